Source: an optimization exercise on an open RTL-to-GDS flow (aim: a short achievable clock period and few clock cycles). Production flows keep margins and buffers that such runs may drop. At most, simulation tests tie the RTL to the original design; equivalence was not proved. Runs are listed by start time; runs that overlapped did not see each other's results, and the first one shown may already differ from the original design. Some runs may be left out. An edit can pass the tests and still lose a function that they never use. Only the layout flow was run in runs 3, 7, 9, 10, 12 and 13; the RTL was not checked for function there. Power and IR drop assume default switching activity.

==> design/flow/run.sh <==
#!/bin/bash
# synth_recipe.tcl (not shown) runs the flow's synth.tcl, then flattens the netlist and writes it again
# the make line also repeats each setting of config.mk as NAME=value (left out here)
make -C /OpenROAD-flow-scripts/flow DESIGN_CONFIG=/design/flow/config.mk WORK_HOME=/design/flow/orfs CLKGATE_MAP_FILE= SYNTH_SCRIPT=/design/flow/synth_recipe.tcl finish
==> design/flow/config.mk <==
export PLATFORM = sky130hd
export DESIGN_NAME = cpu
export DESIGN_NICKNAME = cpu
export VERILOG_FILES = /design/flow/design.v
export SDC_FILE = /design/flow/constraint.sdc
export NUM_CORES = 4
export LEC_CHECK = 0
export CAP_MARGIN = 20
export CORE_MARGIN = 2
export CORE_UTILIZATION = 40
export PLACE_DENSITY = 0.6
export SLEW_MARGIN = 20
==> design/flow/constraint.sdc <==
create_clock -name core_clock -period 8.0 [get_ports {clk}]
set_input_delay 1.6000 -clock core_clock [delete_from_list [all_inputs] [get_ports {clk}]]
set_output_delay 1.6000 -clock core_clock [all_outputs]
set_load 0.01 [all_outputs]
==> design/flow/design.v <==
`timescale 1ns / 1ps
module alu_arith (
    input  wire [7:0] operand_a,     
    input  wire [7:0] operand_b,     
    input  wire [3:0] alu_op,        
    input  wire       carry_in,      
    output reg  [7:0] result,        
    output wire       flag_z,        
    output wire       flag_n,        
    output wire       flag_c,        
    output wire       flag_v         
);
    reg [8:0] extended;
    always @(*) begin
        case (alu_op)
            4'h0: extended = {1'b0, operand_a} + {1'b0, operand_b};
            4'h1: extended = {1'b0, operand_a} + {1'b0, operand_b} + {8'b0, carry_in};
            4'h2: extended = {1'b0, operand_a} - {1'b0, operand_b};
            4'h3: extended = {1'b0, operand_a} - {1'b0, operand_b} - {8'b0, carry_in};
            4'h4: extended = {1'b0, operand_a  & operand_b};
            4'h5: extended = {1'b0, operand_a  | operand_b};
            4'h6: extended = {1'b0, ~(operand_a | operand_b)};
            4'h7: extended = {1'b0, ~(operand_a & operand_b)};
            4'h8: extended = {1'b0, operand_a  ^ operand_b};
            4'h9: extended = {1'b0, operand_a} - {1'b0, operand_b};  
            default: extended = {9{1'b0}};
        endcase
        result = extended[7:0];
    end
    assign flag_z = (result == 8'b0);
    assign flag_n = result[7];
    assign flag_c = extended[8];
    reg flag_v_r;
    always @(*) begin
        case (alu_op)
            4'h0, 4'h1:  
                flag_v_r = (~operand_a[7] & ~operand_b[7] &  result[7])
                         | ( operand_a[7] &  operand_b[7] & ~result[7]);
            4'h2, 4'h3, 4'h9:  
                flag_v_r = (~operand_a[7] &  operand_b[7] &  result[7])
                         | ( operand_a[7] & ~operand_b[7] & ~result[7]);
            default:
                flag_v_r = 1'b0;
        endcase
    end
    assign flag_v = flag_v_r;
endmodule
`timescale 1ns / 1ps
module alu_shift (
    input  wire [7:0] operand_a,     
    input  wire [2:0] alu_op,        
    output reg  [7:0] result,        
    output wire       flag_z,        
    output wire       flag_n,        
    output wire       flag_c         
);
    wire carry_out_left  = operand_a[7];
    wire carry_out_right = operand_a[0];
    reg cin;
    always @(*) begin
        case (alu_op)
            3'h0: cin = carry_out_left;    
            3'h1: cin = 1'b1;              
            3'h2: cin = 1'b0;              
            3'h3: cin = ~carry_out_left;   
            3'h4: cin = carry_out_right;   
            3'h5: cin = 1'b1;              
            3'h6: cin = 1'b0;              
            3'h7: cin = ~carry_out_right;  
            default: cin = 1'b0;
        endcase
    end
    always @(*) begin
        case (alu_op)
            3'h0, 3'h1, 3'h2, 3'h3:  
                result = {operand_a[6:0], cin};
            3'h4, 3'h5, 3'h6, 3'h7:  
                result = {cin, operand_a[7:1]};
            default:
                result = operand_a;
        endcase
    end
    assign flag_z = (result == 8'b0);
    assign flag_n =  result[7];
    assign flag_c = (alu_op[2] == 1'b0) ? carry_out_left    
                                         : carry_out_right;  
endmodule
`timescale 1ns / 1ps
module alu_bitmanip (
    input  wire [7:0] operand_a,     
    input  wire [4:0] alu_op,        
    output reg  [7:0] result,        
    output wire       flag_z,        
    output wire       flag_n         
);
    wire b0 = operand_a[0];
    wire b1 = operand_a[1];
    wire b2 = operand_a[2];
    wire b3 = operand_a[3];
    wire b4 = operand_a[4];
    wire b5 = operand_a[5];
    wire b6 = operand_a[6];
    wire b7 = operand_a[7];
    wire [7:0] inv_INV = {~b7, ~b6, ~b5, ~b4, ~b3, ~b2, ~b1, ~b0};
    wire [7:0] inv_INH = {~b7, ~b6, ~b5, ~b4, b3,   b2,   b1,   b0  };
    wire [7:0] inv_INL = {b7,   b6,   b5,   b4,   ~b3, ~b2, ~b1, ~b0};
    wire [7:0] inv_INE = {~b7, b6,   ~b5, b4,   ~b3, b2,   ~b1, b0  };
    wire [7:0] inv_INO = {b7,   ~b6, b5,   ~b4, b3,   ~b2, b1,   ~b0};
    wire [7:0] inv_IEH = {~b7, b6,   ~b5, b4,   b3,   b2,   b1,   b0  };
    wire [7:0] inv_IOH = {b7,   ~b6, b5,   ~b4, b3,   b2,   b1,   b0  };
    wire [7:0] inv_IEL = {b7,   b6,   b5,   b4,   ~b3, b2,   ~b1, b0  };
    wire [7:0] inv_IOL = {b7,   b6,   b5,   b4,   b3,   ~b2, b1,   ~b0};
    wire [7:0] inv_IFB = {b7,   b6,   b5,   b4,   b3,   b2,   b1,   ~b0};
    wire [7:0] inv_ILB = {~b7, b6,   b5,   b4,   b3,   b2,   b1,   b0  };
    wire [7:0] perm_REV = {b0, b1, b2, b3, b4, b5, b6, b7};
    wire [7:0] perm_RVL = {b7, b6, b5, b4, b0, b1, b2, b3};
    wire [7:0] perm_RVH = {b4, b5, b6, b7, b3, b2, b1, b0};
    wire [7:0] perm_RVE = {b1, b6, b3, b4, b5, b2, b7, b0};
    wire [7:0] perm_RVO = {b7, b0, b5, b2, b3, b4, b1, b6};
    wire [7:0] perm_RLE = {b7, b6, b5, b4, b1, b2, b3, b0};
    wire [7:0] perm_RHE = {b5, b6, b7, b4, b3, b2, b1, b0};
    wire [7:0] perm_RLO = {b7, b6, b5, b4, b3, b0, b1, b2};
    wire [7:0] perm_RHO = {b7, b4, b5, b6, b3, b2, b1, b0};
    always @(*) begin
        case (alu_op)
            5'h00: result = inv_INV;
            5'h01: result = inv_INH;
            5'h02: result = inv_INL;
            5'h03: result = inv_INE;
            5'h04: result = inv_INO;
            5'h05: result = inv_IEH;
            5'h06: result = inv_IOH;
            5'h07: result = inv_IEL;
            5'h08: result = inv_IOL;
            5'h09: result = inv_IFB;
            5'h0A: result = inv_ILB;
            5'h0B: result = perm_REV;
            5'h0C: result = perm_RVL;
            5'h0D: result = perm_RVH;
            5'h0E: result = perm_RVE;
            5'h0F: result = perm_RVO;
            5'h10: result = perm_RLE;
            5'h11: result = perm_RHE;
            5'h12: result = perm_RLO;
            5'h13: result = perm_RHO;
            default: result = operand_a;  
        endcase
    end
    assign flag_z = (result == 8'b0);
    assign flag_n =  result[7];
endmodule
`timescale 1ns / 1ps
module alu (
    input  wire [7:0] operand_a,
    input  wire [7:0] operand_b,
    input  wire [1:0] alu_group,
    input  wire [5:0] alu_op,
    input  wire       carry_in,
    output reg  [7:0] result,
    output reg        flag_z,
    output reg        flag_n,
    output reg        flag_c,
    output reg        flag_v
);
    wire [7:0] arith_result;
    wire       arith_z, arith_n, arith_c, arith_v;
    alu_arith u_arith (
        .operand_a  (operand_a),
        .operand_b  (operand_b),
        .alu_op     (alu_op[3:0]),
        .carry_in   (carry_in),
        .result     (arith_result),
        .flag_z     (arith_z),
        .flag_n     (arith_n),
        .flag_c     (arith_c),
        .flag_v     (arith_v)
    );
    wire [7:0] shift_result;
    wire       shift_z, shift_n, shift_c;
    alu_shift u_shift (
        .operand_a  (operand_a),
        .alu_op     (alu_op[2:0]),
        .result     (shift_result),
        .flag_z     (shift_z),
        .flag_n     (shift_n),
        .flag_c     (shift_c)
    );
    wire [7:0] bitmanip_result;
    wire       bitmanip_z, bitmanip_n;
    alu_bitmanip u_bitmanip (
        .operand_a  (operand_a),
        .alu_op     (alu_op[4:0]),
        .result     (bitmanip_result),
        .flag_z     (bitmanip_z),
        .flag_n     (bitmanip_n)
    );
    always @(*) begin
        case (alu_group)
            2'b00: begin     
                result = arith_result;
                flag_z = arith_z;
                flag_n = arith_n;
                flag_c = arith_c;
                flag_v = arith_v;
            end
            2'b01: begin     
                result = shift_result;
                flag_z = shift_z;
                flag_n = shift_n;
                flag_c = shift_c;
                flag_v = 1'b0;
            end
            2'b10: begin     
                result = bitmanip_result;
                flag_z = bitmanip_z;
                flag_n = bitmanip_n;
                flag_c = 1'b0;
                flag_v = 1'b0;
            end
            default: begin   
                result = operand_a;
                flag_z = 1'b0;
                flag_n = 1'b0;
                flag_c = 1'b0;
                flag_v = 1'b0;
            end
        endcase
    end
endmodule
`timescale 1ns / 1ps
module reg_file (
    input  wire        clk,
    input  wire        rst_n,
    input  wire [3:0]  rd_addr0,
    output wire [15:0] rd_data0,
    input  wire [3:0]  rd_addr1,
    output wire [15:0] rd_data1,
    input  wire [3:0]  rd_addr2,
    output wire [15:0] rd_data2,
    input  wire [3:0]  rd_addr3,
    output wire [15:0] rd_data3,
    input  wire        wr_a_en,
    input  wire [3:0]  wr_a_addr,
    input  wire [7:0]  wr_a_data,
    input  wire        wr_a_wide,
    input  wire [15:0] wr_a_data_wide,
    input  wire        wr_b_en,
    input  wire [3:0]  wr_b_addr,
    input  wire [7:0]  wr_b_data,
    input  wire        wr_b_wide,
    input  wire [15:0] wr_b_data_wide
);
    reg [15:0] regs [1:15];  
    assign rd_data0 = (rd_addr0 == 4'h0) ? 16'h0000 : regs[rd_addr0];
    assign rd_data1 = (rd_addr1 == 4'h0) ? 16'h0000 : regs[rd_addr1];
    assign rd_data2 = (rd_addr2 == 4'h0) ? 16'h0000 : regs[rd_addr2];
    assign rd_data3 = (rd_addr3 == 4'h0) ? 16'h0000 : regs[rd_addr3];
    always @(posedge clk or negedge rst_n) begin
        if (!rst_n) begin
            regs[1]  <= 16'h0000; regs[2]  <= 16'h0000;
            regs[3]  <= 16'h0000; regs[4]  <= 16'h0000;
            regs[5]  <= 16'h0000; regs[6]  <= 16'h0000;
            regs[7]  <= 16'h0000; regs[8]  <= 16'h0000;
            regs[9]  <= 16'h0000; regs[10] <= 16'h0000;
            regs[11] <= 16'h0000; regs[12] <= 16'h0000;
            regs[13] <= 16'h0000; regs[14] <= 16'h0000;
            regs[15] <= 16'h0000;
        end else begin
            if (wr_b_en && wr_b_addr != 4'h0) begin
                if (wr_b_wide)
                    regs[wr_b_addr] <= wr_b_data_wide;
                else
                    regs[wr_b_addr] <= {regs[wr_b_addr][15:8], wr_b_data};
            end
            if (wr_a_en && wr_a_addr != 4'h0) begin
                if (wr_a_wide)
                    regs[wr_a_addr] <= wr_a_data_wide;
                else
                    regs[wr_a_addr] <= {regs[wr_a_addr][15:8], wr_a_data};
            end
        end
    end
endmodule
`timescale 1ns / 1ps
module decode (
    input  wire [31:0] instr,         
    input  wire        instr_valid,   
    output reg  [1:0]  alu_group,     
    output reg  [5:0]  alu_op,        
    output reg  [3:0]  dst_addr,      
    output reg  [3:0]  src1_addr,     
    output reg  [3:0]  src2_addr,     
    output reg  [3:0]  jmp_addr,      
    output reg  [1:0]  mode,          
    output reg  [7:0]  imm,           
    output reg  [15:0] imm_wide,      
    output reg         reg_wr_en,     
    output reg         reg_wr_wide,   
    output reg         mem_rd_en,     
    output reg         mem_wr_en,     
    output reg         mar_wr_en,     
    output reg         mar_inc,       
    output reg         mar_dec,       
    output reg         is_branch,     
    output reg         is_compound,   
    output reg         uses_carry,    
    output reg         valid          
);
    wire [7:0] opcode   = instr[31:24];
    wire [1:0] w1_mode  = instr[23:22];
    wire [3:0] w1_dst   = instr[21:18];
    wire [3:0] w2_src1  = instr[15:12];
    wire [3:0] w2_src2  = instr[11:8];
    wire [7:0] w2_imm   = instr[15:8];
    wire [15:0] w12_addr = instr[23:8];
    wire [3:0] cp_src1  = instr[23:20];
    wire [3:0] cp_src2  = instr[19:16];
    wire [3:0] cp_dst   = instr[15:12];
    wire [3:0] cp_jmp   = instr[7:4];
    always @(*) begin
        alu_group    = 2'b00;
        alu_op       = {2'b0, 4'h0};
        dst_addr     = w1_dst;
        src1_addr    = w2_src1;
        src2_addr    = w2_src2;
        jmp_addr     = 4'h0;
        mode         = w1_mode;
        imm          = w2_imm;
        imm_wide     = w12_addr;
        reg_wr_en    = 1'b0;
        reg_wr_wide  = 1'b0;
        mem_rd_en    = 1'b0;
        mem_wr_en    = 1'b0;
        mar_wr_en    = 1'b0;
        mar_inc      = 1'b0;
        mar_dec      = 1'b0;
        is_branch    = 1'b0;
        is_compound  = 1'b0;
        uses_carry   = 1'b0;
        valid        = instr_valid;
        if (instr_valid) begin
            case (opcode)
                8'h00: begin alu_group = 2'b00; alu_op = {2'b0, 4'h0}; reg_wr_en = 1; end
                8'h01: begin alu_group = 2'b00; alu_op = {2'b0, 4'h1}; reg_wr_en = 1; uses_carry = 1; end
                8'h02: begin alu_group = 2'b00; alu_op = {2'b0, 4'h2}; reg_wr_en = 1; end
                8'h03: begin alu_group = 2'b00; alu_op = {2'b0, 4'h3}; reg_wr_en = 1; uses_carry = 1; end
                8'h04: begin alu_group = 2'b00; alu_op = {2'b0, 4'h4}; reg_wr_en = 1; end
                8'h05:  begin alu_group = 2'b00; alu_op = {2'b0, 4'h5};  reg_wr_en = 1; end
                8'h06: begin alu_group = 2'b00; alu_op = {2'b0, 4'h6}; reg_wr_en = 1; end
                8'h07: begin alu_group = 2'b00; alu_op = {2'b0, 4'h7}; reg_wr_en = 1; end
                8'h08: begin alu_group = 2'b00; alu_op = {2'b0, 4'h8}; reg_wr_en = 1; end
                8'h09: begin alu_group = 2'b00; alu_op = {2'b0, 4'h9}; reg_wr_en = 0; end  
                8'h0A: begin alu_group = 2'b01; alu_op = {3'b0, 3'h0}; reg_wr_en = 1; end
                8'h0B: begin alu_group = 2'b01; alu_op = {3'b0, 3'h1}; reg_wr_en = 1; end
                8'h0C: begin alu_group = 2'b01; alu_op = {3'b0, 3'h2}; reg_wr_en = 1; end
                8'h0D: begin alu_group = 2'b01; alu_op = {3'b0, 3'h3}; reg_wr_en = 1; end
                8'h0E: begin alu_group = 2'b01; alu_op = {3'b0, 3'h4}; reg_wr_en = 1; end
                8'h0F: begin alu_group = 2'b01; alu_op = {3'b0, 3'h5}; reg_wr_en = 1; end
                8'h10: begin alu_group = 2'b01; alu_op = {3'b0, 3'h6}; reg_wr_en = 1; end
                8'h11: begin alu_group = 2'b01; alu_op = {3'b0, 3'h7}; reg_wr_en = 1; end
                8'h12: begin alu_group = 2'b10; alu_op = {1'b0, 5'h00}; reg_wr_en = 1; end
                8'h13: begin alu_group = 2'b10; alu_op = {1'b0, 5'h01}; reg_wr_en = 1; end
                8'h14: begin alu_group = 2'b10; alu_op = {1'b0, 5'h02}; reg_wr_en = 1; end
                8'h15: begin alu_group = 2'b10; alu_op = {1'b0, 5'h03}; reg_wr_en = 1; end
                8'h16: begin alu_group = 2'b10; alu_op = {1'b0, 5'h04}; reg_wr_en = 1; end
                8'h17: begin alu_group = 2'b10; alu_op = {1'b0, 5'h05}; reg_wr_en = 1; end
                8'h18: begin alu_group = 2'b10; alu_op = {1'b0, 5'h06}; reg_wr_en = 1; end
                8'h19: begin alu_group = 2'b10; alu_op = {1'b0, 5'h07}; reg_wr_en = 1; end
                8'h1A: begin alu_group = 2'b10; alu_op = {1'b0, 5'h08}; reg_wr_en = 1; end
                8'h1B: begin alu_group = 2'b10; alu_op = {1'b0, 5'h09}; reg_wr_en = 1; end
                8'h1C: begin alu_group = 2'b10; alu_op = {1'b0, 5'h0A}; reg_wr_en = 1; end
                8'h1D: begin alu_group = 2'b10; alu_op = {1'b0, 5'h0B}; reg_wr_en = 1; end
                8'h1E: begin alu_group = 2'b10; alu_op = {1'b0, 5'h0C}; reg_wr_en = 1; end
                8'h1F: begin alu_group = 2'b10; alu_op = {1'b0, 5'h0D}; reg_wr_en = 1; end
                8'h20: begin alu_group = 2'b10; alu_op = {1'b0, 5'h0E}; reg_wr_en = 1; end
                8'h21: begin alu_group = 2'b10; alu_op = {1'b0, 5'h0F}; reg_wr_en = 1; end
                8'h22: begin alu_group = 2'b10; alu_op = {1'b0, 5'h10}; reg_wr_en = 1; end
                8'h23: begin alu_group = 2'b10; alu_op = {1'b0, 5'h11}; reg_wr_en = 1; end
                8'h24: begin alu_group = 2'b10; alu_op = {1'b0, 5'h12}; reg_wr_en = 1; end
                8'h25: begin alu_group = 2'b10; alu_op = {1'b0, 5'h13}; reg_wr_en = 1; end
                8'h26: begin is_branch = 1; src1_addr = w1_dst; alu_group = 2'b11; end
                8'h27: begin is_branch = 1; src1_addr = w1_dst; alu_group = 2'b11; end
                8'h28: begin is_branch = 1; src1_addr = w1_dst; alu_group = 2'b11; end
                8'h29: begin is_branch = 1; src1_addr = w1_dst; alu_group = 2'b11; end
                8'h2A: begin is_branch = 1; src1_addr = w1_dst; alu_group = 2'b11; end
                8'h2B: begin is_branch = 1; src1_addr = w1_dst; alu_group = 2'b11; end
                8'h2C: begin is_branch = 1; src1_addr = w1_dst; alu_group = 2'b11; end
                8'h38: begin is_branch = 1; src1_addr = w1_dst; alu_group = 2'b11; end
                8'h39: begin is_branch = 1; src1_addr = w1_dst; alu_group = 2'b11; end
                8'h3A: begin is_branch = 1; src1_addr = w1_dst; alu_group = 2'b11; end
                8'h2D: begin
                    alu_group = 2'b11;
                    reg_wr_en = 1;
                    mem_rd_en = (w1_mode == 2'b11);
                end
                8'h2E: begin
                    alu_group = 2'b11;
                    mar_wr_en = 1;
                    imm_wide  = w12_addr;
                end
                8'h2F: begin
                    alu_group = 2'b11;
                    mar_wr_en = 1;
                    src1_addr = w1_dst;  
                end
                8'h30: begin
                    alu_group = 2'b11;
                    mem_rd_en = 1;
                    reg_wr_en = 1;
                end
                8'h31: begin
                    alu_group = 2'b11;
                    mem_wr_en = 1;
                    src1_addr = w1_dst;  
                end
                8'h32: begin alu_group = 2'b11; mar_inc = 1; end
                8'h33: begin alu_group = 2'b11; mar_dec = 1; end
                8'h34: begin
                    alu_group   = 2'b00;
                    alu_op      = {2'b0, 4'h0};
                    src1_addr   = cp_src1;
                    src2_addr   = cp_src2;
                    dst_addr    = cp_dst;
                    jmp_addr    = cp_jmp;
                    reg_wr_en   = 1;
                    is_branch   = 1;
                    is_compound = 1;
                end
                8'h35: begin
                    alu_group   = 2'b00;
                    alu_op      = {2'b0, 4'h2};
                    src1_addr   = cp_src1;  
                    dst_addr    = cp_src1;  
                    jmp_addr    = cp_jmp;
                    reg_wr_en   = 1;
                    is_branch   = 1;
                    is_compound = 1;
                end
                8'h36: begin
                    alu_group   = 2'b00;
                    alu_op      = {2'b0, 4'h2};
                    src1_addr   = cp_src1;
                    src2_addr   = cp_src2;
                    dst_addr    = cp_dst;
                    jmp_addr    = cp_jmp;
                    reg_wr_en   = 1;
                    is_branch   = 1;
                    is_compound = 1;
                end
                8'h37: begin
                    alu_group   = 2'b00;
                    alu_op      = {2'b0, 4'h2};
                    src1_addr   = cp_src1;
                    src2_addr   = cp_src2;
                    dst_addr    = cp_dst;
                    jmp_addr    = cp_jmp;
                    reg_wr_en   = 1;
                    is_branch   = 1;
                    is_compound = 1;
                end
                8'h3B: begin
                    alu_group = 2'b11;
                    src1_addr = w1_dst;  
                end
                8'h3C: begin
                    alu_group  = 2'b11;
                    dst_addr   = w1_dst;  
                    reg_wr_en  = 1;
                    reg_wr_wide = 1;     
                end
                8'h3D: begin
                    alu_group = 2'b11;
                    src1_addr = w1_dst;  
                    is_branch = 1;
                end
                8'h3E: begin
                    alu_group = 2'b11;
                    is_branch = 1;
                end
                default: begin
                    valid = 1'b0;  
                end
            endcase
        end
    end
endmodule
`timescale 1ns / 1ps
`default_nettype none
module fetch (
    input  wire        clk,
    input  wire        rst_n,
    output wire [15:0] mem_addr,      
    input  wire [7:0]  mem_data,      
    input  wire        pc_load_en,    
    input  wire [15:0] pc_load_val,   
    output reg  [31:0] instr,         
    output wire        instr_valid,   
    output wire [15:0] pc,            
    output wire        stall          
);
    localparam S_RST0 = 3'd7;    
    localparam S_RST1 = 3'd6;    
    localparam S_W0   = 3'd0;
    localparam S_W1   = 3'd1;
    localparam S_W2   = 3'd2;
    localparam S_W3   = 3'd3;
    localparam S_DONE = 3'd4;
    localparam RESET_VEC_LO = 16'hFFFC;
    localparam RESET_VEC_HI = 16'hFFFD;
    reg [2:0]  state;
    reg [15:0] pc_r;
    reg [2:0]  instr_len;
    reg [7:0]  vec_lo;       
    wire in_rst = (state == S_RST0) || (state == S_RST1);
    assign mem_addr = (state == S_RST0) ? RESET_VEC_LO :
                      (state == S_RST1) ? RESET_VEC_HI :
                                          pc_r;
    assign pc         = pc_r;
    assign stall      = (state != S_DONE);
    assign instr_valid = (state == S_DONE);
    function [2:0] opcode_len;
        input [7:0] opc;
        begin
            case (opc)
                8'h2F,
                8'h30, 8'h31,
                8'h32, 8'h33,
                8'h26,  8'h27, 8'h28,
                8'h29,  8'h2A, 8'h2B, 8'h2C,
                8'h38,  8'h39, 8'h3A,
                8'h3B, 8'h3C, 8'h3D, 8'h3E:
                    opcode_len = 3'd2;
                8'h34, 8'h35, 8'h36, 8'h37:
                    opcode_len = 3'd4;
                default:
                    opcode_len = 3'd3;
            endcase
        end
    endfunction
    always @(posedge clk or negedge rst_n) begin
        if (!rst_n) begin
            pc_r        <= 16'h0000;
            state       <= S_RST0;       
            instr_len   <= 3'd3;
            instr       <= 32'h0000_0000;
            vec_lo      <= 8'h00;
        end else begin
            if (pc_load_en && !in_rst) begin
                pc_r        <= pc_load_val;
                state       <= S_W0;
                instr       <= 32'h0000_0000;
            end else begin
                case (state)
                    S_RST0: begin
                        vec_lo <= mem_data;
                        state  <= S_RST1;
                    end
                    S_RST1: begin
                        pc_r  <= {mem_data, vec_lo};
                        state <= S_W0;
                    end
                    S_W0: begin
                        instr[31:24] <= mem_data;
                        instr[23:0]  <= 24'h000000;
                        instr_len    <= opcode_len(mem_data);
                        pc_r         <= pc_r + 1;
                        state        <= S_W1;
                    end
                    S_W1: begin
                        instr[23:16] <= mem_data;
                        pc_r         <= pc_r + 1;
                        if (instr_len == 3'd2) begin
                            instr[15:0] <= 16'h0000;
                            state       <= S_DONE;
                        end else begin
                            state       <= S_W2;
                        end
                    end
                    S_W2: begin
                        instr[15:8]  <= mem_data;
                        pc_r         <= pc_r + 1;
                        if (instr_len == 3'd3) begin
                            instr[7:0]  <= 8'h00;
                            state       <= S_DONE;
                        end else begin
                            state       <= S_W3;
                        end
                    end
                    S_W3: begin
                        instr[7:0]   <= mem_data;
                        pc_r         <= pc_r + 1;
                        state        <= S_DONE;
                    end
                    S_DONE: begin
                        state        <= S_W0;
                    end
                    default: begin
                        state       <= S_W0;
                    end
                endcase
            end
        end
    end
endmodule
`timescale 1ns / 1ps
module execute (
    input  wire        clk,
    input  wire        rst_n,
    input  wire [31:0] instr,
    input  wire        instr_valid,
    input  wire [7:0]  mem_rd_data,
    output reg  [15:0] mar,           
    output wire [7:0]  mem_wr_data,   
    output wire        mem_wr_en,     
    output reg         pc_load_en,
    output reg  [15:0] pc_load_val,
    output wire [4:0]  flags,         
    input  wire [15:0] pc_in,         
    output wire [3:0]  sp,            
    output wire        stall          
);
    assign stall = 1'b0;
    wire [1:0]  alu_group;
    wire [5:0]  alu_op;
    wire [3:0]  dst_addr, src1_addr, src2_addr, jmp_addr;
    wire [1:0]  mode;
    wire [7:0]  imm;
    wire [15:0] imm_wide;
    wire        reg_wr_en, reg_wr_wide;
    wire        mem_rd_en, dec_mem_wr_en;
    wire        mar_wr_en, mar_inc, mar_dec;
    wire        is_branch, is_compound, uses_carry;
    wire        dec_valid;
    reg  [31:0] instr_r;
    reg         valid_r;
    reg [15:0] pc_in_r;    
    always @(posedge clk or negedge rst_n) begin
        if (!rst_n) begin
            instr_r  <= 32'h0;
            valid_r  <= 1'b0;
            pc_in_r  <= 16'h0000;
        end else begin
            instr_r  <= instr;
            valid_r  <= instr_valid;
            pc_in_r  <= pc_in;    
        end
    end
    decode dec_inst (
        .instr        (instr_r),
        .instr_valid  (valid_r),
        .alu_group    (alu_group),
        .alu_op       (alu_op),
        .dst_addr     (dst_addr),
        .src1_addr    (src1_addr),
        .src2_addr    (src2_addr),
        .jmp_addr     (jmp_addr),
        .mode         (mode),
        .imm          (imm),
        .imm_wide     (imm_wide),
        .reg_wr_en    (reg_wr_en),
        .reg_wr_wide  (reg_wr_wide),
        .mem_rd_en    (mem_rd_en),
        .mem_wr_en    (dec_mem_wr_en),
        .mar_wr_en    (mar_wr_en),
        .mar_inc      (mar_inc),
        .mar_dec      (mar_dec),
        .is_branch    (is_branch),
        .is_compound  (is_compound),
        .uses_carry   (uses_carry),
        .valid        (dec_valid)
    );
    wire [15:0] rd_data0, rd_data1, rd_data2, rd_data3;
    reg        wr_a_en;
    reg [3:0]  wr_a_addr;
    reg [7:0]  wr_a_data;
    reg        wr_a_wide;
    reg [15:0] wr_a_data_wide;
    reg        wr_b_en;           
    reg [3:0]  wr_b_addr;
    reg [15:0] wr_b_data_wide;
    reg_file rf (
        .clk            (clk),
        .rst_n          (rst_n),
        .rd_addr0       (src1_addr),    
        .rd_data0       (rd_data0),
        .rd_addr1       (src2_addr),    
        .rd_data1       (rd_data1),
        .rd_addr2       (dst_addr),     
        .rd_data2       (rd_data2),
        .rd_addr3       (jmp_addr),     
        .rd_data3       (rd_data3),
        .wr_a_en        (wr_a_en),
        .wr_a_addr      (wr_a_addr),
        .wr_a_data      (wr_a_data),
        .wr_a_wide      (wr_a_wide),
        .wr_a_data_wide (wr_a_data_wide),
        .wr_b_en        (wr_b_en),
        .wr_b_addr      (wr_b_addr),
        .wr_b_data      (8'h00),        
        .wr_b_wide      (wr_b_en),      
        .wr_b_data_wide (wr_b_data_wide)
    );
    wire [7:0] opcode = instr_r[31:24];
    reg [15:0] stk_mem [0:15];
    reg [3:0]  stk_sp;            
    reg [15:0] stk_pop_data;      
    wire dec_push_en = dec_valid && valid_r &&
                       ((opcode == 8'h3B) || (opcode == 8'h3D));
    wire dec_pop_en  = dec_valid && valid_r &&
                       ((opcode == 8'h3C)  || (opcode == 8'h3E));
    wire [15:0] stack_push_data = (opcode == 8'h3D) ? pc_in_r : rd_data0;
    assign sp = stk_sp;
    wire [7:0] operand_a = (mode == 2'b00) ? rd_data0[7:0]   
                                           : rd_data2[7:0];  
    wire [7:0] operand_b = (mode == 2'b10)              ? imm             
                         : (mode == 2'b11)              ? mem_rd_data      
                         : (opcode == 8'h35)         ? 8'h01            
                         :                               rd_data1[7:0];   
    reg [4:0] flags_r;    
    reg        pop_wb_en;      
    reg [3:0]  pop_wb_addr;    
    reg        ret_pending;    
    assign flags = flags_r;
    wire flag_O = flags_r[4];
    wire flag_V = flags_r[3];
    wire flag_C = flags_r[2];
    wire flag_N = flags_r[1];
    wire flag_Z = flags_r[0];
    wire [7:0] alu_result;
    wire       alu_zero, alu_neg, alu_carry, alu_ovf;
    alu alu_inst (
        .operand_a  (operand_a),
        .operand_b  (operand_b),
        .alu_group  (alu_group),
        .alu_op     (alu_op),
        .carry_in   (uses_carry ? flag_C : 1'b0),
        .result     (alu_result),
        .flag_z     (alu_zero),
        .flag_n     (alu_neg),
        .flag_c     (alu_carry),
        .flag_v     (alu_ovf)
    );
    wire alu_odd = ^alu_result;
    wire branch_taken;
    assign branch_taken =
        (opcode == 8'h26)                                  ? 1'b1          :
        (opcode == 8'h27)                                  ? flag_Z        :
        (opcode == 8'h28)                                  ? flag_N        :
        (opcode == 8'h29)                                  ? (~flag_Z & ~flag_N) :
        (opcode == 8'h2A)                                  ? flag_V        :
        (opcode == 8'h2B)                                  ? flag_C        :
        (opcode == 8'h2C)                                  ? flag_O        :
        (opcode == 8'h38)                                  ? ~flag_Z       :
        (opcode == 8'h39)                                  ? (flag_N == flag_V) :
        (opcode == 8'h3A)                                  ? (flag_N != flag_V || flag_Z) :
        (opcode == 8'h34)                                  ? ~alu_zero     :
        (opcode == 8'h35)                                  ? ~alu_zero     :
        (opcode == 8'h36)                                  ? (alu_neg | alu_zero) :
        (opcode == 8'h37)                                  ? ~alu_zero     :
        1'b0;
    assign mem_wr_en   = dec_mem_wr_en & valid_r;
    assign mem_wr_data = rd_data0[7:0];   
    always @(posedge clk or negedge rst_n) begin
        if (!rst_n) begin
            flags_r        <= 5'b00000;
            mar            <= 16'h0000;
            wr_a_en        <= 1'b0;
            wr_a_addr      <= 4'h0;
            wr_a_data      <= 8'h00;
            wr_a_wide      <= 1'b0;
            wr_a_data_wide <= 16'h0000;
            pc_load_en     <= 1'b0;
            pc_load_val    <= 16'h0000;
            pop_wb_en      <= 1'b0;
            pop_wb_addr    <= 4'h0;
            ret_pending    <= 1'b0;
            wr_b_en        <= 1'b0;
            wr_b_addr      <= 4'h0;
            wr_b_data_wide <= 16'h0000;
            stk_sp         <= 4'h0;
            stk_pop_data   <= 16'h0000;
        end else begin
            wr_a_en     <= 1'b0;
            wr_b_en     <= 1'b0;
            pc_load_en  <= 1'b0;
            pop_wb_en   <= 1'b0;
            ret_pending <= 1'b0;
            if (pop_wb_en) begin
                wr_b_en        <= 1'b1;
                wr_b_addr      <= pop_wb_addr;
                wr_b_data_wide <= stk_pop_data;
            end
            if (dec_push_en && !dec_pop_en) begin
                stk_mem[stk_sp] <= stack_push_data;
                stk_sp          <= stk_sp - 1;
            end else if (dec_pop_en && !dec_push_en) begin
                stk_pop_data    <= stk_mem[stk_sp + 4'h1];
                stk_sp          <= stk_sp + 1;
            end
            if (valid_r) begin
                if (alu_group != 2'b11) begin
                    flags_r[0] <= alu_zero;            
                    flags_r[1] <= alu_neg;             
                    flags_r[2] <= alu_carry;           
                    flags_r[3] <= alu_ovf;             
                    flags_r[4] <= alu_odd;             
                end
                if (mar_wr_en) begin
                    if (opcode == 8'h2E)
                        mar <= imm_wide;               
                    else
                        mar <= rd_data0;               
                end else if (mar_inc) begin
                    mar <= mar + 1;
                end else if (mar_dec) begin
                    mar <= mar - 1;
                end
                if (reg_wr_en) begin
                    wr_a_en   <= 1'b1;
                    wr_a_wide <= reg_wr_wide;
                    wr_a_addr <= is_compound ? dst_addr : dst_addr;
                    if (mem_rd_en) begin
                        wr_a_data <= mem_rd_data;
                    end else if (opcode == 8'h2D) begin
                        wr_a_data <= rd_data0[7:0];
                    end else begin
                        wr_a_data <= alu_result;
                    end
                    if (reg_wr_wide)
                        wr_a_data_wide <= rd_data0;  
                end
                if (is_branch && branch_taken &&
                    opcode != 8'h3D && opcode != 8'h3E) begin
                    pc_load_en  <= 1'b1;
                    pc_load_val <= is_compound ? rd_data3 : rd_data0;
                end
                if (opcode == 8'h3D) begin
                    pc_load_en  <= 1'b1;
                    pc_load_val <= rd_data0;
                end
                if (opcode == 8'h3C) begin
                    pop_wb_en   <= 1'b1;
                    pop_wb_addr <= dst_addr;
                end
                if (opcode == 8'h3E) begin
                    pc_load_en  <= 1'b1;
                    pc_load_val <= stk_mem[stk_sp + 4'h1];
                end
            end
        end
    end
endmodule
`timescale 1ns/1ps
module cpu (
    input  wire        clk,
    input  wire        rst_n,
    output wire [15:0] imem_addr,
    input  wire [7:0]  imem_data,
    output wire [15:0] dmem_addr,       
    input  wire [7:0]  dmem_rd_data,
    output wire [7:0]  dmem_wr_data,
    output wire        dmem_wr_en
);
    wire [31:0] instr;
    wire        instr_valid;
    wire        pc_load_en;
    wire [15:0] pc_load_val;
    wire        fetch_stall;
    wire        exec_stall;
    wire [15:0] mar;
    wire [15:0] pc_wire;
    wire [3:0]  sp_wire;
    wire [4:0]  flags_wire;
    fetch u_fetch (
        .clk         (clk),
        .rst_n       (rst_n),
        .mem_addr    (imem_addr),
        .mem_data    (imem_data),
        .pc_load_en  (pc_load_en),
        .pc_load_val (pc_load_val),
        .instr       (instr),
        .instr_valid (instr_valid),
        .pc          (pc_wire),
        .stall       (fetch_stall)
    );
    execute u_execute (
        .clk         (clk),
        .rst_n       (rst_n),
        .instr       (instr),
        .instr_valid (instr_valid),
        .mem_rd_data (dmem_rd_data),
        .mar         (mar),
        .mem_wr_data (dmem_wr_data),
        .mem_wr_en   (dmem_wr_en),
        .pc_load_en  (pc_load_en),
        .pc_load_val (pc_load_val),
        .pc_in       (pc_wire),
        .sp          (sp_wire),
        .flags       (flags_wire),
        .stall       (exec_stall)
    );
    assign dmem_addr = mar;
endmodule
==> results of run 1 <==
## cell type report
class	instances	area (sq um)	area share
timing repair buffer	310	2510	0.0515
multi-input combinational	3281	22000	0.451
inverter	95	357	0.00732
antenna	2	5.00	0.000103
tap	1403	1760	0.0360
clock buffer	112	2260	0.0465
clock inverter	32	483	0.00992
sequential	721	19400	0.398
## cell families (layout without fill, tap and decap cells)
logic type | after synthesis | in the layout | synth area share
compound gates | 1453 | 1453 | 0.234
simple gates | 1333 | 1333 | 0.147
flops | 721 | 721 | 0.451
buf+inv | 461 | 549 | 0.0451
mux | 370 | 370 | 0.0910
xor+xnor | 66 | 66 | 0.0138
fa+ha+maj | 59 | 59 | 0.0176
other cells | 0 | 2 | 0
## cell usage after synthesis, drive strengths merged (45+ instances only)
| cell type | number |
|---|---|
| nand2 | 461 |
| dfrtp | 452 |
| nor2 | 343 |
| o21ai | 331 |
| a21oi | 281 |
| clkbuf | 278 |
| edfxtp | 264 |
| mux2i | 234 |
| a22oi | 221 |
| mux2 | 135 |
| nand3 | 124 |
| inv | 93 |
| buf | 88 |
| a22o | 84 |
| a211oi | 81 |
| nor2b | 78 |
| a221oi | 64 |
| nor3 | 63 |
| a222oi | 58 |
| nand4 | 57 |
| ha | 54 |
| and3 | 47 |
| xnor2 | 46 |
| a31oi | 45 |
## power by group through the flow
stage          logic [W]  clock network, W  registers [W]
5_1_grt           0.0107           0.00407        0.00520
2_1_floorplan    0.00622                 0        0.00482
4_1_cts          0.00983           0.00392        0.00514
3_5_place_dp     0.00978                 0        0.00521
3_3_place_gp     0.00982                 0        0.00520
6_report          0.0102           0.00388        0.00518
## layer usage
metal / track usage / up-vias
met5: 0 / -
met4: 0.186 / 12
met3: 0.0939 / 741
met2: 0.533 / 2659
met1: 0.449 / 19900
li1: - / 16900
## sequential cells by signal (all words and copies together) (netlist names), 3 cells and up
signal,flops
u_execute.stk_mem,256
u_execute.rf.regs,248
u_execute.instr_r,28
u_fetch.instr,28
u_execute.mar,16
u_execute.pc_in_r,16
u_execute.pc_load_val,16
u_execute.stk_pop_data,16
u_execute.wr_a_data_wide,16
u_execute.wr_b_data_wide,16
u_fetch.pc_r,16
u_execute.wr_a_data,8
u_fetch.vec_lo,8
u_execute.flags_r,5
u_execute.pop_wb_addr,4
u_execute.stk_sp,4
u_execute.wr_a_addr,4
u_execute.wr_b_addr,4
u_fetch.instr_len,3
u_fetch.state,3
## final timing paths
path                                  startpoint                   endpoint  slack, ns  cells past startpoint
setup reg to reg           u_execute.instr_r[31]  u_execute.pc_load_val[10]       0.43                     31
hold reg to reg                u_fetch.instr[14]      u_execute.instr_r[14]       0.38                      0
setup / recovery           u_execute.instr_r[31]  u_execute.pc_load_val[10]       0.43                     31
min in group asynchronous                  rst_n   u_execute.rf.regs[4][12]       0.84                      1
max in group asynchronous                  rst_n      u_execute.instr_r[29]       4.92                      3
hold / removal                 u_fetch.instr[14]      u_execute.instr_r[14]       0.38                      0
## repair_timing
action                                  CTS  global route
endpoints found under the setup margin   15            21
pin swaps                                 0             2
resized for setup                         1            21
setup buffers                             0             2
## cell usage in the layout (no fill, tap or decap), types with 58 or more instances in the layout
cell type	n
nand2_1	459
dfrtp_1	448
o21ai_0	312
nor2_1	304
a21oi_1	273
edfxtp_1	264
buf_4	249
mux2i_1	232
a22oi_1	221
mux2_2	131
nand3_1	124
inv_1	92
a22o_1	84
clkbuf_16	82
nor2b_1	77
a211oi_1	76
a221oi_1	63
a222oi_1	58
## through the flow
| stage | cells | worst slack (ns) | utilization | power, W |
|---|---|---|---|---|
| floorplan | 4463 | 0.979 | - | 0.0110 |
| global placement | 5807 | 0.125 | 0.429 | 0.0150 |
| detailed placement | 5807 | -0.0130 | 0.429 | 0.0150 |
| CTS | 5951 | 0.0777 | 0.455 | 0.0189 |
| global route | 5955 | 0.00249 | 0.456 | 0.0200 |
| finish | 5956 | 0.427 | 0.456 | 0.0192 |
## worst reg2reg max path, delay by kind of cell, from the launching register on
family,cells,cell delay [ns]
compound gates,14,3.22
fa+ha+maj,2,0.81
simple gates,9,1.67
flops,1,0.48
buf+inv,3,0.67
xor+xnor,2,0.31
mux,1,0.32
==> impl_metrics.ini, run 1 <==
[placement]
dpl.hpwl_microns = 136000
gp_congestion = 1.03
portBuffers = 58
postPlaceCellArea_sq_um = 45800

[floorplan]
rows = 120
ios = 59
fp.coreArea_sq_um = 107000
fp.dieH_microns = 332
die_area_sq_um = 110000
initial_core_util = 0.402
dieWidth_microns = 332

[final_layout]
drive_gt1_frac = 0.146
synthToLayoutAreaGrowth_pct = 13.5
design_area_sq_um = 48700
nNetsFinal = 4564
final.fill_count = 10100

[pwr]
p_switching_w = 0.00900
p_seq_frac = 0.269
clkPwrFrac = 0.202
pwr-share-comb = 0.529
power.density_nw_per_um2 = 395
swShare = 0.468
peakVddDrop_v = 0.000225
internal_power_w = 0.0102
power.leakage_nw = 18.9

[grt]
grt_overflow = 0
grt_usage = 0.348
antenna_found_initial = 9
grt_pass1_vias = 38200
grt_pass1_wl_microns = 281000
grt_start_max_net_pins = 161

[yosys]
syn_avg_cell_area_sq_um = 9.62
postSynth.asyncResetShare = 0.634
syn_area_sq_um = 42900
synth_cell_types = 124
yosys_warnings = 10
synth_top_area_cell = dfrtp_1
synth_seq_area_share = 0.451
syn_inst = 4463
synth_edf_count = 264
synth-seq-cells = 721
syn_nets = 4538
synth_top_cells_by_area = dfrtp_1, edfxtp_1, mux2i_1
synth_ff_type = dfrtp_1
netlist.area_leader.share = 0.263

[timing]
tightest_slew_ns = 1.19
period_share = 0.947
setup_tns_ns = 0
fmax_mhz = 132
min_period_ns = 7.57
fin_skew_ns = 0.0377
slew_violations = 0
rsz0062_at_grt = false
holdWs_ns = 0.377
slew_headroom = 0.206
hold_viol_final = 0
finalSetupViolCount = 0

[setup_path]
cpPeakStageDelay_ns = 0.51
critPathMaxFanout = 14
critPathKind = reg -> reg
critPathLaunchType = register
cp_top_family = compound AO/OA/AOI/OAI gates
required_ns = 8.56
cp_slowest_cell = fa_1
arrival_ns = 8.13
critPathCaptureType = register
crit_buf_inv = 3

[detailed_routing]
final_antenna_net_count = 0
wl_met1_microns = 77200
dr.pass1.iters = 10
finalWirelength_microns = 197000
routed-wl-met2_microns = 86000
drcViolationCount = 0
post_drt_wl_per_cell_microns = 33.1
via_per_inst = 6.74
drt_iter0_drc = 6083
vias = 40200
wl_met3_microns = 21000
routed.top_layer = met5

[cts]
cts_inserted_buffers = 80
htreeDepth = 3
cts_tree = done
path_clk_slew_ns = 0.06
clock_path_buffers = 3
clock_sinks = 721
cts_root_buf = clkbuf_16
hold_buffers = 0
clk_latency_ns = 0.70

[hold_path]
hp-class = reg -> reg

[run]
maxCapViolations = 0

[status]
outcome = timing/DRC/antenna clean
Testbench counts, summed over its fixed seeds: cycles 192,956.
==> inputs of run 2 (changes only) <==
==> design/flow/design.v (replaced) <==
`timescale 1ns / 1ps
`timescale 1ns / 1ps
`timescale 1ns / 1ps
`timescale 1ns / 1ps
`timescale 1ns / 1ps
`timescale 1ns / 1ps
`timescale 1ns / 1ps
`timescale 1ns / 1ps
`timescale 1ns / 1ps
`default_nettype none
module cpu (
    input  wire        clk,
    input  wire        rst_n,
    output wire [15:0] imem_addr,
    input  wire [7:0]  imem_data,
    output wire [15:0] dmem_addr,
    input  wire [7:0]  dmem_rd_data,
    output wire [7:0]  dmem_wr_data,
    output wire        dmem_wr_en
);
    reg  [15:0] rf [1:15];
    wire [15:0] rv [0:15];
    assign rv[0] = 16'h0000;
    genvar gi;
    generate
        for (gi = 1; gi < 16; gi = gi + 1) begin : g_rv
            assign rv[gi] = rf[gi];
        end
    endgenerate
    reg         fO, fV, fC, fN, fZ;
    reg  [15:0] mar;
    reg  [15:0] stk [0:15];
    reg  [3:0]  sp;
    reg  [15:0] tos;             
    reg         s_rv0, s_rv1, s_op, s_b1, s_b2, s_b3;
    reg  [15:0] fa;              
    reg  [15:0] jt;              
    reg         sel_j;           
    reg         sel_t;           
    reg  [7:0]  op;              
    reg  [7:0]  w1;              
    reg  [7:0]  vlo;             
    wire [15:0] cur = sel_j ? jt : (sel_t ? tos : fa);
    assign imem_addr = cur;
    wire [7:0]  b    = imem_data;
    wire [15:0] cur1 = cur + 16'd1;
    wire [15:0] cur2 = cur + 16'd2;
    wire [15:0] r_52 = rv[b[5:2]];
    wire [15:0] r_74 = rv[b[7:4]];
    wire [15:0] r_30 = rv[b[3:0]];
    wire o_arith = (op <= 8'h09) || (op >= 8'h3F);    
    wire o_unary = (op >= 8'h0A) && (op <= 8'h25);    
    wire o_jump  = ((op >= 8'h26) && (op <= 8'h2C)) ||
                   ((op >= 8'h38) && (op <= 8'h3A));
    wire o_mov   = (op == 8'h2D);
    wire o_lmar  = (op == 8'h2E);
    wire o_smar  = (op == 8'h2F);
    wire o_load  = (op == 8'h30);
    wire o_stor  = (op == 8'h31);
    wire o_push  = (op == 8'h3B);
    wire o_pop   = (op == 8'h3C);
    wire o_call  = (op == 8'h3D);
    wire o_comp  = (op >= 8'h34) && (op <= 8'h37);
    wire o_djn   = (op == 8'h35);
    wire o_std3  = o_arith | o_unary | o_mov | o_lmar;
    wire b_imar  = (b == 8'h32);
    wire b_dmar  = (b == 8'h33);
    wire b_ret   = (b == 8'h3E);
    wire [1:0] bmode = b[7:6];
    wire [1:0] mode  = w1[7:6];
    wire need_w2 = o_lmar |
                   (o_mov   & (bmode != 2'b11)) |
                   (o_arith & (bmode != 2'b11)) |
                   (o_unary & (bmode == 2'b00));
    wire djn_skip = o_djn & (bmode != 2'b10);
    reg jcond;
    always @(*) begin
        case (op)
            8'h26: jcond = 1'b1;
            8'h27: jcond = fZ;
            8'h28: jcond = fN;
            8'h29: jcond = ~fZ & ~fN;
            8'h2A: jcond = fV;
            8'h2B: jcond = fC;
            8'h2C: jcond = fO;
            8'h38: jcond = ~fZ;
            8'h39: jcond = (fN == fV);
            8'h3A: jcond = (fN != fV) | fZ;
            default:  jcond = 1'b0;
        endcase
    end
    reg  [7:0]  A, B;
    reg  [3:0]  xrd;
    reg  [15:0] d16;             
    reg  [7:0]  wd;              
    reg         x_alu;           
    reg         x_we;            
    reg         x_pass;          
    reg         x_sub;
    reg  [1:0]  x_cm;            
    reg  [2:0]  x_sel;           
    reg  [2:0]  x_sh;
    reg  [4:0]  x_bm;
    reg  [1:0]  x_cj;            
    reg         x_mar_ld, x_imar, x_dmar;
    reg         x_push, x_pop, x_popw;
    reg         x_stor;
    reg         c_alu, c_we, c_sub;
    reg  [1:0]  c_cm;
    reg  [2:0]  c_sel;
    reg  [2:0]  c_sh;
    reg  [4:0]  c_bm;
    reg  [1:0]  c_cj;
    always @(*) begin
        c_alu = 1'b1; c_we = 1'b0; c_sub = 1'b0; c_cm = 2'd0; c_sel = 3'd0;
        c_sh  = op[2:0] - 3'd2;      
        c_bm  = op[4:0] - 5'h12;     
        c_cj  = 2'd0;
        case (op)
            8'h00: begin c_we = 1'b1; end
            8'h01: begin c_we = 1'b1; c_cm = 2'd2; end
            8'h02: begin c_we = 1'b1; c_sub = 1'b1; c_cm = 2'd1; end
            8'h03: begin c_we = 1'b1; c_sub = 1'b1; c_cm = 2'd3; end
            8'h04: begin c_we = 1'b1; c_sel = 3'd1; end
            8'h05:  begin c_we = 1'b1; c_sel = 3'd2; end
            8'h06: begin c_we = 1'b1; c_sel = 3'd3; end
            8'h07: begin c_we = 1'b1; c_sel = 3'd4; end
            8'h08: begin c_we = 1'b1; c_sel = 3'd5; end
            8'h09: begin c_sub = 1'b1; c_cm = 2'd1; end
            8'h34: begin c_we = 1'b1; c_cj = 2'd1; end
            8'h35: begin c_we = 1'b1; c_sub = 1'b1; c_cm = 2'd1; c_cj = 2'd1; end
            8'h36: begin c_we = 1'b1; c_sub = 1'b1; c_cm = 2'd1; c_cj = 2'd2; end
            8'h37: begin c_we = 1'b1; c_sub = 1'b1; c_cm = 2'd1; c_cj = 2'd1; end
            default: begin
                if (o_unary) begin
                    c_we  = 1'b1;
                    c_sel = (op <= 8'h11) ? 3'd6 : 3'd7;
                end
            end
        endcase
    end
    wire [7:0] bx  = B ^ {8{x_sub}};
    wire       ci  = (x_cm == 2'd0) ? 1'b0 :
                     (x_cm == 2'd1) ? 1'b1 :
                     (x_cm == 2'd2) ? fC : ~fC;
    wire [8:0] s9  = {1'b0, A} + {1'b0, bx} + {8'd0, ci};
    wire       add_c = s9[8] ^ x_sub;
    wire       add_v = (A[7] == bx[7]) & (s9[7] != A[7]);
    wire       sh_right = x_sh[2];
    wire       sh_out   = sh_right ? A[0] : A[7];
    reg        sh_in;
    always @(*) begin
        case (x_sh[1:0])
            2'd0: sh_in = sh_out;
            2'd1: sh_in = 1'b1;
            2'd2: sh_in = 1'b0;
            default: sh_in = ~sh_out;
        endcase
    end
    wire [7:0] sh_r = sh_right ? {sh_in, A[7:1]} : {A[6:0], sh_in};
    reg [7:0] bm_r;
    always @(*) begin
        case (x_bm)
            5'h00: bm_r = A ^ 8'hFF;
            5'h01: bm_r = A ^ 8'hF0;
            5'h02: bm_r = A ^ 8'h0F;
            5'h03: bm_r = A ^ 8'hAA;
            5'h04: bm_r = A ^ 8'h55;
            5'h05: bm_r = A ^ 8'hA0;
            5'h06: bm_r = A ^ 8'h50;
            5'h07: bm_r = A ^ 8'h0A;
            5'h08: bm_r = A ^ 8'h05;
            5'h09: bm_r = A ^ 8'h01;
            5'h0A: bm_r = A ^ 8'h80;
            5'h0B: bm_r = {A[0], A[1], A[2], A[3], A[4], A[5], A[6], A[7]};
            5'h0C: bm_r = {A[7], A[6], A[5], A[4], A[0], A[1], A[2], A[3]};
            5'h0D: bm_r = {A[4], A[5], A[6], A[7], A[3], A[2], A[1], A[0]};
            5'h0E: bm_r = {A[1], A[6], A[3], A[4], A[5], A[2], A[7], A[0]};
            5'h0F: bm_r = {A[7], A[0], A[5], A[2], A[3], A[4], A[1], A[6]};
            5'h10: bm_r = {A[7], A[6], A[5], A[4], A[1], A[2], A[3], A[0]};
            5'h11: bm_r = {A[5], A[6], A[7], A[4], A[3], A[2], A[1], A[0]};
            5'h12: bm_r = {A[7], A[6], A[5], A[4], A[3], A[0], A[1], A[2]};
            5'h13: bm_r = {A[7], A[4], A[5], A[6], A[3], A[2], A[1], A[0]};
            default: bm_r = A;
        endcase
    end
    reg [7:0] res;
    reg       res_c, res_v;
    always @(*) begin
        res_c = 1'b0; res_v = 1'b0;
        case (x_sel)
            3'd0: begin res = s9[7:0]; res_c = add_c; res_v = add_v; end
            3'd1: res = A & B;
            3'd2: res = A | B;
            3'd3: res = ~(A | B);
            3'd4: res = ~(A & B);
            3'd5: res = A ^ B;
            3'd6: begin res = sh_r; res_c = sh_out; end
            default: res = bm_r;
        endcase
        if (x_pass) res = A;
    end
    wire res_z = (res == 8'h00);
    wire res_n = res[7];
    wire res_o = ^res;
    wire ccond = (x_cj == 2'd2) ? (res_n | res_z) : ~res_z;
    assign dmem_addr    = mar;
    assign dmem_wr_en   = x_stor;
    assign dmem_wr_data = wd;
    always @(posedge clk or negedge rst_n) begin
        if (!rst_n) begin
            s_rv0 <= 1'b1; s_rv1 <= 1'b0; s_op <= 1'b0;
            s_b1  <= 1'b0; s_b2  <= 1'b0; s_b3 <= 1'b0;
            fa    <= 16'hFFFC;
            jt    <= 16'h0000;
            sel_j <= 1'b0;
            sel_t <= 1'b0;
            op    <= 8'h00;
            w1    <= 8'h00;
            vlo   <= 8'h00;
            A     <= 8'h00;
            B     <= 8'h00;
            xrd   <= 4'h0;
            d16   <= 16'h0000;
            wd    <= 8'h00;
            x_alu <= 1'b0; x_we <= 1'b0; x_pass <= 1'b0; x_sub <= 1'b0;
            x_cm  <= 2'd0; x_sel <= 3'd0; x_sh <= 3'd0; x_bm <= 5'd0; x_cj <= 2'd0;
            x_mar_ld <= 1'b0; x_imar <= 1'b0; x_dmar <= 1'b0;
            x_push <= 1'b0; x_pop <= 1'b0; x_popw <= 1'b0; x_stor <= 1'b0;
        end else begin
            sel_j <= 1'b0;
            sel_t <= 1'b0;
            x_alu <= 1'b0; x_we <= 1'b0; x_pass <= 1'b0; x_cj <= 2'd0;
            x_mar_ld <= 1'b0; x_imar <= 1'b0; x_dmar <= 1'b0;
            x_push <= 1'b0; x_pop <= 1'b0; x_popw <= 1'b0; x_stor <= 1'b0;
            fa <= cur1;
            x_sub <= c_sub; x_cm <= c_cm; x_sel <= c_sel; x_sh <= c_sh; x_bm <= c_bm;
            if (s_rv0) begin
                vlo   <= b;
                s_rv0 <= 1'b0;
                s_rv1 <= 1'b1;
            end
            if (s_rv1) begin
                jt    <= {b, vlo};
                sel_j <= 1'b1;
                s_rv1 <= 1'b0;
                s_op  <= 1'b1;
            end
            if (s_op) begin
                op <= b;
                if (b_imar | b_dmar) begin
                    x_imar <= b_imar;
                    x_dmar <= b_dmar;
                    fa     <= cur2;
                end else if (b_ret) begin
                    x_pop  <= 1'b1;
                    sel_t  <= 1'b1;
                end else begin
                    s_op <= 1'b0;
                    s_b1 <= 1'b1;
                end
            end
            if (s_b1) begin
                w1  <= b;
                s_b1 <= 1'b0;
                if (o_std3) begin
                    xrd <= b[5:2];
                    A   <= (o_mov & (bmode == 2'b11)) ? dmem_rd_data : r_52[7:0];
                    B   <= dmem_rd_data;
                    if (need_w2) begin
                        s_b2 <= 1'b1;
                    end else begin
                        s_op   <= 1'b1;
                        fa     <= cur2;
                        x_alu  <= ~o_mov;
                        x_we   <= o_mov | c_we;
                        x_pass <= o_mov;
                    end
                end else if (o_comp) begin
                    xrd <= b[7:4];
                    A   <= r_74[7:0];
                    B   <= (bmode == 2'b11) ? dmem_rd_data :
                           o_djn            ? 8'h01 : r_30[7:0];
                    if (djn_skip) begin
                        s_b3   <= 1'b1;
                        fa     <= cur2;
                        x_alu  <= 1'b1;
                        x_we   <= 1'b1;
                        x_cj   <= c_cj;
                    end else begin
                        s_b2 <= 1'b1;
                    end
                end else begin
                    s_op <= 1'b1;
                    xrd  <= b[5:2];
                    A    <= dmem_rd_data;           
                    wd   <= r_52[7:0];              
                    d16  <= o_call ? cur1 : r_52;   
                    jt   <= r_52;                   
                    sel_j    <= (o_jump & jcond) | o_call;
                    x_mar_ld <= o_smar;
                    x_stor   <= o_stor;
                    x_push   <= o_push | o_call;
                    x_pop    <= o_pop;
                    x_popw   <= o_pop;
                    x_we     <= o_load;
                    x_pass   <= o_load;
                end
            end
            if (s_b2) begin
                s_b2 <= 1'b0;
                if (o_comp) begin
                    s_b3 <= 1'b1;
                    if (!o_djn) begin
                        xrd <= b[7:4];
                        if (mode != 2'b00) A <= r_74[7:0];
                    end
                    if (mode == 2'b10) B <= b;
                    x_alu <= 1'b1;
                    x_we  <= 1'b1;
                    x_cj  <= c_cj;
                end else begin
                    s_op <= 1'b1;
                    d16  <= {w1, b};                
                    if (o_mov | (mode == 2'b00)) A <= r_74[7:0];
                    B    <= (mode == 2'b10) ? b : r_30[7:0];
                    x_mar_ld <= o_lmar;
                    x_alu    <= ~o_mov & ~o_lmar;
                    x_we     <= o_mov | c_we;
                    x_pass   <= o_mov;
                end
            end
            if (s_b3) begin
                s_b3  <= 1'b0;
                s_op  <= 1'b1;
                jt    <= r_74;
                sel_j <= ccond;
            end
        end
    end
    always @(posedge clk or negedge rst_n) begin
        if (!rst_n) begin
            fO <= 1'b0; fV <= 1'b0; fC <= 1'b0; fN <= 1'b0; fZ <= 1'b0;
            mar <= 16'h0000;
            sp  <= 4'h0;
        end else begin
            if (x_alu) begin
                fZ <= res_z;
                fN <= res_n;
                fC <= res_c;
                fV <= res_v;
                fO <= res_o;
            end
            if (x_mar_ld)
                mar <= d16;
            else if (x_imar)
                mar <= mar + 16'd1;
            else if (x_dmar)
                mar <= mar - 16'd1;
            if (x_push)
                sp <= sp - 4'd1;
            else if (x_pop)
                sp <= sp + 4'd1;
        end
    end
    integer i;
    always @(posedge clk or negedge rst_n) begin
        if (!rst_n) begin
            for (i = 1; i < 16; i = i + 1)
                rf[i] <= 16'h0000;
        end else begin
            for (i = 1; i < 16; i = i + 1) begin
                if (x_popw && xrd == i[3:0])
                    rf[i] <= tos;
                else if (x_we && xrd == i[3:0])
                    rf[i][7:0] <= res;
            end
        end
    end
    always @(posedge clk) begin
        if (x_push)
            stk[sp] <= d16;
    end
    always @(posedge clk) begin
        if (s_rv0 | s_rv1)
            tos <= stk[4'd1];
        else if (x_push)
            tos <= d16;
        else if (x_pop)
            tos <= stk[sp + 4'd2];
    end
endmodule
`default_nettype wire
==> run 2 against run 1 <==
Die area down 16%. Maximum frequency up 61%. Utilization about the same. Sequential cell count fell by 53. Routed wire length is 28% lower. Sequential share of layout area up 5.0 points. Power fell by 24%. Setup slack improved by 2.9 ns. Largest cell class is now registers. Synthesized area is 16% lower. Worst hold slack gained 0.13 ns.
==> impl_metrics.ini, run 2 <==
[yosys]
synth_cell_types = 107
syn_inst = 3368
yosysMostFrequentCell = nand2_1
yosys.area_share.simple = 0.139
synthTopCellsByCount = nand2_1, dfrtp_1, edfxtp_1
netlist.area_leader.share = 0.266
muxShareOfSynthArea = 0.108
synth_edf_count = 272
synth-seq-cells = 668
synth_top_family_by_area = compound AO/OA/AOI/OAI gates
syn_area_sq_um = 35900
synth-compound-area-share = 0.176
syn_avg_cell_area_sq_um = 10.7
postSynth.asyncResetShare = 0.593
synth_ff_type = dfrtp_1
synth_top_area_cell = dfrtp_1
yosys.area_share.adder = 0.0197
syn_nets = 3440
synth-xor-area-share = 0.0161
yosys_warnings = 2
synth_top_cells_by_area = dfrtp_1, edfxtp_1, mux4_2
synth_seq_area_share = 0.504

[floorplan]
fp.dieH_microns = 303
dieWidth_microns = 303
initial_core_util = 0.405
fp.coreArea_sq_um = 88600
die_area_sq_um = 92100
ios = 59
rows = 109

[final_layout]
drive_gt1_frac = 0.149
synthToLayoutAreaGrowth_pct = 12.8
largest_reg_flops = 256
most-common-layout-cells = nand2_1, dfrtp_1, edfxtp_1
top_register = stk
mostFrequentLayoutCell = nand2_1
nNetsFinal = 3422
finalNonFillerCells = 4577
reg_top3 = stk: 256 flops, rf: 240 flops

[cts]
cts_tree = done
cts_inserted_buffers = 78
cts_root_buf = clkbuf_16
htreeDepth = 3
clock_sinks = 668
cts_setup_buffers = 0
hold_buffers = 0
clock_path_buffers = 3
post_cts_resized = 0
clk_latency_ns = 0.67
path_clk_slew_ns = 0.06

[placement]
dpl.cell_count = 4434
gp_congestion = 1.03
portBuffers = 58
dpl.hpwl_microns = 97900

[timing]
hold_viol_final = 0
fin_skew_ns = 0.0409
slew_violations = 0
fmax_mhz = 212
tightest_slew_ns = 1.25
slew_headroom = 0.161
setup_tns_ns = 0
min_period_ns = 4.71
rsz0062_at_grt = false
finalSetupViolCount = 0
period_share = 0.588

[grt]
grt_pass1_vias = 27800
grt_overflow = 0
antenna_found_initial = 4
grt_usage = 0.303
grt_start_max_net_pins = 155
grt_pass1_wl_microns = 203000

[setup_path]
r2r_setup_slack_ns = 3.59
required_ns = 6.40
critPathKind = reg -> out
arrival_ns = 3.11
critPathMaxFanout = 16
critPathCaptureType = output pin
critPathLaunchType = register

[pwr]
p_switching_w = 0.00601
power.leakage_nw = 15.9
power.density_nw_per_um2 = 362
clkPwrFrac = 0.255
pwr-share-comb = 0.351
peakVddDrop_v = 0.000284
p_seq_frac = 0.394
swShare = 0.411
internal_power_w = 0.00862

[detailed_routing]
drcViolationCount = 0
final_antenna_net_count = 0
finalWirelength_microns = 141000
post_drt_wl_per_cell_microns = 30.8
dr.pass1.iters = 8
via_per_inst = 6.55
drt_iter0_drc = 4352
vias = 30000

[status]
outcome = timing/DRC/antenna clean

[hold_path]
hp-class = reg -> reg

[run]
maxCapViolations = 0
[run 2: changes by cell type after synthesis, moves of 41 or more]
cell / before / now
mux4_2: 1 / 86
nand3_1: 124 / 83
a21oi_1: 277 / 118
o21ai_0: 313 / 166
nand2_1: 460 / 501
a22oi_1: 221 / 128
clkbuf_1: 278 / 160
a22o_1: 84 / 21
dfrtp_1: 452 / 381
nor2b_1: 78 / 34
mux2i_1: 232 / 73
nand4_1: 57 / 13
nor2_1: 339 / 268
[run 2: path summary, 6_finish.rpt]
check | end | startpoint | cells after the start
min in group asynchronous | rf[9][1] | rst_n | 1
setup reg to reg | sel_j | x_sub | 16
max in group asynchronous | rf[14][8] | rst_n | 2
hold / removal | d16[13] | w1[5] | 2
hold reg to reg | d16[13] | w1[5] | 2
setup / recovery | imem_addr[10] | tos[10] | 5
[run 2: cell families after synthesis]
family	after synthesis
flip-flops	668
XOR/XNOR	66
buffers and inverters	315
multiplexers	266
adder cells (fa/ha/maj)	54
other	1
AND/OR/NAND/NOR	1107
AO/OA/AOI/OAI	891
[run 2: power groups by stage]
stage	Clock, W	Combinational, W	Sequential, W
floorplan	0	0.00371	0.00489
global placement	0	0.00500	0.00577
detailed placement	0	0.00505	0.00574
CTS	0.00378	0.00507	0.00569
global route	0.00391	0.00555	0.00579
finish	0.00373	0.00514	0.00577
[run 2: routing by layer]
layer	GRT usage	wire length (microns)	vias up
met5	0	0	-
met1	0.444	59900	15100
met2	0.436	59700	1863
met4	0.121	6290	0
met3	0.0675	15300	346
li1	-	-	12600
[run 2: final cells by class]
type	instances	area [sq um]
well taps	1165	1460
fillers	8200	48200
inverters	69	259
clock buffers	101	2130
flip-flops and latches	668	18100
clock inverters	39	574
diodes	2	5.00
multi-input cells	2385	16700
repair buffers	148	1250
[run 2: worst max-delay path: stages (launching register included)]
cell	delay, ns
edfxtp_1	0.77
mux2i_1	0.29
nor2_1	0.06
a21oi_1	0.54
inv_1	0.19
clkdlybuf4s50_1	0.57
[run 2: per-stage QoR]
step | area [sq um] | power, W | hold slack, ns | worst slack [ns] | util
2_1_floorplan | 35900 | 0.00861 | 0.369 | 4.33 | -
3_3_place_gp | 37700 | 0.0108 | 0.479 | 2.97 | 0.426
3_5_place_dp | 37700 | 0.0108 | 0.493 | 2.87 | 0.426
4_1_cts | 40400 | 0.0145 | 0.477 | 3.27 | 0.456
5_1_grt | 40500 | 0.0153 | 0.529 | 3.21 | 0.456
6_report | 40500 | 0.0146 | 0.503 | 3.29 | 0.456
Testbench counts for the RTL of run 2, summed over its fixed seeds: cycles 116,082.
==> inputs of run 3 (changes only) <==
--- a/design/flow/design.v
+++ b/design/flow/design.v
@@ -34,14 +34,11 @@
     reg  [15:0] tos;             
     reg         s_rv0, s_rv1, s_op, s_b1, s_b2, s_b3;
     reg  [15:0] fa;              
-    reg  [15:0] jt;              
-    reg         sel_j;           
-    reg         sel_t;           
     reg  [7:0]  op;              
     reg  [7:0]  w1;              
     reg  [7:0]  vlo;             
-    wire [15:0] cur = sel_j ? jt : (sel_t ? tos : fa);
-    assign imem_addr = cur;
+    wire [15:0] cur = fa;
+    assign imem_addr = fa;
     wire [7:0]  b    = imem_data;
     wire [15:0] cur1 = cur + 16'd1;
     wire [15:0] cur2 = cur + 16'd2;
@@ -204,6 +201,9 @@
     wire res_n = res[7];
     wire res_o = ^res;
     wire ccond = (x_cj == 2'd2) ? (res_n | res_z) : ~res_z;
+    wire [15:0] tos_d = (s_rv0 | s_rv1) ? stk[4'd1] :
+                        x_push          ? d16 :
+                        x_pop           ? stk[sp + 4'd2] : tos;
     assign dmem_addr    = mar;
     assign dmem_wr_en   = x_stor;
     assign dmem_wr_data = wd;
@@ -212,9 +212,6 @@
             s_rv0 <= 1'b1; s_rv1 <= 1'b0; s_op <= 1'b0;
             s_b1  <= 1'b0; s_b2  <= 1'b0; s_b3 <= 1'b0;
             fa    <= 16'hFFFC;
-            jt    <= 16'h0000;
-            sel_j <= 1'b0;
-            sel_t <= 1'b0;
             op    <= 8'h00;
             w1    <= 8'h00;
             vlo   <= 8'h00;
@@ -228,8 +225,6 @@
             x_mar_ld <= 1'b0; x_imar <= 1'b0; x_dmar <= 1'b0;
             x_push <= 1'b0; x_pop <= 1'b0; x_popw <= 1'b0; x_stor <= 1'b0;
         end else begin
-            sel_j <= 1'b0;
-            sel_t <= 1'b0;
             x_alu <= 1'b0; x_we <= 1'b0; x_pass <= 1'b0; x_cj <= 2'd0;
             x_mar_ld <= 1'b0; x_imar <= 1'b0; x_dmar <= 1'b0;
             x_push <= 1'b0; x_pop <= 1'b0; x_popw <= 1'b0; x_stor <= 1'b0;
@@ -241,8 +236,7 @@
                 s_rv1 <= 1'b1;
             end
             if (s_rv1) begin
-                jt    <= {b, vlo};
-                sel_j <= 1'b1;
+                fa    <= {b, vlo};
                 s_rv1 <= 1'b0;
                 s_op  <= 1'b1;
             end
@@ -254,7 +248,7 @@
                     fa     <= cur2;
                 end else if (b_ret) begin
                     x_pop  <= 1'b1;
-                    sel_t  <= 1'b1;
+                    fa     <= tos_d;
                 end else begin
                     s_op <= 1'b0;
                     s_b1 <= 1'b1;
@@ -296,8 +290,8 @@
                     A    <= dmem_rd_data;           
                     wd   <= r_52[7:0];              
                     d16  <= o_call ? cur1 : r_52;   
-                    jt   <= r_52;                   
-                    sel_j    <= (o_jump & jcond) | o_call;
+                    if ((o_jump & jcond) | o_call)
+                        fa <= r_52;                 
                     x_mar_ld <= o_smar;
                     x_stor   <= o_stor;
                     x_push   <= o_push | o_call;
@@ -333,8 +327,8 @@
             if (s_b3) begin
                 s_b3  <= 1'b0;
                 s_op  <= 1'b1;
-                jt    <= r_74;
-                sel_j <= ccond;
+                if (ccond)
+                    fa <= r_74;
             end
         end
     end
@@ -382,12 +376,7 @@
             stk[sp] <= d16;
     end
     always @(posedge clk) begin
-        if (s_rv0 | s_rv1)
-            tos <= stk[4'd1];
-        else if (x_push)
-            tos <= d16;
-        else if (x_pop)
-            tos <= stk[sp + 4'd2];
+        tos <= tos_d;
     end
 endmodule
 `default_nettype wire
--- a/design/flow/config.mk
+++ b/design/flow/config.mk
@@ -9,4 +9,5 @@
 export CORE_MARGIN = 2
 export CORE_UTILIZATION = 40
 export PLACE_DENSITY = 0.6
+export SETUP_SLACK_MARGIN = 5
 export SLEW_MARGIN = 20
==> run 3 against run 2 <==
Synthesized area is 1.3% higher. Utilization increased by 3.8 points. Sequential share of layout area shrank 5.3 points. Largest cell class is now multi-input combinational cells.
==> impl_metrics.ini, run 3 <==
[timing]
fmax_mhz = 245
finalSetupViolCount = 0
slew_violations = 0
tightest_slew_ns = 1.24
hold_viol_final = 0
min_period_ns = 4.09
fin_skew_ns = 0.0445
period_share = 0.511
slew_headroom = 0.170
setup_tns_ns = 0
rsz0062_at_grt = true

[cts]
path_clk_slew_ns = 0.06
clk_latency_ns = 0.67
cts_root_buf = clkbuf_16
clock_sinks = 650
htreeDepth = 3
cts_tree = done
clock_path_buffers = 3
hold_buffers = 0
cts_inserted_buffers = 73

[placement]
postPlaceCellArea_sq_um = 38200
dpl.hpwl_microns = 97000
gp_congestion = 1.04
portBuffers = 58

[setup_path]
cpPeakStageDelay_ns = 0.39
reg2reg_depth = 19
cp_num_cells = 19
endpoint = fa[10]
rr_endpoint = fa[10]
cp_cell_sequence = nand2_2, xnor2_4, fa_2, inv_2, fa_2, nor2b_2, o21ai_2, nor3b_2, o31ai_2, a221oi_2, a311oi_2, buf_6, inv_4, ha_4, and4_4, or3_4, o211a_4, nand4_1, o221a_1
crit_buf_inv = 3
r2r-start = fC
critPathCaptureType = register
critPathLaunchType = register
cpMostUsedCell = fa_2
required_ns = 8.60
cp_slowest_cell = fa_2
critPathMaxFanout = 11
critPathKind = reg -> reg
cp_top_family = compound AO/OA/AOI/OAI gates
arrival_ns = 4.69
r2r_setup_slack_ns = 3.91
critPathLaunch = fC

[yosys]
syn_area_sq_um = 36300
postSynth.asyncResetShare = 0.582
syn_inst = 3531
syn_avg_cell_area_sq_um = 10.3
synth-seq-cells = 650
synth_top_family_by_area = compound AO/OA/AOI/OAI gates
synth-compound-area-share = 0.197
synth_ff_type = dfrtp_1
synth_top_area_cell = dfrtp_1
synthTopCellsByCount = nand2_1, dfrtp_1, nor2_1
synth_edf_count = 256
yosys_warnings = 2
yosysMostFrequentCell = nand2_1
muxShareOfSynthArea = 0.102
yosys.area_share.adder = 0.0197
synth_cell_types = 108
synth-xor-area-share = 0.0168
yosys.area_share.simple = 0.143
synth_seq_area_share = 0.481
synth_top_cells_by_area = dfrtp_1, edfxtp_1, nand2_1
syn_nets = 3603
netlist.area_leader.share = 0.250

[detailed_routing]
post_drt_wl_per_cell_microns = 31.1
via_per_inst = 6.75
drt_iter0_drc = 5555
vias = 33100
dr.pass1.iters = 13
final_antenna_net_count = 0
drcViolationCount = 0
finalWirelength_microns = 152000

[pwr]
power.density_nw_per_um2 = 363
peakVddDrop_v = 0.000409
power.leakage_nw = 17.6

[floorplan]
fp.coreArea_sq_um = 90000
die_area_sq_um = 93200
initial_core_util = 0.404
rows = 110
fp.dieH_microns = 305
ios = 59
dieWidth_microns = 305

[final_layout]
multi_input_area_sq_um = 19000
mostFrequentLayoutCell = nand2_1
largest_reg_flops = 256
reg_top3 = stk: 256 flops, rf: 240 flops
top_register = stk
final.fill_count = 8157
drive_gt1_frac = 0.253
most-common-layout-cells = nand2_1, dfrtp_1, edfxtp_1
synthToLayoutAreaGrowth_pct = 22.4
nNetsFinal = 3728
design_area_sq_um = 44500
regArea_sq_um = 17500

[grt]
grt_pass1_vias = 31100
grt_pass1_wl_microns = 218000
grt_start_max_net_pins = 119
grt_usage = 0.317
grt_overflow = 0
antenna_found_initial = 6

[hold_path]
min_from = wd[2]
min_path_cells = 2
hp-class = reg -> reg

[status]
outcome = timing/DRC/antenna clean

[run]
maxCapViolations = 0
==> run 3: stage by stage <==
step	total power, W	cells	setup WS [ns]	hold slack (ns)	util
6_report	0.0161	4895	3.91	0.482	0.494
5_1_grt	0.0168	4893	3.79	0.490	0.494
4_1_cts	0.0154	4818	3.99	0.484	0.478
3_5_place_dp	0.0111	4553	2.60	0.475	0.425
3_3_place_gp	0.0111	4553	2.62	0.464	0.424
2_1_floorplan	0.00904	3531	3.93	0.352	-
==> run 3: cell type report <==
cell class,count,share of cell area
clock inverters,40,0.0103
clock buffers,94,0.0454
diodes,4,0.000225
well taps,1176,0.0331
multi-input cells,2538,0.428
flip-flops and latches,650,0.394
inverters,60,0.00560
repair buffers,333,0.0832
==> run 3: worst min path at each step <==
stage / to / slack (ns)
2_1_floorplan: x_bm[0] / 0.35
3_3_place_gp: wd[6] / 0.46
3_5_place_dp: wd[2] / 0.48
4_1_cts: wd[2] / 0.48
5_1_grt: wd[2] / 0.49
6_report: wd[2] / 0.48
==> run 3: worst min-delay path, delay by kind of cell (launching register included) <==
kind	cells	cell delay, ns
and+or+nand+nor	1	0.04
DFF	1	0.34
AOI/OAI and AO/OA	1	0.06
==> run 3: cells by family (layout without fill, tap and decap cells) <==
group	Yosys count	after routing
AO/OA/AOI/OAI	1022	1024
XOR/XNOR	68	68
adder cells (fa/ha/maj)	55	55
buffers and inverters	348	527
flip-flops	650	650
multiplexers	279	279
other	1	5
AND/OR/NAND/NOR	1108	1111
==> run 3: timing repair <==
item | in CTS | in global routing
buffers inserted | 113 | 68
endpoints found under the setup margin | 334 | 212
gates cloned | 18 | 3
pin swaps | 67 | 83
gates resized for setup | 344 | 179
==> run 3: where the power goes <==
group	internal [W]	leakage [nW]	switching (W)	total [W]
Sequential	0.00426	7.32	0.00140	0.00566
Combinational	0.00304	9.07	0.00394	0.00699
Clock	0.00200	1.21	0.00148	0.00349
==> run 3: routing by layer <==
metal,up-vias,global-route usage,share of wire
li1,13600,-,-
met1,16300,0.427,0.39
met2,2518,0.448,0.41
met3,668,0.113,0.13
met4,6,0.160,0.065
met5,-,0.00207,0.00086
==> inputs of run 4 (changes only) <==
--- a/design/flow/design.v
+++ b/design/flow/design.v
@@ -19,14 +19,6 @@
     output wire        dmem_wr_en
 );
     reg  [15:0] rf [1:15];
-    wire [15:0] rv [0:15];
-    assign rv[0] = 16'h0000;
-    genvar gi;
-    generate
-        for (gi = 1; gi < 16; gi = gi + 1) begin : g_rv
-            assign rv[gi] = rf[gi];
-        end
-    endgenerate
     reg         fO, fV, fC, fN, fZ;
     reg  [15:0] mar;
     reg  [15:0] stk [0:15];
@@ -34,17 +26,35 @@
     reg  [15:0] tos;             
     reg         s_rv0, s_rv1, s_op, s_b1, s_b2, s_b3;
     reg  [15:0] fa;              
+    reg  [15:0] ia_n;            
     reg  [7:0]  op;              
     reg  [7:0]  w1;              
     reg  [7:0]  vlo;             
-    wire [15:0] cur = fa;
-    assign imem_addr = fa;
-    wire [7:0]  b    = imem_data;
-    wire [15:0] cur1 = cur + 16'd1;
-    wire [15:0] cur2 = cur + 16'd2;
-    wire [15:0] r_52 = rv[b[5:2]];
-    wire [15:0] r_74 = rv[b[7:4]];
-    wire [15:0] r_30 = rv[b[3:0]];
+    assign imem_addr = ~ia_n;
+    wire [7:0]  b  = imem_data;
+    wire [7:0]  md = dmem_rd_data;
+    wire [15:0] p1 = fa + 16'd1;
+    wire [15:0] p2 = {fa[15:1] + 15'd1, fa[0]};
+    function [15:0] rsel;
+        input [3:0] idx;
+        input [239:0] regs;      
+        integer k;
+        begin
+            rsel = 16'h0000;
+            for (k = 1; k < 16; k = k + 1)
+                rsel = rsel | (regs[(k-1)*16 +: 16] & {16{idx == k}});
+        end
+    endfunction
+    wire [239:0] rflat;
+    genvar gi;
+    generate
+        for (gi = 1; gi < 16; gi = gi + 1) begin : g_rf
+            assign rflat[(gi-1)*16 +: 16] = rf[gi];
+        end
+    endgenerate
+    wire [15:0] r_52 = rsel(b[5:2], rflat);
+    wire [15:0] r_74 = rsel(b[7:4], rflat);
+    wire [7:0]  r_30 = rsel(b[3:0], rflat);
     wire o_arith = (op <= 8'h09) || (op >= 8'h3F);    
     wire o_unary = (op >= 8'h0A) && (op <= 8'h25);    
     wire o_jump  = ((op >= 8'h26) && (op <= 8'h2C)) ||
@@ -60,11 +70,12 @@
     wire o_comp  = (op >= 8'h34) && (op <= 8'h37);
     wire o_djn   = (op == 8'h35);
     wire o_std3  = o_arith | o_unary | o_mov | o_lmar;
+    wire o_two   = ~o_std3 & ~o_comp;
     wire b_imar  = (b == 8'h32);
     wire b_dmar  = (b == 8'h33);
     wire b_ret   = (b == 8'h3E);
-    wire [1:0] bmode = b[7:6];
-    wire [1:0] mode  = w1[7:6];
+    wire [1:0] bmode = b[7:6];       
+    wire [1:0] mode  = w1[7:6];      
     wire need_w2 = o_lmar |
                    (o_mov   & (bmode != 2'b11)) |
                    (o_arith & (bmode != 2'b11)) |
@@ -83,6 +94,7 @@
             8'h38: jcond = ~fZ;
             8'h39: jcond = (fN == fV);
             8'h3A: jcond = (fN != fV) | fZ;
+            8'h3D: jcond = 1'b1;
             default:  jcond = 1'b0;
         endcase
     end
@@ -92,27 +104,22 @@
     reg  [7:0]  wd;              
     reg         x_alu;           
     reg         x_we;            
-    reg         x_pass;          
+    reg         x_passa;         
+    reg         x_passb;         
     reg         x_sub;
-    reg  [1:0]  x_cm;            
+    reg         x_ci;            
     reg  [2:0]  x_sel;           
     reg  [2:0]  x_sh;
     reg  [4:0]  x_bm;
-    reg  [1:0]  x_cj;            
+    reg         x_sle;           
     reg         x_mar_ld, x_imar, x_dmar;
     reg         x_push, x_pop, x_popw;
     reg         x_stor;
-    reg         c_alu, c_we, c_sub;
+    reg         c_we, c_sub;
     reg  [1:0]  c_cm;
     reg  [2:0]  c_sel;
-    reg  [2:0]  c_sh;
-    reg  [4:0]  c_bm;
-    reg  [1:0]  c_cj;
     always @(*) begin
-        c_alu = 1'b1; c_we = 1'b0; c_sub = 1'b0; c_cm = 2'd0; c_sel = 3'd0;
-        c_sh  = op[2:0] - 3'd2;      
-        c_bm  = op[4:0] - 5'h12;     
-        c_cj  = 2'd0;
+        c_we = 1'b0; c_sub = 1'b0; c_cm = 2'd0; c_sel = 3'd0;
         case (op)
             8'h00: begin c_we = 1'b1; end
             8'h01: begin c_we = 1'b1; c_cm = 2'd2; end
@@ -124,10 +131,10 @@
             8'h07: begin c_we = 1'b1; c_sel = 3'd4; end
             8'h08: begin c_we = 1'b1; c_sel = 3'd5; end
             8'h09: begin c_sub = 1'b1; c_cm = 2'd1; end
-            8'h34: begin c_we = 1'b1; c_cj = 2'd1; end
-            8'h35: begin c_we = 1'b1; c_sub = 1'b1; c_cm = 2'd1; c_cj = 2'd1; end
-            8'h36: begin c_we = 1'b1; c_sub = 1'b1; c_cm = 2'd1; c_cj = 2'd2; end
-            8'h37: begin c_we = 1'b1; c_sub = 1'b1; c_cm = 2'd1; c_cj = 2'd1; end
+            8'h34: begin c_we = 1'b1; end
+            8'h35: begin c_we = 1'b1; c_sub = 1'b1; c_cm = 2'd1; end
+            8'h36: begin c_we = 1'b1; c_sub = 1'b1; c_cm = 2'd1; end
+            8'h37: begin c_we = 1'b1; c_sub = 1'b1; c_cm = 2'd1; end
             default: begin
                 if (o_unary) begin
                     c_we  = 1'b1;
@@ -136,13 +143,43 @@
             end
         endcase
     end
-    wire [7:0] bx  = B ^ {8{x_sub}};
-    wire       ci  = (x_cm == 2'd0) ? 1'b0 :
-                     (x_cm == 2'd1) ? 1'b1 :
-                     (x_cm == 2'd2) ? fC : ~fC;
-    wire [8:0] s9  = {1'b0, A} + {1'b0, bx} + {8'd0, ci};
-    wire       add_c = s9[8] ^ x_sub;
-    wire       add_v = (A[7] == bx[7]) & (s9[7] != A[7]);
+    wire c_ci = (c_cm == 2'd0) ? 1'b0 :
+                (c_cm == 2'd1) ? 1'b1 :
+                (c_cm == 2'd2) ? fC : ~fC;
+    wire [7:0] bx = B ^ {8{x_sub}};
+    wire [7:0] g  = A & bx;
+    wire [7:0] pp = A ^ bx;
+    reg [7:0] G0, P0, G1, P1, G2, P2, G3;
+    integer q;
+    always @(*) begin
+        G0 = g; P0 = pp;
+        G0[0] = g[0] | (pp[0] & x_ci);
+        for (q = 0; q < 8; q = q + 1) begin
+            G1[q] = G0[q]; P1[q] = P0[q];
+            if (q >= 1) begin
+                G1[q] = G0[q] | (P0[q] & G0[q-1]);
+                P1[q] = P0[q] & P0[q-1];
+            end
+        end
+        for (q = 0; q < 8; q = q + 1) begin
+            G2[q] = G1[q]; P2[q] = P1[q];
+            if (q >= 2) begin
+                G2[q] = G1[q] | (P1[q] & G1[q-2]);
+                P2[q] = P1[q] & P1[q-2];
+            end
+        end
+        for (q = 0; q < 8; q = q + 1) begin
+            G3[q] = G2[q];
+            if (q >= 4)
+                G3[q] = G2[q] | (P2[q] & G2[q-4]);
+        end
+    end
+    wire [8:0] cy = {G3, x_ci};
+    wire [7:0] sum   = pp ^ cy[7:0];
+    wire       add_c = cy[8] ^ x_sub;
+    wire       add_v = (A[7] == bx[7]) & (sum[7] != A[7]);
+    wire [7:0] zt    = {A[6:0] | bx[6:0], x_ci};
+    wire       add_z = ~|(pp ^ zt);
     wire       sh_right = x_sh[2];
     wire       sh_out   = sh_right ? A[0] : A[7];
     reg        sh_in;
@@ -186,7 +223,7 @@
     always @(*) begin
         res_c = 1'b0; res_v = 1'b0;
         case (x_sel)
-            3'd0: begin res = s9[7:0]; res_c = add_c; res_v = add_v; end
+            3'd0: begin res = sum; res_c = add_c; res_v = add_v; end
             3'd1: res = A & B;
             3'd2: res = A | B;
             3'd3: res = ~(A | B);
@@ -195,23 +232,46 @@
             3'd6: begin res = sh_r; res_c = sh_out; end
             default: res = bm_r;
         endcase
-        if (x_pass) res = A;
+        if (x_passa) res = A;
+        if (x_passb) res = B;
     end
-    wire res_z = (res == 8'h00);
+    wire res_z = (x_sel == 3'd0) ? add_z : (res == 8'h00);
     wire res_n = res[7];
     wire res_o = ^res;
-    wire ccond = (x_cj == 2'd2) ? (res_n | res_z) : ~res_z;
+    wire ccond = x_sle ? (sum[7] | add_z) : ~add_z;
     wire [15:0] tos_d = (s_rv0 | s_rv1) ? stk[4'd1] :
                         x_push          ? d16 :
                         x_pop           ? stk[sp + 4'd2] : tos;
     assign dmem_addr    = mar;
     assign dmem_wr_en   = x_stor;
     assign dmem_wr_data = wd;
+    wire sel_vec = s_rv1;
+    wire sel_r52 = s_b1 & ((o_jump | o_call) & jcond);
+    wire sel_r74 = s_b3 & ccond;
+    wire sel_tos = s_op & b_ret;
+    wire sel_p2  = (s_op & (b_imar | b_dmar)) |
+                   (s_b1 & o_std3 & ~need_w2) |
+                   (s_b1 & o_comp & djn_skip);
+    wire sel_p1  = ~(sel_vec | sel_r52 | sel_r74 | sel_tos | sel_p2);
+    wire [15:0] fa_d = ({16{sel_vec}} & {b, vlo}) |
+                       ({16{sel_r52}} & r_52) |
+                       ({16{sel_r74}} & r_74) |
+                       ({16{sel_tos}} & tos_d) |
+                       ({16{sel_p2}}  & p2) |
+                       ({16{sel_p1}}  & p1);
+    always @(posedge clk or negedge rst_n) begin
+        if (!rst_n) begin
+            fa   <= 16'hFFFC;
+            ia_n <= ~16'hFFFC;
+        end else begin
+            fa   <= fa_d;
+            ia_n <= ~fa_d;
+        end
+    end
     always @(posedge clk or negedge rst_n) begin
         if (!rst_n) begin
             s_rv0 <= 1'b1; s_rv1 <= 1'b0; s_op <= 1'b0;
             s_b1  <= 1'b0; s_b2  <= 1'b0; s_b3 <= 1'b0;
-            fa    <= 16'hFFFC;
             op    <= 8'h00;
             w1    <= 8'h00;
             vlo   <= 8'h00;
@@ -220,23 +280,27 @@
             xrd   <= 4'h0;
             d16   <= 16'h0000;
             wd    <= 8'h00;
-            x_alu <= 1'b0; x_we <= 1'b0; x_pass <= 1'b0; x_sub <= 1'b0;
-            x_cm  <= 2'd0; x_sel <= 3'd0; x_sh <= 3'd0; x_bm <= 5'd0; x_cj <= 2'd0;
+            x_alu <= 1'b0; x_we <= 1'b0; x_passa <= 1'b0; x_passb <= 1'b0;
+            x_sub <= 1'b0; x_ci <= 1'b0; x_sel <= 3'd0; x_sh <= 3'd0; x_bm <= 5'd0;
+            x_sle <= 1'b0;
             x_mar_ld <= 1'b0; x_imar <= 1'b0; x_dmar <= 1'b0;
             x_push <= 1'b0; x_pop <= 1'b0; x_popw <= 1'b0; x_stor <= 1'b0;
         end else begin
-            x_alu <= 1'b0; x_we <= 1'b0; x_pass <= 1'b0; x_cj <= 2'd0;
+            x_alu <= 1'b0; x_we <= 1'b0; x_passa <= 1'b0; x_passb <= 1'b0;
             x_mar_ld <= 1'b0; x_imar <= 1'b0; x_dmar <= 1'b0;
             x_push <= 1'b0; x_pop <= 1'b0; x_popw <= 1'b0; x_stor <= 1'b0;
-            fa <= cur1;
-            x_sub <= c_sub; x_cm <= c_cm; x_sel <= c_sel; x_sh <= c_sh; x_bm <= c_bm;
+            x_sub <= c_sub;
+            x_ci  <= c_ci;
+            x_sel <= c_sel;
+            x_sh  <= op[2:0] - 3'd2;      
+            x_bm  <= op[4:0] - 5'h12;     
+            x_sle <= (op == 8'h36);
             if (s_rv0) begin
                 vlo   <= b;
                 s_rv0 <= 1'b0;
                 s_rv1 <= 1'b1;
             end
             if (s_rv1) begin
-                fa    <= {b, vlo};
                 s_rv1 <= 1'b0;
                 s_op  <= 1'b1;
             end
@@ -245,90 +309,76 @@
                 if (b_imar | b_dmar) begin
                     x_imar <= b_imar;
                     x_dmar <= b_dmar;
-                    fa     <= cur2;
                 end else if (b_ret) begin
                     x_pop  <= 1'b1;
-                    fa     <= tos_d;
                 end else begin
                     s_op <= 1'b0;
                     s_b1 <= 1'b1;
                 end
             end
             if (s_b1) begin
-                w1  <= b;
+                w1   <= b;
                 s_b1 <= 1'b0;
+                A    <= o_comp ? r_74[7:0] : r_52[7:0];
+                B    <= (o_comp & (bmode != 2'b11)) ? (o_djn ? 8'h01 : r_30) : md;
+                xrd  <= o_comp ? b[7:4] : b[5:2];
+                wd   <= r_52[7:0];                  
+                d16  <= o_call ? p1 : r_52;         
                 if (o_std3) begin
-                    xrd <= b[5:2];
-                    A   <= (o_mov & (bmode == 2'b11)) ? dmem_rd_data : r_52[7:0];
-                    B   <= dmem_rd_data;
                     if (need_w2) begin
                         s_b2 <= 1'b1;
                     end else begin
-                        s_op   <= 1'b1;
-                        fa     <= cur2;
-                        x_alu  <= ~o_mov;
-                        x_we   <= o_mov | c_we;
-                        x_pass <= o_mov;
+                        s_op    <= 1'b1;
+                        x_alu   <= ~o_mov;
+                        x_we    <= o_mov | c_we;
+                        x_passb <= o_mov;
                     end
                 end else if (o_comp) begin
-                    xrd <= b[7:4];
-                    A   <= r_74[7:0];
-                    B   <= (bmode == 2'b11) ? dmem_rd_data :
-                           o_djn            ? 8'h01 : r_30[7:0];
                     if (djn_skip) begin
                         s_b3   <= 1'b1;
-                        fa     <= cur2;
                         x_alu  <= 1'b1;
                         x_we   <= 1'b1;
-                        x_cj   <= c_cj;
                     end else begin
                         s_b2 <= 1'b1;
                     end
                 end else begin
-                    s_op <= 1'b1;
-                    xrd  <= b[5:2];
-                    A    <= dmem_rd_data;           
-                    wd   <= r_52[7:0];              
-                    d16  <= o_call ? cur1 : r_52;   
-                    if ((o_jump & jcond) | o_call)
-                        fa <= r_52;                 
+                    s_op     <= 1'b1;
                     x_mar_ld <= o_smar;
                     x_stor   <= o_stor;
                     x_push   <= o_push | o_call;
                     x_pop    <= o_pop;
                     x_popw   <= o_pop;
                     x_we     <= o_load;
-                    x_pass   <= o_load;
+                    x_passb  <= o_load;
                 end
             end
             if (s_b2) begin
                 s_b2 <= 1'b0;
+                d16  <= {w1, b};                    
+                if (mode == 2'b10)
+                    B <= b;
+                else if (o_std3)
+                    B <= r_30;
                 if (o_comp) begin
                     s_b3 <= 1'b1;
                     if (!o_djn) begin
                         xrd <= b[7:4];
                         if (mode != 2'b00) A <= r_74[7:0];
                     end
-                    if (mode == 2'b10) B <= b;
-                    x_alu <= 1'b1;
-                    x_we  <= 1'b1;
-                    x_cj  <= c_cj;
+                    x_alu  <= 1'b1;
+                    x_we   <= 1'b1;
                 end else begin
                     s_op <= 1'b1;
-                    d16  <= {w1, b};                
                     if (o_mov | (mode == 2'b00)) A <= r_74[7:0];
-                    B    <= (mode == 2'b10) ? b : r_30[7:0];
                     x_mar_ld <= o_lmar;
                     x_alu    <= ~o_mov & ~o_lmar;
                     x_we     <= o_mov | c_we;
-                    x_pass   <= o_mov;
+                    x_passa  <= o_mov;
                 end
             end
             if (s_b3) begin
-                s_b3  <= 1'b0;
-                s_op  <= 1'b1;
-                if (ccond)
-                    fa <= r_74;
+                s_b3 <= 1'b0;
+                s_op <= 1'b1;
             end
         end
     end
--- a/design/flow/config.mk
+++ b/design/flow/config.mk
@@ -5,9 +5,11 @@
 export SDC_FILE = /design/flow/constraint.sdc
 export NUM_CORES = 4
 export LEC_CHECK = 0
+export ABC_CLOCK_PERIOD_IN_PS = 2500
 export CAP_MARGIN = 20
 export CORE_MARGIN = 2
 export CORE_UTILIZATION = 40
 export PLACE_DENSITY = 0.6
 export SETUP_SLACK_MARGIN = 5
 export SLEW_MARGIN = 20
+export TNS_END_PERCENT = 100
==> run 4 against run 3 <==
Power is 2.5% lower. Via count fell by 4.1%. Largest cell class unchanged. Clock power hardly changed. Sequential power decreased by 2%. Maximum frequency grew 15%. Critical path depth fell by 4. Register-to-register slack gained 0.52 ns. Global-route usage down 0.90 points. Critical endpoint is now fZ. Setup slack improved by 0.52 ns.
==> impl_metrics.ini, run 4 <==
[yosys]
syn_avg_cell_area_sq_um = 10.9
syn_inst = 3247
postSynth.asyncResetShare = 0.591
synth_ff_type = dfrtp_1
synth_top_area_cell = dfrtp_1
yosys_warnings = 2
synthTopCellsByCount = dfrtp_1, nor2_1, edfxtp_1
syn_nets = 3326
synth_top_cells_by_area = dfrtp_1, edfxtp_1, mux4_2
synth_cell_types = 92
syn_area_sq_um = 35500
netlist.area_leader.share = 0.265
synth_seq_area_share = 0.503
yosysMostFrequentCell = dfrtp_1
synth_edf_count = 256
synth-seq-cells = 665

[setup_path]
r2r_setup_slack_ns = 4.43
critPathLaunchType = register
arrival_ns = 4.13
critPathKind = reg -> reg
r2r-start = A[0]
critPathCaptureType = register
reg2reg_depth = 15
rr_endpoint = fZ
critPathMaxFanout = 2
required_ns = 8.56

[floorplan]
rows = 109
fp.coreArea_sq_um = 88100
initial_core_util = 0.403
fp.dieH_microns = 302
die_area_sq_um = 91100
ios = 59
dieWidth_microns = 302

[timing]
finalSetupViolCount = 0
period_share = 0.446
fmax_mhz = 280
slew_violations = 0
rsz0062_at_grt = true
tightest_slew_ns = 1.38
hold_viol_final = 0
fin_skew_ns = 0.0349
setup_tns_ns = 0
slew_headroom = 0.0766
holdWs_ns = 0.442
min_period_ns = 3.57

[cts]
htreeDepth = 3
cts_root_buf = clkbuf_16
clock_sinks = 665
clock_path_buffers = 3
hold_buffers = 0
cts_inserted_buffers = 75
path_clk_slew_ns = 0.06
cts_tree = done
clk_latency_ns = 0.66

[final_layout]
utilization = 0.518
nNetsFinal = 3591
drive_gt1_frac = 0.318
design_area_sq_um = 45600
largest_reg_flops = 256
finalNonFillerCells = 4738
reg_top3 = stk: 256 flops, rf: 240 flops
mostFrequentLayoutCell = dfrtp_1
most-common-layout-cells = dfrtp_1, nor2_1, edfxtp_1
top_register = stk
synthToLayoutAreaGrowth_pct = 28.5

[hold_path]
min_from = s_b3
min_path_cells = 1
hp-class = reg -> reg
hold_path_end = s_b3

[detailed_routing]
vias = 31700
via_per_inst = 6.69
drcViolationCount = 0
final_antenna_net_count = 0
drt_iter0_drc = 4895
post_drt_wl_per_cell_microns = 30.9
dr.pass1.iters = 13
finalWirelength_microns = 146000

[grt]
antenna_found_initial = 4
grt_pass1_vias = 29500
grt_pass1_wl_microns = 206000
grt_usage = 0.308
grt_overflow = 0
grt_start_max_net_pins = 161

[placement]
gp_congestion = 1.01
dpl.hpwl_microns = 88600
postPlaceCellArea_sq_um = 37900
portBuffers = 58
dpl.cell_count = 4307

[pwr]
power.leakage_nw = 18.1
peakVddDrop_v = 0.000467
power.density_nw_per_um2 = 345

[run]
maxCapViolations = 0

[status]
outcome = timing/DRC/antenna clean
[run 4: area by class of cell]
cell class | instances | area, sq um
tap | 1165 | 1460
clock buffer | 99 | 2010
fill | 7632 | 42500
sequential | 665 | 17900
clock inverter | 34 | 485
antenna | 5 | 12.5
multi-input combinational | 2253 | 18600
inverter | 87 | 358
timing repair buffer | 430 | 4740
[run 4: cells by family after synthesis]
group | Yosys count | synth area share
simple gates | 946 | 0.126
compound gates | 890 | 0.184
flops | 665 | 0.503
buf+inv | 337 | 0.0368
mux | 275 | 0.110
xor+xnor | 72 | 0.0178
fa+ha+maj | 61 | 0.0223
other cells | 1 | 0.000106
[run 4: power breakdown]
part,total [W],internal [W],switching [W]
Sequential,0.00555,0.00424,0.00131
Clock,0.00350,0.00199,0.00150
Combinational,0.00668,0.00298,0.00370
Total,0.0157,0.00922,0.00651
[run 4: metrics by stage]
stage               worst slack (ns)  total power, W
floorplan                       4.56         0.00844
global route                    4.38          0.0163
finish                          4.43          0.0157
global placement                2.99          0.0104
CTS                             4.54          0.0147
detailed placement              2.91          0.0104
[run 4: what timing repair did]
item / CTS / global route
setup endpoints to repair: 345 / 209
pin swaps: 73 / 160
gates resized for setup: 372 / 288
buffers inserted: 172 / 91
hold endpoints to repair: 0 / 0
cloned: 21 / 9
[run 4: worst max-delay path by stage]
stage                       startpoint  endpoint  slack, ns  depth (start not counted)
after CTS                         A[0]        fO       4.54                         14
after global routing             x_sub        fO       4.38                         14
after global placement    imem_data[7]     fa[9]       2.99                          9
final                             A[0]        fZ       4.43                         15
after floorplan           imem_data[6]  ia_n[10]       4.56                          8
after detailed placement  imem_data[4]   ia_n[9]       2.91                          8
[run 4: worst max-delay path, stage by stage (launching register included)]
cell        delay (ns)
dfrtp_2           0.42
clkinvlp_4        0.16
fa_2              0.44
inv_2             0.08
fa_2              0.43
mux2i_4           0.19
o221ai_2          0.11
o21bai_4          0.19
a2111o_1          0.30
o2111a_2          0.21
a21oi_4           0.28
ha_4              0.17
nand4_1           0.12
nor2_1            0.15
a21oi_1           0.06
a21oi_1           0.16
[run 4: metal layers]
| layer | vias to the layer above | wire length (microns) | GRT usage |
|---|---|---|---|
| li1 | 13000 | - | - |
| met1 | 15800 | 57300 | 0.419 |
| met2 | 2277 | 60700 | 0.443 |
| met3 | 628 | 18200 | 0.0906 |
| met4 | 4 | 10000 | 0.161 |
| met5 | - | 17 | 0 |
Testbench counts for the RTL of run 4, summed over its fixed seeds: cycles 116,082.
==> inputs of run 5 (changes only) <==
--- a/design/flow/config.mk
+++ b/design/flow/config.mk
@@ -5,7 +5,6 @@
 export SDC_FILE = /design/flow/constraint.sdc
 export NUM_CORES = 4
 export LEC_CHECK = 0
-export ABC_CLOCK_PERIOD_IN_PS = 2500
 export CAP_MARGIN = 20
 export CORE_MARGIN = 2
 export CORE_UTILIZATION = 40
==> run 5 against run 4 <==
Final area stayed put. Critical path type unchanged. Sequential power is essentially flat. Sequential cell count stayed put. Largest cell class unchanged. Clock power about the same. Critical path depth unchanged. Largest power group unchanged. Setup slack is the same. Maximum frequency stayed put. Still clean.
==> impl_metrics.ini, run 5 <==
[yosys]
yosys_warnings = 2
yosysMostFrequentCell = dfrtp_1
synth_top_area_cell = dfrtp_1
postSynth.asyncResetShare = 0.591
synth-seq-cells = 665
netlist.area_leader.share = 0.265
synth_ff_type = dfrtp_1
syn_area_sq_um = 35500
syn_avg_cell_area_sq_um = 10.9
syn_nets = 3326
syn_inst = 3247
synthTopCellsByCount = dfrtp_1, nor2_1, edfxtp_1
synth_seq_area_share = 0.503
synth_edf_count = 256
synth_top_cells_by_area = dfrtp_1, edfxtp_1, mux4_2
synth_cell_types = 92

[final_layout]
nNetsFinal = 3591
regArea_sq_um = 17900
most-common-layout-cells = dfrtp_1, nor2_1, edfxtp_1
reg_top3 = stk: 256 flops, rf: 240 flops
largest_reg_flops = 256
mostFrequentLayoutCell = dfrtp_1
synthToLayoutAreaGrowth_pct = 28.5
utilization = 0.518
drive_gt1_frac = 0.318
design_area_sq_um = 45600
final.fill_count = 7632
top_register = stk
multi_input_area_sq_um = 18600

[detailed_routing]
via_per_inst = 6.69
post_drt_wl_per_cell_microns = 30.9
drcViolationCount = 0
finalWirelength_microns = 146000
dr.pass1.iters = 13
vias = 31700
drt_iter0_drc = 4895
final_antenna_net_count = 0

[grt]
grt_use_met2 = 0.443
antenna_found_initial = 4
grt_pass1_vias = 29500
grt_usage = 0.308
grt_util_met1 = 0.419
grt_start_max_net_pins = 161
grt_use_met3 = 0.0906
grt.busiest_layer = met2
grt_pass1_wl_microns = 206000
grt_overflow = 0

[setup_path]
crit_buf_inv = 2
critPathLaunchType = register
cp_slowest_cell = fa_2
critPathKind = reg -> reg
cp_cell_sequence = clkinvlp_4, fa_2, inv_2, fa_2, mux2i_4, o221ai_2, o21bai_4, a2111o_1, o2111a_2, a21oi_4, ha_4, nand4_1, nor2_1, a21oi_1, a21oi_1
cp_top_family = compound AO/OA/AOI/OAI gates
critPathCaptureType = register
required_ns = 8.56
arrival_ns = 4.13
critPathMaxFanout = 2
cpPeakStageDelay_ns = 0.44

[timing]
tightest_slew_ns = 1.38
min_period_ns = 3.57
finalSetupViolCount = 0
period_share = 0.446
slew_violations = 0
setup_tns_ns = 0
slew_headroom = 0.0766
fin_skew_ns = 0.0349
fmax_mhz = 280
rsz0062_at_grt = true
hold_viol_final = 0

[pwr]
clkPwrFrac = 0.222
internal_power_w = 0.00922
p_switching_w = 0.00651
swShare = 0.414
peakVddDrop_v = 0.000467
power.density_nw_per_um2 = 345
p_seq_frac = 0.353
power.leakage_nw = 18.1
pwr-share-comb = 0.425

[floorplan]
fp.coreArea_sq_um = 88100
dieWidth_microns = 302
initial_core_util = 0.403
rows = 109
ios = 59
die_area_sq_um = 91100
fp.dieH_microns = 302

[placement]
postPlaceCellArea_sq_um = 37900
dpl.hpwl_microns = 88600
gp_congestion = 1.01
portBuffers = 58

[cts]
cts_tree = done
cts_inserted_buffers = 75
clock_path_buffers = 3
htreeDepth = 3
clock_sinks = 665
hold_buffers = 0
cts_root_buf = clkbuf_16
clk_latency_ns = 0.66
path_clk_slew_ns = 0.06

[run]
maxCapViolations = 0

[hold_path]
hp-class = reg -> reg

[status]
outcome = timing/DRC/antenna clean
run 5: path summary, 6_finish.rpt:
path / cells after the start / start / end / slack (ns)
max in group asynchronous: 2 / rst_n / mar[0] / 5.54
setup reg to reg: 15 / A[0] / fZ / 4.43
min in group asynchronous: 1 / rst_n / rf[1][0] / 1.00
hold / removal: 1 / s_b3 / s_b3 / 0.44
hold reg to reg: 1 / s_b3 / s_b3 / 0.44
setup / recovery: 15 / A[0] / fZ / 4.43
run 5: cells by family after synthesis:
| logic type | after synthesis | share of synthesized area |
|---|---|---|
| compound gates | 890 | 0.184 |
| xor+xnor | 72 | 0.0178 |
| fa+ha+maj | 61 | 0.0223 |
| buf+inv | 337 | 0.0368 |
| flops | 665 | 0.503 |
| mux | 275 | 0.110 |
| other cells | 1 | 0.000106 |
| simple gates | 946 | 0.126 |
run 5: timing repair:
action / CTS / global route
gates resized for setup: 372 / 288
pin swaps: 73 / 160
endpoints found under the setup margin: 345 / 209
setup buffers: 172 / 91
cloned: 21 / 9
run 5: worst register-to-register path: stages (launching register included):
cell and delay [ns]:
dfrtp_2 0.42, clkinvlp_4 0.16, fa_2 0.44, inv_2 0.08, fa_2 0.43, mux2i_4 0.19
o221ai_2 0.11, o21bai_4 0.19, a2111o_1 0.30, o2111a_2 0.21, a21oi_4 0.28, ha_4 0.18
nand4_1 0.12, nor2_1 0.15, a21oi_1 0.06, a21oi_1 0.16
run 5: cell type report:
| cell class | count | area share |
|---|---|---|
| clock buffer | 99 | 0.0440 |
| sequential | 665 | 0.393 |
| timing repair buffer | 430 | 0.104 |
| tap | 1165 | 0.0320 |
| clock inverter | 34 | 0.0106 |
| inverter | 87 | 0.00784 |
| multi-input combinational | 2253 | 0.409 |
| antenna | 5 | 0.000274 |
run 5: metal layers:
| layer | share of wire | vias to the layer above |
|---|---|---|
| met5 | 0.00012 | - |
| met4 | 0.069 | 4 |
| met3 | 0.12 | 628 |
| li1 | - | 13000 |
| met2 | 0.42 | 2277 |
| met1 | 0.39 | 15800 |
run 5: power groups by stage:
stage / clock (W) / combinational, W / sequential [W]
after floorplan: 0 / 0.00369 / 0.00475
after CTS: 0.00354 / 0.00568 / 0.00544
after detailed placement: 0 / 0.00487 / 0.00552
after global routing: 0.00368 / 0.00708 / 0.00558
after global placement: 0 / 0.00482 / 0.00554
final: 0.00350 / 0.00668 / 0.00555
run 5: per-stage QoR:
| stage | cells | setup WS [ns] | hold WS [ns] | power (W) |
|---|---|---|---|---|
| finish | 4738 | 4.43 | 0.442 | 0.0157 |
| global route | 4733 | 4.38 | 0.479 | 0.0163 |
| CTS | 4633 | 4.54 | 0.447 | 0.0147 |
| detailed placement | 4307 | 2.91 | 0.439 | 0.0104 |
| global placement | 4307 | 2.99 | 0.427 | 0.0104 |
| floorplan | 3247 | 4.56 | 0.352 | 0.00844 |
==> inputs of run 6 (changes only) <==
--- a/design/flow/design.v
+++ b/design/flow/design.v
@@ -19,18 +19,23 @@
     output wire        dmem_wr_en
 );
     reg  [15:0] rf [1:15];
-    reg         fO, fV, fC, fN, fZ;
+    reg         fV, fC;
+    reg  [7:0]  fres;            
+    reg         fvalid;          
+    wire        fZ = fvalid & (fres == 8'h00);
+    wire        fN = fres[7];
+    wire        fO = ^fres;
     reg  [15:0] mar;
     reg  [15:0] stk [0:15];
     reg  [3:0]  sp;
     reg  [15:0] tos;             
     reg         s_rv0, s_rv1, s_op, s_b1, s_b2, s_b3;
     reg  [15:0] fa;              
-    reg  [15:0] ia_n;            
+    reg  [15:0] ia_x;            
     reg  [7:0]  op;              
     reg  [7:0]  w1;              
     reg  [7:0]  vlo;             
-    assign imem_addr = ~ia_n;
+    assign imem_addr = ia_x ^ 16'hFFFC;
     wire [7:0]  b  = imem_data;
     wire [7:0]  md = dmem_rd_data;
     wire [15:0] p1 = fa + 16'd1;
@@ -218,26 +223,27 @@
             default: bm_r = A;
         endcase
     end
-    reg [7:0] res;
-    reg       res_c, res_v;
+    reg [7:0] oth;               
+    reg       oth_c;
     always @(*) begin
-        res_c = 1'b0; res_v = 1'b0;
+        oth_c = 1'b0;
         case (x_sel)
-            3'd0: begin res = sum; res_c = add_c; res_v = add_v; end
-            3'd1: res = A & B;
-            3'd2: res = A | B;
-            3'd3: res = ~(A | B);
-            3'd4: res = ~(A & B);
-            3'd5: res = A ^ B;
-            3'd6: begin res = sh_r; res_c = sh_out; end
-            default: res = bm_r;
+            3'd1: oth = A & B;
+            3'd2: oth = A | B;
+            3'd3: oth = ~(A | B);
+            3'd4: oth = ~(A & B);
+            3'd5: oth = A ^ B;
+            3'd6: begin oth = sh_r; oth_c = sh_out; end
+            default: oth = bm_r;
         endcase
-        if (x_passa) res = A;
-        if (x_passb) res = B;
+        if (x_passa) oth = A;
+        if (x_passb) oth = B;
+        if (x_popw)  oth = tos[7:0];
     end
-    wire res_z = (x_sel == 3'd0) ? add_z : (res == 8'h00);
-    wire res_n = res[7];
-    wire res_o = ^res;
+    wire       x_add = (x_sel == 3'd0) & ~x_passa & ~x_passb & ~x_popw;
+    wire [7:0] res   = x_add ? sum : oth;
+    wire       res_c = x_add ? add_c : oth_c;
+    wire       res_v = x_add & add_v;
     wire ccond = x_sle ? (sum[7] | add_z) : ~add_z;
     wire [15:0] tos_d = (s_rv0 | s_rv1) ? stk[4'd1] :
                         x_push          ? d16 :
@@ -247,27 +253,46 @@
     assign dmem_wr_data = wd;
     wire sel_vec = s_rv1;
     wire sel_r52 = s_b1 & ((o_jump | o_call) & jcond);
-    wire sel_r74 = s_b3 & ccond;
     wire sel_tos = s_op & b_ret;
     wire sel_p2  = (s_op & (b_imar | b_dmar)) |
                    (s_b1 & o_std3 & ~need_w2) |
                    (s_b1 & o_comp & djn_skip);
-    wire sel_p1  = ~(sel_vec | sel_r52 | sel_r74 | sel_tos | sel_p2);
-    wire [15:0] fa_d = ({16{sel_vec}} & {b, vlo}) |
+    wire sel_p1  = ~(sel_vec | sel_r52 | sel_tos | sel_p2);
+    wire [15:0] fa_o = ({16{sel_vec}} & {b, vlo}) |
                        ({16{sel_r52}} & r_52) |
-                       ({16{sel_r74}} & r_74) |
                        ({16{sel_tos}} & tos_d) |
                        ({16{sel_p2}}  & p2) |
                        ({16{sel_p1}}  & p1);
+    wire [15:0] fa_d = (s_b3 & ccond) ? r_74 : fa_o;
     always @(posedge clk or negedge rst_n) begin
         if (!rst_n) begin
             fa   <= 16'hFFFC;
-            ia_n <= ~16'hFFFC;
+            ia_x <= 16'h0000;
         end else begin
             fa   <= fa_d;
-            ia_n <= ~fa_d;
+            ia_x <= fa_d ^ 16'hFFFC;
         end
     end
+    wire b_m11  = (bmode == 2'b11);
+    wire selA52 = s_b1 & ~o_comp;
+    wire selA74 = (s_b1 & o_comp) |
+                  (s_b2 & o_comp & ~o_djn & (mode != 2'b00)) |
+                  (s_b2 & ~o_comp & (o_mov | (mode == 2'b00)));
+    wire selAh  = ~(selA52 | selA74);
+    wire [7:0] A_d = ({8{selA52}} & r_52[7:0]) |
+                     ({8{selA74}} & r_74[7:0]) |
+                     ({8{selAh}}  & A);
+    wire selB30 = (s_b1 & o_comp & ~o_djn & ~b_m11) |
+                  (s_b2 & o_std3 & (mode != 2'b10));
+    wire selB1  = s_b1 & o_comp & o_djn & ~b_m11;
+    wire selBmd = s_b1 & ~(o_comp & ~b_m11);
+    wire selBb  = s_b2 & (mode == 2'b10);
+    wire selBh  = ~(selB30 | selB1 | selBmd | selBb);
+    wire [7:0] B_d = ({8{selB30}} & r_30) |
+                     {7'd0, selB1} |
+                     ({8{selBmd}} & md) |
+                     ({8{selBb}}  & b) |
+                     ({8{selBh}}  & B);
     always @(posedge clk or negedge rst_n) begin
         if (!rst_n) begin
             s_rv0 <= 1'b1; s_rv1 <= 1'b0; s_op <= 1'b0;
@@ -289,6 +314,8 @@
             x_alu <= 1'b0; x_we <= 1'b0; x_passa <= 1'b0; x_passb <= 1'b0;
             x_mar_ld <= 1'b0; x_imar <= 1'b0; x_dmar <= 1'b0;
             x_push <= 1'b0; x_pop <= 1'b0; x_popw <= 1'b0; x_stor <= 1'b0;
+            A <= A_d;
+            B <= B_d;
             x_sub <= c_sub;
             x_ci  <= c_ci;
             x_sel <= c_sel;
@@ -319,8 +346,6 @@
             if (s_b1) begin
                 w1   <= b;
                 s_b1 <= 1'b0;
-                A    <= o_comp ? r_74[7:0] : r_52[7:0];
-                B    <= (o_comp & (bmode != 2'b11)) ? (o_djn ? 8'h01 : r_30) : md;
                 xrd  <= o_comp ? b[7:4] : b[5:2];
                 wd   <= r_52[7:0];                  
                 d16  <= o_call ? p1 : r_52;         
@@ -355,21 +380,15 @@
             if (s_b2) begin
                 s_b2 <= 1'b0;
                 d16  <= {w1, b};                    
-                if (mode == 2'b10)
-                    B <= b;
-                else if (o_std3)
-                    B <= r_30;
                 if (o_comp) begin
                     s_b3 <= 1'b1;
                     if (!o_djn) begin
                         xrd <= b[7:4];
-                        if (mode != 2'b00) A <= r_74[7:0];
                     end
                     x_alu  <= 1'b1;
                     x_we   <= 1'b1;
                 end else begin
                     s_op <= 1'b1;
-                    if (o_mov | (mode == 2'b00)) A <= r_74[7:0];
                     x_mar_ld <= o_lmar;
                     x_alu    <= ~o_mov & ~o_lmar;
                     x_we     <= o_mov | c_we;
@@ -384,16 +403,15 @@
     end
     always @(posedge clk or negedge rst_n) begin
         if (!rst_n) begin
-            fO <= 1'b0; fV <= 1'b0; fC <= 1'b0; fN <= 1'b0; fZ <= 1'b0;
+            fV <= 1'b0; fC <= 1'b0; fres <= 8'h00; fvalid <= 1'b0;
             mar <= 16'h0000;
             sp  <= 4'h0;
         end else begin
             if (x_alu) begin
-                fZ <= res_z;
-                fN <= res_n;
-                fC <= res_c;
-                fV <= res_v;
-                fO <= res_o;
+                fres   <= res;
+                fvalid <= 1'b1;
+                fC     <= res_c;
+                fV     <= res_v;
             end
             if (x_mar_ld)
                 mar <= d16;
@@ -414,10 +432,10 @@
                 rf[i] <= 16'h0000;
         end else begin
             for (i = 1; i < 16; i = i + 1) begin
-                if (x_popw && xrd == i[3:0])
-                    rf[i] <= tos;
-                else if (x_we && xrd == i[3:0])
+                if ((x_we | x_popw) && xrd == i[3:0])
                     rf[i][7:0] <= res;
+                if (x_popw && xrd == i[3:0])
+                    rf[i][15:8] <= tos[15:8];
             end
         end
     end
==> run 6 against run 5 <==
Sequential share of layout area up 1.8 points. Final area down 3.8%. Synthesized cell count down 3.9%. First-iteration DRC count about the same. Final cell count down 4.0%. Power down 10%. Synthesized area down 0.75%. Maximum frequency up 11%. Utilization down 1.4 points. Highest routed layer unchanged. Combinational power down 21%. Clock skew up 0.0093 ns.
==> impl_metrics.ini, run 6 <==
[timing]
layout_setup_ws_ns = 4.78
slew_violations = 0
setup_tns_ns = 0
fin_skew_ns = 0.0443
tightest_slew_ns = 1.25
rsz0062_at_grt = true
hold_viol_final = 0
finalSetupViolCount = 0
fmax_mhz = 311
slew_headroom = 0.163
period_share = 0.402
min_period_ns = 3.22

[yosys]
syn_nets = 3200
synth-seq-cells = 669
syn_inst = 3121
syn_avg_cell_area_sq_um = 11.3
yosysMostFrequentCell = dfrtp_1
synth_cell_types = 109
yosys_warnings = 2
postSynth.asyncResetShare = 0.593
netlist.area_leader.share = 0.271
synth_seq_area_share = 0.510
synth_top_area_cell = dfrtp_1
synth_top_cells_by_area = dfrtp_1, edfxtp_1, mux2_2
synthTopCellsByCount = dfrtp_1, edfxtp_1, nand2_1
syn_area_sq_um = 35200
synth_edf_count = 256
synth_ff_type = dfrtp_1

[setup_path]
critPathLaunchType = primary input
rr_endpoint = ia_x[13]
arrival_ns = 3.80
critPathCaptureType = register
required_ns = 8.58
r2r-start = x_sub
r2r_setup_slack_ns = 4.93
critPathKind = in -> reg
reg2reg_depth = 14
critPathMaxFanout = 5

[grt]
grt_start_max_net_pins = 157
antenna_found_initial = 6
grt_pass1_vias = 28100
grt_pass1_wl_microns = 195000
grt_usage = 0.291
grt_overflow = 0

[final_layout]
final.fill_count = 7685
drive_gt1_frac = 0.317
reg_top3 = stk: 256 flops, rf: 240 flops
nNetsFinal = 3406
mostFrequentLayoutCell = dfrtp_1
most-common-layout-cells = dfrtp_1, edfxtp_1, nand2_1
utilization = 0.504
finalNonFillerCells = 4549
largest_reg_flops = 256
synthToLayoutAreaGrowth_pct = 24.5
top_register = stk

[cts]
clk_latency_ns = 0.66
cts_inserted_buffers = 74
clock_path_buffers = 3
clock_sinks = 669
cts_tree = done
htreeDepth = 3
cts_root_buf = clkbuf_16
path_clk_slew_ns = 0.06

[detailed_routing]
drcViolationCount = 0
via_per_inst = 6.49
vias = 29500
finalWirelength_microns = 135000
dr.pass1.iters = 13
final_antenna_net_count = 0
drt_iter0_drc = 4896
post_drt_wl_per_cell_microns = 29.7

[floorplan]
dieWidth_microns = 301
rows = 108
initial_core_util = 0.405
fp.dieH_microns = 301
fp.coreArea_sq_um = 87000
die_area_sq_um = 90500
ios = 59

[placement]
dpl.cell_count = 4180
gp_congestion = 0.993
dpl.hpwl_microns = 83900
portBuffers = 58
pre_cts_ws_ns = 2.97

[hold_path]
min_path_cells = 2
hp-class = reg -> reg
hold_path_end = d16[9]
min_from = w1[1]

[pwr]
peakVddDrop_v = 0.000259
power.leakage_nw = 17.5
p_total_w = 0.0142
power.density_nw_per_um2 = 323

[run]
maxCapViolations = 0

[status]
outcome = timing/DRC/antenna clean
-- run 6: changes by cell type in the layout (fill, tap and decap cells not counted), sizes merged, moves of 14 or more --
cell / delta
inv: +24
o211ai: -17
nand3: +16
nor3: -18
a21oi: +39
mux4: -14
nor2: -99
o21a: -20
buf: -80
o31ai: -20
mux2: +95
a221oi: -73
-- run 6: layer usage --
metal | part of all wire | vias up | track usage
met5 | 0.00068 | - | 0
met3 | 0.12 | 584 | 0.0881
met2 | 0.43 | 1998 | 0.436
li1 | - | 12300 | -
met4 | 0.055 | 6 | 0.125
met1 | 0.40 | 14600 | 0.391
-- run 6: power breakdown --
group / leakage (nW) / switching (W) / internal [W] / total (W)
logic: 8.66 / 0.00305 / 0.00223 / 0.00528
registers: 7.67 / 0.00113 / 0.00425 / 0.00538
clock network: 1.20 / 0.00152 / 0.00197 / 0.00349
total: 17.5 / 0.00569 / 0.00846 / 0.0142
-- run 6: repair_timing --
action / in CTS / in global routing
endpoints found under the hold margin: 0 / 0
gates cloned: 20 / 3
gates resized for setup: 341 / 181
hold buffers: 0 / 0
setup endpoints to repair: 300 / 205
pin swaps: 71 / 107
setup buffers: 140 / 63
-- run 6: area by class of cell --
class	count	area (sq um)	share of cell area
Sequential cell	669	18000	0.411
Timing Repair Buffer	359	3920	0.0894
Clock inverter	41	475	0.0108
Antenna cell	5	12.5	0.000285
Clock buffer	97	2010	0.0458
Multi-Input combinational cell	2110	17500	0.399
Timing Repair inverter	1	5.00	0.000114
Tap cell	1155	1450	0.0329
Inverter	112	480	0.0109
-- run 6: cells by family after synthesis --
family / synth area share
AO/OA/AOI/OAI: 0.166
AND/OR/NAND/NOR: 0.110
flip-flops: 0.510
multiplexers: 0.131
buffers and inverters: 0.0421
XOR/XNOR: 0.0189
adder cells (fa/ha/maj): 0.0228
other: 0.000106
-- run 6: worst max-delay path, stage by stage --
cell and delay, ns:
buf_16 0.12, buf_12 0.14, buf_16 0.12, buf_4 0.13, buf_8 0.12, nor2b_4 0.14, a22o_1 0.23, and3_1 0.23
nor4_4 0.32, buf_6 0.18, nor2_4 0.03, a211oi_2 0.17, o211ai_1 0.13, o31a_1 0.12
-- run 6: worst max path at each step --
stage / slack [ns] / from / cells past startpoint / endpoint
2_1_floorplan: 4.59 / imem_data[5] / 9 / ia_x[3]
3_3_place_gp: 3.07 / imem_data[4] / 9 / ia_x[4]
3_5_place_dp: 2.97 / imem_data[5] / 9 / ia_x[4]
4_1_cts: 4.85 / imem_data[3] / 13 / fa[15]
5_1_grt: 4.71 / imem_data[3] / 14 / ia_x[15]
6_report: 4.78 / imem_data[3] / 14 / fa[15]
-- run 6: through the flow --
step,cell area (sq um),hold slack (ns)
detailed placement,37300,0.446
finish,43900,0.493
CTS,42500,0.490
global route,43900,0.524
global placement,37300,0.439
floorplan,35900,0.349
Testbench counts for the RTL of run 6, summed over its fixed seeds: cycles 116,082.
==> inputs of run 7 (changes only) <==
--- a/design/flow/design.v
+++ b/design/flow/design.v
@@ -50,6 +50,17 @@
                 rsel = rsel | (regs[(k-1)*16 +: 16] & {16{idx == k}});
         end
     endfunction
+    function [15:0] rselg;
+        input [3:0] idx;
+        input gate;
+        input [239:0] regs;
+        integer k;
+        begin
+            rselg = 16'h0000;
+            for (k = 1; k < 16; k = k + 1)
+                rselg = rselg | (regs[(k-1)*16 +: 16] & {16{gate & (idx == k)}});
+        end
+    endfunction
     wire [239:0] rflat;
     genvar gi;
     generate
@@ -257,13 +268,14 @@
     wire sel_p2  = (s_op & (b_imar | b_dmar)) |
                    (s_b1 & o_std3 & ~need_w2) |
                    (s_b1 & o_comp & djn_skip);
-    wire sel_p1  = ~(sel_vec | sel_r52 | sel_tos | sel_p2);
-    wire [15:0] fa_o = ({16{sel_vec}} & {b, vlo}) |
-                       ({16{sel_r52}} & r_52) |
+    wire sel_r74 = s_b3 & ccond;     
+    wire sel_p1  = ~(sel_vec | sel_r52 | sel_tos | sel_p2 | sel_r74);
+    wire [15:0] fa_d = rselg(b[5:2], sel_r52, rflat) |
+                       rselg(b[7:4], sel_r74, rflat) |
+                       ({16{sel_vec}} & {b, vlo}) |
                        ({16{sel_tos}} & tos_d) |
                        ({16{sel_p2}}  & p2) |
                        ({16{sel_p1}}  & p1);
-    wire [15:0] fa_d = (s_b3 & ccond) ? r_74 : fa_o;
     always @(posedge clk or negedge rst_n) begin
         if (!rst_n) begin
             fa   <= 16'hFFFC;
@@ -279,8 +291,10 @@
                   (s_b2 & o_comp & ~o_djn & (mode != 2'b00)) |
                   (s_b2 & ~o_comp & (o_mov | (mode == 2'b00)));
     wire selAh  = ~(selA52 | selA74);
-    wire [7:0] A_d = ({8{selA52}} & r_52[7:0]) |
-                     ({8{selA74}} & r_74[7:0]) |
+    wire [15:0] A52 = rselg(b[5:2], selA52, rflat);
+    wire [15:0] A74 = rselg(b[7:4], selA74, rflat);
+    wire [15:0] B30 = rselg(b[3:0], selB30, rflat);
+    wire [7:0] A_d = A52[7:0] | A74[7:0] |
                      ({8{selAh}}  & A);
     wire selB30 = (s_b1 & o_comp & ~o_djn & ~b_m11) |
                   (s_b2 & o_std3 & (mode != 2'b10));
@@ -288,7 +302,7 @@
     wire selBmd = s_b1 & ~(o_comp & ~b_m11);
     wire selBb  = s_b2 & (mode == 2'b10);
     wire selBh  = ~(selB30 | selB1 | selBmd | selBb);
-    wire [7:0] B_d = ({8{selB30}} & r_30) |
+    wire [7:0] B_d = B30[7:0] |
                      {7'd0, selB1} |
                      ({8{selBmd}} & md) |
                      ({8{selBb}}  & b) |
@@ -316,6 +330,8 @@
             x_push <= 1'b0; x_pop <= 1'b0; x_popw <= 1'b0; x_stor <= 1'b0;
             A <= A_d;
             B <= B_d;
+            wd  <= r_52[7:0];                                    
+            d16 <= s_b2 ? {w1, b} : (o_call ? p1 : r_52);        
             x_sub <= c_sub;
             x_ci  <= c_ci;
             x_sel <= c_sel;
@@ -347,8 +363,6 @@
                 w1   <= b;
                 s_b1 <= 1'b0;
                 xrd  <= o_comp ? b[7:4] : b[5:2];
-                wd   <= r_52[7:0];                  
-                d16  <= o_call ? p1 : r_52;         
                 if (o_std3) begin
                     if (need_w2) begin
                         s_b2 <= 1'b1;
@@ -379,7 +393,6 @@
             end
             if (s_b2) begin
                 s_b2 <= 1'b0;
-                d16  <= {w1, b};                    
                 if (o_comp) begin
                     s_b3 <= 1'b1;
                     if (!o_djn) begin
==> run 7 against run 6 <==
Still clean on timing, DRC and antenna. Critical path type is now reg -> reg. Clock skew shrank 0.0022 ns. Highest routed layer unchanged. Sequential share of layout area fell by 1.6 points. Global-route usage increased by 6.0 points. Critical endpoint is now fa[9]. Synthesized cell count up 1.1%. Combinational power grew 8.1%.
==> impl_metrics.ini, run 7 <==
[status]
outcome = timing/DRC/antenna clean

[placement]
gp_congestion = 1.04
dpl.hpwl_microns = 103000
portBuffers = 58

[pwr]
p_seq_frac = 0.386
p_switching_w = 0.00642
swShare = 0.419
pwr-share-comb = 0.372
peakVddDrop_v = 0.000243
power.density_nw_per_um2 = 335
p_total_w = 0.0153
clkPwrFrac = 0.242
power.leakage_nw = 18.0
internal_power_w = 0.00892

[setup_path]
required_ns = 8.59
r2r_setup_slack_ns = 4.12
arrival_ns = 4.47
critPathKind = reg -> reg
cpMostUsedCell = buf_6
cp_cell_sequence = buf_4, inv_1, ha_1, xnor2_1, or4_4, o31ai_4, a31o_4, buf_6, nor3_2, buf_6, buf_4, buf_6, a221oi_2, nand4b_1, a211o_1
reg2reg_depth = 15
cpPeakStageDelay_ns = 0.56
rr_endpoint = fa[9]
r2r-start = A[4]
crit_buf_inv = 6
cp_slowest_cell = or4_4
cp_num_cells = 15
critPathLaunchType = register
critPathMaxFanout = 10
critPathLaunch = A[4]
critPathCaptureType = register
cp_top_family = compound AO/OA/AOI/OAI gates
endpoint = fa[9]

[cts]
clock_path_buffers = 3
clk_latency_ns = 0.67
cts_root_buf = clkbuf_16
cts_inserted_buffers = 76
clock_sinks = 669
path_clk_slew_ns = 0.07
htreeDepth = 3
cts_tree = done

[grt]
antenna_found_initial = 11
grt_start_max_net_pins = 150
grt_usage = 0.351
grt_pass1_wl_microns = 227000
grt_overflow = 0
grt_pass1_vias = 30100

[final_layout]
largest_reg_flops = 256
nNetsFinal = 3581
synthToLayoutAreaGrowth_pct = 28.7
drive_gt1_frac = 0.348
regArea_sq_um = 18000
multi_input_area_sq_um = 18300
top_register = stk
final.fill_count = 7614
reg_top3 = stk: 256 flops, rf: 240 flops
mostFrequentLayoutCell = dfrtp_1
most-common-layout-cells = dfrtp_1, buf_4, edfxtp_1
utilization = 0.518

[timing]
finalSetupViolCount = 0
tightest_slew_ns = 1.16
slew_violations = 0
fin_skew_ns = 0.0421
min_period_ns = 3.88
period_share = 0.485
hold_viol_final = 0
setup_tns_ns = 0
slew_headroom = 0.217
fmax_mhz = 258
rsz0062_at_grt = true

[detailed_routing]
drcViolationCount = 0
via_per_inst = 6.74
drt_iter0_drc = 5492
vias = 31900
dr.pass1.iters = 7
final_antenna_net_count = 0
post_drt_wl_per_cell_microns = 34.7
finalWirelength_microns = 164000

[yosys]
syn_inst = 3156
netlist.area_leader.share = 0.269
yosys.area_share.adder = 0.0226
synth-seq-cells = 669
synth_cell_types = 101
yosys.area_share.simple = 0.116
synthTopCellsByCount = dfrtp_1, edfxtp_1, nand2_1
synth_top_cells_by_area = dfrtp_1, edfxtp_1, mux2_2
synth_top_family_by_area = compound AO/OA/AOI/OAI gates
yosys_warnings = 2
synth_top_area_cell = dfrtp_1
syn_area_sq_um = 35500
syn_nets = 3235
synth_ff_type = dfrtp_1
synth_edf_count = 256
postSynth.asyncResetShare = 0.593
muxShareOfSynthArea = 0.139
synth-xor-area-share = 0.0185
synth_seq_area_share = 0.505
syn_avg_cell_area_sq_um = 11.3
synth-compound-area-share = 0.162
yosysMostFrequentCell = dfrtp_1

[run]
maxCapViolations = 0

[floorplan]
initial_core_util = 0.403
rows = 109
dieWidth_microns = 302
fp.coreArea_sq_um = 88200
fp.dieH_microns = 302
ios = 59
die_area_sq_um = 91200

[hold_path]
hp-class = reg -> reg
run 7: cell count changes after synthesis, moves of 21 or more:
| cell | change |
|---|---|
| o21ai_0 | +43 |
| a22o_1 | +25 |
| buf_2 | -25 |
| a22oi_1 | -24 |
| nor2_1 | +23 |
| a21oi_1 | +21 |
run 7: kinds of logic (layout without fill, tap and decap cells):
logic type,after synthesis,after routing
compound gates,820,824
mux,366,366
other cells,1,4
simple gates,853,855
fa+ha+maj,62,62
xor+xnor,75,75
buf+inv,310,713
flops,669,669
run 7: worst min-delay path by stage:
stage                      start       to  slack (ns)  cells after the start
after floorplan           fvalid   fvalid        0.44                      1
after global placement    fvalid   fvalid        0.45                      1
after detailed placement  fvalid   fvalid        0.46                      1
after CTS                 fvalid   fvalid        0.47                      1
after global routing       w1[3]  d16[11]        0.51                      2
final                     fvalid   fvalid        0.47                      1
run 7: power groups by stage:
stage	Combinational, W	Clock [W]	Sequential (W)
2_1_floorplan	0.00315	0	0.00486
3_3_place_gp	0.00427	0	0.00587
3_5_place_dp	0.00430	0	0.00585
4_1_cts	0.00509	0.00375	0.00577
5_1_grt	0.00600	0.00390	0.00590
6_report	0.00571	0.00372	0.00592
run 7: final cells by class:
type                            count  area share
Timing Repair Buffer              480       0.106
Antenna cell                        3    0.000164
Clock inverter                     43      0.0128
Clock buffer                       98      0.0458
Inverter                           92     0.00821
Multi-Input combinational cell   2183       0.401
Tap cell                         1165      0.0319
Sequential cell                   669       0.394
run 7: per-layer routing:
| metal | vias to the layer above | part of all wire | global-route usage |
|---|---|---|---|
| li1 | 12800 | - | - |
| met1 | 15700 | 0.38 | 0.462 |
| met2 | 2587 | 0.41 | 0.492 |
| met3 | 779 | 0.14 | 0.141 |
| met4 | 14 | 0.072 | 0.193 |
| met5 | - | 0.0012 | 0 |
run 7: worst register-to-register path, cell delays in order, from the launching register on:
cell      delay (ns)
dfrtp_1         0.32
buf_4           0.23
inv_1           0.24
ha_1            0.28
xnor2_1         0.13
or4_4           0.56
o31ai_4         0.28
a31o_4          0.28
buf_6           0.16
nor3_2          0.04
buf_6           0.15
buf_4           0.15
buf_6           0.13
a221oi_2        0.29
nand4b_1        0.28
a211o_1         0.31
run 7: per-stage QoR:
step	setup WS [ns]	cells	hold slack (ns)	cell area, sq um
6_report	4.12	4733	0.468	45700
2_1_floorplan	4.42	3156	0.440	36200
5_1_grt	4.10	4731	0.514	45700
3_3_place_gp	2.89	4252	0.455	37800
4_1_cts	4.31	4631	0.469	44200
3_5_place_dp	2.85	4253	0.455	37900
run 7: timing repair:
item,CTS,global route
resized for setup,481,190
buffers inserted,222,94
pin swaps,125,104
hold buffers,0,0
setup endpoints to repair,387,194
gates cloned,15,3
endpoints found under the hold margin,0,0
==> inputs of run 8 (changes only) <==
==> design/flow/design.v: back to that of run 6 <==
==> design/flow/flow/run.sh (new file) <==
#!/bin/bash
set -euo pipefail
bash standard.sh SETUP_SLACK_MARGIN=5.6 finish > standard.log 2>&1
==> design/flow/standard.sh (new file) <==
#!/bin/bash
# synth_recipe.tcl (not shown) runs the flow's synth.tcl, then flattens the netlist and writes it again
# the make line also repeats each setting of config.mk as NAME=value (left out here)
make -C /OpenROAD-flow-scripts/flow DESIGN_CONFIG=/design/flow/config.mk WORK_HOME=/design/flow/orfs CLKGATE_MAP_FILE= SYNTH_SCRIPT=/design/flow/synth_recipe.tcl "${@:-finish}"
removed: design/flow/run.sh
==> run 8 against run 7 <==
Still clean on timing, DRC and antenna. Non-clock buffer count rose by 30. Count of clock-buffer cells in the layout shrank 2. Routed wire length decreased by 7.1%. Final area grew 4.4%. Critical path depth shrank 3. Synthesized area fell by 0.85%. Sequential share of layout area decreased by 1.7 points. First-iteration DRC count down 3.8%. Register-to-register slack gained 0.84 ns. Final cell count decreased by 0.65%. Via count shrank 1.2%.
==> impl_metrics.ini, run 8 <==
[timing]
slew_violations = 0
tightest_slew_ns = 1.02
setup_tns_ns = 0
finalSetupViolCount = 0
hold_viol_final = 0
fin_skew_ns = 0.0444
min_period_ns = 3.12
slew_headroom = 0.315
rsz0062_at_grt = true
fmax_mhz = 321
period_share = 0.389

[yosys]
postSynth.asyncResetShare = 0.593
synth_seq_area_share = 0.510
synthTopCellsByCount = dfrtp_1, edfxtp_1, nand2_1
syn_area_sq_um = 35200
synth_top_area_cell = dfrtp_1
synth_top_cells_by_area = dfrtp_1, edfxtp_1, mux2_2
yosys_warnings = 2
syn_avg_cell_area_sq_um = 11.3
yosysMostFrequentCell = dfrtp_1
syn_nets = 3200
synth_edf_count = 256
synth_cell_types = 109
syn_inst = 3121
netlist.area_leader.share = 0.271
synth-seq-cells = 669
synth_ff_type = dfrtp_1

[status]
outcome = timing/DRC/antenna clean

[setup_path]
rr_endpoint = ia_x[8]
r2r-start = B[1]
cpPeakStageDelay_ns = 0.38
cp_slowest_cell = nor4b_4
cp_cell_sequence = buf_16, buf_12, nor4b_4, buf_6, a22oi_2, o211ai_1, nor3_4, buf_6, nor2_1, a22oi_1, o211a_1, mux2_4
r2r_setup_slack_ns = 4.96
arrival_ns = 3.65
cpMostUsedCell = buf_6
required_ns = 8.53
critPathMaxFanout = 7
reg2reg_depth = 12
critPathCaptureType = register
critPathLaunchType = primary input
critPathKind = in -> reg

[pwr]
p_total_w = 0.0161
peakVddDrop_v = 0.000316
power.density_nw_per_um2 = 338
power.leakage_nw = 19.0

[cts]
cts_root_buf = clkbuf_16
cts_inserted_buffers = 74
hold_buffers = 0
clk_latency_ns = 0.68
clock_path_buffers = 3
clock_sinks = 669
htreeDepth = 3
path_clk_slew_ns = 0.07
cts_tree = done

[grt]
grt_overflow = 0
grt_start_max_net_pins = 148
antenna_found_initial = 5
grt_pass1_vias = 30600
grt_usage = 0.327
grt_pass1_wl_microns = 216000

[hold_path]
min_from = w1[1]
min_path_cells = 2
hp-class = reg -> reg
hold_path_end = d16[9]

[detailed_routing]
final_antenna_net_count = 0
vias = 31500
drcViolationCount = 0
finalWirelength_microns = 152000
drt_iter0_drc = 5286
dr.pass1.iters = 13
post_drt_wl_per_cell_microns = 32.4
via_per_inst = 6.70

[final_layout]
final.fill_count = 7173
synthToLayoutAreaGrowth_pct = 35.5
design_area_sq_um = 47800
mostFrequentLayoutCell = dfrtp_1
regArea_sq_um = 18000
top_register = stk
nNetsFinal = 3563
drive_gt1_frac = 0.417
most-common-layout-cells = dfrtp_1, edfxtp_1, buf_4
reg_top3 = stk: 256 flops, rf: 240 flops
multi_input_area_sq_um = 19000
utilization = 0.549
largest_reg_flops = 256

[placement]
postPlaceCellArea_sq_um = 37600
dpl.hpwl_microns = 87700
portBuffers = 58
gp_congestion = 0.973

[floorplan]
ios = 59
rows = 108
dieWidth_microns = 301
initial_core_util = 0.405
die_area_sq_um = 90500
fp.dieH_microns = 301
fp.coreArea_sq_um = 87000

[run]
maxCapViolations = 0
-- run 8: changes by cell type in the layout (fill, tap and decap cells not counted), sizes merged, moves of 21 or more --
cell    change
buf        +52
nand4      -21
nor2       -21
a211oi     +21
a22oi      +25
a22o       -24
o21ai      -25
-- run 8: timing repair --
action / in CTS / in global routing
gates resized for setup: 785 / 212
buffers inserted: 282 / 60
cloned: 47 / 3
endpoints found under the setup margin: 678 / 518
pin swaps: 211 / 158
-- run 8: worst max-delay path by stage --
stage                      start  endpoint  slack [ns]  cells past startpoint
floorplan           imem_data[5]   ia_x[3]        4.59                      9
global placement    imem_data[5]   ia_x[4]        3.09                     10
detailed placement  imem_data[5]   ia_x[4]        3.05                     10
CTS                        x_sub   ia_x[8]        5.03                     11
global route        imem_data[3]  ia_x[15]        4.88                     12
finish              imem_data[4]   ia_x[5]        4.88                     12
-- run 8: power by group --
group          internal, W  switching, W
sequential         0.00426       0.00112
combinational      0.00313       0.00397
clock              0.00213       0.00154
-- run 8: worst max-delay path, delay by kind of cell --
kind / cells / cell delay, ns
buf+inv: 4 / 0.64
simple gates: 3 / 0.58
compound gates: 4 / 0.54
mux: 1 / 0.25
-- run 8: final cells by class --
type,count,area share
well taps,1155,0.0303
clock inverters,41,0.0128
clock buffers,96,0.0426
inverters,112,0.0102
repair buffers,510,0.128
flip-flops and latches,669,0.378
repair inverters,2,0.000341
multi-input cells,2115,0.398
diodes,2,0.000105
-- run 8: cell families after synthesis --
| group | Yosys count | share of synthesized area |
|---|---|---|
| AO/OA/AOI/OAI | 817 | 0.166 |
| XOR/XNOR | 75 | 0.0189 |
| adder cells (fa/ha/maj) | 62 | 0.0228 |
| buffers and inverters | 345 | 0.0421 |
| flip-flops | 669 | 0.510 |
| multiplexers | 352 | 0.131 |
| other | 1 | 0.000106 |
| AND/OR/NAND/NOR | 800 | 0.110 |
-- run 8: metrics by stage --
step,hold slack (ns),setup slack (ns),cells
final,0.502,4.88,4702
after global routing,0.517,4.88,4701
after CTS,0.502,5.03,4637
after detailed placement,0.452,3.05,4171
after global placement,0.444,3.09,4171
after floorplan,0.349,4.59,3121
-- run 8: layer usage --
layer | track usage | wire length (microns) | vias to the layer above
met5 | 0 | 68 | -
met4 | 0.178 | 11100 | 4
met3 | 0.0991 | 18700 | 776
met2 | 0.486 | 65500 | 2406
met1 | 0.427 | 57100 | 15700
li1 | - | - | 12700
Testbench counts for the RTL of run 8, summed over its fixed seeds: cycles 116,082.
==> inputs of run 9 (changes only) <==
--- a/design/flow/design.v
+++ b/design/flow/design.v
@@ -316,6 +316,8 @@
             x_push <= 1'b0; x_pop <= 1'b0; x_popw <= 1'b0; x_stor <= 1'b0;
             A <= A_d;
             B <= B_d;
+            wd  <= r_52[7:0];                                    
+            d16 <= s_b2 ? {w1, b} : (o_call ? p1 : r_52);        
             x_sub <= c_sub;
             x_ci  <= c_ci;
             x_sel <= c_sel;
@@ -347,8 +349,6 @@
                 w1   <= b;
                 s_b1 <= 1'b0;
                 xrd  <= o_comp ? b[7:4] : b[5:2];
-                wd   <= r_52[7:0];                  
-                d16  <= o_call ? p1 : r_52;         
                 if (o_std3) begin
                     if (need_w2) begin
                         s_b2 <= 1'b1;
@@ -379,7 +379,6 @@
             end
             if (s_b2) begin
                 s_b2 <= 1'b0;
-                d16  <= {w1, b};                    
                 if (o_comp) begin
                     s_b3 <= 1'b1;
                     if (!o_djn) begin
==> run 9 against run 8 <==
Clock skew down 0.0060 ns. Worst hold slack lost 0.029 ns. Register-to-register slack lost 0.11 ns. Combinational power shrank 9.6%. Clock power hardly changed. Die area shrank 0.84%. Synthesized cell count decreased by 3.1%. Via count decreased by 3.5%. Global-route usage shrank 1.5 points. First-iteration DRC count down 2.0%. Synthesized area fell by 0.85%. Critical path type unchanged. Critical endpoint is now B[0].
==> impl_metrics.ini, run 9 <==
[status]
outcome = timing/DRC/antenna clean

[timing]
holdWs_ns = 0.473
setup_tns_ns = 0
min_period_ns = 3.18
rsz0062_at_grt = true
fin_skew_ns = 0.0384
period_share = 0.398
slew_violations = 0
slew_headroom = 0.199
fmax_mhz = 314
layout_setup_ws_ns = 4.82
tightest_slew_ns = 1.19
finalSetupViolCount = 0
hold_viol_final = 0

[grt]
grt_pass1_wl_microns = 206000
grt_overflow = 0
grt_start_max_net_pins = 168
antenna_found_initial = 4
grt_pass1_vias = 29800
grt_usage = 0.311

[detailed_routing]
vias = 30400
drcViolationCount = 0
drt_iter0_drc = 5180
via_per_inst = 6.60
finalWirelength_microns = 144000
final_antenna_net_count = 0
dr.pass1.iters = 11
post_drt_wl_per_cell_microns = 31.3

[setup_path]
reg2reg_depth = 15
critPathMaxFanout = 17
endpoint = B[0]
cpPeakStageDelay_ns = 0.49
rr_endpoint = fa[14]
critPathCaptureType = register
critPathLaunchType = primary input
cp_slowest_cell = a222oi_1
r2r-start = x_sub
cp_cell_sequence = buf_16, nor2b_4, buf_6, a22oi_1, nor2_1, a21oi_1, o221ai_2, a222oi_1, nand2_1
critPathKind = in -> reg
critPathLaunch = imem_data[3]
required_ns = 8.50
r2r_setup_slack_ns = 4.85
arrival_ns = 3.68

[hold_path]
min_from = fvalid
hp-class = reg -> reg

[final_layout]
reg_top3 = stk: 256 flops, rf: 240 flops
utilization = 0.538
multi_input_area_sq_um = 18200
regArea_sq_um = 18000
nNetsFinal = 3470
largest_reg_flops = 256
final.fill_count = 7086
most-common-layout-cells = dfrtp_1, edfxtp_1, buf_4
finalNonFillerCells = 4609
drive_gt1_frac = 0.406
mostFrequentLayoutCell = dfrtp_1
top_register = stk
synthToLayoutAreaGrowth_pct = 33.5

[yosys]
netlist.area_leader.share = 0.274
synth_ff_type = dfrtp_1
yosysMostFrequentCell = dfrtp_1
syn_area_sq_um = 34900
postSynth.asyncResetShare = 0.593
syn_inst = 3025
synth_cell_types = 97
yosys_warnings = 2
synth_top_area_cell = dfrtp_1
synth_top_cells_by_area = dfrtp_1, edfxtp_1, mux2_2
synthTopCellsByCount = dfrtp_1, mux2_2, nand2_1
syn_nets = 3104
syn_avg_cell_area_sq_um = 11.5
synth_seq_area_share = 0.514
synth-seq-cells = 669
synth_edf_count = 256

[cts]
path_clk_slew_ns = 0.05
cts_inserted_buffers = 76
cts_root_buf = clkbuf_16
hold_buffers = 0
clk_latency_ns = 0.67
clock_path_buffers = 3
htreeDepth = 3
clock_sinks = 669
cts_tree = done

[placement]
pre_cts_ws_ns = 2.99
dpl.cell_count = 4083
gp_congestion = 0.995
portBuffers = 58
dpl.hpwl_microns = 83300

[floorplan]
ios = 59
dieWidth_microns = 300
initial_core_util = 0.403
fp.dieH_microns = 300
die_area_sq_um = 89700
fp.coreArea_sq_um = 86600
rows = 108

[pwr]
power.leakage_nw = 18.7
power.density_nw_per_um2 = 330
peakVddDrop_v = 0.000275

[run]
maxCapViolations = 0
## run 9: cell count changes after synthesis, moves of 12 or more
cell,before,now
nor2_1,209,169
nand2b_1,17,29
a221o_1,8,21
a22oi_1,166,121
a211oi_1,34,18
o21ai_1,20,2
a221oi_1,35,47
a21oi_1,158,98
o21ai_0,103,148
mux2_2,237,277
inv_1,105,80
nand3_1,96,66
nand2_1,241,269
## run 9: layout make-up
| class | instances | share of cell area |
|---|---|---|
| clock inverters | 40 | 0.0122 |
| flip-flops and latches | 669 | 0.387 |
| diodes | 1 | 0.0000537 |
| repair buffers | 502 | 0.126 |
| well taps | 1155 | 0.0310 |
| clock buffers | 100 | 0.0447 |
| multi-input cells | 2059 | 0.391 |
| inverters | 83 | 0.00786 |
## run 9: through the flow
step           power (W)  area (sq um)
2_1_floorplan    0.00802         36200
3_3_place_gp     0.00952         37300
3_5_place_dp     0.00963         37300
4_1_cts           0.0147         45300
5_1_grt           0.0160         46600
6_report          0.0154         46600
## run 9: cells by family (layout without fill, tap and decap cells)
group | after synthesis | in the layout | share of synthesized area
AOI/OAI and AO/OA | 779 | 780 | 0.162
muxes | 378 | 378 | 0.140
and+or+nand+nor | 760 | 763 | 0.105
DFF | 669 | 669 | 0.514
adders and majority gates | 62 | 62 | 0.0230
buffers and inverters | 301 | 725 | 0.0369
xor gates and xnor gates | 75 | 75 | 0.0188
other | 1 | 2 | 0.000107
## run 9: power by group
| part | internal (W) | total (W) | switching, W |
|---|---|---|---|
| clock network | 0.00213 | 0.00367 | 0.00154 |
| logic | 0.00299 | 0.00642 | 0.00344 |
| registers | 0.00424 | 0.00532 | 0.00108 |
| total | 0.00936 | 0.0154 | 0.00605 |
## run 9: timing repair
item | 4_1_cts | 5_1_grt
hold endpoints to repair | 0 | 0
gates resized for setup | 726 | 170
setup buffers | 287 | 60
cloned | 34 | 4
pin swaps | 187 | 102
endpoints found under the setup margin | 645 | 465
## run 9: worst min-delay path by stage
stage | endpoint | cells past startpoint
after global placement | s_b3 | 1
final | fvalid | 1
after floorplan | s_b3 | 1
after CTS | fvalid | 1
after detailed placement | fvalid | 1
after global routing | fvalid | 1
## run 9: critical path, delay by kind of cell
| family | cells | cell delay [ns] |
|---|---|---|
| AND/OR/NAND/NOR | 3 | 0.36 |
| AO/OA/AOI/OAI | 4 | 1.39 |
| buffers and inverters | 2 | 0.31 |
## run 9: routing by layer
layer  global-route usage  wire [microns]  up-vias
met4                0.166           10200        2
met5                    0              13        -
li1                     -               -    12300
met3                0.100           16400      695
met1                0.395           54100    15200
met2                0.474           63500     2194
==> inputs of run 10 (changes only) <==
--- a/design/flow/design.v
+++ b/design/flow/design.v
@@ -244,32 +244,43 @@
     wire [7:0] res   = x_add ? sum : oth;
     wire       res_c = x_add ? add_c : oth_c;
     wire       res_v = x_add & add_v;
-    wire ccond = x_sle ? (sum[7] | add_z) : ~add_z;
+    wire ccond = ~x_sle & ~add_z;
+    wire sle_t = x_sle & (sum[7] | add_z);
+    reg         sle_pend;
+    reg  [15:0] jt_sle;
     wire [15:0] tos_d = (s_rv0 | s_rv1) ? stk[4'd1] :
                         x_push          ? d16 :
                         x_pop           ? stk[sp + 4'd2] : tos;
     assign dmem_addr    = mar;
     assign dmem_wr_en   = x_stor;
     assign dmem_wr_data = wd;
+    wire s_opv   = s_op & ~sle_pend;     
     wire sel_vec = s_rv1;
     wire sel_r52 = s_b1 & ((o_jump | o_call) & jcond);
-    wire sel_tos = s_op & b_ret;
-    wire sel_p2  = (s_op & (b_imar | b_dmar)) |
+    wire sel_r74 = s_b3 & ccond;
+    wire sel_tos = s_opv & b_ret;
+    wire sel_p2  = (s_opv & (b_imar | b_dmar)) |
                    (s_b1 & o_std3 & ~need_w2) |
                    (s_b1 & o_comp & djn_skip);
-    wire sel_p1  = ~(sel_vec | sel_r52 | sel_tos | sel_p2);
-    wire [15:0] fa_o = ({16{sel_vec}} & {b, vlo}) |
-                       ({16{sel_r52}} & r_52) |
-                       ({16{sel_tos}} & tos_d) |
-                       ({16{sel_p2}}  & p2) |
-                       ({16{sel_p1}}  & p1);
-    wire [15:0] fa_d = (s_b3 & ccond) ? r_74 : fa_o;
+    wire sel_p1  = ~(sel_vec | sel_r52 | sel_r74 | sel_tos | sel_p2 | sle_pend);
+    wire [15:0] fa_o = ({16{sel_vec}}  & {b, vlo}) |
+                       ({16{sle_pend}} & jt_sle) |
+                       ({16{sel_tos}}  & tos_d) |
+                       ({16{sel_p2}}   & p2) |
+                       ({16{sel_p1}}   & p1);
+    wire [15:0] fa_d = ({16{sel_r52}} & r_52) |
+                       ({16{sel_r74}} & r_74) |
+                       fa_o;
     always @(posedge clk or negedge rst_n) begin
         if (!rst_n) begin
             fa   <= 16'hFFFC;
             ia_x <= 16'h0000;
+            sle_pend <= 1'b0;
+            jt_sle   <= 16'h0000;
         end else begin
             fa   <= fa_d;
+            sle_pend <= s_b3 & sle_t;
+            jt_sle   <= r_74;
             ia_x <= fa_d ^ 16'hFFFC;
         end
     end
@@ -316,8 +327,6 @@
             x_push <= 1'b0; x_pop <= 1'b0; x_popw <= 1'b0; x_stor <= 1'b0;
             A <= A_d;
             B <= B_d;
-            wd  <= r_52[7:0];                                    
-            d16 <= s_b2 ? {w1, b} : (o_call ? p1 : r_52);        
             x_sub <= c_sub;
             x_ci  <= c_ci;
             x_sel <= c_sel;
@@ -333,7 +342,7 @@
                 s_rv1 <= 1'b0;
                 s_op  <= 1'b1;
             end
-            if (s_op) begin
+            if (s_opv) begin
                 op <= b;
                 if (b_imar | b_dmar) begin
                     x_imar <= b_imar;
@@ -349,6 +358,8 @@
                 w1   <= b;
                 s_b1 <= 1'b0;
                 xrd  <= o_comp ? b[7:4] : b[5:2];
+                wd   <= r_52[7:0];                  
+                d16  <= o_call ? p1 : r_52;         
                 if (o_std3) begin
                     if (need_w2) begin
                         s_b2 <= 1'b1;
@@ -379,6 +390,7 @@
             end
             if (s_b2) begin
                 s_b2 <= 1'b0;
+                d16  <= {w1, b};                    
                 if (o_comp) begin
                     s_b3 <= 1'b1;
                     if (!o_djn) begin
==> run 10 against run 9 <==
Synthesized area grew 4.1%. Via count grew 7.5%. Critical path depth is the same. Highest routed layer unchanged. Sequential share of layout area shrank 1.4 points. Worst hold slack lost 0.0012 ns. Final cell count grew 5.7%. Critical endpoint is now ia_x[14]. Routed wire length grew 6.5%. Still clean. Largest cell class unchanged. First-iteration DRC count grew 10%. Combinational power grew 13%. Utilization grew 1.2 points. Maximum frequency shrank 3.1%. Synthesized cell count grew 5.3%.
==> impl_metrics.ini, run 10 <==
[grt]
grt_pass1_vias = 30600
grt_start_max_net_pins = 154
grt_usage = 0.313
antenna_found_initial = 6
grt_pass1_wl_microns = 216000
grt_overflow = 0

[floorplan]
fp.coreArea_sq_um = 90000
die_area_sq_um = 93400
initial_core_util = 0.404
dieWidth_microns = 306
fp.dieH_microns = 306
ios = 59
rows = 110

[final_layout]
mostFrequentLayoutCell = dfrtp_1
final.fill_count = 7343
nNetsFinal = 3709
drive_gt1_frac = 0.421
top_register = stk
reg_top3 = stk: 256 flops, rf: 240 flops
largest_reg_flops = 256
design_area_sq_um = 49500
synthToLayoutAreaGrowth_pct = 36.1
most-common-layout-cells = dfrtp_1, buf_4, edfxtp_1

[yosys]
synth-xor-area-share = 0.0169
synth_top_cells_by_area = dfrtp_1, edfxtp_1, mux2_2
yosys.area_share.simple = 0.121
syn_avg_cell_area_sq_um = 11.4
synth_top_area_cell = dfrtp_1
synth_cell_types = 106
synth_top_family_by_area = compound AO/OA/AOI/OAI gates
syn_nets = 3263
synth-seq-cells = 686
netlist.area_leader.share = 0.275
muxShareOfSynthArea = 0.131
synth_seq_area_share = 0.505
synthTopCellsByCount = dfrtp_1, edfxtp_1, mux2_2
syn_area_sq_um = 36400
synth-compound-area-share = 0.164
syn_inst = 3184
synth_ff_type = dfrtp_1
postSynth.asyncResetShare = 0.603
synth_edf_count = 256
yosys_warnings = 2
yosysMostFrequentCell = dfrtp_1
yosys.area_share.adder = 0.0218

[pwr]
p_total_w = 0.0164
peakVddDrop_v = 0.000267
power.leakage_nw = 20.0
power.density_nw_per_um2 = 332

[timing]
min_period_ns = 3.28
period_share = 0.411
rsz0062_at_grt = true
fmax_mhz = 304
setup_tns_ns = 0
finalSetupViolCount = 0
slew_headroom = 0.120
tightest_slew_ns = 1.32
slew_violations = 0
layout_setup_ws_ns = 4.72
fin_skew_ns = 0.0447
hold_viol_final = 0

[cts]
htreeDepth = 3
cts_inserted_buffers = 77
path_clk_slew_ns = 0.06
hold_buffers = 0
clk_latency_ns = 0.67
cts_root_buf = clkbuf_16
clock_path_buffers = 3
cts_tree = done
clock_sinks = 686

[setup_path]
r2r_setup_slack_ns = 4.89
critPathKind = in -> reg
required_ns = 8.55
critPathLaunchType = primary input
endpoint = ia_x[14]
reg2reg_depth = 13
critPathLaunch = imem_data[5]
rr_endpoint = fa[6]
arrival_ns = 3.84
critPathCaptureType = register
critPathMaxFanout = 35
r2r-start = x_sub

[placement]
dpl.hpwl_microns = 87300
pre_cts_ws_ns = 3.03
postPlaceCellArea_sq_um = 38700
portBuffers = 58
gp_congestion = 1.01

[detailed_routing]
via_per_inst = 6.71
drt_iter0_drc = 5710
dr.pass1.iters = 12
vias = 32700
drcViolationCount = 0
finalWirelength_microns = 154000
final_antenna_net_count = 0
post_drt_wl_per_cell_microns = 31.5

[run]
maxCapViolations = 0

[hold_path]
min_path_cells = 1
hp-class = reg -> reg

[status]
outcome = timing/DRC/antenna clean
## run 10: cell types whose count changed in the layout (fill, tap and decap cells not counted), sizes merged, moves of 15 or more
| cell | previous run | this run |
|---|---|---|
| a21oi | 110 | 125 |
| a211oi | 19 | 34 |
| nand3 | 68 | 84 |
| a221oi | 47 | 22 |
| dfrtp | 382 | 399 |
| buf | 481 | 584 |
| mux2 | 277 | 221 |
| mux4 | 62 | 78 |
| nand2 | 269 | 216 |
| a22oi | 122 | 148 |
| nor3 | 55 | 79 |
## run 10: how the worst min path moves through the flow
| stage | slack [ns] | end | start |
|---|---|---|---|
| final | 0.47 | fvalid | fvalid |
| after global routing | 0.49 | fvalid | fvalid |
| after CTS | 0.47 | fvalid | fvalid |
| after detailed placement | 0.44 | fvalid | fvalid |
| after global placement | 0.45 | fvalid | fvalid |
| after floorplan | 0.37 | x_bm[0] | op[0] |
## run 10: cell type report
class / count / area (sq um) / share of cell area
clock buffers: 104 / 2070 / 0.0418
multi-input cells: 2155 / 19600 / 0.396
repair buffers: 610 / 6960 / 0.140
inverters: 100 / 447 / 0.00902
clock inverters: 38 / 488 / 0.00985
diodes: 5 / 12.5 / 0.000253
flip-flops and latches: 686 / 18500 / 0.373
well taps: 1176 / 1470 / 0.0297
## run 10: kinds of logic after synthesis
logic type / after synthesis
buffers and inverters: 348
AO/OA/AOI/OAI: 823
other: 1
AND/OR/NAND/NOR: 847
XOR/XNOR: 68
flip-flops: 686
adder cells (fa/ha/maj): 61
multiplexers: 350
## run 10: metal layers
metal  GRT usage  share of wire  vias to the layer above
met4       0.170          0.069                        6
met2       0.459           0.42                     2531
li1            -              -                    13200
met5           0        0.00029                        -
met3      0.0889           0.12                      771
met1       0.420           0.39                    16200
## run 10: where the power goes
| group | leakage [nW] | internal, W | total [W] | switching, W |
|---|---|---|---|---|
| registers | 7.87 | 0.00440 | 0.00553 | 0.00113 |
| logic | 10.8 | 0.00337 | 0.00728 | 0.00391 |
| clock network | 1.24 | 0.00204 | 0.00362 | 0.00157 |
## run 10: per-stage QoR
step,instances,utilization,hold slack (ns)
5_1_grt,4869,0.550,0.491
3_5_place_dp,4241,0.430,0.444
4_1_cts,4763,0.526,0.468
2_1_floorplan,3184,-,0.374
6_report,4874,0.550,0.472
3_3_place_gp,4241,0.430,0.454
## run 10: worst max-delay path, cell delays in order
cell,delay [ns]
bufbuf_16,0.34
nand2b_1,0.08
nor3_1,0.95
a21oi_2,0.07
nor4bb_4,0.23
buf_4,0.17
nor3_2,0.19
a2111oi_4,0.06
o221a_2,0.13
## run 10: timing repair
item	in CTS	in global routing
gates cloned	34	4
pin swaps	220	155
endpoints found under the setup margin	693	529
buffers inserted	346	102
resized for setup	739	273
==> inputs of run 11 (changes only) <==
==> design/flow/design.v: back to that of run 6 <==
==> design/flow/config.mk (replaced) <==
export PLATFORM = sky130hd
export DESIGN_NAME = cpu
export DESIGN_NICKNAME = cpu
export VERILOG_FILES = /design/flow/design.v
export SDC_FILE = /design/flow/constraint.sdc
export NUM_CORES = 4
export LEC_CHECK = 0
export CAP_MARGIN = 40
export CORE_MARGIN = 2
export CORE_UTILIZATION = 40
export PLACE_DENSITY = 0.6
export SETUP_SLACK_MARGIN = 5
export SLEW_MARGIN = 40
export TNS_END_PERCENT = 100
==> run 11 against run 10 <==
Final cell count decreased by 3.0%. First-iteration DRC count decreased by 12%. Maximum frequency increased by 3.9%. Clock power decreased by 2%. Routed wire length decreased by 1.6%. Non-clock buffer count decreased by 73. Setup slack improved by 0.12 ns. Final area decreased by 3.3%. Worst hold slack improved by 0.029 ns. Still clean on timing, DRC and antenna. Clock skew increased by 0.0038 ns. Critical path depth increased by 3. Highest routed layer unchanged. Synthesized area decreased by 3.1%.
==> impl_metrics.ini, run 11 <==
[status]
outcome = timing/DRC/antenna clean

[placement]
dpl.hpwl_microns = 88200
gp_congestion = 0.973
portBuffers = 58
dpl.cell_count = 4180

[grt]
grt_overflow = 0
grt_pass1_vias = 30500
grt_pass1_wl_microns = 214000
grt_start_max_net_pins = 148
grt_usage = 0.324
antenna_found_initial = 5

[yosys]
synth-compound-area-share = 0.166
synth_seq_area_share = 0.510
synth-xor-area-share = 0.0189
yosys.area_share.simple = 0.110
muxShareOfSynthArea = 0.131
synth-seq-cells = 669
yosys.area_share.adder = 0.0228
syn_avg_cell_area_sq_um = 11.3
synth_edf_count = 256
netlist.area_leader.share = 0.271
yosys_warnings = 2
synthTopCellsByCount = dfrtp_1, edfxtp_1, nand2_1
synth_top_family_by_area = compound AO/OA/AOI/OAI gates
syn_area_sq_um = 35200
syn_inst = 3121
yosysMostFrequentCell = dfrtp_1
synth_top_cells_by_area = dfrtp_1, edfxtp_1, mux2_2
postSynth.asyncResetShare = 0.593
synth_ff_type = dfrtp_1
synth_top_area_cell = dfrtp_1
synth_cell_types = 109
syn_nets = 3200

[final_layout]
top_register = stk
drive_gt1_frac = 0.422
mostFrequentLayoutCell = dfrtp_1
most-common-layout-cells = dfrtp_1, buf_4, edfxtp_1
multi_input_area_sq_um = 18900
largest_reg_flops = 256
finalNonFillerCells = 4730
regArea_sq_um = 18000
synthToLayoutAreaGrowth_pct = 35.9
reg_top3 = stk: 256 flops, rf: 240 flops
nNetsFinal = 3591
final.fill_count = 7172

[timing]
min_period_ns = 3.16
fin_skew_ns = 0.0485
fmax_mhz = 316
slew_headroom = 0.429
hold_viol_final = 0
finalSetupViolCount = 0
tightest_slew_ns = 0.856
rsz0062_at_grt = true
slew_violations = 0
setup_tns_ns = 0
period_share = 0.395

[hold_path]
hp-class = reg -> reg
min_from = w1[1]

[cts]
cts_tree = done
htreeDepth = 3
clock_sinks = 669
cts_root_buf = clkbuf_16
cts_inserted_buffers = 76
clk_latency_ns = 0.67
hold_buffers = 0
path_clk_slew_ns = 0.06
clock_path_buffers = 3

[setup_path]
critPathLaunch = imem_data[2]
critPathMaxFanout = 6
cp_slowest_cell = a211oi_4
arrival_ns = 3.69
critPathCaptureType = register
critPathKind = in -> reg
required_ns = 8.53
r2r-start = x_sub
critPathLaunchType = primary input
cp_cell_sequence = buf_16, buf_16, buf_8, and4bb_4, buf_4, buf_6, a22oi_2, nand4_1, a211oi_4, nand2_1, a311oi_2, a21oi_1
cpMostUsedCell = buf_16
cpPeakStageDelay_ns = 0.36

[floorplan]
die_area_sq_um = 90500
rows = 108
initial_core_util = 0.405
fp.dieH_microns = 301
fp.coreArea_sq_um = 87000
dieWidth_microns = 301
ios = 59

[detailed_routing]
final_antenna_net_count = 0
via_per_inst = 6.64
drt_iter0_drc = 5051
drcViolationCount = 0
dr.pass1.iters = 13
finalWirelength_microns = 151000
vias = 31400
post_drt_wl_per_cell_microns = 31.9

[pwr]
power.leakage_nw = 19.2
peakVddDrop_v = 0.000261
power.density_nw_per_um2 = 334

[run]
maxCapViolations = 0
run 11: cell types whose count changed after synthesis, moves of 18 or more:
| cell | before | now |
|---|---|---|
| a21oi_1 | 124 | 158 |
| a22oi_1 | 148 | 166 |
| and3_1 | 40 | 22 |
| nand2_1 | 216 | 241 |
| nor2_1 | 183 | 209 |
| nor3_1 | 77 | 54 |
| o21ai_0 | 151 | 103 |
run 11: power breakdown:
group / internal (W) / leakage (nW) / switching, W
clock network: 0.00201 / 1.25 / 0.00155
logic: 0.00317 / 10.2 / 0.00387
registers: 0.00426 / 7.65 / 0.00113
run 11: area by class of cell:
type / instances / area share
Antenna cell: 1 / 0.0000522
Clock buffer: 97 / 0.0434
Clock inverter: 43 / 0.0103
Inverter: 112 / 0.0105
Multi-Input combinational cell: 2112 / 0.396
Sequential cell: 669 / 0.376
Tap cell: 1155 / 0.0302
Timing Repair Buffer: 537 / 0.132
Timing Repair inverter: 4 / 0.00112
run 11: critical path: cells and delay by family:
kind | cells | cell delay (ns)
buffers and inverters | 5 | 0.70
AOI/OAI and AO/OA | 4 | 0.83
and+or+nand+nor | 3 | 0.55
run 11: repair_timing:
item / CTS / global route
resized for setup: 773 / 210
cloned: 38 / 4
setup endpoints to repair: 545 / 470
pin swaps: 210 / 147
setup buffers: 295 / 69
run 11: path summary, 6_finish.rpt:
| path | end | slack [ns] | cells past startpoint |
|---|---|---|---|
| worst max-delay path | d16[8] | 4.84 | 12 |
| worst min-delay path | d16[9] | 0.50 | 2 |
| worst max register to register | ia_x[0] | 4.90 | 13 |
| worst min register to register | d16[9] | 0.50 | 2 |
| max in group asynchronous | sp[0] | 5.87 | 3 |
| min in group asynchronous | rf[9][2] | 0.81 | 1 |
run 11: cells by family (layout without fill, tap and decap cells):
family          count (synthesis)  in the layout
compound gates                817            819
simple gates                  800            803
flops                         669            669
mux                           352            352
buf+inv                       345            793
xor+xnor                       75             75
fa+ha+maj                      62             62
other cells                     1              2
run 11: per-layer routing:
metal	global-route usage	wire, microns	part of all wire	vias up
li1	-	-	-	12700
met1	0.420	57400	0.38	15700
met2	0.485	65700	0.43	2251
met3	0.101	17800	0.12	717
met4	0.173	9920	0.066	10
met5	0.00317	256	0.0017	-
run 11: through the flow:
step                setup WS [ns]  power [W]   util  hold WS, ns  area (sq um)
floorplan                    4.59    0.00811      -        0.349         36400
global placement             3.09    0.00968  0.431        0.444         37500
detailed placement           3.11    0.00990  0.434        0.453         37800
CTS                          4.99     0.0153  0.532        0.498         46300
global route                 4.84     0.0165  0.550        0.517         47900
finish                       4.84     0.0160  0.550        0.501         47900
Testbench counts for the RTL of run 11, summed over its fixed seeds: cycles 116,082.
==> inputs of run 12 (changes only) <==
==> design/flow/design.v: back to that of run 10 <==
==> run 12 against run 11 <==
Synthesized area is 3.2% higher. Utilization fell by 0.54 points. Sequential cell count grew 17. Clock skew is 0.0050 ns higher. Critical endpoint is now ia_x[12]. Highest routed layer unchanged.
==> impl_metrics.ini, run 12 <==
[cts]
clock_path_buffers = 3
cts_inserted_buffers = 77
clk_latency_ns = 0.67
clock_sinks = 686
cts_tree = done
hold_buffers = 0
htreeDepth = 3
path_clk_slew_ns = 0.06
cts_root_buf = clkbuf_16

[final_layout]
synthToLayoutAreaGrowth_pct = 34.9
final.fill_count = 7395
most-common-layout-cells = dfrtp_1, buf_4, edfxtp_1
multi_input_area_sq_um = 19500
largest_reg_flops = 256
finalNonFillerCells = 4820
reg_top3 = stk: 256 flops, rf: 240 flops
mostFrequentLayoutCell = dfrtp_1
design_area_sq_um = 49100
drive_gt1_frac = 0.408
nNetsFinal = 3654
top_register = stk
regArea_sq_um = 18500

[setup_path]
critPathMaxFanout = 9
critPathCaptureType = register
reg2reg_depth = 16
required_ns = 8.58
critPathLaunchType = primary input
arrival_ns = 3.78
critPathKind = in -> reg

[yosys]
synthTopCellsByCount = dfrtp_1, edfxtp_1, mux2_2
syn_area_sq_um = 36400
synth_top_family_by_area = compound AO/OA/AOI/OAI gates
syn_nets = 3263
muxShareOfSynthArea = 0.131
yosysMostFrequentCell = dfrtp_1
yosys.area_share.adder = 0.0218
syn_inst = 3184
synth-xor-area-share = 0.0169
yosys.area_share.simple = 0.121
synth_cell_types = 106
postSynth.asyncResetShare = 0.603
yosys_warnings = 2
netlist.area_leader.share = 0.275
synth_top_area_cell = dfrtp_1
synth_top_cells_by_area = dfrtp_1, edfxtp_1, mux2_2
synth_ff_type = dfrtp_1
synth-compound-area-share = 0.164
syn_avg_cell_area_sq_um = 11.4
synth-seq-cells = 686
synth_seq_area_share = 0.505
synth_edf_count = 256

[detailed_routing]
drcViolationCount = 0
via_per_inst = 6.67
wl_met1_microns = 58200
wl_met3_microns = 18300
routed-wl-met2_microns = 64200
drt_iter0_drc = 5062
dr.pass1.iters = 21
finalWirelength_microns = 151000
routed.top_layer = met5
vias = 32200
final_antenna_net_count = 0
post_drt_wl_per_cell_microns = 31.2

[placement]
gp_congestion = 1.01
dpl.cell_count = 4248
dpl.hpwl_microns = 87700
portBuffers = 58
postPlaceCellArea_sq_um = 38900

[grt]
grt_pass1_vias = 30400
grt_usage = 0.310
grt_pass1_wl_microns = 214000
grt_overflow = 0
antenna_found_initial = 5
grt_start_max_net_pins = 154

[timing]
holdWs_ns = 0.473
fmax_mhz = 312
hold_viol_final = 0
setup_tns_ns = 0
min_period_ns = 3.20
fin_skew_ns = 0.0535
finalSetupViolCount = 0
slew_headroom = 0.417
rsz0062_at_grt = true
tightest_slew_ns = 0.871
period_share = 0.400
slew_violations = 0

[hold_path]
min_path_cells = 1
hp-class = reg -> reg

[floorplan]
fp.dieH_microns = 306
die_area_sq_um = 93400
ios = 59
dieWidth_microns = 306
rows = 110
fp.coreArea_sq_um = 90000
initial_core_util = 0.404

[pwr]
power.leakage_nw = 19.7
p_total_w = 0.0164
peakVddDrop_v = 0.000237
power.density_nw_per_um2 = 335

[run]
maxCapViolations = 0

[status]
outcome = timing/DRC/antenna clean
-- run 12: changes by cell type after synthesis, moves of 15 or more --
cell,change
a21oi_1,-34
a22oi_1,-18
and3_1,+18
clkbuf_1,+16
dfrtp_1,+17
mux2_2,-17
mux4_2,+15
nand2_1,-25
nor2_1,-26
nor3_1,+23
o21ai_0,+48
o21ai_1,-15
-- run 12: final cells by class --
class	count	area share
diodes	4	0.000204
clock inverters	34	0.0101
inverters	100	0.00895
clock buffers	110	0.0438
repair buffers	556	0.132
flip-flops and latches	686	0.377
well taps	1176	0.0300
multi-input cells	2154	0.398
-- run 12: timing repair --
item	4_1_cts	5_1_grt
setup endpoints to repair	590	442
gates cloned	34	5
gates resized for setup	710	229
pin swaps	217	147
buffers inserted	292	92
endpoints found under the hold margin	0	0
-- run 12: where the power goes --
group	internal, W	total (W)	switching (W)
Combinational	0.00335	0.00722	0.00387
Clock	0.00211	0.00368	0.00157
Sequential	0.00440	0.00554	0.00114
Total	0.00986	0.0164	0.00658
-- run 12: critical path: stages --
cell      delay [ns]
buf_16          0.13
buf_12          0.12
buf_16          0.13
nor4bb_4        0.15
buf_6           0.16
buf_12          0.15
a222oi_1        0.39
nand4_1         0.26
a222oi_1        0.31
o211a_1         0.22
o211a_1         0.16
-- run 12: per-stage QoR --
stage                     utilization  worst slack [ns]
after floorplan                     -              4.46
after global placement          0.430              3.04
after detailed placement        0.432              3.03
after CTS                       0.525              4.87
after global routing            0.545              4.76
final                           0.545              4.80
-- run 12: worst paths after layout --
path	slack (ns)	endpoint	from
worst max register to register	4.88	ia_x[2]	x_sub
max in group asynchronous	5.93	fa[11]	rst_n
worst max-delay path	4.80	ia_x[12]	imem_data[7]
worst min register to register	0.47	fvalid	fvalid
worst min-delay path	0.47	fvalid	fvalid
min in group asynchronous	0.87	rf[6][3]	rst_n
-- run 12: cell families (layout without fill, tap and decap cells) --
family	count (synthesis)	after routing
fa+ha+maj	61	61
mux	350	350
buf+inv	348	800
simple gates	847	850
compound gates	823	824
other cells	1	5
xor+xnor	68	68
flops	686	686
-- run 12: layer usage --
metal,track usage,vias to the layer above
li1,-,13100
met1,0.420,16000
met2,0.449,2400
met3,0.0893,670
met4,0.167,2
met5,0,-
==> inputs of run 13 (changes only) <==
--- a/design/flow/design.v
+++ b/design/flow/design.v
@@ -327,6 +327,8 @@
             x_push <= 1'b0; x_pop <= 1'b0; x_popw <= 1'b0; x_stor <= 1'b0;
             A <= A_d;
             B <= B_d;
+            wd  <= r_52[7:0];                                    
+            d16 <= s_b2 ? {w1, b} : (o_call ? p1 : r_52);        
             x_sub <= c_sub;
             x_ci  <= c_ci;
             x_sel <= c_sel;
@@ -358,8 +360,6 @@
                 w1   <= b;
                 s_b1 <= 1'b0;
                 xrd  <= o_comp ? b[7:4] : b[5:2];
-                wd   <= r_52[7:0];                  
-                d16  <= o_call ? p1 : r_52;         
                 if (o_std3) begin
                     if (need_w2) begin
                         s_b2 <= 1'b1;
@@ -390,7 +390,6 @@
             end
             if (s_b2) begin
                 s_b2 <= 1'b0;
-                d16  <= {w1, b};                    
                 if (o_comp) begin
                     s_b3 <= 1'b1;
                     if (!o_djn) begin
==> run 13 against run 12 <==
Clock power up 1%. Register-to-register slack got worse by 0.16 ns. Combinational power fell by 1%. Synthesized area down 0.64%. Clock skew down 0.012 ns.
==> impl_metrics.ini, run 13 <==
[status]
outcome = timing/DRC/antenna clean

[pwr]
p_switching_w = 0.00658
internal_power_w = 0.00970
peakVddDrop_v = 0.000299
swShare = 0.404
clkPwrFrac = 0.229
pwr-share-comb = 0.439
p_seq_frac = 0.333
power.leakage_nw = 19.9
power.density_nw_per_um2 = 328

[detailed_routing]
via_per_inst = 6.68
drt_iter0_drc = 4972
final_antenna_net_count = 0
drcViolationCount = 0
finalWirelength_microns = 158000
dr.pass1.iters = 11
vias = 32700
post_drt_wl_per_cell_microns = 32.3

[timing]
slew_headroom = 0.392
finalSetupViolCount = 0
tightest_slew_ns = 0.911
fmax_mhz = 294
fin_skew_ns = 0.0419
hold_viol_final = 0
layout_setup_ws_ns = 4.60
period_share = 0.425
slew_violations = 0
rsz0062_at_grt = true
holdWs_ns = 0.470
min_period_ns = 3.40
setup_tns_ns = 0

[grt]
grt_usage = 0.327
grt_start_max_net_pins = 142
grt_overflow = 0
grt_pass1_wl_microns = 222000
antenna_found_initial = 8
grt_pass1_vias = 30800

[final_layout]
largest_reg_flops = 256
design_area_sq_um = 49600
most-common-layout-cells = dfrtp_1, buf_4, edfxtp_1
reg_top3 = stk: 256 flops, rf: 240 flops
top_register = stk
drive_gt1_frac = 0.428
mostFrequentLayoutCell = dfrtp_1
insertedDiodeCount = 0
synthToLayoutAreaGrowth_pct = 37.3
nNetsFinal = 3745

[yosys]
synth-seq-cells = 686
synth_seq_area_share = 0.509
synthTopCellsByCount = dfrtp_1, nor2_1, edfxtp_1
postSynth.asyncResetShare = 0.603
synth_cell_types = 103
synth_edf_count = 256
netlist.area_leader.share = 0.276
syn_area_sq_um = 36100
syn_nets = 3288
yosysMostFrequentCell = dfrtp_1
syn_avg_cell_area_sq_um = 11.3
synth_top_area_cell = dfrtp_1
syn_inst = 3209
synth_ff_type = dfrtp_1
synth_top_cells_by_area = dfrtp_1, edfxtp_1, mux2_2
yosys_warnings = 2

[setup_path]
reg2reg_depth = 16
arrival_ns = 3.99
cp_cell_sequence = buf_16, buf_12, buf_4, buf_6, nor4b_2, buf_6, a221oi_2, and3_4, nand3_4, a222oi_1, nand3_1, a31o_2
critPathMaxFanout = 8
r2r-start = x_sub
critPathLaunchType = primary input
cpMostUsedCell = buf_6
critPathCaptureType = register
r2r_setup_slack_ns = 4.72
rr_endpoint = rf[14][6]
critPathKind = in -> reg
cp_slowest_cell = a222oi_1
cpPeakStageDelay_ns = 0.43
required_ns = 8.59

[hold_path]
hp-class = reg -> reg
min_from = fvalid
min_path_cells = 1
hold_path_end = fvalid

[floorplan]
dieWidth_microns = 305
rows = 110
fp.dieH_microns = 305
initial_core_util = 0.403
fp.coreArea_sq_um = 89700
die_area_sq_um = 92800
ios = 59

[placement]
portBuffers = 58
gp_congestion = 0.997
dpl.hpwl_microns = 90800
postPlaceCellArea_sq_um = 38600
pre_cts_ws_ns = 2.95

[cts]
clock_sinks = 686
path_clk_slew_ns = 0.06
clk_latency_ns = 0.69
cts_inserted_buffers = 77
hold_buffers = 0
clock_path_buffers = 3
cts_tree = done
cts_root_buf = clkbuf_16
htreeDepth = 3

[run]
maxCapViolations = 0
-- run 13: cell types whose count changed after synthesis, sizes merged, moves of 20 or more --
cell   change
nor3      -44
a22o      +30
a21oi    +100
nand3     -20
mux2      -22
a22oi     -46
nor2      +96
-- run 13: cell families (layout without fill, tap and decap cells) --
family / Yosys count / after routing / synth area share
AOI/OAI and AO/OA: 878 / 879 / 0.169
xor gates and xnor gates: 70 / 70 / 0.0170
DFF: 686 / 686 / 0.509
other: 1 / 1 / 0.000104
buffers and inverters: 323 / 838 / 0.0385
and+or+nand+nor: 844 / 847 / 0.114
adders and majority gates: 61 / 61 / 0.0219
muxes: 346 / 346 / 0.131
-- run 13: power by group through the flow --
| stage | Sequential (W) | Combinational [W] | Clock (W) |
|---|---|---|---|
| 4_1_cts | 0.00533 | 0.00611 | 0.00375 |
| 3_5_place_dp | 0.00546 | 0.00455 | 0 |
| 3_3_place_gp | 0.00552 | 0.00444 | 0 |
| 2_1_floorplan | 0.00475 | 0.00347 | 0 |
| 5_1_grt | 0.00545 | 0.00751 | 0.00390 |
| 6_report | 0.00541 | 0.00714 | 0.00372 |
-- run 13: repair_timing --
item,CTS,global route
cloned,37,4
endpoints found under the setup margin,560,387
resized for setup,770,305
pin swaps,239,200
endpoints found under the hold margin,0,0
buffers inserted,332,111
-- run 13: critical path, delay by kind of cell --
kind | cells | cell delay (ns)
AOI/OAI and AO/OA | 3 | 0.96
buffers and inverters | 5 | 0.67
and+or+nand+nor | 4 | 0.71
-- run 13: worst max path at each step --
stage               slack (ns)       to         start
finish                    4.60    fa[5]  imem_data[6]
global route              4.58  ia_x[1]  imem_data[6]
CTS                       4.76  ia_x[1]  imem_data[6]
detailed placement        2.95    fa[3]  imem_data[2]
global placement          2.79  ia_x[7]  imem_data[5]
floorplan                 4.51  ia_x[8]  imem_data[5]
-- run 13: area by class of cell --
class                   count  area (sq um)
well taps                1176          1470
fillers                  7300         40100
clock buffers             100          2110
repair inverters            2          46.3
inverters                  82           393
clock inverters            41           537
repair buffers            613          6990
flip-flops and latches    686         18500
multi-input cells        2204         19600
-- run 13: per-stage QoR --
step	utilization	total power [W]	instances
after floorplan	-	0.00822	3209
after global placement	0.428	0.00996	4267
after detailed placement	0.431	0.0100	4277
after CTS	0.526	0.0152	4787
after global routing	0.553	0.0169	4904
final	0.553	0.0163	4904
-- run 13: per-layer routing --
metal,global-route usage,vias up,part of all wire
met5,0.00310,-,0.00036
met3,0.106,731,0.12
li1,-,13200,-
met1,0.441,16400,0.39
met4,0.160,10,0.066
met2,0.471,2484,0.42

[afterwards: timing with drivers on the ports]
The flow's constraints put no driver on any port. The routed layouts listed below were extracted and timed again, unchanged, in two steps. Step 1 sets driving cells, clkbuf_16 on the clock port and buf_2 on the other inputs (assumed; they add their load-dependent delay and slew). Step 2 moves the port delays by t, midway between the first and last clock arrival at a register: inputs arrive t later, outputs are due t later. That takes back most of the time a late clock gives input paths. a / b / c = ideal ports / drivers / drivers and shift; a / b = the first two.
run | t, ns | setup WS [ns] | hold WS [ns] | slew at the worst register clock pin (ns) | cell pins on the clock port's net
run 1 | 0.753 | 0.427 / 0.427 / 0.427 | 0.377 / 0.377 / 0.377 | 0.07 / 0.07 | 1
run 2 | 0.720 | 3.293 / 3.224 / 2.677 | 0.503 / 0.503 / 0.503 | 0.06 / 0.06 | 1
run 3 | 0.712 | 3.911 / 3.911 / 3.784 | 0.482 / 0.482 / 0.482 | 0.07 / 0.07 | 1
run 4 | 0.702 | 4.431 / 4.431 / 3.917 | 0.442 / 0.442 / 0.442 | 0.06 / 0.06 | 1
run 5 | 0.702 | 4.431 / 4.431 / 3.917 | 0.442 / 0.442 / 0.442 | 0.06 / 0.06 | 1
run 6 | 0.708 | 4.781 / 4.710 / 4.002 | 0.493 / 0.493 / 0.493 | 0.07 / 0.07 | 1
run 7 | 0.716 | 4.121 / 4.121 / 3.532 | 0.468 / 0.468 / 0.468 | 0.07 / 0.07 | 1
run 8 | 0.728 | 4.885 / 4.709 / 3.981 | 0.502 / 0.502 / 0.502 | 0.07 / 0.07 | 1
run 9 | 0.720 | 4.817 / 4.630 / 3.910 | 0.473 / 0.473 / 0.473 | 0.07 / 0.07 | 1
run 10 | 0.716 | 4.716 / 4.525 / 3.808 | 0.472 / 0.472 / 0.472 | 0.07 / 0.07 | 1
run 11 | 0.724 | 4.838 / 4.778 / 4.055 | 0.501 / 0.501 / 0.501 | 0.07 / 0.07 | 1
run 12 | 0.704 | 4.798 / 4.622 / 3.918 | 0.473 / 0.473 / 0.473 | 0.07 / 0.07 | 1
run 13 | 0.742 | 4.600 / 4.565 / 3.822 | 0.470 / 0.470 / 0.470 | 0.07 / 0.07 | 1
After both steps every run listed still meets setup and hold. For run 10, which loses most, drivers alone change the setup slack by -0.191 ns; drivers and shift together by -0.908 ns.
